Source: an optimization exercise on an open RTL-to-GDS flow (aim: small area). Production flows keep margins and buffers that such runs may drop.
RTL that was checked went through simulation tests only; none was proved equivalent to the original.
Order is by start time. A run may have started before the one above it ended, and the first run may already hold edits.
Some runs may be left out. An edit can pass the tests and still lose a function that they never use.
Only the layout flow was run in runs 1, 18, 20 and 21; the RTL was not checked for function there.
The flow treats the clock pin as an ideal source, which a real chip does not have.

$ cat run.sh
#!/bin/bash
# synth_recipe.tcl (not shown) runs the flow's synth.tcl, then flattens the netlist and writes it again
# the make line also repeats each setting of config.mk as NAME=value (left out here)
make -C /OpenROAD-flow-scripts/flow DESIGN_CONFIG=/design/flow/config.mk WORK_HOME=/design/flow/orfs CLKGATE_MAP_FILE= SYNTH_SCRIPT=/design/flow/synth_recipe.tcl finish
$ cat config.mk
export PLATFORM = sky130hd
export DESIGN_NAME = top
export DESIGN_NICKNAME = top
export VERILOG_FILES = /design/flow/design.v
export SDC_FILE = /design/flow/constraint.sdc
export NUM_CORES = 4
export LEC_CHECK = 0
export CAP_MARGIN = 20
export CORE_MARGIN = 2
export CORE_UTILIZATION = 40
export SLEW_MARGIN = 20
$ cat constraint.sdc
create_clock -name core_clock -period 10.0 [get_ports {clk}]
set_input_delay 2.0000 -clock core_clock [delete_from_list [all_inputs] [get_ports {clk}]]
set_output_delay 2.0000 -clock core_clock [all_outputs]
set_load 0.01 [all_outputs]
$ cat design.v
`timescale 1ns/1ps
module tcounter
  #(
    parameter N=100
    )
   (
    input      clk,
    input      rst_l,
    input      clear,
    output reg done
    );
   integer     clk_count;
   always @(posedge clk, negedge rst_l) begin
      if (!rst_l) begin
	 done      <= 0;
	 clk_count <= 0;	 
      end
      else begin
	 if (clear) begin	    
	    clk_count <= 0;
	    done      <= 0;
	 end
	 else if (clk_count == N) 
	    done <= 1;
	 else 
	    clk_count <= clk_count + 1;	   	 
      end
   end
endmodule  
`timescale 1ns/1ps
module debouncer
  (
   input clk,
   input rst_l,
   input btn,
   output reg btn_db
   );
   reg [1:0]  state;
   reg              clear;
   wire       t;  
   localparam WAIT    = 0;
   localparam PRESS   = 1;
   localparam RELEASE = 2;
   tcounter T1
     (
      .clk(clk),
      .rst_l(rst_l),
      .clear(clear),
      .done(t)
      );
   always @(posedge clk, negedge rst_l) begin
      if (!rst_l) begin
        state  <= WAIT;
        clear  <= 1;
        btn_db <= 0;        
      end
      else begin
        case (state)
          WAIT:
            begin
              btn_db <= 0;
              if (btn) begin
                 state <= PRESS;   
                 clear <= 0;       
              end
              else
                clear <= 1;              
            end
          PRESS:
            begin
	       if(!btn & !t) begin
		  clear <= 1;
		  state <= WAIT;
	       end
	       else if(!btn & t) begin
		  clear <= 1;
		  btn_db <= 1;
		  state <= RELEASE;
	       end
	       else if(btn) begin
		  clear <= 0;
	       end
            end
          RELEASE:
            begin
	       if(t & !clear) begin
		  btn_db <= 0;
		  state <= WAIT;
	       end
	       else if(!t | clear) begin
		  btn_db <= 0;
		  clear <= 0;
	       end
            end
          default:
            begin
               btn_db <= 0;
              clear  <= 1;
              state  <= WAIT;
            end
        endcase
      end
   end
endmodule  
`timescale 1ns/1ps
module transmit(
    input cw,
    input ccw,
    input arm_up,
    input arm_down,
    input load_line_up,
    input load_line_down,
    input [1:0] speed,
    output reg [7:0] uart_send_byte
);
    reg valid_cw, valid_ccw;
    reg valid_arm_up, valid_arm_down;
    reg valid_load_line_up, valid_load_line_down;
    always @(*) begin
        uart_send_byte = 8'd0;
        valid_cw = cw & ~ccw;
        valid_ccw = ccw & ~cw;
        valid_arm_up = arm_up & ~arm_down;
        valid_arm_down = arm_down & ~arm_up;
        valid_load_line_up = load_line_up & ~load_line_down;
        valid_load_line_down = load_line_down & ~load_line_up;
        uart_send_byte = {speed, valid_cw, valid_ccw, valid_arm_up, valid_arm_down, valid_load_line_up, valid_load_line_down};
    end
endmodule
`timescale 1ns/1ps
module uart_tx (
    input clk,             
    input rst,             
    input [7:0] data_in,   
    output reg tx          
);
    parameter BAUD_RATE = 9600;
    parameter CLOCK_FREQ = 100000000;  
    localparam BIT_PERIOD = CLOCK_FREQ / BAUD_RATE;  
    reg [9:0] data;                 
    reg [3:0] bit_index;            
    reg [19:0] clk_counter;         
    reg [7:0] last_data;            
	reg [3:0] state;
    always @(posedge clk or posedge rst) begin
        if (rst) begin
            state <= 0;
            tx <= 1;   
            bit_index <= 0;
            clk_counter <= 0;
            last_data <= 8'b0;
        end else begin
            case (state)
                0: begin
                    tx <= 1;  
                    if (data_in != last_data) begin
                        last_data <= data_in;
                        state <= 1;
                    end
                end
                1: begin
                    data <= {1'b1, data_in, 1'b0};  
                    bit_index <= 0;
                    clk_counter <= BIT_PERIOD + 1;
                    state <= 2;
                end
                2: begin
                    if (clk_counter < BIT_PERIOD) begin
                        clk_counter <= clk_counter + 1;
                    end else begin
                        clk_counter <= 0;
                        tx <= (bit_index == 4'd10) ? 1'b1 : data[bit_index];  
		        bit_index <= bit_index + 1;
                        if (bit_index == 10) begin
                            state <= 3;
                        end
                    end
                end
                3: begin
                    tx <= 1;  
                    state <= 0;
		   bit_index <= 0;
                end
            endcase
        end
    end
endmodule
module sev_seg_display (
        input clk,
        input rst,
        input [7:0] data_in,
        output reg [6:0] seg,
        output reg [3:0] an
);
    reg [15:0] clk_div;  
    reg [1:0] clk_count;
    reg  cw, ccw, arm_up, arm_down, load_line_up, load_line_down;
    reg [1:0] speed;
    always @(posedge clk or posedge rst) begin
        if (rst) begin
            clk_div <= 16'd0;
            clk_count <= 2'd0;
        end else begin
        clk_div <= clk_div + 1;
        if (clk_div == 16'd50000) begin  
            clk_div <= 0;
            clk_count <= clk_count + 1;
        end
        end
    end
    always @(posedge clk or posedge rst) begin
        if (rst) begin
            {speed, cw, ccw, arm_up, arm_down, load_line_up, load_line_down} <= 8'd0;
        end else begin
        load_line_down <= data_in[0];
        load_line_up <= data_in[1];
        arm_down <= data_in[2];
        arm_up <= data_in[3];
        ccw <= data_in[4];
        cw <= data_in[5];
        speed[0] <= data_in[6];
        speed[1] <= data_in[7];
        end
    end
    always @(posedge clk or posedge rst) begin
        if (rst) begin
            seg <= 7'b1111111;
            an <= 4'b1111;
        end else begin
        seg <= 7'b1111111;
        an <= 4'b1111;
        case (clk_count)
            2'b00: begin  
                an <= 4'b1110;
                if (load_line_down) begin
		   seg <= 7'b0100011;  
		end else if (load_line_up) begin
		   seg <= 7'b0011100;  
		end else begin
		   seg <= 7'b0111111;
		end
            end
            2'b01: begin
	       an <= 4'b1101;
                if (arm_down) begin
		   seg <= 7'b0100011;  
		end else if (arm_up) begin
		   seg <= 7'b0011100;  
		end else begin
		   seg <= 7'b0111111;
		end
	    end
            2'b10: begin  
                an <= 4'b1011;
                if (cw)   seg <= 7'b0101111;  
                if (ccw)  seg <= 7'b1000111;  
            end
            2'b11: begin  
                an <= 4'b0111;
                case (speed)
                    2'b00: seg <= 7'b1111001;  
                    2'b01: seg <= 7'b0100100;  
                    2'b10: seg <= 7'b0110000;  
                    2'b11: seg <= 7'b0011001;  
                endcase
            end
        endcase
        end
    end
endmodule
`timescale 1ns/1ps
`timescale 1ns/1ps
module top (
	input  btn_up,
	input  btn_dn,
	input  clk,
	input  rst,
	input  cw,
	input  ccw,
	input  arm_up,
	input  arm_down,
	input  load_line_up,
	input  load_line_down,
	output wire [7:0] uart_data,
	output wire tx,  
	output wire [6:0] seg,
	output wire [3:0] an
);
    reg [1:0] speed;   
    wire speed_up, speed_dn;   
    debouncer db_up (
        .clk(clk),
        .rst_l(~rst),   
        .btn(btn_up),
        .btn_db(speed_up)
    );
    debouncer db_down (
        .clk(clk),
        .rst_l(~rst),
        .btn(btn_dn),
        .btn_db(speed_dn)
    );
    always @(posedge clk or posedge rst) begin
        if (rst)
            speed <= 2'b00;   
        else begin
            if (speed_up && speed < 2'b11)   
                speed <= speed + 1;
            if (speed_dn && speed > 2'b00)   
                speed <= speed - 1;
        end
    end
    transmit tx_module (
        .cw(cw),
        .ccw(ccw),
        .arm_up(arm_up),
        .arm_down(arm_down),
        .load_line_up(load_line_up),
        .load_line_down(load_line_down),
        .speed(speed),   
        .uart_send_byte(uart_data)
    );
    uart_tx uart_module (
		.clk(clk),
		.rst(rst),
		.data_in(uart_data),
		.tx(tx)		
    );
   sev_seg_display display (
			    .clk(clk),
			    .rst(rst),
			    .data_in(uart_data),
			    .seg(seg),
			    .an(an)
			    );
endmodule
==> metrics.cfg, run 1 <==
[grt]
grt_use_total_pct = 15.4
antenna_found_initial = 0
grt_pass1_vias = 5239
grt-ovfl-total = 0
grt_start_max_net_pins = 86
grt_pass1_wl_um = 25500

[setup_path]
required_ns = 8.00
slowest_stage = clkdlybuf4s50_1
cp-start-kind = input port
crit_buf_inv = 2
critPathMaxStageDelay_ns = 0.64
crit_path_frequent_cell = clkdlybuf4s50_1
end_kind = output pin
path_cells = clkdlybuf4s50_1 > nor2b_1 > clkdlybuf4s50_1
worst-setup-path-type = in2out
critPathMaxFanout = 6
cp_data_arrival_time_ns = 3.55
critPathTopFamily = buffers and inverters

[logic_synthesis]
synth_xor_area_share_pct = 8.95
ys_types = 64
netlist_area_mm2 = 0.00773
synth_async_sr_flop_share_pct = 94.9
ys_seq_elements = 156
syn_area_per_cell_um2 = 10.0
synth_edf_count = 8
synth_area_leaders = dfrtp_1 (43%), nor2_1 (5.3%), xor2_1 (5.1%)
syn-num-nets = 806
seq_area_frac_synth_pct = 51.2
synth_cells = 771
synth_top_family_by_area = simple AND/OR/NAND/NOR gates
synthMuxAreaShare_pct = 2.52
ys.flop_type = dfrtp_1
yosysWarnings = 6
synth_simple_gate_area_share_pct = 22.4
synth_area_leader_cell = dfrtp_1
synth_fa_ha_area_share_pct = 4.04
synth_top_area_share_pct = 43.4
synth_compound_area_share_pct = 7.28

[clocking]
cts-root-buf = clkbuf_16
cts_hold_buf = 0
cts_tree = yes
cts_buffers = 17
insertion_delay_ns = 0.42
cts_max_path_buffers = 2
clk_pin_slew_worst_paths_ns = 0.06
post_cts.repair.setup_buffers = 0
cts.sinks = 156
htreeDepth = 4
post_cts_resized = 0

[timing]
tns_ns = 0
worstMarginPinSlew_ns = 0.914
relSlewSlack_pct = 38.5
final-setup-viol-count = 0
fin_worst_skew_ns = 0.00903
holdWs_ns = 0.461
rsz0062_at_grt = no
fmax_mhz = 180
fin_crit_ns = 5.55
hold_viol = 0
report.final.slew_viol_count = 0
finalCritPeriodShare_pct = 55.5
setup_ws_ns = 4.45

[drt]
drt_iter0_drc = 368
drc = 0
viasPerCell = 5.16
wire_per_inst_um = 13.7
vias = 5519
wirelength_um = 14700
ant_nets = 0
firstDrtPassIters = 5

[floorplan]
core_area_mm2 = 0.0188
num_io_pins = 30
die_w_um = 143
die_h_um = 143
rows = 50
floorplan.initialDensity_pct = 41.1
die-area_mm2 = 0.0205

[place]
place_ws_ns = 4.45
place_congestion = 0.761
hpwl_um = 9770
dp_cells = 1037
io_buffers = 29

[final_layout]
area_growth_pct = 15.4
finalNonFillerCells = 1069
drive_above_1_share_pct = 8.65
nets = 831
num_antenna_cells = 0

[job]
max-cap-violations = 0

[outcome]
status = no timing/DRC/antenna violations

[hold_path]
hp-class = reg2reg

==> final cells by class <==
cell class,instances,area (µm²)
well taps,260,325
flip-flops and latches,156,3960
clock buffers,24,514
fillers,1772,9910
multi-input cells,547,3520
clock inverters,8,129
inverters,42,163
repair buffers,32,313
==> kinds of logic (layout without fill, tap and decap cells) <==
logic type,count (synthesis),after routing
buffers and inverters,68,106
AND/OR/NAND/NOR,337,337
multiplexers,18,18
flip-flops,156,156
adder cells (fa/ha/maj),25,25
AO/OA/AOI/OAI,88,88
XOR/XNOR,79,79
==> state kept, by name (all words and copies together) (netlist names), 2 cells and up <==
signal / flops
display.speed: 2
uart_module.data: 8
uart_module.state: 2
uart_module.bit_index: 4
display.an: 4
db_up.state: 2
uart_module.clk_counter: 20
uart_module.last_data: 8
display.clk_div: 16
db_down.T1.clk_count: 32
display.seg: 7
db_down.state: 2
db_up.T1.clk_count: 32
speed: 2
display.clk_count: 2
==> placed cells by master (no fill, tap or decap), drive strengths merged, types with 4 or more instances in the layout <==
| cell | Yosys | final |
|---|---|---|
| xor2 | 45 | 45 |
| clkinv | 1 | 4 |
| nand2b | 10 | 10 |
| and4 | 9 | 9 |
| xnor2 | 34 | 34 |
| nand2 | 45 | 45 |
| nor4b | 4 | 4 |
| nand4 | 32 | 32 |
| inv | 41 | 42 |
| mux2i | 6 | 6 |
| o2111ai | 5 | 5 |
| a21oi | 26 | 26 |
| o22ai | 4 | 4 |
| clkdlybuf4s50 | 0 | 29 |
| nor3 | 12 | 12 |
| edfxtp | 8 | 8 |
| dfstp | 14 | 14 |
| and3 | 12 | 12 |
| o21ai | 20 | 20 |
| ha | 25 | 25 |
| clkbuf | 20 | 24 |
| dfrtp | 134 | 134 |
| nor2 | 110 | 110 |
| nor2b | 13 | 13 |
| nor4 | 25 | 25 |
| a31oi | 7 | 7 |
| nand3 | 39 | 39 |
| and2 | 4 | 4 |
| mux2 | 12 | 12 |
==> worst register-to-register path, delay by kind of cell, from the launching register on <==
family	cells	cell delay, ns
buf+inv	1	0.12
fa+ha+maj	1	0.56
flops	1	0.42
compound gates	1	0.73
mux	1	0.31
simple gates	3	0.55
==> worst paths after layout <==
kind,endpoint,from,slack [ns],depth (start not counted)
hold reg to reg,db_up.clear,db_up.state[1],0.46,1
hold / removal,db_up.clear,db_up.state[1],0.46,1
max in group asynchronous,db_up.T1.clk_count[1],rst,6.58,3
setup reg to reg,uart_module.bit_index[0],uart_module.state[0],7.20,7
setup / recovery,uart_data[4],ccw,4.45,3
min in group asynchronous,uart_module.bit_index[1],rst,2.11,2
==> synth_stat cells, drive strengths merged, types with 3 or more instances <==
cell type,count
dfrtp,134
nor2,110
nand2,45
xor2,45
inv,41
nand3,39
xnor2,34
nand4,32
a21oi,26
ha,25
nor4,25
clkbuf,20
o21ai,20
dfstp,14
nor2b,13
and3,12
mux2,12
nor3,12
nand2b,10
and4,9
edfxtp,8
a31oi,7
buf,6
mux2i,6
o2111ai,5
and2,4
nor4b,4
o22ai,4
a21o,3
and3b,3
o31ai,3
or2,3
or3,3
==> through the flow <==
stage          utilization, %  area [µm²]
2_1_floorplan               -        7730
3_3_place_gp             43.9        8260
3_5_place_dp             43.9        8260
4_1_cts                  47.3        8910
5_1_grt                  47.4        8920
6_report                 47.4        8920
==> layer usage <==
layer | track usage (%) | routed length [µm] | vias to the layer above
met5 | 0 | 0 | -
met4 | 5.37 | 248 | 0
met3 | 2.92 | 405 | 21
met2 | 23.6 | 6540 | 77
met1 | 21.8 | 7500 | 2664
li1 | - | - | 2757
Power of run 1 is not shown: the default activity estimate is doubtful for this run.
==> run 2, diff against run 1 <==
==> design.v (replaced) <==
`timescale 1ns/1ps
module tcounter (
    input        clk,
    input        rst,
    input        clear,
    output       done
    );
   localparam [6:0] START = 7'b0010001;
   reg [6:0] c;
   wire      low6 = &c[5:0];
   assign    done = low6 & c[6];
   wire      fb   = ~(c[6] ^ c[0]) | low6;
   always @(posedge clk or posedge rst)
     if (rst) c[6] <= 1'b0;
     else     c[6] <= clear ? START[6] : c[5];
   always @(posedge clk)
     c[5:0] <= clear ? START[5:0] : {c[4:0], fb};
endmodule
`timescale 1ns/1ps
module debouncer (
   input  clk,
   input  rst,
   input  btn,
   output btn_db
   );
   localparam [1:0] IDLE = 2'd0, PRESS = 2'd1, PULSE = 2'd2, RELEASE = 2'd3;
   reg [1:0] ph;
   wire      t;
   wire clear = (ph == PULSE) |
                (ph == IDLE  & ~(btn & t)) |
                (ph == PRESS & ~btn);
   tcounter T1 (.clk(clk), .rst(rst), .clear(clear), .done(t));
   assign btn_db = (ph == PULSE);
   always @(posedge clk or posedge rst) begin
      if (rst)
        ph <= IDLE;
      else
        case (ph)
          IDLE:    if (btn) ph <= PRESS;
          PRESS:   if (!btn) ph <= t ? PULSE : IDLE;
          PULSE:   ph <= RELEASE;
          RELEASE: if (t) ph <= IDLE;
        endcase
   end
endmodule
`timescale 1ns/1ps
module transmit(
    input cw,
    input ccw,
    input arm_up,
    input arm_down,
    input load_line_up,
    input load_line_down,
    input [1:0] speed,
    output wire [7:0] uart_send_byte
);
    assign uart_send_byte = {speed,
                             cw & ~ccw, ccw & ~cw,
                             arm_up & ~arm_down, arm_down & ~arm_up,
                             load_line_up & ~load_line_down, load_line_down & ~load_line_up};
endmodule
`timescale 1ns/1ps
module uart_tx (
    input clk,
    input rst,
    input [7:0] data_in,
    output reg tx
);
    localparam [1:0] IDLE = 2'd0, LOAD = 2'd1, SEND = 2'd2, DONE = 2'd3;
    localparam [13:0] TFIRE = 14'b10010111110000;
    localparam [13:0] TMASK = 14'b01111111111111;   
    reg [1:0]  state;
    reg [7:0]  last_data;
    reg [9:0]  sh;
    reg [13:0] c;
    wire hit  = ((c & TMASK) == (TFIRE & TMASK));
    wire send = (state == SEND);
    wire fire = send & hit;
    wire fin  = ~|sh;
    always @(posedge clk or posedge rst) begin
        if (rst) begin
            state     <= IDLE;
            tx        <= 1'b1;
            last_data <= 8'b0;
        end else begin
            case (state)
                IDLE: begin
                    last_data <= data_in;
                    if (data_in != last_data) state <= LOAD;
                end
                LOAD: state <= SEND;
                SEND: if (hit) begin
                    tx <= sh[0] | fin;
                    if (fin) state <= DONE;
                end
                DONE: state <= IDLE;
            endcase
        end
    end
    always @(posedge clk) begin
        if (state == LOAD)
            sh <= {1'b1, data_in, 1'b0};
        else if (fire)
            sh <= {1'b0, sh[9:1]};
        c <= send ? {c[12:0], c[13] ^ c[0] ^ hit} : TFIRE;
    end
endmodule
module sev_seg_display (
        input clk,
        input rst,
        input [7:0] data_in,
        output wire [6:0] seg,
        output wire [3:0] an
);
    localparam [15:0] DSTART = 16'b0110011010000110;
    localparam [15:0] DLAST  = 16'b0011001101000011;
    localparam [15:0] DMASK  = 16'b0111111111111011;
    reg [15:0] d;
    reg [1:0]  digit;       
    reg [1:0]  pair;        
    reg        live;        
    reg [1:0]  sdigit;      
    reg [1:0]  spair;
    wire       wrap = ((d & DMASK) == (DLAST & DMASK));
    wire [1:0] digit_n = digit + {1'b0, wrap};
    always @(posedge clk or posedge rst) begin
        if (rst) begin
            d     <= DSTART;
            digit <= 2'd0;
            pair  <= 2'd0;
            live  <= 1'b0;
        end else begin
            d     <= {d[14:0], d[15] ^ d[8] ^ wrap};
            digit <= digit_n;
            pair  <= data_in[{digit_n, 1'b0} +: 2];
            live  <= 1'b1;
        end
    end
    always @(posedge clk) begin
        sdigit <= digit;
        spair  <= pair;
    end
    reg [6:0] s;
    always @(*) begin
        case (sdigit)
            2'd0, 2'd1: s = spair[0] ? 7'b0100011 : spair[1] ? 7'b0011100 : 7'b0111111;
            2'd2:       s = spair[0] ? 7'b1000111 : spair[1] ? 7'b0101111 : 7'b1111111;
            default:    case (spair)
                            2'd0: s = 7'b1111001;
                            2'd1: s = 7'b0100100;
                            2'd2: s = 7'b0110000;
                            default: s = 7'b0011001;
                        endcase
        endcase
    end
    assign seg = live ? s : 7'b1111111;
    assign an  = live ? ~(4'b0001 << sdigit) : 4'b1111;
endmodule
`timescale 1ns/1ps
module top (
	input  btn_up,
	input  btn_dn,
	input  clk,
	input  rst,
	input  cw,
	input  ccw,
	input  arm_up,
	input  arm_down,
	input  load_line_up,
	input  load_line_down,
	output wire [7:0] uart_data,
	output wire tx,
	output wire [6:0] seg,
	output wire [3:0] an
);
    reg  [1:0] speed;
    wire speed_up, speed_dn;   
    debouncer db_up   (.clk(clk), .rst(rst), .btn(btn_up), .btn_db(speed_up));
    debouncer db_down (.clk(clk), .rst(rst), .btn(btn_dn), .btn_db(speed_dn));
    always @(posedge clk or posedge rst) begin
        if (rst)
            speed <= 2'b00;
        else if (speed_dn && speed != 2'b00)
            speed <= speed - 2'b01;
        else if (speed_up && speed != 2'b11)
            speed <= speed + 2'b01;
    end
    transmit tx_module (
        .cw(cw), .ccw(ccw),
        .arm_up(arm_up), .arm_down(arm_down),
        .load_line_up(load_line_up), .load_line_down(load_line_down),
        .speed(speed),
        .uart_send_byte(uart_data)
    );
    uart_tx uart_module (.clk(clk), .rst(rst), .data_in(uart_data), .tx(tx));
    sev_seg_display display (.clk(clk), .rst(rst), .data_in(uart_data), .seg(seg), .an(an));
endmodule
==> run 2 against run 1 <==
Worst setup slack better by 0.029 ns; via count down 63%; sequential share of layout area increased by 5.7 points; utilization up 1.3 points; global-route usage is 1.5 points lower; maximum frequency rose by 0.53%; critical path depth stayed put; worst hold slack got worse by 0.11 ns; first-iteration DRC count fell by 79%; die area fell by 57%; flip-flop and latch count decreased by 76.
==> metrics.cfg, run 2 <==
[outcome]
status = no timing/DRC/antenna violations

[drt]
drt-met1-wl_um = 2620  ; -65%
wirelength_um = 5290  ; -64%
met3_length_um = 235  ; -42%
ant_nets = 0  ; unchanged
route.met2.wl_um = 2320  ; -64%
vias = 2038  ; -63%
drt_iter0_drc = 78  ; -79%
wire_per_inst_um = 12.7  ; -7.6%
drc = 0  ; unchanged
routed.top_layer = met4
viasPerCell = 4.90  ; -5.1%
firstDrtPassIters = 4  ; -1

[logic_synthesis]
yosysWarnings = 5  ; -1
synth_top_family_by_area = simple AND/OR/NAND/NOR gates
ys_seq_elements = 80  ; -49%
synth_cells = 277  ; -64%
syn_area_per_cell_um2 = 11.6  ; +15%
synth_area_leader_cell = dfrtp_1
synth_edf_count = 8  ; unchanged
synth_simple_gate_area_share_pct = 18.6  ; -3.8 points
synth_xor_area_share_pct = 3.00  ; -5.9 points
seq_area_frac_synth_pct = 58.9  ; +7.7 points
synth_async_sr_flop_share_pct = 50.0  ; -45 points
synth_compound_area_share_pct = 7.72  ; +0.44 points
netlist_area_mm2 = 0.00321  ; -59%
synthMuxAreaShare_pct = 5.58  ; +3.1 points
synth_area_leaders = dfrtp_1 (25%), dfxtp_1 (20%), edfxtp_1 (7.5%)
synth_top_cells_by_count = dfrtp_1 (32), dfxtp_1 (32), nand2_1 (26)
ys_types = 47  ; -27%
syn-num-nets = 296  ; -63%
ys.flop_type = dfxtp_1
synth_fa_ha_area_share_pct = 3.51  ; -0.54 points
synth_top_area_share_pct = 25.0  ; -18 points

[setup_path]
r2r-end = display.pair[0]
regToRegStartpoint = display.d[4]
required_ns = 8.00  ; about the same
r2r_cells = 6  ; -1
critPathMaxFanout = 5  ; -1
crit_start = cw
worst-setup-path-type = in2out
rrSetupSlack_ns = 7.64  ; +0.44 ns
cp-start-kind = input port
end_kind = output pin
cp_data_arrival_time_ns = 3.52  ; -0.03 ns

[final_layout]
area_growth_pct = 17.7
drive_above_1_share_pct = 13.4  ; +4.7 points
top_register = display.d
reg_top3 = display.d: 16 flops, uart_module.c: 14 flops, uart_module.sh: 10 flops
largest_register_ffs = 16
num_antenna_cells = 0  ; unchanged
final_cell_mix = dfrtp_1 (32), dfxtp_1 (32), clkdlybuf4s50_1 (29)
finish.utilization_pct = 48.6  ; +1.3 points
nets = 328  ; -61%

[clocking]
cts.sinks = 80  ; -49%
post_cts_resized = 0  ; unchanged
cts-root-buf = clkbuf_8
post_cts.repair.setup_buffers = 0  ; unchanged
insertion_delay_ns = 0.35  ; -0.07 ns
cts_buffers = 9  ; -8
clk_pin_slew_worst_paths_ns = 0.08  ; +0.02 ns
cts_tree = yes
cts_hold_buf = 0  ; unchanged
htreeDepth = 3  ; -1
cts_max_path_buffers = 2  ; unchanged

[timing]
hold_viol = 0  ; unchanged
fin_crit_ns = 5.52  ; -0.0291 ns
finalCritPeriodShare_pct = 55.2  ; -0.29 points
fin_worst_skew_ns = 0.00798  ; -0.00106 ns
fmax_mhz = 181  ; +0.53%
rsz0062_at_grt = no
setup_ws_ns = 4.48  ; +0.0291 ns
report.final.slew_viol_count = 0  ; unchanged
tns_ns = 0  ; unchanged
worstMarginPinSlew_ns = 0.545  ; -0.369 ns
relSlewSlack_pct = 63.6  ; +25 points
holdWs_ns = 0.355  ; -0.107 ns
final-setup-viol-count = 0  ; unchanged

[floorplan]
core_area_mm2 = 0.00777  ; -59%
rows = 32  ; -36%
die_w_um = 93.6  ; -35%
floorplan.initialDensity_pct = 41.3  ; +0.24 points
num_io_pins = 30  ; unchanged
die-area_mm2 = 0.00876  ; -57%
die_h_um = 93.6  ; -35%

[hold_path]
hold_end = display.spair[0]
hp-class = reg2reg
worstHoldStart = display.pair[0]
whs_path_depth = 0  ; -1

[grt]
antenna_found_initial = 0  ; unchanged
grt-ovfl-total = 0  ; unchanged
grt_use_total_pct = 13.8  ; -1.5 points
grt_pass1_wl_um = 9290  ; -64%
grt_pass1_vias = 1946  ; -63%
grt_start_max_net_pins = 41  ; -52%

[place]
place_ws_ns = 4.49  ; +0.0364 ns
place_congestion = 0.728  ; -4.4%
io_buffers = 29  ; unchanged
hpwl_um = 3640  ; -63%

[job]
max-cap-violations = 0  ; unchanged

[run 2: cell count changes after synthesis, sizes merged, moves of 16 or more]
cell	before	now
dfrtp	134	32
nor2	110	10
xor2	45	2
nand3	39	4
dfxtp	0	32
inv	41	12
nand4	32	5
xnor2	34	9
a21oi	26	5
nor4	25	4
nand2	45	26
ha	25	9
[run 2: routing by layer]
layer	track usage, %	vias up
met3	3.46	9
met5	0	-
met4	6.88	0
met1	18.8	966
li1	-	1024
met2	20.6	39
[run 2: cell families (layout without fill, tap and decap cells)]
kind of cell / Yosys count / after routing
buf+inv: 21 / 58
mux: 14 / 14
other cells: 1 / 1
simple gates: 103 / 103
flops: 80 / 80
compound gates: 38 / 38
fa+ha+maj: 9 / 9
xor+xnor: 11 / 11
[run 2: worst max path at each step]
stage                   endpoint  slack [ns]  depth (start not counted)
CTS                 uart_data[5]        4.45                          3
global placement    uart_data[0]        4.50                          3
floorplan           uart_data[5]        5.69                          1
global route        uart_data[5]        4.43                          3
finish              uart_data[5]        4.48                          3
detailed placement  uart_data[5]        4.49                          3
[run 2: final cells by class]
cell class              instances  area, µm²
well taps                     102        128
fillers                       718       3990
clock inverters                 6       51.3
clock buffers                  10        128
inverters                      12       45.0
flip-flops and latches         80       1890
multi-input cells             176       1240
repair buffers                 30        298
[run 2: per-stage QoR]
| step | cells | cell area, µm² |
|---|---|---|
| final | 416 | 3780 |
| after global routing | 416 | 3780 |
| after CTS | 416 | 3780 |
| after detailed placement | 400 | 3600 |
| after global placement | 400 | 3600 |
| after floorplan | 277 | 3210 |
[run 2: worst max-delay path, stage by stage]
cell and delay, ns:
clkdlybuf4s50_1 0.53, nor2b_1 0.38, clkdlybuf4s50_1 0.61
Power of run 2 is not shown: the default activity estimate is doubtful for this run.
==> run 3, diff against run 2 <==
==> flow/run.sh (new file) <==
#!/bin/bash
export BUFFER_PORTS_ARGS="-buffer_cell sky130_fd_sc_hd__buf_1"
export CTS_ARGS="-sink_clustering_enable -repair_clock_nets -dont_use_dummy_load -buf_list sky130_fd_sc_hd__clkbuf_16 -sink_clustering_size 100 -sink_clustering_max_diameter 500"
bash standard.sh > standard.log 2>&1
==> standard.sh (new file) <==
#!/bin/bash
# synth_recipe.tcl (not shown) runs the flow's synth.tcl, then flattens the netlist and writes it again
# the make line also repeats each setting of config.mk as NAME=value (left out here)
make -C /OpenROAD-flow-scripts/flow DESIGN_CONFIG=/design/flow/config.mk WORK_HOME=/design/flow/orfs CLKGATE_MAP_FILE= SYNTH_SCRIPT=/design/flow/synth_recipe.tcl "${@:-finish}"
removed: run.sh
==> run 3 against run 2 <==
Still clean; first-iteration DRC count up 26%; worst hold slack worse by 0.014 ns; design area down 3.6%; die area unchanged; wire length up 3.8%; area after synthesis unchanged; worst setup slack better by 0.77 ns; critical path depth unchanged; maximum frequency up 16%; critical path type unchanged; highest routed layer unchanged.
==> metrics.cfg, run 3 <==
[outcome]
status = no timing/DRC/antenna violations

[setup_path]
worst-setup-path-type = in2out
cp_data_arrival_time_ns = 2.75  ; -0.77 ns
end_kind = output pin
cp-start-kind = input port
required_ns = 8.00  ; about the same
critPathMaxFanout = 5  ; unchanged
path_cells = buf_1 > nor2b_1 > buf_1
slowest_stage = nor2b_1
critPathMaxStageDelay_ns = 0.36  ; -0.25 ns
crit_path_frequent_cell = buf_1

[place]
io_buffers = 29  ; unchanged
dp_cells = 400  ; unchanged
hpwl_um = 3770  ; +3.5%
place_congestion = 0.772  ; +6.1%

[timing]
rsz0062_at_grt = no
tns_ns = 0  ; unchanged
final-setup-viol-count = 0  ; unchanged
worstMarginPinSlew_ns = 0.615  ; +0.0692 ns
fin_crit_ns = 4.75  ; -0.775 ns
hold_viol = 0  ; unchanged
fmax_mhz = 211  ; +16%
fin_worst_skew_ns = 0.0185  ; +0.0105 ns
relSlewSlack_pct = 59.0  ; -4.6 points
report.final.slew_viol_count = 0  ; unchanged
finalCritPeriodShare_pct = 47.5  ; -7.7 points

[hold_path]
hp-class = reg2reg

[grt]
grt_start_max_net_pins = 41  ; unchanged
grt-ovfl-total = 0  ; unchanged
antenna_found_initial = 0  ; unchanged
grt_pass1_wl_um = 9390  ; +1.0%
grt_use_total_pct = 14.0  ; +0.16 points
grt_pass1_vias = 1957  ; +0.57%

[clocking]
cts.sinks = 80  ; unchanged
htreeDepth = 3  ; unchanged
post_cts.repair.setup_buffers = 0  ; unchanged
cts_max_path_buffers = 2  ; unchanged
post_cts_resized = 0  ; unchanged
cts_buffers = 9  ; unchanged
cts_hold_buf = 0  ; unchanged
insertion_delay_ns = 0.33  ; -0.02 ns
cts-root-buf = clkbuf_16
clk_pin_slew_worst_paths_ns = 0.04  ; -0.04 ns
cts_tree = yes

[logic_synthesis]
ys_types = 47  ; unchanged
syn-num-nets = 296  ; unchanged
synth_area_leader_cell = dfrtp_1
synth_async_sr_flop_share_pct = 50.0  ; unchanged
yosysWarnings = 5  ; unchanged
ys_seq_elements = 80  ; unchanged
synth_top_cells_by_count = dfrtp_1 (32), dfxtp_1 (32), nand2_1 (26)
synth_edf_count = 8  ; unchanged
synth_top_area_share_pct = 25.0  ; unchanged
netlist_area_mm2 = 0.00321  ; unchanged
synth_cells = 277  ; unchanged
seq_area_frac_synth_pct = 58.9  ; unchanged
ys.flop_type = dfxtp_1
syn_area_per_cell_um2 = 11.6  ; unchanged
synth_area_leaders = dfrtp_1 (25%), dfxtp_1 (20%), edfxtp_1 (7.5%)

[drt]
vias = 2068  ; +1.5%
wire_per_inst_um = 13.4  ; +5.6%
wirelength_um = 5490  ; +3.8%
drc = 0  ; unchanged
viasPerCell = 5.06  ; +3.2%
drt_iter0_drc = 98  ; +26%
ant_nets = 0  ; unchanged
firstDrtPassIters = 4  ; unchanged

[floorplan]
core_area_mm2 = 0.00777  ; unchanged
die_h_um = 93.6  ; unchanged
die-area_mm2 = 0.00876  ; unchanged
floorplan.initialDensity_pct = 41.3  ; unchanged
num_io_pins = 30  ; unchanged
die_w_um = 93.6  ; unchanged
rows = 32  ; unchanged

[final_layout]
final_cell_mix = dfrtp_1 (32), dfxtp_1 (32), buf_1 (29)
nets = 328  ; unchanged
reg_top3 = display.d: 16 flops, uart_module.c: 14 flops, uart_module.sh: 10 flops
num_antenna_cells = 0  ; unchanged
area_growth_pct = 13.5
finalNonFillerCells = 409  ; -1.7%
drive_above_1_share_pct = 11.7  ; -1.6 points
top_register = display.d
largest_register_ffs = 16  ; unchanged

[job]
max-cap-violations = 0  ; unchanged

run 3: changes by cell type in the layout (fill, tap and decap cells not counted):
| cell | before | now |
|---|---|---|
| buf_1 | 0 | 29 |
| clkdlybuf4s50_1 | 29 | 0 |
| clkbuf_16 | 0 | 9 |
| clkbuf_8 | 9 | 0 |
| clkinv_4 | 3 | 0 |
| inv_6 | 2 | 0 |
| clkbuf_1 | 1 | 0 |
| clkinvlp_4 | 1 | 0 |
run 3: cells by family after synthesis:
family	after synthesis	share of synthesized area (%)
AND/OR/NAND/NOR	103	18.6
flip-flops	80	58.9
AO/OA/AOI/OAI	38	7.72
buffers and inverters	21	2.49
multiplexers	14	5.57
XOR/XNOR	11	3.00
adder cells (fa/ha/maj)	9	3.51
other	1	0.117
run 3: stage by stage:
stage	hold slack (ns)	util, %	instance area [µm²]	setup WS, ns
finish	0.341	46.9	3640	5.25
global route	0.345	46.9	3640	5.19
CTS	0.342	46.9	3640	5.27
detailed placement	0.334	44.0	3420	5.28
global placement	0.328	44.0	3420	5.27
floorplan	0.324	-	3210	5.69
run 3: path summary, 6_finish.rpt:
| check | start | endpoint | slack, ns | cells past startpoint |
|---|---|---|---|---|
| worst max register to register | uart_module.c[0] | uart_module.sh[6] | 7.60 | 4 |
| worst min register to register | display.pair[1] | display.spair[1] | 0.34 | 0 |
| min in group asynchronous | rst | display.d[11] | 1.75 | 3 |
| max in group asynchronous | rst | display.d[13] | 7.87 | 3 |
| worst max-delay path | load_line_down | uart_data[0] | 5.25 | 3 |
| worst min-delay path | display.pair[1] | display.spair[1] | 0.34 | 0 |
run 3: critical path, delay by kind of cell:
family | cells | cell delay (ns)
buf+inv | 2 | 0.38
simple gates | 1 | 0.36
run 3: per-layer routing:
layer | global-route usage (%) | routed length (µm) | up-vias
met5 | 0 | 0 | -
met1 | 19.4 | 2680 | 994
met2 | 20.1 | 2430 | 56
met4 | 6.76 | 97 | 0
met3 | 3.87 | 280 | 9
li1 | - | - | 1009
run 3: cell type report:
cell class,count,area (µm²)
flip-flops and latches,80,1890
well taps,102,128
inverters,12,45.0
fillers,758,4120
multi-input cells,176,1240
clock buffers,9,225
repair buffers,30,116
Power of run 3 is not shown: the default activity estimate is doubtful for this run.
==> run 4, diff against run 3 <==
==> flow/run.sh (replaced) <==
#!/bin/bash
export BUFFER_PORTS_ARGS="-buffer_cell sky130_fd_sc_hd__buf_1"
export CTS_ARGS="-repair_clock_nets -dont_use_dummy_load -buf_list sky130_fd_sc_hd__clkbuf_8"
bash standard.sh > standard.log 2>&1
--- a/config.mk
+++ b/config.mk
@@ -7,5 +7,5 @@
 export LEC_CHECK = 0
 export CAP_MARGIN = 20
 export CORE_MARGIN = 2
-export CORE_UTILIZATION = 40
+export CORE_UTILIZATION = 65
 export SLEW_MARGIN = 20
==> run 4 against run 3 <==
Non-clock buffer count unchanged; maximum frequency increased by 0.90%; sequential share of layout area increased by 2.2 points; design area decreased by 4.0%; clock skew increased by 0.00059 ns; area after synthesis unchanged; wire length decreased by 6.9%; count of clock-buffer cells in the layout unchanged; register-to-register slack improved by 0.04 ns; first-iteration DRC count increased by 30%; global-route usage increased by 6.8 points.
==> metrics.cfg, run 4 <==
[drt]
viasPerCell = 5.27  ; +4.2%
wire_per_inst_um = 13.7  ; +1.8%
drt_iter0_drc = 127  ; +30%
vias = 1970  ; -4.7%
firstDrtPassIters = 4  ; unchanged
wirelength_um = 5110  ; -6.9%
ant_nets = 0  ; unchanged
drc = 0  ; unchanged

[timing]
hold_viol = 0  ; unchanged
worstMarginPinSlew_ns = 0.564  ; -0.0505 ns
rsz0062_at_grt = no
finalCritPeriodShare_pct = 47.1  ; -0.42 points
fin_crit_ns = 4.71  ; -0.0424 ns
relSlewSlack_pct = 62.4  ; +3.4 points
fmax_mhz = 212  ; +0.90%
tns_ns = 0  ; unchanged
fin_worst_skew_ns = 0.0191  ; +0.000594 ns
final-setup-viol-count = 0  ; unchanged
report.final.slew_viol_count = 0  ; unchanged

[setup_path]
path_cells = buf_1 > nor2b_1 > buf_1
cp_data_arrival_time_ns = 2.71  ; -0.04 ns
regToRegStartpoint = display.d[4]
r2r-end = display.pair[0]
crit_path_frequent_cell = buf_1
cp-start-kind = input port
r2r_cells = 6  ; +2
critPathTopFamily = buffers and inverters
endpoint = uart_data[0]
rrSetupSlack_ns = 7.64  ; +0.04 ns
required_ns = 8.00  ; about the same
slowest_stage = nor2b_1
worst-setup-path-type = in2out
critPathMaxStageDelay_ns = 0.33  ; -0.03 ns
cp.depth = 3  ; unchanged
crit_start = load_line_down
end_kind = output pin
critPathMaxFanout = 5  ; unchanged
crit_buf_inv = 2  ; unchanged

[logic_synthesis]
synth_top_area_share_pct = 25.0  ; unchanged
seq_area_frac_synth_pct = 58.9  ; unchanged
yosysWarnings = 5  ; unchanged
synth_top_family_by_area = simple AND/OR/NAND/NOR gates
netlist_area_mm2 = 0.00321  ; unchanged
synth_fa_ha_area_share_pct = 3.51  ; unchanged
synthMuxAreaShare_pct = 5.58  ; unchanged
synth_xor_area_share_pct = 3.00  ; unchanged
synth_edf_count = 8  ; unchanged
synth_area_leaders = dfrtp_1 (25%), dfxtp_1 (20%), edfxtp_1 (7.5%)
ys_seq_elements = 80  ; unchanged
synth_async_sr_flop_share_pct = 50.0  ; unchanged
ys_types = 47  ; unchanged
synth_compound_area_share_pct = 7.72  ; unchanged
synth_area_leader_cell = dfrtp_1
syn-num-nets = 296  ; unchanged
syn_area_per_cell_um2 = 11.6  ; unchanged
synth_simple_gate_area_share_pct = 18.6  ; unchanged
synth_cells = 277  ; unchanged
synth_top_cells_by_count = dfrtp_1 (32), dfxtp_1 (32), nand2_1 (26)
ys.flop_type = dfxtp_1

[place]
io_buffers = 29  ; unchanged
place_congestion = 0.768  ; -0.56%
hpwl_um = 3670  ; -2.7%

[grt]
grt_use_total_pct = 20.8  ; +6.8 points
grt_pass1_wl_um = 8370  ; -11%
grt_start_max_net_pins = 40  ; -2.4%
grt_pass1_vias = 1853  ; -5.3%
grt-ovfl-total = 0  ; unchanged
antenna_found_initial = 0  ; unchanged

[floorplan]
die_h_um = 74.3  ; -21%
rows = 25  ; -22%
die-area_mm2 = 0.00552  ; -37%
num_io_pins = 30  ; unchanged
floorplan.initialDensity_pct = 67.5  ; +26 points
core_area_mm2 = 0.00475  ; -39%
die_w_um = 74.3  ; -21%

[final_layout]
num_antenna_cells = 0  ; unchanged
nets = 328  ; unchanged
final_cell_mix = dfrtp_1 (32), dfxtp_1 (32), buf_1 (29)
area_growth_pct = 9.01
reg_top3 = display.d: 16 flops, uart_module.c: 14 flops, uart_module.sh: 10 flops
largest_register_ffs = 16  ; unchanged
drive_above_1_share_pct = 11.7  ; unchanged
top_register = display.d

[job]
max-cap-violations = 0  ; unchanged

[clocking]
cts_tree = yes
insertion_delay_ns = 0.34  ; about the same
post_cts.repair.setup_buffers = 0  ; unchanged
cts_max_path_buffers = 2  ; unchanged
post_cts_resized = 0  ; unchanged
cts_buffers = 9  ; unchanged
clk_pin_slew_worst_paths_ns = 0.08  ; +0.04 ns
cts-root-buf = clkbuf_8
htreeDepth = 3  ; unchanged
cts_hold_buf = 0  ; unchanged
cts.sinks = 80  ; unchanged

[outcome]
status = no timing/DRC/antenna violations

[hold_path]
hp-class = reg2reg
whs_path_depth = 0  ; unchanged

-- run 4: through the flow --
stage / cell area, µm² / hold WS, ns / cells / worst slack (ns) / util (%)
after floorplan: 3210 / 0.324 / 277 / 5.69 / -
after global placement: 3370 / 0.327 / 365 / 5.34 / 71.0
after detailed placement: 3370 / 0.334 / 365 / 5.30 / 71.0
after CTS: 3500 / 0.344 / 374 / 5.30 / 73.6
after global routing: 3500 / 0.353 / 374 / 5.23 / 73.6
final: 3500 / 0.346 / 374 / 5.29 / 73.6
-- run 4: worst min-delay path by stage --
stage | start | endpoint | slack [ns]
finish | display.d[9] | display.d[10] | 0.35
global route | display.pair[0] | display.spair[0] | 0.35
CTS | display.d[9] | display.d[10] | 0.34
detailed placement | display.pair[0] | display.spair[0] | 0.33
global placement | display.pair[0] | display.spair[0] | 0.33
floorplan | display.pair[0] | display.spair[0] | 0.32
-- run 4: cell type report --
cell class / count / area (µm²)
clock buffers: 9 / 124
fillers: 361 / 1260
inverters: 12 / 45.0
multi-input cells: 176 / 1240
flip-flops and latches: 80 / 1890
well taps: 67 / 83.8
repair buffers: 30 / 116
-- run 4: worst reg2reg max path, stage by stage (launching register included) --
cell and delay [ns]:
dfrtp_1 0.38, nor4_1 0.27, nand4_1 0.13, nor4_1 0.39, ha_1 0.25, xnor2_1 0.23, mux4_2 0.57
-- run 4: cell families (layout without fill, tap and decap cells) --
| logic type | Yosys count | in the layout |
|---|---|---|
| xor gates and xnor gates | 11 | 11 |
| DFF | 80 | 80 |
| and+or+nand+nor | 103 | 103 |
| muxes | 14 | 14 |
| adders and majority gates | 9 | 9 |
| AOI/OAI and AO/OA | 38 | 38 |
| buffers and inverters | 21 | 51 |
| other | 1 | 1 |
-- run 4: routing by layer --
metal	global-route usage, %	part of all wire [%]	vias to the layer above
met3	6.50	4.2	7
met2	30.6	43	35
met1	29.2	51	918
li1	-	-	1010
met5	0	0	-
met4	8.33	1.3	0
Power of run 4 is not shown: the default activity estimate is doubtful for this run.
==> run 5, diff against run 4 <==
==> flow/run.sh (replaced) <==
#!/bin/bash
export BUFFER_PORTS_ARGS="-buffer_cell sky130_fd_sc_hd__buf_1"
export CTS_ARGS="-repair_clock_nets -dont_use_dummy_load -buf_list sky130_fd_sc_hd__clkbuf_16 -sink_buffer_max_cap_derate 1.0"
bash standard.sh > standard.log 2>&1
==> run 5 against run 4 <==
Worst hold slack lost 0.0035 ns; critical path depth is the same; clock skew shrank 0.0064 ns; first-iteration DRC count shrank 13%; worst setup slack lost 0.014 ns; still clean; design area grew 2.9%; via count grew 3.1%; final cell count is the same; count of clock-buffer cells in the layout is the same; die area is the same; wire length grew 8.9%.
==> metrics.cfg, run 5 <==
[final_layout]
nets = 328  ; unchanged
regArea_mm2 = 0.00189  ; unchanged
drive_above_1_share_pct = 11.7  ; unchanged
area_growth_pct = 12.2
num_antenna_cells = 0  ; unchanged
fillers = 340  ; -5.8%
multiInputGateArea_mm2 = 0.00124  ; unchanged
reg_top3 = display.d: 16 flops, uart_module.c: 14 flops, uart_module.sh: 10 flops
largest_register_ffs = 16  ; unchanged
final_cell_mix = dfrtp_1 (32), dfxtp_1 (32), buf_1 (29)
top_register = display.d

[drt]
vias = 2032  ; +3.1%
ant_nets = 0  ; unchanged
met3_length_um = 187  ; -12%
routed.top_layer = met4
wire_per_inst_um = 14.9  ; +8.9%
wirelength_um = 5560  ; +8.9%
drt-met1-wl_um = 2730  ; +4.5%
firstDrtPassIters = 4  ; unchanged
viasPerCell = 5.43  ; +3.1%
route.met2.wl_um = 2530  ; +14%
drt_iter0_drc = 111  ; -13%
drc = 0  ; unchanged

[floorplan]
die_w_um = 74.3  ; unchanged
rows = 25  ; unchanged
die_h_um = 74.3  ; unchanged
floorplan.initialDensity_pct = 67.5  ; unchanged
core_area_mm2 = 0.00475  ; unchanged
die-area_mm2 = 0.00552  ; unchanged
num_io_pins = 30  ; unchanged

[clocking]
cts_max_path_buffers = 2  ; unchanged
insertion_delay_ns = 0.33  ; about the same
cts_tree = yes
cts_hold_buf = 0  ; unchanged
clk_pin_slew_worst_paths_ns = 0.05  ; -0.03 ns
cts_buffers = 9  ; unchanged
cts-root-buf = clkbuf_16
post_cts.repair.setup_buffers = 0  ; unchanged
cts.sinks = 80  ; unchanged
htreeDepth = 3  ; unchanged
post_cts_resized = 0  ; unchanged

[setup_path]
critPathTopFamily = buffers and inverters
required_ns = 8.00  ; about the same
slowest_stage = nor2b_1
rrSetupSlack_ns = 7.52  ; -0.12 ns
critPathMaxFanout = 5  ; unchanged
crit_start = load_line_down
end_kind = output pin
endpoint = uart_data[0]
r2r-end = display.pair[0]
critPathMaxStageDelay_ns = 0.34  ; about the same
regToRegStartpoint = display.d[4]
worst-setup-path-type = in2out
crit_path_frequent_cell = buf_1
cp-start-kind = input port
cp_data_arrival_time_ns = 2.72  ; about the same
crit_buf_inv = 2  ; unchanged
r2r_cells = 6  ; unchanged
path_cells = buf_1 > nor2b_1 > buf_1
cp.depth = 3  ; unchanged

[job]
max-cap-violations = 0  ; unchanged

[logic_synthesis]
synth_area_leaders = dfrtp_1 (25%), dfxtp_1 (20%), edfxtp_1 (7.5%)
seq_area_frac_synth_pct = 58.9  ; unchanged
synth_area_leader_cell = dfrtp_1
ys.flop_type = dfxtp_1
synth_fa_ha_area_share_pct = 3.51  ; unchanged
syn_area_per_cell_um2 = 11.6  ; unchanged
synth_top_family_by_area = simple AND/OR/NAND/NOR gates
synth_simple_gate_area_share_pct = 18.6  ; unchanged
synth_edf_count = 8  ; unchanged
synth_async_sr_flop_share_pct = 50.0  ; unchanged
synth_cells = 277  ; unchanged
yosysWarnings = 5  ; unchanged
netlist_area_mm2 = 0.00321  ; unchanged
syn-num-nets = 296  ; unchanged
synth_top_area_share_pct = 25.0  ; unchanged
ys_types = 47  ; unchanged
synth_compound_area_share_pct = 7.72  ; unchanged
synthMuxAreaShare_pct = 5.58  ; unchanged
synth_top_cells_by_count = dfrtp_1 (32), dfxtp_1 (32), nand2_1 (26)
synth_xor_area_share_pct = 3.00  ; unchanged
ys_seq_elements = 80  ; unchanged

[timing]
tns_ns = 0  ; unchanged
relSlewSlack_pct = 59.9  ; -2.5 points
report.final.slew_viol_count = 0  ; unchanged
fin_worst_skew_ns = 0.0126  ; -0.00642 ns
worstMarginPinSlew_ns = 0.601  ; +0.0374 ns
final-setup-viol-count = 0  ; unchanged
fin_crit_ns = 4.72  ; +0.0137 ns
hold_viol = 0  ; unchanged
rsz0062_at_grt = no
finalCritPeriodShare_pct = 47.2  ; +0.14 points
fmax_mhz = 212  ; -0.29%

[place]
place_congestion = 0.768  ; unchanged
io_buffers = 29  ; unchanged
hpwl_um = 3670  ; unchanged

[grt]
grt-ovfl-total = 0  ; unchanged
grt_pass1_vias = 1951  ; +5.3%
grt_use_total_pct = 22.2  ; +1.4 points
grt_start_max_net_pins = 40  ; unchanged
grt_pass1_wl_um = 8910  ; +6.5%
antenna_found_initial = 0  ; unchanged

[outcome]
status = no timing/DRC/antenna violations

[hold_path]
hp-class = reg2reg

## run 5: cell types whose count changed in the layout (fill, tap and decap cells not counted)
cell       before  now
clkbuf_16       0    9
clkbuf_8        9    0
## run 5: cell type report
cell class | count | share of cell area (%)
flip-flops and latches | 80 | 52.6
multi-input cells | 176 | 34.4
clock buffers | 9 | 6.26
repair buffers | 30 | 3.23
well taps | 67 | 2.33
inverters | 12 | 1.25
## run 5: worst min-delay path by stage
stage | start | endpoint | slack (ns) | cells after the start
after floorplan | display.pair[0] | display.spair[0] | 0.32 | 0
after global placement | display.pair[0] | display.spair[0] | 0.33 | 0
after detailed placement | display.pair[0] | display.spair[0] | 0.33 | 0
after CTS | display.pair[0] | display.spair[0] | 0.35 | 0
after global routing | display.pair[0] | display.spair[0] | 0.35 | 0
final | display.pair[0] | display.spair[0] | 0.34 | 0
## run 5: cell families after synthesis
family / Yosys count
AO/OA/AOI/OAI: 38
XOR/XNOR: 11
adder cells (fa/ha/maj): 9
buffers and inverters: 21
flip-flops: 80
multiplexers: 14
other: 1
AND/OR/NAND/NOR: 103
## run 5: per-layer routing
metal / vias up / GRT usage, %
met1: 966 / 30.6
li1: 1011 / -
met5: - / 0
met2: 43 / 34.2
met4: 0 / 11.3
met3: 12 / 4.07
## run 5: metrics by stage
stage	instances	utilization (%)	worst slack (ns)	area (µm²)	hold slack, ns
floorplan	277	-	5.69	3210	0.324
global placement	365	71.0	5.34	3370	0.327
detailed placement	365	71.0	5.30	3370	0.334
CTS	374	75.7	5.29	3600	0.346
global route	374	75.7	5.20	3600	0.348
finish	374	75.7	5.28	3600	0.343
## run 5: worst reg2reg max path, stage by stage (launching register included)
cell and delay (ns):
dfrtp_1 0.39, nor4_1 0.26, nand4_1 0.13, nor4_1 0.43, ha_1 0.26, xnor2_1 0.26, mux4_2 0.60
Power of run 5 is not shown: the default activity estimate is doubtful for this run.
==> run 6, diff against run 5 <==
==> flow/run.sh (replaced) <==
#!/bin/bash
export BUFFER_PORTS_ARGS="-buffer_cell sky130_fd_sc_hd__buf_1"
export CTS_ARGS="-sink_clustering_enable -repair_clock_nets -dont_use_dummy_load -buf_list sky130_fd_sc_hd__clkbuf_8 -sink_buffer_max_cap_derate 1.0 -sink_clustering_size 100 -sink_clustering_max_diameter 500"
bash standard.sh > standard.log 2>&1
==> run 6 against run 5 <==
Still clean; first-iteration DRC count grew 14%; die area is the same; global-route usage shrank 1.4 points; sequential share of layout area grew 1.5 points; via count shrank 3.1%; critical endpoint unchanged.
==> metrics.cfg, run 6 <==
[timing]
fin_crit_ns = 4.71  ; -0.0137 ns
fmax_mhz = 212  ; +0.29%
hold_viol = 0  ; unchanged
worstMarginPinSlew_ns = 0.564  ; -0.0374 ns
relSlewSlack_pct = 62.4  ; +2.5 points
finalCritPeriodShare_pct = 47.1  ; -0.14 points
tns_ns = 0  ; unchanged
report.final.slew_viol_count = 0  ; unchanged
rsz0062_at_grt = no
final-setup-viol-count = 0  ; unchanged
fin_worst_skew_ns = 0.0191  ; +0.00642 ns

[logic_synthesis]
seq_area_frac_synth_pct = 58.9  ; unchanged
synth_edf_count = 8  ; unchanged
synth_top_area_share_pct = 25.0  ; unchanged
synth_top_cells_by_count = dfrtp_1 (32), dfxtp_1 (32), nand2_1 (26)
synth_area_leaders = dfrtp_1 (25%), dfxtp_1 (20%), edfxtp_1 (7.5%)
ys_types = 47  ; unchanged
synth_area_leader_cell = dfrtp_1
syn-num-nets = 296  ; unchanged
synth_async_sr_flop_share_pct = 50.0  ; unchanged
ys_seq_elements = 80  ; unchanged
yosysWarnings = 5  ; unchanged
ys.flop_type = dfxtp_1
synth_cells = 277  ; unchanged
syn_area_per_cell_um2 = 11.6  ; unchanged
netlist_area_mm2 = 0.00321  ; unchanged

[place]
place_congestion = 0.768  ; unchanged
io_buffers = 29  ; unchanged
hpwl_um = 3670  ; unchanged

[grt]
grt_start_max_net_pins = 40  ; unchanged
grt_pass1_vias = 1853  ; -5.0%
grt_pass1_wl_um = 8370  ; -6.1%
grt_use_total_pct = 20.8  ; -1.4 points
antenna_found_initial = 0  ; unchanged
grt-ovfl-total = 0  ; unchanged

[setup_path]
end_kind = output pin
required_ns = 8.00  ; about the same
critPathMaxFanout = 5  ; unchanged
cp_data_arrival_time_ns = 2.71  ; about the same
crit_start = load_line_down
regToRegStartpoint = display.d[4]
cp-start-kind = input port
worst-setup-path-type = in2out

[clocking]
insertion_delay_ns = 0.34  ; about the same
clk_pin_slew_worst_paths_ns = 0.08  ; +0.03 ns
post_cts_resized = 0  ; unchanged
cts_hold_buf = 0  ; unchanged
htreeDepth = 3  ; unchanged
cts_max_path_buffers = 2  ; unchanged
cts-root-buf = clkbuf_8
cts.sinks = 80  ; unchanged
post_cts.repair.setup_buffers = 0  ; unchanged
cts_buffers = 9  ; unchanged
cts_tree = yes

[final_layout]
final_cell_mix = dfrtp_1 (32), dfxtp_1 (32), buf_1 (29)
drive_above_1_share_pct = 11.7  ; unchanged
fillers = 361  ; +6.2%
nets = 328  ; unchanged
reg_top3 = display.d: 16 flops, uart_module.c: 14 flops, uart_module.sh: 10 flops
largest_register_ffs = 16  ; unchanged
area_growth_pct = 9.01
top_register = display.d
num_antenna_cells = 0  ; unchanged

[outcome]
status = no timing/DRC/antenna violations

[floorplan]
floorplan.initialDensity_pct = 67.5  ; unchanged
die-area_mm2 = 0.00552  ; unchanged
die_h_um = 74.3  ; unchanged
rows = 25  ; unchanged
die_w_um = 74.3  ; unchanged
num_io_pins = 30  ; unchanged
core_area_mm2 = 0.00475  ; unchanged

[drt]
wirelength_um = 5110  ; -8.2%
drt_iter0_drc = 127  ; +14%
viasPerCell = 5.27  ; -3.1%
ant_nets = 0  ; unchanged
vias = 1970  ; -3.1%
wire_per_inst_um = 13.7  ; -8.2%
firstDrtPassIters = 4  ; unchanged
drc = 0  ; unchanged

[hold_path]
worstHoldStart = display.d[9]
hp-class = reg2reg

[job]
max-cap-violations = 0  ; unchanged

[run 6: cell count changes in the layout (fill, tap and decap cells not counted)]
cell / change
clkbuf_8: +9
clkbuf_16: -9
[run 6: area by class of cell]
class | instances | area, µm² | area share, %
Timing Repair Buffer | 30 | 116 | 3.33
Inverter | 12 | 45.0 | 1.29
Tap cell | 67 | 83.8 | 2.40
Sequential cell | 80 | 1890 | 54.1
Clock buffer | 9 | 124 | 3.54
Multi-Input combinational cell | 176 | 1240 | 35.4
[run 6: through the flow]
| stage | hold slack (ns) | setup WS, ns | instance area (µm²) | utilization [%] | cells |
|---|---|---|---|---|---|
| global route | 0.353 | 5.23 | 3500 | 73.6 | 374 |
| CTS | 0.344 | 5.30 | 3500 | 73.6 | 374 |
| global placement | 0.327 | 5.34 | 3370 | 71.0 | 365 |
| finish | 0.346 | 5.29 | 3500 | 73.6 | 374 |
| detailed placement | 0.334 | 5.30 | 3370 | 71.0 | 365 |
| floorplan | 0.324 | 5.69 | 3210 | - | 277 |
[run 6: routing by layer]
layer	vias to the layer above	track usage, %	share of wire (%)	wire, µm
li1	1010	-	-	-
met1	918	29.2	51	2610
met2	35	30.6	43	2220
met3	7	6.50	4.2	212
met4	0	8.33	1.3	66
met5	-	0	0	0
[run 6: worst paths after layout]
kind	slack [ns]	endpoint	cells past startpoint
max	5.29	uart_data[0]	3
min	0.35	display.d[10]	0
max reg2reg	7.64	display.pair[0]	6
min reg2reg	0.35	display.d[10]	0
max in group asynchronous	7.86	display.d[1]	3
min in group asynchronous	1.49	display.live	2
[run 6: critical path, stage by stage]
cell,delay (ns)
buf_1,0.19
nor2b_1,0.33
buf_1,0.19
[run 6: cell families after synthesis]
group	count (synthesis)	share of synthesized area [%]
DFF	80	58.9
and+or+nand+nor	103	18.6
AOI/OAI and AO/OA	38	7.72
xor gates and xnor gates	11	3.00
buffers and inverters	21	2.49
muxes	14	5.57
other	1	0.117
adders and majority gates	9	3.51
Power of run 6 is not shown: the default activity estimate is doubtful for this run.
==> run 7, diff against run 6 <==
--- a/design.v
+++ b/design.v
@@ -66,7 +66,7 @@
     input [7:0] data_in,
     output reg tx
 );
-    localparam [1:0] IDLE = 2'd0, LOAD = 2'd1, SEND = 2'd2, DONE = 2'd3;
+    localparam [1:0] IDLE = 2'd0, LOAD = 2'd1, SEND = 2'd3, DONE = 2'd2;
     localparam [13:0] TFIRE = 14'b10010111110000;
     localparam [13:0] TMASK = 14'b01111111111111;   
     reg [1:0]  state;
@@ -122,7 +122,15 @@
     reg [1:0]  sdigit;      
     reg [1:0]  spair;
     wire       wrap = ((d & DMASK) == (DLAST & DMASK));
-    wire [1:0] digit_n = digit + {1'b0, wrap};
+    wire [1:0] digit_n = {digit[1] ^ (digit[0] & wrap), digit[0] ^ wrap};
+    reg  [1:0] pair_n;
+    always @(*)
+        case (digit_n)
+            2'd0:    pair_n = data_in[1:0];
+            2'd1:    pair_n = data_in[3:2];
+            2'd2:    pair_n = data_in[5:4];
+            default: pair_n = data_in[7:6];
+        endcase
     always @(posedge clk or posedge rst) begin
         if (rst) begin
             d     <= DSTART;
@@ -132,7 +140,7 @@
         end else begin
             d     <= {d[14:0], d[15] ^ d[8] ^ wrap};
             digit <= digit_n;
-            pair  <= data_in[{digit_n, 1'b0} +: 2];
+            pair  <= pair_n;
             live  <= 1'b1;
         end
     end
@@ -140,21 +148,21 @@
         sdigit <= digit;
         spair  <= pair;
     end
-    reg [6:0] s;
-    always @(*) begin
-        case (sdigit)
-            2'd0, 2'd1: s = spair[0] ? 7'b0100011 : spair[1] ? 7'b0011100 : 7'b0111111;
-            2'd2:       s = spair[0] ? 7'b1000111 : spair[1] ? 7'b0101111 : 7'b1111111;
-            default:    case (spair)
-                            2'd0: s = 7'b1111001;
-                            2'd1: s = 7'b0100100;
-                            2'd2: s = 7'b0110000;
-                            default: s = 7'b0011001;
-                        endcase
-        endcase
-    end
-    assign seg = live ? s : 7'b1111111;
-    assign an  = live ? ~(4'b0001 << sdigit) : 4'b1111;
+    wire p1 = spair[1], p0 = spair[0];
+    wire lo = ~sdigit[1];                  
+    wire d2 = sdigit[1] & ~sdigit[0];
+    wire d3 = sdigit[1] & sdigit[0];
+    wire [6:0] s;
+    assign s[6] = ~lo & ~p1 & (d2 | ~p0);
+    assign s[5] = lo ? ~p1 : d2 ? ~p0 : ~(p1 & p0);
+    assign s[4] = d3 ? (p1 | ~p0) : ~p0 & ~(d2 & p1);
+    assign s[3] = d3 ? ~(p1 ^ p0) : ~p0;
+    assign s[2] = lo ? ~p0 : d2 | (~p1 & p0);
+    assign s[1] = lo ? ~p1 : d2;
+    assign s[0] = lo ? ~p1 : d2 | ~(p1 ^ p0);
+    assign seg = s | {7{~live}};
+    assign an  = {~live | ~d3, ~live | ~d2,
+                  ~live | ~(lo & sdigit[0]), ~live | ~(lo & ~sdigit[0])};
 endmodule
 `timescale 1ns/1ps
 module top (
==> flow/run.sh (replaced) <==
#!/bin/bash
export BUFFER_PORTS_ARGS="-buffer_cell sky130_fd_sc_hd__buf_1"
export CTS_ARGS="-sink_clustering_enable -repair_clock_nets -dont_use_dummy_load -buf_list {sky130_fd_sc_hd__clkbuf_4 sky130_fd_sc_hd__clkbuf_8}"
bash standard.sh > standard.log 2>&1
==> run 7 against run 6 <==
Count of clock-buffer cells in the layout unchanged; wire length increased by 0.16%; largest cell class unchanged; non-clock buffer count unchanged; design area decreased by 4.0%; clock skew about the same.
==> metrics.cfg, run 7 <==
[outcome]
status = no timing/DRC/antenna violations

[logic_synthesis]
netlist_area_mm2 = 0.00309  ; -3.6%
synth_top_cells_by_count = dfrtp_1 (32), dfxtp_1 (32), nand2_1 (15)
ys.flop_type = dfxtp_1
synth_area_leaders = dfrtp_1 (26%), dfxtp_1 (21%), edfxtp_1 (7.8%)
seq_area_frac_synth_pct = 61.2  ; +2.2 points
synth_edf_count = 8  ; unchanged
synth_area_leader_cell = dfrtp_1
synth_async_sr_flop_share_pct = 50.0  ; unchanged
yosysWarnings = 5  ; unchanged
synth_top_area_share_pct = 25.9  ; +0.94 points
ys_seq_elements = 80  ; unchanged
syn-num-nets = 265  ; -10%
ys_types = 49  ; +4.3%
syn_area_per_cell_um2 = 12.3  ; +5.9%
synth_cells = 252  ; -9.0%

[place]
hpwl_um = 3530  ; -3.9%
placed_cell_area_mm2 = 0.00324  ; -4.1%
io_buffers = 29  ; unchanged
place_congestion = 0.796  ; +3.6%

[timing]
fin_worst_skew_ns = 0.0194  ; +0.000363 ns
report.final.slew_viol_count = 0  ; unchanged
hold_viol = 0  ; unchanged
tns_ns = 0  ; unchanged
fin_crit_ns = 4.67  ; -0.0349 ns
finalCritPeriodShare_pct = 46.7  ; -0.35 points
final-setup-viol-count = 0  ; unchanged
rsz0062_at_grt = no
relSlewSlack_pct = 53.5  ; -8.8 points
worstMarginPinSlew_ns = 0.695  ; +0.131 ns
fmax_mhz = 214  ; +0.75%

[clocking]
post_cts_resized = 0  ; unchanged
htreeDepth = 3  ; unchanged
cts_tree = yes
cts_buffers = 9  ; unchanged
post_cts.repair.setup_buffers = 0  ; unchanged
cts_hold_buf = 0  ; unchanged
cts.sinks = 80  ; unchanged
insertion_delay_ns = 0.35  ; about the same
cts_max_path_buffers = 2  ; unchanged
cts-root-buf = clkbuf_8
clk_pin_slew_worst_paths_ns = 0.05  ; -0.03 ns

[floorplan]
die_w_um = 73.0  ; -1.7%
die-area_mm2 = 0.00533  ; -3.4%
core_area_mm2 = 0.00466  ; -2.0%
rows = 25  ; unchanged
num_io_pins = 30  ; unchanged
die_h_um = 73.0  ; -1.7%
floorplan.initialDensity_pct = 66.4  ; -1.1 points

[drt]
firstDrtPassIters = 4  ; unchanged
vias = 1923  ; -2.4%
viasPerCell = 5.74  ; +9.0%
ant_nets = 0  ; unchanged
wire_per_inst_um = 15.3  ; +12%
wirelength_um = 5120  ; +0.16%
drc = 0  ; unchanged
drt_iter0_drc = 80  ; -37%

[final_layout]
design_area_mm2 = 0.00336  ; -4.0%
nets = 296  ; -9.8%
area_growth_pct = 8.62
final_cell_mix = dfrtp_1 (32), dfxtp_1 (32), buf_1 (29)
drive_above_1_share_pct = 16.0  ; +4.3 points
num_antenna_cells = 0  ; unchanged
reg_top3 = display.d: 16 flops, uart_module.c: 14 flops, uart_module.sh: 10 flops
largest_register_ffs = 16  ; unchanged
top_register = display.d

[setup_path]
critPathTopFamily = simple AND/OR/NAND/NOR gates
end_kind = output pin
crit_path_frequent_cell = buf_1
critPathMaxFanout = 6  ; +1
crit_buf_inv = 2  ; unchanged
cp-start-kind = input port
slowest_stage = nor2b_1
path_cells = buf_1 > nor2b_1 > buf_1
cp_data_arrival_time_ns = 2.67  ; -0.04 ns
crit_start = arm_up
worst-setup-path-type = in2out
required_ns = 8.00  ; about the same
critPathMaxStageDelay_ns = 0.39  ; +0.06 ns
regToRegStartpoint = display.d[1]

[grt]
use_met1_pct = 29.3  ; +0.063 points
grt_start_max_net_pins = 34  ; -15%
grt_pass1_vias = 1800  ; -2.9%
grt-ovfl-total = 0  ; unchanged
met3_usage_pct = 8.98  ; +2.5 points
top_usage_layer = met2
grt_pass1_wl_um = 8430  ; +0.74%
grt_use_total_pct = 21.6  ; +0.82 points
grtUsageMet2_pct = 31.2  ; +0.68 points
antenna_found_initial = 0  ; unchanged

[hold_path]
hp-class = reg2reg
worstHoldStart = display.pair[1]

[job]
max-cap-violations = 0  ; unchanged

==> run 7: worst paths after layout <==
kind | to | slack [ns] | cells after the start
min reg2reg | display.spair[1] | 0.34 | 0
max | uart_data[3] | 5.33 | 3
max reg2reg | display.pair[1] | 7.34 | 6
max in group asynchronous | display.d[1] | 7.70 | 3
min in group asynchronous | uart_module.state[1] | 1.54 | 2
min | display.spair[1] | 0.34 | 0
==> run 7: logic make-up (layout without fill, tap and decap cells) <==
logic type	after synthesis	count (layout)	synth area share (%)
compound gates	31	31	7.20
flops	80	80	61.2
buf+inv	18	47	2.31
other cells	1	1	0.121
xor+xnor	9	9	2.55
simple gates	96	96	19.7
mux	14	14	5.74
fa+ha+maj	3	3	1.21
==> run 7: final cells by class <==
class	count	area [µm²]
multi-input cells	154	1130
fillers	348	1300
repair buffers	30	116
inverters	8	30.0
flip-flops and latches	80	1890
well taps	54	67.6
clock buffers	9	124
==> run 7: routing by layer <==
metal	wire length, µm	share of wire (%)
met5	0	0
met4	77	1.5
met3	262	5.1
met2	2300	45
met1	2480	48
==> run 7: stage by stage <==
| step | setup slack, ns | std cells | hold slack [ns] | util (%) |
|---|---|---|---|---|
| after global routing | 5.25 | 335 | 0.351 | 72.1 |
| final | 5.33 | 335 | 0.340 | 72.1 |
| after CTS | 5.33 | 335 | 0.342 | 72.1 |
| after detailed placement | 5.31 | 326 | 0.329 | 69.4 |
| after global placement | 5.33 | 326 | 0.327 | 69.4 |
| after floorplan | 5.67 | 252 | 0.324 | - |
==> run 7: worst register-to-register path, cell delays in order, from the launching register on <==
cell and delay, ns:
dfstp_2 0.54, nor4bb_1 0.34, nand4_1 0.15, nor4_1 0.37
ha_1 0.25, xor2_1 0.33, mux4_2 0.56
Power of run 7 is not shown: the default activity estimate is doubtful for this run.
==> run 8, diff against run 7 <==
==> flow/run.sh (replaced) <==
#!/bin/bash
export BUFFER_PORTS_ARGS="-buffer_cell sky130_fd_sc_hd__buf_1"
export CTS_ARGS="-sink_clustering_enable -repair_clock_nets -dont_use_dummy_load -buf_list sky130_fd_sc_hd__clkbuf_4"
bash standard.sh > standard.log 2>&1
==> run 8 against run 7 <==
Non-clock buffer count unchanged; register-to-register slack got worse by 0.02 ns; first-iteration DRC count increased by 11%; worst setup slack got worse by 0.0086 ns; worst hold slack improved by 0.0050 ns; sequential share of layout area increased by 0.96 points; clock skew increased by 0.014 ns; largest cell class unchanged.
==> metrics.cfg, run 8 <==
[timing]
fin_worst_skew_ns = 0.0334  ; +0.0139 ns
final-setup-viol-count = 0  ; unchanged
relSlewSlack_pct = 52.3  ; -1.3 points
fin_crit_ns = 4.68  ; +0.00863 ns
hold_viol = 0  ; unchanged
tns_ns = 0  ; unchanged
rsz0062_at_grt = no
finalCritPeriodShare_pct = 46.8  ; +0.086 points
fmax_mhz = 214  ; -0.18%
setup_ws_ns = 5.32  ; -0.00863 ns
report.final.slew_viol_count = 0  ; unchanged
worstMarginPinSlew_ns = 0.715  ; +0.0194 ns

[final_layout]
reg_top3 = display.d: 16 flops, uart_module.c: 14 flops, uart_module.sh: 10 flops
drive_above_1_share_pct = 16.0  ; unchanged
num_antenna_cells = 0  ; unchanged
nets = 296  ; unchanged
fillers = 352  ; +1.1%
final_cell_mix = dfrtp_1 (32), dfxtp_1 (32), buf_1 (29)
top_register = display.d
largest_register_ffs = 16  ; unchanged
design_area_mm2 = 0.00330  ; -1.7%
area_growth_pct = 6.80

[place]
place_ws_ns = 5.31  ; unchanged
hpwl_um = 3530  ; unchanged
io_buffers = 29  ; unchanged
place_congestion = 0.796  ; unchanged
placed_cell_area_mm2 = 0.00324  ; unchanged

[grt]
antenna_found_initial = 0  ; unchanged
grt_pass1_wl_um = 8380  ; -0.57%
grt-ovfl-total = 0  ; unchanged
grt_use_total_pct = 21.3  ; -0.28 points
grt_pass1_vias = 1774  ; -1.4%
grt_start_max_net_pins = 34  ; unchanged

[setup_path]
cp_data_arrival_time_ns = 2.68  ; about the same
end_kind = output pin
critPathMaxFanout = 6  ; unchanged
worst-setup-path-type = in2out
required_ns = 8.00  ; about the same
cp-start-kind = input port

[clocking]
cts_buffers = 9  ; unchanged
cts.sinks = 80  ; unchanged
post_cts.repair.setup_buffers = 0  ; unchanged
cts_max_path_buffers = 2  ; unchanged
clk_pin_slew_worst_paths_ns = 0.07  ; +0.02 ns
insertion_delay_ns = 0.41  ; +0.06 ns
cts_tree = yes
cts_hold_buf = 0  ; unchanged
htreeDepth = 3  ; unchanged
cts-root-buf = clkbuf_4
post_cts_resized = 0  ; unchanged

[floorplan]
die-area_mm2 = 0.00533  ; unchanged
floorplan.initialDensity_pct = 66.4  ; unchanged
die_h_um = 73.0  ; unchanged
rows = 25  ; unchanged
die_w_um = 73.0  ; unchanged
core_area_mm2 = 0.00466  ; unchanged
num_io_pins = 30  ; unchanged

[logic_synthesis]
yosysWarnings = 5  ; unchanged
seq_area_frac_synth_pct = 61.2  ; unchanged
synth_cells = 252  ; unchanged
syn-num-nets = 265  ; unchanged
synth_area_leaders = dfrtp_1 (26%), dfxtp_1 (21%), edfxtp_1 (7.8%)
syn_area_per_cell_um2 = 12.3  ; unchanged
synth_area_leader_cell = dfrtp_1
synth_async_sr_flop_share_pct = 50.0  ; unchanged
ys_seq_elements = 80  ; unchanged
synth_edf_count = 8  ; unchanged
ys_types = 49  ; unchanged
synth_top_cells_by_count = dfrtp_1 (32), dfxtp_1 (32), nand2_1 (15)
synth_top_area_share_pct = 25.9  ; unchanged
ys.flop_type = dfxtp_1
netlist_area_mm2 = 0.00309  ; unchanged

[drt]
wire_per_inst_um = 15.3  ; +0.12%
drc = 0  ; unchanged
drt_iter0_drc = 89  ; +11%
ant_nets = 0  ; unchanged
wirelength_um = 5120  ; +0.12%
vias = 1931  ; +0.42%
firstDrtPassIters = 4  ; unchanged
viasPerCell = 5.76  ; +0.42%

[hold_path]
hp-class = reg2reg

[job]
max-cap-violations = 0  ; unchanged

[outcome]
status = no timing/DRC/antenna violations

==> run 8: layer usage <==
metal	track usage (%)	vias up	part of all wire (%)
li1	-	955	-
met1	29.4	929	49
met2	31.3	41	45
met3	7.73	6	5.1
met4	7.41	0	1.4
met5	0	-	0
==> run 8: kinds of logic (layout without fill, tap and decap cells) <==
group,Yosys count,count (layout),share of synthesized area [%]
AO/OA/AOI/OAI,31,31,7.20
XOR/XNOR,9,9,2.55
adder cells (fa/ha/maj),3,3,1.21
buffers and inverters,18,47,2.31
flip-flops,80,80,61.2
multiplexers,14,14,5.74
other,1,1,0.121
AND/OR/NAND/NOR,96,96,19.7
==> run 8: final timing paths <==
| kind | slack [ns] | startpoint | end | depth (start not counted) |
|---|---|---|---|---|
| setup / recovery | 5.32 | arm_up | uart_data[3] | 3 |
| hold / removal | 0.34 | display.pair[1] | display.spair[1] | 0 |
| setup reg to reg | 7.32 | display.d[1] | display.pair[1] | 6 |
| hold reg to reg | 0.34 | display.pair[1] | display.spair[1] | 0 |
| max in group asynchronous | 7.75 | rst | display.d[1] | 3 |
| min in group asynchronous | 1.47 | rst | db_down.T1.c[6] | 2 |
==> run 8: area by class of cell <==
type | instances | area, µm² | share of cell area (%)
Tap cell | 54 | 67.6 | 2.05
Multi-Input combinational cell | 154 | 1130 | 34.2
Clock buffer | 9 | 67.6 | 2.05
Sequential cell | 80 | 1890 | 57.3
Timing Repair Buffer | 30 | 116 | 3.52
Inverter | 8 | 30.0 | 0.909
==> run 8: worst max-delay path, cell delays in order <==
cell     delay [ns]
buf_1          0.08
nor2b_1        0.40
buf_1          0.20
==> run 8: metrics by stage <==
| stage | utilization, % | hold WS (ns) | instances |
|---|---|---|---|
| 3_5_place_dp | 69.4 | 0.329 | 326 |
| 6_report | 70.9 | 0.345 | 335 |
| 3_3_place_gp | 69.4 | 0.327 | 326 |
| 2_1_floorplan | - | 0.324 | 252 |
| 4_1_cts | 70.9 | 0.347 | 335 |
| 5_1_grt | 70.9 | 0.356 | 335 |
Power of run 8 is not shown: the default activity estimate is doubtful for this run.
==> run 9, diff against run 8 <==
==> flow/run.sh (replaced) <==
#!/bin/bash
# The standard layout (standard.sh), with two changes: the port buffers
# use the smallest buffer cell, and clock tree synthesis uses clkbuf_4 and
# no dummy load cells. The full make output goes to standard.log.
export BUFFER_PORTS_ARGS="-buffer_cell sky130_fd_sc_hd__buf_1"
export CTS_ARGS="-sink_clustering_enable -repair_clock_nets -dont_use_dummy_load -buf_list sky130_fd_sc_hd__clkbuf_4"
bash standard.sh > standard.log 2>&1
==> run 9 against run 8 <==
Synthesized cell count unchanged; clock skew unchanged; area after synthesis unchanged; final cell count unchanged; highest routed layer unchanged; largest cell class unchanged.
==> metrics.cfg, run 9 <==
[outcome]
status = no timing/DRC/antenna violations

[clocking]
post_cts_resized = 0  ; unchanged
htreeDepth = 3  ; unchanged
cts-root-buf = clkbuf_4
cts_max_path_buffers = 2  ; unchanged
cts_hold_buf = 0  ; unchanged
cts_buffers = 9  ; unchanged
cts.sinks = 80  ; unchanged
cts_tree = yes
clk_pin_slew_worst_paths_ns = 0.07  ; about the same
post_cts.repair.setup_buffers = 0  ; unchanged
insertion_delay_ns = 0.41  ; about the same

[final_layout]
num_antenna_cells = 0  ; unchanged
top_register = display.d
nets = 296  ; unchanged
largest_register_ffs = 16  ; unchanged
area_growth_pct = 6.80  ; unchanged
drive_above_1_share_pct = 16.0  ; unchanged
fillers = 352  ; unchanged
final_cell_mix = dfrtp_1 (32), dfxtp_1 (32), buf_1 (29)
reg_top3 = display.d: 16 flops, uart_module.c: 14 flops, uart_module.sh: 10 flops
multiInputGateArea_mm2 = 0.00113  ; unchanged
regArea_mm2 = 0.00189  ; unchanged

[grt]
grt-ovfl-total = 0  ; unchanged
grt_use_total_pct = 21.3  ; unchanged
antenna_found_initial = 0  ; unchanged
grt_pass1_vias = 1774  ; unchanged
grt_pass1_wl_um = 8380  ; unchanged
grt_start_max_net_pins = 34  ; unchanged

[drt]
ant_nets = 0  ; unchanged
drc = 0  ; unchanged
drt_iter0_drc = 89  ; unchanged
vias = 1931  ; unchanged
wirelength_um = 5120  ; unchanged
wire_per_inst_um = 15.3  ; unchanged
firstDrtPassIters = 4  ; unchanged
viasPerCell = 5.76  ; unchanged

[logic_synthesis]
syn-num-nets = 265  ; unchanged
ys_types = 49  ; unchanged
synth_area_leaders = dfrtp_1 (26%), dfxtp_1 (21%), edfxtp_1 (7.8%)
netlist_area_mm2 = 0.00309  ; unchanged
synth_fa_ha_area_share_pct = 1.21  ; unchanged
synth_simple_gate_area_share_pct = 19.7  ; unchanged
synth_cells = 252  ; unchanged
ys.flop_type = dfxtp_1
synth_xor_area_share_pct = 2.55  ; unchanged
synth_compound_area_share_pct = 7.20  ; unchanged
synthMuxAreaShare_pct = 5.74  ; unchanged
seq_area_frac_synth_pct = 61.2  ; unchanged
synth_edf_count = 8  ; unchanged
syn_area_per_cell_um2 = 12.3  ; unchanged
synth_top_family_by_area = simple AND/OR/NAND/NOR gates
synth_top_area_share_pct = 25.9  ; unchanged
yosysWarnings = 5  ; unchanged
ys_seq_elements = 80  ; unchanged
synth_area_leader_cell = dfrtp_1
synth_top_cells_by_count = dfrtp_1 (32), dfxtp_1 (32), nand2_1 (15)
synth_async_sr_flop_share_pct = 50.0  ; unchanged

[setup_path]
path_cells = buf_1 > nor2b_1 > buf_1
rrSetupSlack_ns = 7.32  ; about the same
critPathMaxStageDelay_ns = 0.40  ; about the same
critPathTopFamily = simple AND/OR/NAND/NOR gates
cp-start-kind = input port
cp.depth = 3  ; unchanged
crit_path_frequent_cell = buf_1
end_kind = output pin
worst-setup-path-type = in2out
critPathMaxFanout = 6  ; unchanged
r2r_cells = 6  ; unchanged
required_ns = 8.00  ; about the same
crit_buf_inv = 2  ; unchanged
r2r-end = display.pair[1]
slowest_stage = nor2b_1
regToRegStartpoint = display.d[1]
cp_data_arrival_time_ns = 2.68  ; about the same

[floorplan]
core_area_mm2 = 0.00466  ; unchanged
die_h_um = 73.0  ; unchanged
rows = 25  ; unchanged
die_w_um = 73.0  ; unchanged
num_io_pins = 30  ; unchanged
die-area_mm2 = 0.00533  ; unchanged
floorplan.initialDensity_pct = 66.4  ; unchanged

[timing]
report.final.slew_viol_count = 0  ; unchanged
rsz0062_at_grt = no
final-setup-viol-count = 0  ; unchanged
hold_viol = 0  ; unchanged
worstMarginPinSlew_ns = 0.715  ; unchanged
finalCritPeriodShare_pct = 46.8  ; unchanged
fin_worst_skew_ns = 0.0334  ; unchanged
tns_ns = 0  ; unchanged
fin_crit_ns = 4.68  ; unchanged
relSlewSlack_pct = 52.3  ; unchanged
fmax_mhz = 214  ; unchanged

[place]
hpwl_um = 3530  ; unchanged
io_buffers = 29  ; unchanged
place_congestion = 0.796  ; unchanged

[hold_path]
whs_path_depth = 0  ; unchanged
hp-class = reg2reg
hold_end = display.spair[1]
worstHoldStart = display.pair[1]

[job]
max-cap-violations = 0  ; unchanged

run 9: cell counts in the layout (fill, tap and decap cells not counted):
Identical to the previous run, type by type.
run 9: cells by family after synthesis:
group,count (synthesis)
other,1
DFF,80
AOI/OAI and AO/OA,31
xor gates and xnor gates,9
adders and majority gates,3
muxes,14
buffers and inverters,18
and+or+nand+nor,96
run 9: worst max-delay path by stage:
stage,startpoint,to,slack [ns]
after floorplan,load_line_down,uart_data[0],5.67
after global placement,arm_up,uart_data[3],5.33
after detailed placement,load_line_up,uart_data[1],5.31
after CTS,arm_up,uart_data[3],5.33
after global routing,arm_down,uart_data[2],5.25
final,arm_up,uart_data[3],5.32
run 9: metrics by stage:
step	cell area [µm²]	setup WS (ns)	std cells	utilization, %	hold WS [ns]
floorplan	3090	5.67	252	-	0.324
global placement	3240	5.33	326	69.4	0.327
detailed placement	3240	5.31	326	69.4	0.329
CTS	3300	5.33	335	70.9	0.347
global route	3300	5.25	335	70.9	0.356
finish	3300	5.32	335	70.9	0.345
run 9: layer usage:
layer / share of wire (%) / track usage [%]
met4: 1.4 / 7.41
met3: 5.1 / 7.73
met5: 0 / 0
met1: 49 / 29.4
met2: 45 / 31.3
run 9: final cells by class:
class                           instances  area share [%]
Multi-Input combinational cell        154            34.2
Inverter                                8           0.909
Timing Repair Buffer                   30            3.52
Tap cell                               54            2.05
Clock buffer                            9            2.05
Sequential cell                        80            57.3
Power of run 9 is not shown: the default activity estimate is doubtful for this run.
==> run 10, diff against run 9 <==
--- a/design.v
+++ b/design.v
@@ -6,15 +6,18 @@
     output       done
     );
    localparam [6:0] START = 7'b0010001;
-   reg [6:0] c;
+   localparam [6:0] INV = 7'b0101010;
+   localparam [6:0] BSTART = START ^ INV;
+   reg [6:0] b;
+   wire [6:0] c = b ^ INV;
    wire      low6 = &c[5:0];
    assign    done = low6 & c[6];
    wire      fb   = ~(c[6] ^ c[0]) | low6;
    always @(posedge clk or posedge rst)
-     if (rst) c[6] <= 1'b0;
-     else     c[6] <= clear ? START[6] : c[5];
+     if (rst) b[6] <= INV[6];
+     else     b[6] <= clear ? BSTART[6] : ~b[5];
    always @(posedge clk)
-     c[5:0] <= clear ? START[5:0] : {c[4:0], fb};
+     b[5:0] <= clear ? BSTART[5:0] : {~b[4:0], fb ^ INV[0]};
 endmodule
 `timescale 1ns/1ps
 module debouncer (
@@ -69,10 +72,13 @@
     localparam [1:0] IDLE = 2'd0, LOAD = 2'd1, SEND = 2'd3, DONE = 2'd2;
     localparam [13:0] TFIRE = 14'b10010111110000;
     localparam [13:0] TMASK = 14'b01111111111111;   
+    localparam [13:0] TINV  = 14'b01010101010101;
+    localparam [13:0] UFIRE = TFIRE ^ TINV;
     reg [1:0]  state;
     reg [7:0]  last_data;
     reg [9:0]  sh;
-    reg [13:0] c;
+    reg [13:0] u;
+    wire [13:0] c = u ^ TINV;
     wire hit  = ((c & TMASK) == (TFIRE & TMASK));
     wire send = (state == SEND);
     wire fire = send & hit;
@@ -102,7 +108,7 @@
             sh <= {1'b1, data_in, 1'b0};
         else if (fire)
             sh <= {1'b0, sh[9:1]};
-        c <= send ? {c[12:0], c[13] ^ c[0] ^ hit} : TFIRE;
+        u <= send ? {~u[12:0], c[13] ^ c[0] ^ hit ^ TINV[0]} : UFIRE;
     end
 endmodule
 module sev_seg_display (
==> run 10 against run 9 <==
Global-route usage is 0.34 points higher; count of clock-buffer cells in the layout did not move; wire length shrank 2.0%; critical path depth unchanged; worst hold slack better by 0.011 ns; largest cell class unchanged.
==> metrics.cfg, run 10 <==
[grt]
met3_usage_pct = 6.39  ; -1.3 points
grt_pass1_wl_um = 8560  ; +2.1%
antenna_found_initial = 0  ; unchanged
top_usage_layer = met2
grt_start_max_net_pins = 41  ; +21%
grt_pass1_vias = 1875  ; +5.7%
grt-ovfl-total = 0  ; unchanged
grt_use_total_pct = 21.7  ; +0.34 points
grtUsageMet2_pct = 32.3  ; +0.98 points
use_met1_pct = 29.8  ; +0.35 points

[final_layout]
largest_register_ffs = 16  ; unchanged
area_growth_pct = 7.18
finalNonFillerCells = 342  ; +2.1%
top_register = display.d
final_cell_mix = dfrtp_1 (32), dfxtp_1 (32), nand2_1 (29), buf_1 (29), nor2_1 (16)
nets = 305  ; +3.0%
drive_above_1_share_pct = 12.4  ; -3.6 points
num_antenna_cells = 0  ; unchanged
reg_top3 = display.d: 16 flops, uart_module.u: 14 flops, uart_module.sh: 10 flops

[timing]
fmax_mhz = 212  ; -0.82%
setup_ws_ns = 5.28  ; -0.0386 ns
tns_ns = 0  ; unchanged
rsz0062_at_grt = no
fin_crit_ns = 4.72  ; +0.0386 ns
finalCritPeriodShare_pct = 47.2  ; +0.39 points
hold_viol = 0  ; unchanged
fin_worst_skew_ns = 0.0227  ; -0.0107 ns
worstMarginPinSlew_ns = 0.782  ; +0.0672 ns
final-setup-viol-count = 0  ; unchanged
relSlewSlack_pct = 47.8  ; -4.5 points
report.final.slew_viol_count = 0  ; unchanged

[clocking]
insertion_delay_ns = 0.41  ; about the same
cts-root-buf = clkbuf_4
cts_tree = yes
cts_buffers = 9  ; unchanged
post_cts_resized = 0  ; unchanged
cts_hold_buf = 0  ; unchanged
htreeDepth = 3  ; unchanged
post_cts.repair.setup_buffers = 0  ; unchanged
clk_pin_slew_worst_paths_ns = 0.11  ; +0.04 ns
cts_max_path_buffers = 2  ; unchanged
cts.sinks = 80  ; unchanged

[logic_synthesis]
netlist_area_mm2 = 0.00305  ; -1.4%
syn_area_per_cell_um2 = 11.8  ; -4.0%
ys_seq_elements = 80  ; unchanged
synth_edf_count = 8  ; unchanged
syn-num-nets = 272  ; +2.6%
ys.flop_type = dfxtp_1
synth_cells = 259  ; +2.8%
synth_area_leader_cell = dfrtp_1
ys_types = 44  ; -10%
synth_top_area_share_pct = 26.3  ; +0.36 points
synth_async_sr_flop_share_pct = 50.0  ; unchanged
yosysWarnings = 5  ; unchanged
synth_area_leaders = dfrtp_1 (26%), dfxtp_1 (21%), edfxtp_1 (7.9%)
seq_area_frac_synth_pct = 62.0  ; +0.85 points
synth_top_cells_by_count = dfrtp_1 (32), dfxtp_1 (32), nand2_1 (29)

[drt]
drc = 0  ; unchanged
drt_iter0_drc = 95  ; +6.7%
wire_per_inst_um = 14.7  ; -4.0%
wirelength_um = 5020  ; -2.0%
ant_nets = 0  ; unchanged
viasPerCell = 5.78  ; +0.24%
firstDrtPassIters = 4  ; unchanged
vias = 1976  ; +2.3%

[setup_path]
critPathTopFamily = simple AND/OR/NAND/NOR gates
required_ns = 8.00  ; about the same
critPathMaxStageDelay_ns = 0.37  ; -0.03 ns
cp_data_arrival_time_ns = 2.72  ; +0.04 ns
critPathMaxFanout = 5  ; -1
slowest_stage = nor2b_1
cp-start-kind = input port
crit_buf_inv = 2  ; unchanged
end_kind = output pin
crit_path_frequent_cell = buf_1
path_cells = buf_1 > nor2b_1 > buf_1
worst-setup-path-type = in2out

[outcome]
status = no timing/DRC/antenna violations

[place]
place_ws_ns = 5.31  ; -0.00348 ns
io_buffers = 29  ; unchanged
dp_cells = 333  ; +2.1%
place_congestion = 0.774  ; -2.8%
hpwl_um = 3520  ; -0.37%

[floorplan]
die_w_um = 72.5  ; -0.65%
num_io_pins = 30  ; unchanged
core_area_mm2 = 0.00444  ; -4.6%
floorplan.initialDensity_pct = 68.6  ; +2.3 points
die-area_mm2 = 0.00526  ; -1.3%
rows = 24  ; -4.0%
die_h_um = 72.5  ; -0.65%

[job]
max-cap-violations = 0  ; unchanged

[hold_path]
hp-class = reg2reg

run 10: changes by cell type after synthesis, moves of 3 or more:
cell,change
and3_1,-6
nor2_1,+10
nor2b_1,-3
and2_1,-7
or4_1,-3
nor3_1,+4
xnor2_1,+3
o21ai_0,+4
nand2_1,+14
nor4_1,+3
or2_2,-7
run 10: area by class of cell:
type	instances	area, µm²
tap	52	65.1
fill	315	1170
sequential	80	1890
inverter	9	33.8
timing repair buffer	30	116
clock buffer	9	67.6
multi-input combinational	162	1090
run 10: final timing paths:
| kind | startpoint | slack [ns] | cells past startpoint | end |
|---|---|---|---|---|
| max | load_line_down | 5.28 | 3 | uart_data[0] |
| min | display.pair[0] | 0.36 | 0 | display.spair[0] |
| max reg2reg | display.d[9] | 7.42 | 6 | display.pair[1] |
| min reg2reg | display.pair[0] | 0.36 | 0 | display.spair[0] |
| max in group asynchronous | rst | 7.96 | 3 | display.d[14] |
| min in group asynchronous | rst | 1.67 | 3 | display.d[11] |
run 10: metal layers:
| metal | vias to the layer above | wire length (µm) |
|---|---|---|
| met5 | - | 0 |
| met4 | 0 | 91 |
| met3 | 13 | 244 |
| met2 | 57 | 2230 |
| met1 | 924 | 2450 |
| li1 | 982 | - |
run 10: stage by stage:
stage | hold WS [ns] | area [µm²] | utilization (%)
2_1_floorplan | 0.324 | 3050 | -
6_report | 0.356 | 3270 | 73.6
5_1_grt | 0.376 | 3270 | 73.6
3_3_place_gp | 0.325 | 3200 | 72.0
3_5_place_dp | 0.340 | 3200 | 72.0
4_1_cts | 0.359 | 3270 | 73.6
run 10: kinds of logic (layout without fill, tap and decap cells):
| family | after synthesis | after routing | synth area share [%] |
|---|---|---|---|
| xor+xnor | 11 | 11 | 3.16 |
| simple gates | 102 | 102 | 19.0 |
| fa+ha+maj | 3 | 3 | 1.23 |
| mux | 10 | 10 | 4.43 |
| flops | 80 | 80 | 62.0 |
| compound gates | 35 | 35 | 8.00 |
| other cells | 1 | 1 | 0.123 |
| buf+inv | 17 | 48 | 2.09 |
Power of run 10 is not shown: the default activity estimate is doubtful for this run.
==> run 11, diff against run 10 <==
--- a/design.v
+++ b/design.v
@@ -76,13 +76,19 @@
     localparam [13:0] UFIRE = TFIRE ^ TINV;
     reg [1:0]  state;
     reg [7:0]  last_data;
-    reg [9:0]  sh;
     reg [13:0] u;
+    reg [7:0]  ring;
+    localparam [3:0] KSTART = 4'b0010;
+    localparam [3:0] KINV   = 4'b1010;
+    reg [3:0]  kb;
+    wire [3:0] k = kb ^ KINV;
     wire [13:0] c = u ^ TINV;
     wire hit  = ((c & TMASK) == (TFIRE & TMASK));
     wire send = (state == SEND);
-    wire fire = send & hit;
-    wire fin  = ~|sh;
+    wire load = (state == LOAD);
+    wire start = ~k[2] & ~k[0];         
+    wire high  = ~k[3] & ~k[1];         
+    wire fin   = k[2] & ~k[1] & k[0];   
     always @(posedge clk or posedge rst) begin
         if (rst) begin
             state     <= IDLE;
@@ -96,7 +102,7 @@
                 end
                 LOAD: state <= SEND;
                 SEND: if (hit) begin
-                    tx <= sh[0] | fin;
+                    tx <= ~start & (high | ring[7]);
                     if (fin) state <= DONE;
                 end
                 DONE: state <= IDLE;
@@ -104,11 +110,11 @@
         end
     end
     always @(posedge clk) begin
-        if (state == LOAD)
-            sh <= {1'b1, data_in, 1'b0};
-        else if (fire)
-            sh <= {1'b0, sh[9:1]};
-        u <= send ? {~u[12:0], c[13] ^ c[0] ^ hit ^ TINV[0]} : UFIRE;
+        u    <= send ? {~u[12:0], c[13] ^ c[0] ^ hit ^ TINV[0]} : UFIRE;
+        ring <= load ? {data_in[7], data_in[0], data_in[1], data_in[2],
+                        data_in[3], data_in[4], data_in[5], data_in[6]}
+                     : {ring[6:0], ring[7]};
+        kb   <= load ? KSTART ^ KINV : {~kb[2:0], k[3] ^ k[0] ^ KINV[0]};
     end
 endmodule
 module sev_seg_display (
==> run 11 against run 10 <==
Still clean on timing, DRC and antenna; clock skew up 0.0077 ns; critical path depth up 1; die area down 2.7%; first-iteration DRC count down 8.4%; critical endpoint is now uart_data[2]; highest routed layer unchanged.
==> metrics.cfg, run 11 <==
[outcome]
status = no timing/DRC/antenna violations

[setup_path]
critPathTopFamily = buffers and inverters
critPathMaxStageDelay_ns = 0.18  ; -0.19 ns
required_ns = 8.00  ; about the same
slowest_stage = nand2b_1
path_cells = buf_1 > nand2b_1 > inv_1 > buf_1
cp-start-kind = input port
crit_buf_inv = 3  ; +1
cp_data_arrival_time_ns = 2.56  ; -0.16 ns
critPathMaxFanout = 4  ; -1
worst-setup-path-type = in2out
cp.depth = 4  ; +1
crit_path_frequent_cell = buf_1
end_kind = output pin
r2r_cells = 6  ; unchanged

[logic_synthesis]
synth_top_cells_by_count = nand2_1 (49), dfxtp_1 (42), dfrtp_1 (32)
netlist_area_mm2 = 0.00296  ; -2.8%
yosysWarnings = 5  ; unchanged
synth_most_common_cell = nand2_1
synth_xor_area_share_pct = 4.14  ; +0.98 points
synth_top_family_by_area = simple AND/OR/NAND/NOR gates
synth_async_sr_flop_share_pct = 48.8  ; -1.2 points
syn_area_per_cell_um2 = 10.7  ; -9.5%
seq_area_frac_synth_pct = 62.5  ; +0.46 points
synth_simple_gate_area_share_pct = 19.3  ; +0.38 points
ys_seq_elements = 82  ; +2.5%
synth_area_leader_cell = dfxtp_1
ys.flop_type = dfxtp_1
synthMuxAreaShare_pct = 3.04  ; -1.4 points
synth_top_area_share_pct = 28.4  ; +2.1 points
synth_compound_area_share_pct = 6.92  ; -1.1 points
synth_edf_count = 0  ; -8
syn-num-nets = 291  ; +7.0%
synth_cells = 278  ; +7.3%
ys_types = 38  ; -14%
synth_area_leaders = dfxtp_1 (28%), dfrtp_1 (27%), dfstp_2 (7.1%)
synth_fa_ha_area_share_pct = 1.27  ; +0.036 points

[drt]
ant_nets = 0  ; unchanged
routed.top_layer = met4
drt_iter0_drc = 87  ; -8.4%
drt-met1-wl_um = 2330  ; -4.9%
firstDrtPassIters = 4  ; unchanged
drc = 0  ; unchanged
wirelength_um = 4610  ; -8.1%
met3_length_um = 191  ; -22%
route.met2.wl_um = 2030  ; -9.1%
wire_per_inst_um = 12.8  ; -13%
vias = 1904  ; -3.6%
viasPerCell = 5.29  ; -8.5%

[clocking]
cts_tree = yes
clk_pin_slew_worst_paths_ns = 0.11  ; about the same
cts_buffers = 9  ; unchanged
post_cts_resized = 0  ; unchanged
cts_max_path_buffers = 2  ; unchanged
cts-root-buf = clkbuf_4
cts.sinks = 82  ; +2.5%
insertion_delay_ns = 0.40  ; about the same
post_cts.repair.setup_buffers = 0  ; unchanged
cts_hold_buf = 0  ; unchanged
htreeDepth = 3  ; unchanged

[place]
place_ws_ns = 5.45  ; +0.140 ns
io_buffers = 29  ; unchanged
place_congestion = 0.853  ; +10%
hpwl_um = 3370  ; -4.1%

[timing]
final-setup-viol-count = 0  ; unchanged
fmax_mhz = 220  ; +3.6%
rsz0062_at_grt = no
finalCritPeriodShare_pct = 45.6  ; -1.6 points
holdWs_ns = 0.354  ; -0.00148 ns
tns_ns = 0  ; unchanged
report.final.slew_viol_count = 0  ; unchanged
hold_viol = 0  ; unchanged
fin_crit_ns = 4.56  ; -0.163 ns
setup_ws_ns = 5.44  ; +0.163 ns
fin_worst_skew_ns = 0.0304  ; +0.00768 ns

[floorplan]
floorplan.initialDensity_pct = 67.6  ; -1.0 points
die_w_um = 71.5  ; -1.3%
die-area_mm2 = 0.00512  ; -2.7%
num_io_pins = 30  ; unchanged
rows = 24  ; unchanged
die_h_um = 71.5  ; -1.3%
core_area_mm2 = 0.00438  ; -1.4%

[grt]
antenna_found_initial = 0  ; unchanged
grt_start_max_net_pins = 41  ; unchanged
grt-ovfl-total = 0  ; unchanged
grt_pass1_wl_um = 8200  ; -4.1%
grt_use_total_pct = 21.0  ; -0.70 points
grt_pass1_vias = 1877  ; +0.11%

[final_layout]
area_growth_pct = 7.22  ; about the same
mostFrequentLayoutCell = nand2_1
top_register = display.d
drive_above_1_share_pct = 9.42  ; -3.0 points
final_cell_mix = nand2_1 (49), dfxtp_1 (42), dfrtp_1 (32)
num_antenna_cells = 0  ; unchanged
nets = 323  ; +5.9%
reg_top3 = display.d: 16 flops, uart_module.u: 14 flops
largest_register_ffs = 16  ; unchanged

[hold_path]
hp-class = reg2reg
whs_path_depth = 0  ; unchanged

[job]
max-cap-violations = 0  ; unchanged

run 11: changes by cell type after synthesis, sizes merged, moves of 8 or more:
cell / before / now
dfxtp: 32 / 42
a22o: 8 / 0
nand2: 30 / 49
o21ai: 10 / 22
edfxtp: 8 / 0
run 11: worst paths after layout:
check,startpoint,endpoint,slack (ns)
setup / recovery,arm_up,uart_data[2],5.44
min in group asynchronous,rst,uart_module.last_data[5],1.67
hold reg to reg,display.pair[1],display.spair[1],0.35
hold / removal,display.pair[1],display.spair[1],0.35
max in group asynchronous,rst,display.d[10],7.95
setup reg to reg,display.d[13],display.pair[0],7.74
run 11: layout make-up:
type	count	area, µm²
clock buffer	9	67.6
tap	52	65.1
timing repair buffer	30	116
inverter	12	45.0
fill	349	1210
sequential	82	1850
multi-input combinational	175	1030
run 11: cell families after synthesis:
logic type	Yosys count
AND/OR/NAND/NOR	115
flip-flops	82
AO/OA/AOI/OAI	36
buffers and inverters	21
XOR/XNOR	14
multiplexers	6
adder cells (fa/ha/maj)	3
other	1
run 11: stage by stage:
step,util (%),cells,instance area [µm²]
after floorplan,-,278,2960
after global placement,70.9,351,3110
after detailed placement,70.9,351,3110
after CTS,72.5,360,3180
after global routing,72.5,360,3180
final,72.5,360,3180
run 11: metal layers:
metal	global-route usage, %	vias to the layer above
li1	-	988
met1	30.1	872
met2	31.1	37
met3	5.49	7
met4	8.18	0
met5	0	-
Power of run 11 is not shown: the default activity estimate is doubtful for this run.
==> run 12, diff against run 11 <==
--- a/design.v
+++ b/design.v
@@ -153,7 +153,7 @@
             d     <= {d[14:0], d[15] ^ d[8] ^ wrap};
             digit <= digit_n;
             pair  <= pair_n;
-            live  <= 1'b1;
+            live  <= ~rst;   
         end
     end
     always @(posedge clk) begin
==> flow/run.sh (replaced) <==
#!/bin/bash
# The standard layout (standard.sh), with these changes:
# - after the standard synthesis, each combinational cell is given its
#   smallest drive strength (downsize.py; registers are not touched), since
#   the 10 ns clock leaves ample slack; the resizer still repairs slew and
#   capacitance afterwards;
# - the port buffers use the smallest buffer cell;
# - clock tree synthesis uses clkbuf_4 and no dummy load cells.
# Each step's full output goes to its own log file here.
set -e
R=$PWD/orfs/results/$FLOW_PLATFORM/top/base
export BUFFER_PORTS_ARGS="-buffer_cell sky130_fd_sc_hd__buf_1"
export CTS_ARGS="-sink_clustering_enable -repair_clock_nets -dont_use_dummy_load -buf_list sky130_fd_sc_hd__clkbuf_16 -sink_clustering_size 100 -sink_clustering_max_diameter 1000"
export PRE_CTS_TCL=$PWD/flow/pre_cts.tcl
bash standard.sh $R/1_2_yosys.v > synth.log 2>&1
python3 flow/downsize.py $FLOW_HOME/platforms/$FLOW_PLATFORM/lib/sky130_fd_sc_hd__tt_025C_1v80.lib $R/1_2_yosys.v > downsize.log 2>&1
bash standard.sh > standard.log 2>&1
==> flow/downsize.py (new file) <==
#!/usr/bin/env python3
"""Give every combinational cell of a mapped netlist the smallest-area drive
strength of its kind (same function and pins, e.g. nor4_4 -> nor4_1).
Registers, tie cells and buffers are left as they are.
usage: downsize.py LIBERTY NETLIST  (NETLIST is rewritten in place)"""
import re, sys, collections

lib, net = sys.argv[1], sys.argv[2]
text = open(lib).read()
area = {m.group(1): float(m.group(2)) for m in re.finditer(
    r'cell\s*\(\s*"?(sky130_fd_sc_hd__\w+?)"?\s*\)\s*\{.*?area\s*:\s*([\d.]+)', text, re.S)}
dont = re.compile(r'__(lpflow|probe|df|edf|sdf|sedf|dl|conb|buf|clkbuf|clkinv|clkdly|tap|fill|decap|diode|ha_|fa_|macro)')
kinds = collections.defaultdict(list)
for c in area:
    m = re.match(r'(sky130_fd_sc_hd__\w+)_(\d+)$', c)
    if m and not dont.search(c):
        kinds[m.group(1)].append(c)
best = {}
for k, cells in kinds.items():
    for c in cells:
        small = min(cells, key=lambda x: (area[x], int(x.rsplit('_', 1)[1])))
        if area[small] < area[c]:
            best[c] = small
v = open(net).read()
count = collections.Counter()
def swap(m):
    c = m.group(1)
    if c in best:
        count[(c, best[c])] += 1
        return best[c] + m.group(2)
    return m.group(0)
v = re.sub(r'\b(sky130_fd_sc_hd__\w+)(\s+\S+\s*\()', swap, v)
open(net, 'w').write(v)
for (a, b), n in sorted(count.items()):
    print(f'{n:4d} {a} -> {b} ({area[a]} -> {area[b]})')
print('area saved:', round(sum(n * (area[a] - area[b]) for (a, b), n in count.items()), 3))
==> flow/pre_cts.tcl (new file) <==
set_max_fanout 100 [current_design]
==> run 12 against run 11 <==
Still clean on timing, DRC and antenna; global-route usage up 0.71 points; wire length up 5.2%; synthesized cell count down 1.8%; flip-flop and latch count unchanged; area after synthesis down 1.7%; clock skew down 0.014 ns; first-iteration DRC count up 91%; sequential share of layout area down 1.9 points; die area down 1.6%; worst setup slack worse by 0.040 ns; maximum frequency down 0.88%; via count up 1.7%.
==> metrics.cfg, run 12 <==
[outcome]
status = no timing/DRC/antenna violations

[setup_path]
critPathMaxFanout = 4  ; unchanged
crit_path_frequent_cell = buf_1
slowest_stage = nand2b_1
cp-start-kind = input port
end_kind = output pin
critPathMaxStageDelay_ns = 0.22  ; +0.04 ns
required_ns = 8.00  ; about the same
path_cells = buf_1 > nand2b_1 > inv_1 > buf_1
worst-setup-path-type = in2out
cp_data_arrival_time_ns = 2.60  ; +0.04 ns

[grt]
antenna_found_initial = 0  ; unchanged
top_usage_layer = met2
grt_start_max_net_pins = 42  ; +2.4%
grt-ovfl-total = 0  ; unchanged
grt_pass1_wl_um = 8260  ; +0.67%
met3_usage_pct = 7.55  ; +2.1 points
grt_use_total_pct = 21.7  ; +0.71 points
grtUsageMet2_pct = 34.6  ; +3.5 points
use_met1_pct = 27.5  ; -2.6 points
grt_pass1_vias = 1867  ; -0.53%

[drt]
firstDrtPassIters = 4  ; unchanged
ant_nets = 0  ; unchanged
drt_iter0_drc = 166  ; +91%
wirelength_um = 4850  ; +5.2%
drc = 0  ; unchanged
wire_per_inst_um = 13.7  ; +6.7%
viasPerCell = 5.45  ; +3.1%
vias = 1936  ; +1.7%

[final_layout]
final_cell_mix = nand2_1 (48), dfxtp_1 (42), dfrtp_1 (32)
nets = 318  ; -1.5%
num_antenna_cells = 0  ; unchanged
largest_register_ffs = 16  ; unchanged
area_growth_pct = 12.7
top_register = display.d
mostFrequentLayoutCell = nand2_1
reg_top3 = display.d: 16 flops, uart_module.u: 14 flops
drive_above_1_share_pct = 8.58  ; -0.83 points

[timing]
setup_ws_ns = 5.40  ; -0.0405 ns
rsz0062_at_grt = no
hold_viol = 0  ; unchanged
worstMarginPinSlew_ns = 0.487
report.final.slew_viol_count = 0  ; unchanged
tns_ns = 0  ; unchanged
relSlewSlack_pct = 67.2
fmax_mhz = 218  ; -0.88%
fin_worst_skew_ns = 0.0168  ; -0.0136 ns
finalCritPeriodShare_pct = 46.0  ; +0.40 points
fin_crit_ns = 4.60  ; +0.0405 ns
final-setup-viol-count = 0  ; unchanged

[floorplan]
floorplan.initialDensity_pct = 67.4  ; -0.25 points
num_io_pins = 30  ; unchanged
die_w_um = 70.9  ; -0.82%
die_h_um = 70.9  ; -0.82%
die-area_mm2 = 0.00503  ; -1.6%
rows = 24  ; unchanged
core_area_mm2 = 0.00432  ; -1.4%

[clocking]
post_cts_resized = 0  ; unchanged
cts_tree = yes
insertion_delay_ns = 0.32  ; -0.08 ns
cts.sinks = 82  ; unchanged
cts_buffers = 9  ; unchanged
cts_hold_buf = 0  ; unchanged
clk_pin_slew_worst_paths_ns = 0.05  ; -0.06 ns
post_cts.repair.setup_buffers = 0  ; unchanged

[place]
place_congestion = 0.788  ; -7.6%
hpwl_um = 3280  ; -2.8%
io_buffers = 29  ; unchanged
place_ws_ns = 5.41  ; -0.0337 ns

[job]
max-cap-violations = 0  ; unchanged

[logic_synthesis]
syn_area_per_cell_um2 = 10.7  ; about the same
netlist_area_mm2 = 0.00291  ; -1.7%
syn-num-nets = 286  ; -1.7%
synth_cells = 273  ; -1.8%
yosysWarnings = 5  ; unchanged

[hold_path]
hp-class = reg2reg

==> run 12: per-stage QoR <==
step | hold slack, ns | util [%] | instances | instance area, µm²
3_5_place_dp | 0.330 | 70.7 | 346 | 3060
6_report | 0.339 | 75.9 | 355 | 3280
4_1_cts | 0.342 | 75.9 | 355 | 3280
3_3_place_gp | 0.326 | 70.7 | 346 | 3060
5_1_grt | 0.345 | 75.9 | 355 | 3280
2_1_floorplan | 0.324 | - | 273 | 2910
==> run 12: per-layer routing <==
layer  vias to the layer above  wire [µm]
met1                       913       2200
met3                         8        221
met5                         -          0
met4                         0         68
li1                        971          -
met2                        44       2370
==> run 12: critical path, delay by kind of cell <==
family | cells | cell delay, ns
buffers and inverters | 3 | 0.38
and+or+nand+nor | 1 | 0.22
==> run 12: cell type report <==
class                      instances  area, µm²
tap                               52       65.1
clock buffer                       9        225
inverter                          12       45.0
sequential                        82       1850
fill                             297       1040
multi-input combinational        170        980
timing repair buffer              30        116
==> run 12: worst paths after layout <==
kind,start,endpoint,slack (ns),cells after the start
max in group asynchronous,rst,display.d[10],7.86,3
worst max-delay path,load_line_down,uart_data[1],5.40,4
worst min-delay path,display.pair[0],display.spair[0],0.34,0
worst min register to register,display.pair[0],display.spair[0],0.34,0
worst max register to register,display.d[1],display.pair[0],7.58,6
min in group asynchronous,rst,asynchronous set/reset pin,1.77,3
Power of run 12 is not shown: the default activity estimate is doubtful for this run.
==> run 13, diff against run 12 <==
--- a/flow/run.sh
+++ b/flow/run.sh
@@ -10,8 +10,7 @@
 set -e
 R=$PWD/orfs/results/$FLOW_PLATFORM/top/base
 export BUFFER_PORTS_ARGS="-buffer_cell sky130_fd_sc_hd__buf_1"
-export CTS_ARGS="-sink_clustering_enable -repair_clock_nets -dont_use_dummy_load -buf_list sky130_fd_sc_hd__clkbuf_16 -sink_clustering_size 100 -sink_clustering_max_diameter 1000"
-export PRE_CTS_TCL=$PWD/flow/pre_cts.tcl
+export CTS_ARGS="-sink_clustering_enable -repair_clock_nets -dont_use_dummy_load -buf_list sky130_fd_sc_hd__clkbuf_4"
 bash standard.sh $R/1_2_yosys.v > synth.log 2>&1
 python3 flow/downsize.py $FLOW_HOME/platforms/$FLOW_PLATFORM/lib/sky130_fd_sc_hd__tt_025C_1v80.lib $R/1_2_yosys.v > downsize.log 2>&1
 bash standard.sh > standard.log 2>&1
removed: flow/pre_cts.tcl
==> run 13 against run 12 <==
Largest cell class unchanged; area after synthesis unchanged; first-iteration DRC count decreased by 55%; sequential share of layout area increased by 2.8 points; die area unchanged; register-to-register slack got worse by 0.02 ns; global-route usage decreased by 0.90 points; highest routed layer unchanged; maximum frequency about the same; still clean; clock skew increased by 0.022 ns; design area decreased by 4.8%; final cell count unchanged; count of clock-buffer cells in the layout unchanged; worst hold slack improved by 0.012 ns.
==> metrics.cfg, run 13 <==
[timing]
worstMarginPinSlew_ns = 0.483  ; -0.00341 ns
fin_crit_ns = 4.59  ; -0.00441 ns
rsz0062_at_grt = no
finalCritPeriodShare_pct = 45.9  ; about the same
report.final.slew_viol_count = 0  ; unchanged
fmax_mhz = 218  ; about the same
fin_worst_skew_ns = 0.0388  ; +0.0220 ns
tns_ns = 0  ; unchanged
final-setup-viol-count = 0  ; unchanged
setup_ws_ns = 5.41  ; +0.00441 ns
hold_viol = 0  ; unchanged
relSlewSlack_pct = 67.5  ; +0.23 points

[clocking]
cts_max_path_buffers = 2
cts.sinks = 82  ; unchanged
cts_buffers = 9  ; unchanged
cts_hold_buf = 0  ; unchanged
post_cts_resized = 0  ; unchanged
cts-root-buf = clkbuf_4
clk_pin_slew_worst_paths_ns = 0.09  ; +0.04 ns
cts_tree = yes
htreeDepth = 3
insertion_delay_ns = 0.40  ; +0.08 ns
post_cts.repair.setup_buffers = 0  ; unchanged

[final_layout]
num_antenna_cells = 0  ; unchanged
reg_top3 = display.d: 16 flops, uart_module.u: 14 flops
area_growth_pct = 7.30
largest_register_ffs = 16  ; unchanged
final_cell_mix = nand2_1 (48), dfxtp_1 (42), dfrtp_1 (32)
mostFrequentLayoutCell = nand2_1
nets = 318  ; unchanged
top_register = display.d
drive_above_1_share_pct = 8.58  ; unchanged

[grt]
grt-ovfl-total = 0  ; unchanged
grt_start_max_net_pins = 42  ; unchanged
antenna_found_initial = 0  ; unchanged
grt_pass1_wl_um = 7870  ; -4.7%
grt_use_total_pct = 20.8  ; -0.90 points
grt_pass1_vias = 1822  ; -2.4%

[floorplan]
floorplan.initialDensity_pct = 67.4  ; unchanged
core_area_mm2 = 0.00432  ; unchanged
rows = 24  ; unchanged
num_io_pins = 30  ; unchanged
die_w_um = 70.9  ; unchanged
die_h_um = 70.9  ; unchanged
die-area_mm2 = 0.00503  ; unchanged

[setup_path]
worst-setup-path-type = in2out
critPathMaxFanout = 4  ; unchanged
cp-start-kind = input port
required_ns = 8.00  ; about the same
cp_data_arrival_time_ns = 2.59  ; about the same
end_kind = output pin

[place]
place_ws_ns = 5.41  ; unchanged
io_buffers = 29  ; unchanged
place_congestion = 0.788  ; unchanged
hpwl_um = 3280  ; unchanged

[logic_synthesis]
netlist_area_mm2 = 0.00291  ; unchanged
yosysWarnings = 5  ; unchanged
syn_area_per_cell_um2 = 10.7  ; unchanged
syn-num-nets = 286  ; unchanged
synth_cells = 273  ; unchanged

[drt]
vias = 1933  ; -0.15%
wire_per_inst_um = 13.0  ; -4.7%
drc = 0  ; unchanged
wirelength_um = 4630  ; -4.7%
viasPerCell = 5.45  ; -0.15%
drt_iter0_drc = 74  ; -55%
ant_nets = 0  ; unchanged
firstDrtPassIters = 4  ; unchanged

[job]
max-cap-violations = 0  ; unchanged

[outcome]
status = no timing/DRC/antenna violations

[hold_path]
hp-class = reg2reg

[run 13: changes by cell type in the layout (fill, tap and decap cells not counted)]
cell	before	now
clkbuf_16	9	0
clkbuf_4	0	9
[run 13: final cells by class]
cell class	count	area (µm²)
flip-flops and latches	82	1850
repair buffers	30	116
fillers	326	1200
inverters	12	45.0
well taps	52	65.1
multi-input cells	170	980
clock buffers	9	67.6
[run 13: metal layers]
metal | vias up | track usage (%) | wire, µm
met5 | - | 0 | 0
met3 | 6 | 9.83 | 265
met1 | 906 | 26.3 | 2150
met2 | 49 | 31.0 | 2150
met4 | 0 | 8.60 | 59
li1 | 972 | - | -
[run 13: through the flow]
stage               area, µm²  util (%)  hold slack (ns)  cells
floorplan                2910         -            0.324    273
global placement         3060      70.7            0.326    346
detailed placement       3060      70.7            0.330    346
CTS                      3130      72.3            0.353    355
global route             3130      72.3            0.359    355
finish                   3130      72.3            0.351    355
[run 13: final timing paths]
path,slack [ns],to,cells after the start,start
setup / recovery,5.41,uart_data[1],4,load_line_down
hold / removal,0.35,display.spair[0],0,display.pair[0]
setup reg to reg,7.56,display.pair[0],6,display.d[1]
hold reg to reg,0.35,display.spair[0],0,display.pair[0]
max in group asynchronous,7.95,display.d[10],3,rst
min in group asynchronous,1.68,uart_module.last_data[7],3,rst
[run 13: critical path: stages]
cell and delay [ns]:
buf_1 0.08, nand2b_1 0.22, inv_1 0.13, buf_1 0.16
Power of run 13 is not shown: the default activity estimate is doubtful for this run.
==> run 14, diff against run 13 <==
--- a/flow/run.sh
+++ b/flow/run.sh
@@ -10,7 +10,7 @@
 set -e
 R=$PWD/orfs/results/$FLOW_PLATFORM/top/base
 export BUFFER_PORTS_ARGS="-buffer_cell sky130_fd_sc_hd__buf_1"
-export CTS_ARGS="-sink_clustering_enable -repair_clock_nets -dont_use_dummy_load -buf_list sky130_fd_sc_hd__clkbuf_4"
+export CTS_ARGS="-repair_clock_nets -dont_use_dummy_load -buf_list sky130_fd_sc_hd__clkbuf_8 -distance_between_buffers 500 -sink_clustering_levels 1"
 bash standard.sh $R/1_2_yosys.v > synth.log 2>&1
 python3 flow/downsize.py $FLOW_HOME/platforms/$FLOW_PLATFORM/lib/sky130_fd_sc_hd__tt_025C_1v80.lib $R/1_2_yosys.v > downsize.log 2>&1
 bash standard.sh > standard.log 2>&1
==> run 14 against run 13 <==
Clock skew is 0.015 ns lower; sequential share of layout area is 1.0 points lower; synthesized cell count stayed put; worst setup slack better by 0.013 ns; global-route usage is 0.15 points higher; highest routed layer unchanged; die area stayed put; largest cell class unchanged; still clean on timing, DRC and antenna; maximum frequency is 0.28% higher; non-clock buffer count stayed put; register-to-register slack hardly changed.
==> metrics.cfg, run 14 <==
[clocking]
post_cts.repair.setup_buffers = 0  ; unchanged
cts_buffers = 9  ; unchanged
post_cts_resized = 0  ; unchanged
cts-root-buf = clkbuf_8
cts_hold_buf = 0  ; unchanged
cts_max_path_buffers = 2  ; unchanged
cts.sinks = 82  ; unchanged
clk_pin_slew_worst_paths_ns = 0.06  ; -0.03 ns
cts_tree = yes
htreeDepth = 3  ; unchanged
insertion_delay_ns = 0.34  ; -0.06 ns

[drt]
drt_iter0_drc = 118  ; +59%
firstDrtPassIters = 4  ; unchanged
viasPerCell = 5.41  ; -0.62%
ant_nets = 0  ; unchanged
vias = 1921  ; -0.62%
drc = 0  ; unchanged
wirelength_um = 4620  ; -0.13%
wire_per_inst_um = 13.0  ; -0.13%

[grt]
antenna_found_initial = 0  ; unchanged
grt_pass1_wl_um = 7930  ; +0.71%
grt_use_total_pct = 20.9  ; +0.15 points
grt-ovfl-total = 0  ; unchanged
grt_start_max_net_pins = 42  ; unchanged
grt_pass1_vias = 1838  ; +0.88%

[final_layout]
mostFrequentLayoutCell = nand2_1
area_growth_pct = 9.24
drive_above_1_share_pct = 8.58  ; unchanged
nets = 318  ; unchanged
final_cell_mix = nand2_1 (48), dfxtp_1 (42), dfrtp_1 (32)
design_area_mm2 = 0.00318  ; +1.8%
reg_top3 = display.d: 16 flops, uart_module.u: 14 flops
top_register = display.d
largest_register_ffs = 16  ; unchanged
num_antenna_cells = 0  ; unchanged

[timing]
hold_viol = 0  ; unchanged
relSlewSlack_pct = 67.4  ; about the same
finalCritPeriodShare_pct = 45.8  ; -0.13 points
worstMarginPinSlew_ns = 0.484  ; +0.000321 ns
rsz0062_at_grt = no
fin_crit_ns = 4.58  ; -0.0128 ns
holdWs_ns = 0.342  ; -0.00856 ns
fmax_mhz = 218  ; +0.28%
fin_worst_skew_ns = 0.0235  ; -0.0152 ns
final-setup-viol-count = 0  ; unchanged
tns_ns = 0  ; unchanged
report.final.slew_viol_count = 0  ; unchanged

[outcome]
status = no timing/DRC/antenna violations

[setup_path]
required_ns = 8.00  ; about the same
cp_data_arrival_time_ns = 2.58  ; about the same
worst-setup-path-type = in2out
cp-start-kind = input port
critPathMaxFanout = 4  ; unchanged
end_kind = output pin

[logic_synthesis]
synth_cells = 273  ; unchanged
netlist_area_mm2 = 0.00291  ; unchanged
syn-num-nets = 286  ; unchanged
yosysWarnings = 5  ; unchanged
syn_area_per_cell_um2 = 10.7  ; unchanged

[place]
io_buffers = 29  ; unchanged
hpwl_um = 3280  ; unchanged
placed_cell_area_mm2 = 0.00306  ; unchanged
place_congestion = 0.788  ; unchanged

[floorplan]
die_h_um = 70.9  ; unchanged
floorplan.initialDensity_pct = 67.4  ; unchanged
die_w_um = 70.9  ; unchanged
rows = 24  ; unchanged
num_io_pins = 30  ; unchanged
core_area_mm2 = 0.00432  ; unchanged
die-area_mm2 = 0.00503  ; unchanged

[hold_path]
hp-class = reg2reg

[job]
max-cap-violations = 0  ; unchanged

## run 14: per-layer routing
metal  routed length (µm)  up-vias  GRT usage (%)
met5                    0        -              0
met2                 2130       43           31.5
met1                 2160      896           26.9
li1                     -      975              -
met4                   80        0           9.64
met3                  252        7           8.40
## run 14: worst max-delay path, cell delays in order
cell      delay, ns
buf_1          0.08
nand2b_1       0.21
inv_1          0.12
buf_1          0.16
## run 14: per-stage QoR
stage | setup WS [ns] | std cells | utilization (%)
after floorplan | 5.72 | 273 | -
final | 5.42 | 355 | 73.6
after detailed placement | 5.41 | 346 | 70.7
after global placement | 5.46 | 346 | 70.7
after CTS | 5.41 | 355 | 73.6
after global routing | 5.33 | 355 | 73.6
## run 14: final cells by class
| class | count | area (µm²) |
|---|---|---|
| Clock buffer | 9 | 124 |
| Fill cell | 307 | 1140 |
| Inverter | 12 | 45.0 |
| Multi-Input combinational cell | 170 | 980 |
| Sequential cell | 82 | 1850 |
| Tap cell | 52 | 65.1 |
| Timing Repair Buffer | 30 | 116 |
## run 14: path summary, 6_finish.rpt
path | from | to | slack, ns | depth (start not counted)
max | load_line_down | uart_data[1] | 5.42 | 4
min | display.pair[0] | display.spair[0] | 0.34 | 0
max reg2reg | display.d[1] | display.pair[0] | 7.57 | 6
min reg2reg | display.pair[0] | display.spair[0] | 0.34 | 0
max in group asynchronous | rst | display.d[10] | 7.88 | 3
min in group asynchronous | rst | asynchronous set/reset pin | 1.75 | 3
Power of run 14 is not shown: the default activity estimate is doubtful for this run.
==> run 15, diff against run 14 <==
--- a/flow/run.sh
+++ b/flow/run.sh
@@ -10,7 +10,7 @@
 set -e
 R=$PWD/orfs/results/$FLOW_PLATFORM/top/base
 export BUFFER_PORTS_ARGS="-buffer_cell sky130_fd_sc_hd__buf_1"
-export CTS_ARGS="-repair_clock_nets -dont_use_dummy_load -buf_list sky130_fd_sc_hd__clkbuf_8 -distance_between_buffers 500 -sink_clustering_levels 1"
+export CTS_ARGS="-sink_clustering_enable -sink_clustering_size 40 -sink_clustering_max_diameter 200 -sink_clustering_levels 1 -repair_clock_nets -dont_use_dummy_load -buf_list sky130_fd_sc_hd__clkbuf_8"
 bash standard.sh $R/1_2_yosys.v > synth.log 2>&1
 python3 flow/downsize.py $FLOW_HOME/platforms/$FLOW_PLATFORM/lib/sky130_fd_sc_hd__tt_025C_1v80.lib $R/1_2_yosys.v > downsize.log 2>&1
 bash standard.sh > standard.log 2>&1
==> run 15 against run 14 <==
Area after synthesis is the same; worst hold slack did not move; global-route usage did not move; highest routed layer unchanged.
==> metrics.cfg, run 15 <==
[outcome]
status = no timing/DRC/antenna violations

[clocking]
clk_pin_slew_worst_paths_ns = 0.06  ; about the same
cts-root-buf = clkbuf_8
insertion_delay_ns = 0.34  ; about the same
cts_tree = yes
cts_buffers = 9  ; unchanged
htreeDepth = 3  ; unchanged
post_cts.repair.setup_buffers = 0  ; unchanged
post_cts_resized = 0  ; unchanged
cts_max_path_buffers = 2  ; unchanged
cts_hold_buf = 0  ; unchanged
cts.sinks = 82  ; unchanged

[drt]
drc = 0  ; unchanged
ant_nets = 0  ; unchanged
drt_iter0_drc = 118  ; unchanged
wirelength_um = 4620  ; unchanged
vias = 1921  ; unchanged
viasPerCell = 5.41  ; unchanged
wire_per_inst_um = 13.0  ; unchanged
firstDrtPassIters = 4  ; unchanged

[place]
hpwl_um = 3280  ; unchanged
placed_cell_area_mm2 = 0.00306  ; unchanged
place_congestion = 0.788  ; unchanged
io_buffers = 29  ; unchanged

[hold_path]
hp-class = reg2reg

[final_layout]
top_register = display.d
reg_top3 = display.d: 16 flops, uart_module.u: 14 flops
drive_above_1_share_pct = 8.58  ; unchanged
num_antenna_cells = 0  ; unchanged
largest_register_ffs = 16  ; unchanged
final_cell_mix = nand2_1 (48), dfxtp_1 (42), dfrtp_1 (32)
design_area_mm2 = 0.00318  ; unchanged
area_growth_pct = 9.24  ; unchanged
mostFrequentLayoutCell = nand2_1
fillers = 307  ; unchanged
nets = 318  ; unchanged

[logic_synthesis]
syn_area_per_cell_um2 = 10.7  ; unchanged
synth_cells = 273  ; unchanged
netlist_area_mm2 = 0.00291  ; unchanged
syn-num-nets = 286  ; unchanged
yosysWarnings = 5  ; unchanged

[grt]
antenna_found_initial = 0  ; unchanged
grt_start_max_net_pins = 42  ; unchanged
grt-ovfl-total = 0  ; unchanged
grt_use_total_pct = 20.9  ; unchanged
grt_pass1_vias = 1838  ; unchanged
grt_pass1_wl_um = 7930  ; unchanged

[setup_path]
crit_path_frequent_cell = buf_1
cp-start-kind = input port
required_ns = 8.00  ; about the same
cp_data_arrival_time_ns = 2.58  ; about the same
slowest_stage = nand2b_1
critPathMaxStageDelay_ns = 0.21  ; about the same
end_kind = output pin
worst-setup-path-type = in2out
path_cells = buf_1 > nand2b_1 > inv_1 > buf_1
critPathMaxFanout = 4  ; unchanged

[timing]
hold_viol = 0  ; unchanged
fmax_mhz = 218  ; unchanged
worstMarginPinSlew_ns = 0.484  ; unchanged
tns_ns = 0  ; unchanged
final-setup-viol-count = 0  ; unchanged
fin_worst_skew_ns = 0.0235  ; unchanged
fin_crit_ns = 4.58  ; unchanged
report.final.slew_viol_count = 0  ; unchanged
finalCritPeriodShare_pct = 45.8  ; unchanged
rsz0062_at_grt = no
relSlewSlack_pct = 67.4  ; unchanged

[floorplan]
die_w_um = 70.9  ; unchanged
die_h_um = 70.9  ; unchanged
core_area_mm2 = 0.00432  ; unchanged
floorplan.initialDensity_pct = 67.4  ; unchanged
die-area_mm2 = 0.00503  ; unchanged
rows = 24  ; unchanged
num_io_pins = 30  ; unchanged

[job]
max-cap-violations = 0  ; unchanged

[run 15: cell counts in the layout (fill, tap and decap cells not counted)]
No cell type changed its count.
[run 15: critical path, delay by kind of cell]
kind | cells | cell delay, ns
buffers and inverters | 3 | 0.36
AND/OR/NAND/NOR | 1 | 0.21
[run 15: final cells by class]
class / count / area, µm² / share of cell area (%)
Clock buffer: 9 / 124 / 3.89
Sequential cell: 82 / 1850 / 58.2
Multi-Input combinational cell: 170 / 980 / 30.8
Inverter: 12 / 45.0 / 1.42
Timing Repair Buffer: 30 / 116 / 3.66
Tap cell: 52 / 65.1 / 2.04
[run 15: per-layer routing]
metal  vias up  GRT usage (%)  routed length, µm
met3         7           8.40                252
met2        43           31.5               2130
met5         -              0                  0
met1       896           26.9               2160
li1        975              -                  -
met4         0           9.64                 80
[run 15: path summary, 6_finish.rpt]
check / depth (start not counted) / slack [ns] / start / end
hold / removal: 0 / 0.34 / display.pair[0] / display.spair[0]
hold reg to reg: 0 / 0.34 / display.pair[0] / display.spair[0]
setup reg to reg: 6 / 7.57 / display.d[1] / display.pair[0]
setup / recovery: 4 / 5.42 / load_line_down / uart_data[1]
min in group asynchronous: 3 / 1.75 / rst / asynchronous set/reset pin
max in group asynchronous: 3 / 7.88 / rst / display.d[10]
[run 15: through the flow]
step	hold slack, ns	setup slack [ns]	utilization, %	std cells
CTS	0.345	5.41	73.6	355
floorplan	0.324	5.72	-	273
finish	0.342	5.42	73.6	355
global route	0.349	5.33	73.6	355
detailed placement	0.330	5.41	70.7	346
global placement	0.326	5.46	70.7	346
Power of run 15 is not shown: the default activity estimate is doubtful for this run.
==> run 16, diff against run 15 <==
==> flow/run.sh (replaced) <==
#!/bin/bash
# The standard layout (standard.sh), with these changes:
# - after the standard synthesis, each combinational cell is given its
#   smallest drive strength (downsize.py; registers are not touched), since
#   the 10 ns clock leaves ample slack; the resizer still repairs slew and
#   capacitance afterwards;
# - the port buffers use the smallest buffer cell;
# - clock tree synthesis uses clkbuf_8 and no dummy load cells.
# Each step's full output goes to its own log file here.
set -e
R=$PWD/orfs/results/$FLOW_PLATFORM/top/base
export BUFFER_PORTS_ARGS="-buffer_cell sky130_fd_sc_hd__buf_1"
export CTS_ARGS="-sink_clustering_enable -repair_clock_nets -dont_use_dummy_load -buf_list sky130_fd_sc_hd__clkbuf_8"
bash standard.sh $R/1_2_yosys.v > synth.log 2>&1
python3 flow/downsize.py $FLOW_HOME/platforms/$FLOW_PLATFORM/lib/sky130_fd_sc_hd__tt_025C_1v80.lib $R/1_2_yosys.v > downsize.log 2>&1
bash standard.sh > standard.log 2>&1
==> run 16 against run 15 <==
Still clean on timing, DRC and antenna; worst hold slack did not move; clock skew stayed put; flip-flop and latch count unchanged; non-clock buffer count unchanged; wire length unchanged; sequential share of layout area is the same; worst setup slack unchanged; final cell count stayed put; largest cell class unchanged.
==> metrics.cfg, run 16 <==
[setup_path]
required_ns = 8.00  ; about the same
cp-start-kind = input port
path_cells = buf_1 > nand2b_1 > inv_1 > buf_1
slowest_stage = nand2b_1
critPathMaxFanout = 4  ; unchanged
end_kind = output pin
worst-setup-path-type = in2out
critPathMaxStageDelay_ns = 0.21  ; about the same
crit_buf_inv = 3  ; unchanged
cp_data_arrival_time_ns = 2.58  ; about the same
critPathTopFamily = buffers and inverters
crit_path_frequent_cell = buf_1

[final_layout]
final_cell_mix = nand2_1 (48), dfxtp_1 (42), dfrtp_1 (32)
num_antenna_cells = 0  ; unchanged
reg_top3 = display.d: 16 flops, uart_module.u: 14 flops
largest_register_ffs = 16  ; unchanged
top_register = display.d
design_area_mm2 = 0.00318  ; unchanged
drive_above_1_share_pct = 8.58  ; unchanged
area_growth_pct = 9.24  ; unchanged
finalNonFillerCells = 355  ; unchanged
mostFrequentLayoutCell = nand2_1
nets = 318  ; unchanged

[grt]
grt_start_max_net_pins = 42  ; unchanged
top_usage_layer = met2
met3_usage_pct = 8.40  ; unchanged
antenna_found_initial = 0  ; unchanged
grt_use_total_pct = 20.9  ; unchanged
grt_pass1_vias = 1838  ; unchanged
grtUsageMet2_pct = 31.5  ; unchanged
use_met1_pct = 26.9  ; unchanged
grt-ovfl-total = 0  ; unchanged
grt_pass1_wl_um = 7930  ; unchanged

[timing]
setup_ws_ns = 5.42  ; unchanged
final-setup-viol-count = 0  ; unchanged
worstMarginPinSlew_ns = 0.484  ; unchanged
fmax_mhz = 218  ; unchanged
tns_ns = 0  ; unchanged
fin_worst_skew_ns = 0.0235  ; unchanged
rsz0062_at_grt = no
finalCritPeriodShare_pct = 45.8  ; unchanged
fin_crit_ns = 4.58  ; unchanged
hold_viol = 0  ; unchanged
report.final.slew_viol_count = 0  ; unchanged
relSlewSlack_pct = 67.4  ; unchanged

[logic_synthesis]
syn-num-nets = 286  ; unchanged
synth_cells = 273  ; unchanged
yosysWarnings = 5  ; unchanged
netlist_area_mm2 = 0.00291  ; unchanged
syn_area_per_cell_um2 = 10.7  ; unchanged

[place]
place_congestion = 0.788  ; unchanged
io_buffers = 29  ; unchanged
hpwl_um = 3280  ; unchanged
place_ws_ns = 5.41  ; unchanged
placed_cell_area_mm2 = 0.00306  ; unchanged
dp_cells = 346  ; unchanged

[drt]
viasPerCell = 5.41  ; unchanged
wirelength_um = 4620  ; unchanged
vias = 1921  ; unchanged
firstDrtPassIters = 4  ; unchanged
drt_iter0_drc = 118  ; unchanged
wire_per_inst_um = 13.0  ; unchanged
ant_nets = 0  ; unchanged
drc = 0  ; unchanged

[clocking]
cts_max_path_buffers = 2  ; unchanged
post_cts.repair.setup_buffers = 0  ; unchanged
clk_pin_slew_worst_paths_ns = 0.06  ; about the same
cts-root-buf = clkbuf_8
insertion_delay_ns = 0.34  ; about the same
cts.sinks = 82  ; unchanged
htreeDepth = 3  ; unchanged
cts_hold_buf = 0  ; unchanged
post_cts_resized = 0  ; unchanged
cts_buffers = 9  ; unchanged
cts_tree = yes

[floorplan]
core_area_mm2 = 0.00432  ; unchanged
num_io_pins = 30  ; unchanged
floorplan.initialDensity_pct = 67.4  ; unchanged
rows = 24  ; unchanged
die-area_mm2 = 0.00503  ; unchanged
die_w_um = 70.9  ; unchanged
die_h_um = 70.9  ; unchanged

[hold_path]
hp-class = reg2reg

[job]
max-cap-violations = 0  ; unchanged

[outcome]
status = no timing/DRC/antenna violations

-- run 16: path summary, 6_finish.rpt --
path	start	slack [ns]	endpoint	cells after the start
hold reg to reg	display.pair[0]	0.34	display.spair[0]	0
hold / removal	display.pair[0]	0.34	display.spair[0]	0
setup / recovery	load_line_down	5.42	uart_data[1]	4
setup reg to reg	display.d[1]	7.57	display.pair[0]	6
min in group asynchronous	rst	1.75	asynchronous set/reset pin	3
max in group asynchronous	rst	7.88	display.d[10]	3
-- run 16: metal layers --
layer / vias up / share of wire (%)
met4: 0 / 1.7
met5: - / 0
met1: 896 / 47
li1: 975 / -
met2: 43 / 46
met3: 7 / 5.5
-- run 16: layout make-up --
class	count	area (µm²)
Inverter	12	45.0
Sequential cell	82	1850
Multi-Input combinational cell	170	980
Fill cell	307	1140
Tap cell	52	65.1
Timing Repair Buffer	30	116
Clock buffer	9	124
-- run 16: stage by stage --
step | hold WS, ns | util [%]
finish | 0.342 | 73.6
global route | 0.349 | 73.6
CTS | 0.345 | 73.6
detailed placement | 0.330 | 70.7
global placement | 0.326 | 70.7
floorplan | 0.324 | -
Power of run 16 is not shown: the default activity estimate is doubtful for this run.
==> run 17, diff against run 16 <==
==> flow/run.sh (replaced) <==
#!/bin/bash
# The standard layout (standard.sh), with these changes:
# - after the standard synthesis, each combinational cell is given its
#   smallest-area drive strength, the strongest of equal area (downsize.py;
#   registers are not touched), since
#   the 10 ns clock leaves ample slack; the resizer still repairs slew and
#   capacitance afterwards;
# - the port buffers use the smallest buffer cell;
# - clock tree synthesis uses clkbuf_4 and no dummy load cells.
# Each step's full output goes to its own log file here.
set -e
R=$PWD/orfs/results/$FLOW_PLATFORM/top/base
export BUFFER_PORTS_ARGS="-buffer_cell sky130_fd_sc_hd__buf_1"
export CTS_ARGS="-sink_clustering_enable -repair_clock_nets -dont_use_dummy_load -buf_list sky130_fd_sc_hd__clkbuf_4"
bash standard.sh $R/1_2_yosys.v > synth.log 2>&1
python3 flow/downsize.py $FLOW_HOME/platforms/$FLOW_PLATFORM/lib/sky130_fd_sc_hd__tt_025C_1v80.lib $R/1_2_yosys.v > downsize.log 2>&1
bash standard.sh > standard.log 2>&1
--- a/flow/downsize.py
+++ b/flow/downsize.py
@@ -1,6 +1,7 @@
 #!/usr/bin/env python3
 """Give every combinational cell of a mapped netlist the smallest-area drive
-strength of its kind (same function and pins, e.g. nor4_4 -> nor4_1).
+strength of its kind (same function and pins, e.g. nor4_4 -> nor4_1), and of
+those the strongest (inv_1 -> inv_2, which has the same area).
 Registers, tie cells and buffers are left as they are.
 usage: downsize.py LIBERTY NETLIST  (NETLIST is rewritten in place)"""
 import re, sys, collections
@@ -18,8 +19,8 @@
 best = {}
 for k, cells in kinds.items():
     for c in cells:
-        small = min(cells, key=lambda x: (area[x], int(x.rsplit('_', 1)[1])))
-        if area[small] < area[c]:
+        small = min(cells, key=lambda x: (area[x], -int(x.rsplit('_', 1)[1])))
+        if small != c and area[small] <= area[c]:
             best[c] = small
 v = open(net).read()
 count = collections.Counter()
==> run 17 against run 16 <==
Wire length fell by 3.2%; design area fell by 2.0%; final cell count fell by 0.28%; global-route usage fell by 1.4 points; worst hold slack improved by 0.014 ns; register-to-register slack barely moved; utilization fell by 1.5 points; critical endpoint is now uart_data[4]; worst setup slack improved by 0.012 ns; count of clock-buffer cells in the layout did not move; still clean; critical path type unchanged; flip-flop and latch count did not move; synthesized cell count did not move; maximum frequency rose by 0.27%.
==> metrics.cfg, run 17 <==
[final_layout]
fillers = 323  ; +5.2%
finalNonFillerCells = 354  ; -0.28%
reg_top3 = display.d: 16 flops, uart_module.u: 14 flops
design_area_mm2 = 0.00312  ; -2.0%
area_growth_pct = 7.04
num_antenna_cells = 0  ; unchanged
final_cell_mix = nand2_1 (48), dfxtp_1 (42), dfrtp_1 (32)
mostFrequentLayoutCell = nand2_1
largest_register_ffs = 16  ; unchanged
drive_above_1_share_pct = 12.3  ; +3.7 points
nets = 317  ; -0.31%
top_register = display.d

[floorplan]
die_w_um = 70.9  ; unchanged
rows = 24  ; unchanged
die_h_um = 70.9  ; unchanged
die-area_mm2 = 0.00503  ; unchanged
floorplan.initialDensity_pct = 67.4  ; unchanged
num_io_pins = 30  ; unchanged
core_area_mm2 = 0.00432  ; unchanged

[timing]
setup_ws_ns = 5.43  ; +0.0124 ns
fin_crit_ns = 4.57  ; -0.0124 ns
tns_ns = 0  ; unchanged
worstMarginPinSlew_ns = 0.787  ; +0.303 ns
fmax_mhz = 219  ; +0.27%
finalCritPeriodShare_pct = 45.7  ; -0.12 points
report.final.slew_viol_count = 0  ; unchanged
relSlewSlack_pct = 47.5  ; -20 points
fin_worst_skew_ns = 0.0220  ; -0.00150 ns
rsz0062_at_grt = no
hold_viol = 0  ; unchanged
final-setup-viol-count = 0  ; unchanged

[setup_path]
end_kind = output pin
cp-start-kind = input port
cp_data_arrival_time_ns = 2.57  ; about the same
worst-setup-path-type = in2out
rrSetupSlack_ns = 7.56  ; about the same
critPathMaxFanout = 5  ; +1
required_ns = 8.00  ; about the same

[clocking]
cts_buffers = 9  ; unchanged
cts.sinks = 82  ; unchanged
cts_max_path_buffers = 2  ; unchanged
post_cts.repair.setup_buffers = 0  ; unchanged
insertion_delay_ns = 0.40  ; +0.06 ns
cts_hold_buf = 0  ; unchanged
cts_tree = yes
cts-root-buf = clkbuf_4
htreeDepth = 3  ; unchanged
clk_pin_slew_worst_paths_ns = 0.11  ; +0.05 ns
post_cts_resized = 0  ; unchanged

[logic_synthesis]
netlist_area_mm2 = 0.00291  ; unchanged
syn_area_per_cell_um2 = 10.7  ; unchanged
syn-num-nets = 286  ; unchanged
yosysWarnings = 5  ; unchanged
synth_cells = 273  ; unchanged

[drt]
drc = 0  ; unchanged
viasPerCell = 5.34  ; -1.3%
wirelength_um = 4470  ; -3.2%
vias = 1890  ; -1.6%
drt_iter0_drc = 102  ; -14%
ant_nets = 0  ; unchanged
wire_per_inst_um = 12.6  ; -2.9%
firstDrtPassIters = 4  ; unchanged

[job]
max-cap-violations = 0  ; unchanged

[grt]
grt_pass1_vias = 1776  ; -3.4%
grt_start_max_net_pins = 42  ; unchanged
grt_pass1_wl_um = 7640  ; -3.7%
antenna_found_initial = 0  ; unchanged
grt-ovfl-total = 0  ; unchanged
grt_use_total_pct = 19.6  ; -1.4 points

[place]
hpwl_um = 3250  ; -0.97%
place_congestion = 0.802  ; +1.8%
dp_cells = 345  ; -0.29%
placed_cell_area_mm2 = 0.00305  ; -0.25%
place_ws_ns = 5.42  ; +0.00957 ns
io_buffers = 29  ; unchanged

[outcome]
status = no timing/DRC/antenna violations

[hold_path]
hp-class = reg2reg

## run 17: worst max-delay path: stages
cell and delay [ns]:
buf_1 0.08, nand2b_1 0.24, inv_2 0.09, buf_1 0.15
## run 17: metal layers
metal	vias up	share of wire [%]	GRT usage [%]
li1	970	-	-
met1	880	48	25.6
met2	33	45	30.8
met3	7	4.4	5.27
met4	0	1.9	8.81
met5	-	0	0
## run 17: path summary, 6_finish.rpt
kind,startpoint,end,cells past startpoint
worst min-delay path,display.pair[0],display.spair[0],0
worst max-delay path,cw,uart_data[4],4
max in group asynchronous,rst,uart_module.last_data[1],2
worst min register to register,display.pair[0],display.spair[0],0
min in group asynchronous,rst,display.d[4],2
worst max register to register,display.d[1],display.pair[0],6
## run 17: area by class of cell
class                      instances  area, µm²  area share [%]
clock buffer                       9       67.6            2.17
inverter                          12       45.0            1.44
multi-input combinational        170        980            31.4
sequential                        82       1850            59.4
tap                               52       65.1            2.09
timing repair buffer              29        109            3.49
## run 17: stage by stage
step / util (%) / hold slack, ns
4_1_cts: 72.1 / 0.357
5_1_grt: 72.1 / 0.362
2_1_floorplan: - / 0.324
3_5_place_dp: 70.5 / 0.334
6_report: 72.1 / 0.357
3_3_place_gp: 70.5 / 0.327
Power of run 17 is not shown: the default activity estimate is doubtful for this run.
==> run 18, diff against run 17 <==
--- a/design.v
+++ b/design.v
@@ -125,15 +125,18 @@
         output wire [3:0] an
 );
     localparam [15:0] DSTART = 16'b0110011010000110;
+    localparam [15:0] DNEXT  = 16'b1100110100001100;
     localparam [15:0] DLAST  = 16'b0011001101000011;
     localparam [15:0] DMASK  = 16'b0111111111111011;
-    reg [15:0] d;
+    localparam [15:0] DINV   = 16'b0101010101010101;
+    reg [15:0] db;
+    wire [15:0] d = db ^ DINV;
     reg [1:0]  digit;       
     reg [1:0]  pair;        
     reg        live;        
     reg [1:0]  sdigit;      
     reg [1:0]  spair;
-    wire       wrap = ((d & DMASK) == (DLAST & DMASK));
+    wire       wrap = live & ((d & DMASK) == (DLAST & DMASK));
     wire [1:0] digit_n = {digit[1] ^ (digit[0] & wrap), digit[0] ^ wrap};
     reg  [1:0] pair_n;
     always @(*)
@@ -145,18 +148,17 @@
         endcase
     always @(posedge clk or posedge rst) begin
         if (rst) begin
-            d     <= DSTART;
             digit <= 2'd0;
             pair  <= 2'd0;
             live  <= 1'b0;
         end else begin
-            d     <= {d[14:0], d[15] ^ d[8] ^ wrap};
             digit <= digit_n;
             pair  <= pair_n;
             live  <= ~rst;   
         end
     end
     always @(posedge clk) begin
+        db     <= live ? {~db[14:0], d[15] ^ d[8] ^ wrap ^ DINV[0]} : DNEXT ^ DINV;
         sdigit <= digit;
         spair  <= pair;
     end
==> run 18 against run 17 <==
Utilization rose by 0.11 points; highest routed layer unchanged; synthesized cell count rose by 8.4%; global-route usage rose by 1.6 points; wire length rose by 9.6%; flip-flop and latch count did not move; maximum frequency fell by 0.31%; non-clock buffer count did not move; critical path depth did not move; worst hold slack got worse by 0.00074 ns; die area rose by 1.1%.
==> metrics.cfg, run 18 <==
[place]
hpwl_um = 3580  ; +10%
place_congestion = 0.800  ; -0.25%
io_buffers = 29  ; unchanged

[drt]
viasPerCell = 5.53  ; +3.5%
drt_iter0_drc = 63  ; -38%
drc = 0  ; unchanged
wirelength_um = 4900  ; +9.6%
ant_nets = 0  ; unchanged
firstDrtPassIters = 4  ; unchanged
wire_per_inst_um = 13.1  ; +3.5%
vias = 2072  ; +9.6%

[clocking]
cts_tree = yes
insertion_delay_ns = 0.41  ; about the same
cts_max_path_buffers = 2  ; unchanged
cts-root-buf = clkbuf_4
cts_buffers = 9  ; unchanged
cts_hold_buf = 0  ; unchanged
post_cts.repair.setup_buffers = 0  ; unchanged
post_cts_resized = 0  ; unchanged
cts.sinks = 82  ; unchanged
htreeDepth = 3  ; unchanged
clk_pin_slew_worst_paths_ns = 0.12  ; about the same

[setup_path]
required_ns = 8.00  ; about the same
cp_data_arrival_time_ns = 2.58  ; about the same
critPathMaxFanout = 5  ; unchanged
r2r-end = display.pair[0]
cp-start-kind = input port
rrSetupSlack_ns = 7.77  ; +0.21 ns
end_kind = output pin
worst-setup-path-type = in2out
r2r_cells = 6  ; unchanged
regToRegStartpoint = display.db[14]

[hold_path]
worstHoldStart = display.pair[0]
hold_end = display.spair[0]
whs_path_depth = 0  ; unchanged
hp-class = reg2reg

[floorplan]
die-area_mm2 = 0.00509  ; +1.1%
num_io_pins = 30  ; unchanged
floorplan.initialDensity_pct = 67.6  ; +0.28 points
die_h_um = 71.3  ; +0.53%
die_w_um = 71.3  ; +0.53%
rows = 24  ; unchanged
core_area_mm2 = 0.00435  ; +0.69%

[final_layout]
drive_above_1_share_pct = 9.60  ; -2.7 points
fillers = 336  ; +4.0%
area_growth_pct = 6.75
nets = 338  ; +6.6%
multiInputGateArea_mm2 = 0.00109  ; +12%
final_cell_mix = dfxtp_1 (58), nand2_1 (52), nor2_1 (38)
mostFrequentLayoutCell = dfxtp_1
reg_top3 = display.db: 16 flops, uart_module.u: 14 flops
largest_register_ffs = 16  ; unchanged
top_register = display.db
num_antenna_cells = 0  ; unchanged
regArea_mm2 = 0.00176  ; -4.8%

[grt]
grt_pass1_wl_um = 8360  ; +9.5%
grt-ovfl-total = 0  ; unchanged
grt_use_total_pct = 21.2  ; +1.6 points
grt_start_max_net_pins = 26  ; -38%
antenna_found_initial = 0  ; unchanged
grt_pass1_vias = 1935  ; +9.0%

[logic_synthesis]
synth_cells = 296  ; +8.4%
syn-num-nets = 309  ; +8.0%
netlist_area_mm2 = 0.00295  ; +1.1%
syn_area_per_cell_um2 = 9.95  ; -6.7%
yosysWarnings = 5  ; unchanged

[timing]
final-setup-viol-count = 0  ; unchanged
finalCritPeriodShare_pct = 45.8  ; +0.14 points
tns_ns = 0  ; unchanged
worstMarginPinSlew_ns = 0.593  ; -0.194 ns
report.final.slew_viol_count = 0  ; unchanged
fin_crit_ns = 4.58  ; +0.0141 ns
fin_worst_skew_ns = 0.0265  ; +0.00452 ns
relSlewSlack_pct = 60.1  ; +13 points
rsz0062_at_grt = no
hold_viol = 0  ; unchanged
fmax_mhz = 218  ; -0.31%

[outcome]
status = no timing/DRC/antenna violations

[job]
max-cap-violations = 0  ; unchanged

==> run 18: worst max-delay path, stage by stage <==
cell and delay (ns):
buf_1 0.13, nand2b_1 0.21, inv_2 0.08, buf_1 0.15
==> run 18: final cells by class <==
class                           instances  share of cell area, %
Sequential cell                        82                   56.1
Multi-Input combinational cell        191                   34.8
Timing Repair Buffer                   29                   3.46
Clock buffer                            9                   2.15
Tap cell                               52                   2.07
Inverter                               12                   1.43
==> run 18: how the worst max path moves through the flow <==
stage / start / to / slack [ns] / cells after the start
global route: load_line_down / uart_data[0] / 5.35 / 4
finish: load_line_down / uart_data[1] / 5.42 / 4
detailed placement: load_line_down / uart_data[1] / 5.42 / 4
global placement: load_line_down / uart_data[1] / 5.44 / 4
floorplan: load_line_up / uart_data[0] / 5.76 / 2
CTS: load_line_down / uart_data[1] / 5.42 / 4
==> run 18: routing by layer <==
metal	global-route usage, %	share of wire, %	vias to the layer above
li1	-	-	1055
met1	25.7	44	969
met2	34.5	49	38
met3	7.17	4.4	10
met4	9.22	2.0	0
met5	0	0	-
==> run 18: stage by stage <==
| step | setup slack [ns] | hold WS [ns] | area, µm² | util, % | cells |
|---|---|---|---|---|---|
| floorplan | 5.76 | 0.324 | 2950 | - | 296 |
| global placement | 5.44 | 0.328 | 3080 | 70.7 | 366 |
| detailed placement | 5.42 | 0.331 | 3080 | 70.7 | 366 |
| CTS | 5.42 | 0.360 | 3140 | 72.2 | 375 |
| global route | 5.35 | 0.376 | 3140 | 72.2 | 375 |
| finish | 5.42 | 0.356 | 3140 | 72.2 | 375 |
Power of run 18 is not shown: the default activity estimate is doubtful for this run.
==> run 19, diff against run 18 <==
--- a/design.v
+++ b/design.v
@@ -144,7 +144,7 @@
             2'd0:    pair_n = data_in[1:0];
             2'd1:    pair_n = data_in[3:2];
             2'd2:    pair_n = data_in[5:4];
-            default: pair_n = data_in[7:6];
+            default: pair_n = {data_in[7], data_in[7] ^ data_in[6]};   
         endcase
     always @(posedge clk or posedge rst) begin
         if (rst) begin
@@ -168,12 +168,12 @@
     wire d3 = sdigit[1] & sdigit[0];
     wire [6:0] s;
     assign s[6] = ~lo & ~p1 & (d2 | ~p0);
-    assign s[5] = lo ? ~p1 : d2 ? ~p0 : ~(p1 & p0);
+    assign s[5] = lo ? ~p1 : d2 ? ~p0 : ~(p1 & ~p0);
     assign s[4] = d3 ? (p1 | ~p0) : ~p0 & ~(d2 & p1);
-    assign s[3] = d3 ? ~(p1 ^ p0) : ~p0;
+    assign s[3] = ~p0;
     assign s[2] = lo ? ~p0 : d2 | (~p1 & p0);
     assign s[1] = lo ? ~p1 : d2;
-    assign s[0] = lo ? ~p1 : d2 | ~(p1 ^ p0);
+    assign s[0] = lo ? ~p1 : d2 | ~p0;
     assign seg = s | {7{~live}};
     assign an  = {~live | ~d3, ~live | ~d2,
                   ~live | ~(lo & sdigit[0]), ~live | ~(lo & ~sdigit[0])};
==> run 19 against run 18 <==
Synthesized cell count fell by 2.7%; worst setup slack improved by 0.058 ns; utilization down 0.86 points; clock skew grew 0.0084 ns; count of clock-buffer cells in the layout unchanged; register-to-register slack got worse by 0.16 ns; via count down 5.8%; die area is 2.2% lower.
==> metrics.cfg, run 19 <==
[outcome]
status = no timing/DRC/antenna violations

[clocking]
cts.sinks = 82  ; unchanged
cts_hold_buf = 0  ; unchanged
clk_pin_slew_worst_paths_ns = 0.07  ; -0.05 ns
insertion_delay_ns = 0.40  ; about the same
cts-root-buf = clkbuf_4
cts_buffers = 9  ; unchanged
post_cts_resized = 0  ; unchanged
post_cts.repair.setup_buffers = 0  ; unchanged
cts_tree = yes
htreeDepth = 3  ; unchanged
cts_max_path_buffers = 2  ; unchanged

[setup_path]
critPathMaxStageDelay_ns = 0.21  ; about the same
path_cells = buf_1 > nand2b_1 > inv_2 > buf_1
end_kind = output pin
cp_data_arrival_time_ns = 2.52  ; -0.06 ns
cp-start-kind = input port
slowest_stage = nand2b_1
required_ns = 8.00  ; about the same
critPathMaxFanout = 4  ; -1
crit_path_frequent_cell = buf_1
worst-setup-path-type = in2out

[timing]
worstMarginPinSlew_ns = 0.596  ; +0.00255 ns
final-setup-viol-count = 0  ; unchanged
tns_ns = 0  ; unchanged
relSlewSlack_pct = 60.3  ; +0.19 points
fin_crit_ns = 4.52  ; -0.0581 ns
report.final.slew_viol_count = 0  ; unchanged
rsz0062_at_grt = no
hold_viol = 0  ; unchanged
fmax_mhz = 221  ; +1.3%
fin_worst_skew_ns = 0.0349  ; +0.00836 ns
finalCritPeriodShare_pct = 45.2  ; -0.58 points
holdWs_ns = 0.344  ; -0.0123 ns

[final_layout]
final_cell_mix = dfxtp_1 (58), nand2_1 (49), nor2_1 (33)
drive_above_1_share_pct = 10.4  ; +0.81 points
area_growth_pct = 7.22
num_antenna_cells = 0  ; unchanged
mostFrequentLayoutCell = dfxtp_1
top_register = display.db
regArea_mm2 = 0.00176  ; unchanged
nets = 332  ; -1.8%
reg_top3 = display.db: 16 flops, uart_module.u: 14 flops
largest_register_ffs = 16  ; unchanged
fillers = 343  ; +2.1%
multiInputGateArea_mm2 = 0.00102  ; -6.4%
finalNonFillerCells = 369  ; -1.6%

[drt]
vias = 1952  ; -5.8%
drc = 0  ; unchanged
wirelength_um = 4470  ; -8.8%
viasPerCell = 5.29  ; -4.3%
firstDrtPassIters = 4  ; unchanged
drt_iter0_drc = 66  ; +4.8%
wire_per_inst_um = 12.1  ; -7.3%
ant_nets = 0  ; unchanged

[logic_synthesis]
yosysWarnings = 5  ; unchanged
synth_cells = 288  ; -2.7%
netlist_area_mm2 = 0.00288  ; -2.3%
syn-num-nets = 301  ; -2.6%
syn_area_per_cell_um2 = 9.99  ; +0.42%

[place]
io_buffers = 29  ; unchanged
place_congestion = 0.807  ; +0.86%
hpwl_um = 3260  ; -8.9%
dp_cells = 360  ; -1.6%

[grt]
grt_pass1_wl_um = 8160  ; -2.5%
antenna_found_initial = 0  ; unchanged
grt_pass1_vias = 1895  ; -2.1%
grt_start_max_net_pins = 26  ; unchanged
grt-ovfl-total = 0  ; unchanged
grt_use_total_pct = 20.8  ; -0.36 points

[floorplan]
die-area_mm2 = 0.00498  ; -2.2%
floorplan.initialDensity_pct = 66.6  ; -1.1 points
num_io_pins = 30  ; unchanged
core_area_mm2 = 0.00432  ; -0.69%
rows = 24  ; unchanged
die_w_um = 70.5  ; -1.1%
die_h_um = 70.5  ; -1.1%

[job]
max-cap-violations = 0  ; unchanged

[hold_path]
hp-class = reg2reg

[run 19: final cells by class]
cell class / count / area share (%)
Inverter: 15 / 1.82
Tap cell: 52 / 2.11
Sequential cell: 82 / 57.1
Multi-Input combinational cell: 182 / 33.2
Clock buffer: 9 / 2.19
Timing Repair Buffer: 29 / 3.53
[run 19: final timing paths]
kind                                     to  cells after the start             from  slack (ns)
setup / recovery               uart_data[4]                      4               cw        5.48
hold / removal             display.spair[0]                      0  display.pair[0]        0.34
setup reg to reg            display.pair[1]                      6   display.db[14]        7.61
hold reg to reg            display.spair[0]                      0  display.pair[0]        0.34
max in group asynchronous   display.pair[1]                      2              rst        8.02
min in group asynchronous       db_up.ph[0]                      2              rst        1.61
[run 19: per-stage QoR]
| step | utilization, % | worst slack, ns | area [µm²] |
|---|---|---|---|
| 5_1_grt | 71.4 | 5.44 | 3090 |
| 3_3_place_gp | 69.8 | 5.48 | 3020 |
| 6_report | 71.4 | 5.48 | 3090 |
| 4_1_cts | 71.4 | 5.47 | 3090 |
| 3_5_place_dp | 69.8 | 5.48 | 3020 |
| 2_1_floorplan | - | 5.72 | 2880 |
[run 19: critical path, delay by kind of cell]
family                 cells  cell delay, ns
buffers and inverters      3            0.32
and+or+nand+nor            1            0.21
[run 19: per-layer routing]
metal	up-vias	part of all wire [%]	GRT usage (%)	wire length, µm
met3	10	4.0	4.56	179
met2	38	43	31.8	1920
met1	894	51	28.4	2270
met4	0	2.3	10.7	105
met5	-	0	0	0
li1	1010	-	-	-
Power of run 19 is not shown: the default activity estimate is doubtful for this run.
==> run 20, diff against run 19 <==
--- a/design.v
+++ b/design.v
@@ -1,7 +1,7 @@
 `timescale 1ns/1ps
 module tcounter (
     input        clk,
-    input        rst,
+    input        live,     
     input        clear,
     output       done
     );
@@ -11,18 +11,16 @@
    reg [6:0] b;
    wire [6:0] c = b ^ INV;
    wire      low6 = &c[5:0];
-   assign    done = low6 & c[6];
+   assign    done = low6 & c[6] & live;
    wire      fb   = ~(c[6] ^ c[0]) | low6;
-   always @(posedge clk or posedge rst)
-     if (rst) b[6] <= INV[6];
-     else     b[6] <= clear ? BSTART[6] : ~b[5];
    always @(posedge clk)
-     b[5:0] <= clear ? BSTART[5:0] : {~b[4:0], fb ^ INV[0]};
+     b <= clear ? BSTART : {~b[5:0], fb ^ INV[0]};
 endmodule
 `timescale 1ns/1ps
 module debouncer (
    input  clk,
    input  rst,
+   input  live,
    input  btn,
    output btn_db
    );
@@ -32,7 +30,7 @@
    wire clear = (ph == PULSE) |
                 (ph == IDLE  & ~(btn & t)) |
                 (ph == PRESS & ~btn);
-   tcounter T1 (.clk(clk), .rst(rst), .clear(clear), .done(t));
+   tcounter T1 (.clk(clk), .live(live), .clear(clear), .done(t));
    assign btn_db = (ph == PULSE);
    always @(posedge clk or posedge rst) begin
       if (rst)
@@ -122,7 +120,8 @@
         input rst,
         input [7:0] data_in,
         output wire [6:0] seg,
-        output wire [3:0] an
+        output wire [3:0] an,
+        output reg live         
 );
     localparam [15:0] DSTART = 16'b0110011010000110;
     localparam [15:0] DNEXT  = 16'b1100110100001100;
@@ -133,7 +132,6 @@
     wire [15:0] d = db ^ DINV;
     reg [1:0]  digit;       
     reg [1:0]  pair;        
-    reg        live;        
     reg [1:0]  sdigit;      
     reg [1:0]  spair;
     wire       wrap = live & ((d & DMASK) == (DLAST & DMASK));
@@ -197,8 +195,9 @@
 );
     reg  [1:0] speed;
     wire speed_up, speed_dn;   
-    debouncer db_up   (.clk(clk), .rst(rst), .btn(btn_up), .btn_db(speed_up));
-    debouncer db_down (.clk(clk), .rst(rst), .btn(btn_dn), .btn_db(speed_dn));
+    wire live;                 
+    debouncer db_up   (.clk(clk), .rst(rst), .live(live), .btn(btn_up), .btn_db(speed_up));
+    debouncer db_down (.clk(clk), .rst(rst), .live(live), .btn(btn_dn), .btn_db(speed_dn));
     always @(posedge clk or posedge rst) begin
         if (rst)
             speed <= 2'b00;
@@ -215,5 +214,5 @@
         .uart_send_byte(uart_data)
     );
     uart_tx uart_module (.clk(clk), .rst(rst), .data_in(uart_data), .tx(tx));
-    sev_seg_display display (.clk(clk), .rst(rst), .data_in(uart_data), .seg(seg), .an(an));
-endmodule
+    sev_seg_display display (.clk(clk), .rst(rst), .data_in(uart_data), .seg(seg), .an(an), .live(live));
+endmodule
==> run 20 against run 19 <==
Clock skew decreased by 0.014 ns; design area up 0.45%; synthesized cell count increased by 0.69%; non-clock buffer count unchanged; count of clock-buffer cells in the layout did not move; worst hold slack better by 0.027 ns.
==> metrics.cfg, run 20 <==
[floorplan]
core_area_mm2 = 0.00432  ; unchanged
die_w_um = 70.7  ; +0.28%
rows = 24  ; unchanged
num_io_pins = 30  ; unchanged
floorplan.initialDensity_pct = 67.0  ; +0.41 points
die_h_um = 70.7  ; +0.28%
die-area_mm2 = 0.00500  ; +0.57%

[timing]
fin_worst_skew_ns = 0.0214  ; -0.0135 ns
report.final.slew_viol_count = 0  ; unchanged
final-setup-viol-count = 0  ; unchanged
tns_ns = 0  ; unchanged
rsz0062_at_grt = no
worstMarginPinSlew_ns = 0.644  ; +0.0481 ns
fmax_mhz = 221  ; -0.17%
finalCritPeriodShare_pct = 45.3  ; +0.078 points
relSlewSlack_pct = 57.1  ; -3.2 points
hold_viol = 0  ; unchanged
fin_crit_ns = 4.53  ; +0.00778 ns

[final_layout]
nets = 333  ; +0.30%
multiInputGateArea_mm2 = 0.00105  ; +2.7%
drive_above_1_share_pct = 9.43  ; -0.98 points
mostFrequentLayoutCell = dfxtp_1
top_register = display.db
final_cell_mix = dfxtp_1 (60), nand2_1 (52), nor2_1 (29), buf_1 (29), o21ai_1 (23)
finish.utilization_pct = 71.7  ; +0.32 points
reg_top3 = display.db: 16 flops, uart_module.u: 14 flops
regArea_mm2 = 0.00175  ; -0.57%
fillers = 356  ; +3.8%
largest_register_ffs = 16  ; unchanged
num_antenna_cells = 0  ; unchanged
area_growth_pct = 7.04

[grt]
grt_start_max_net_pins = 24  ; -7.7%
grt-ovfl-total = 0  ; unchanged
grt_pass1_wl_um = 8400  ; +3.0%
grt_use_total_pct = 21.8  ; +0.99 points
antenna_found_initial = 0  ; unchanged
grt_pass1_vias = 1928  ; +1.7%

[outcome]
status = no timing/DRC/antenna violations

[drt]
viasPerCell = 5.44  ; +2.7%
vias = 2011  ; +3.0%
drc = 0  ; unchanged
firstDrtPassIters = 4  ; unchanged
wirelength_um = 4790  ; +7.2%
wire_per_inst_um = 12.9  ; +6.9%
drt_iter0_drc = 63  ; -4.5%
ant_nets = 0  ; unchanged

[clocking]
cts_hold_buf = 0  ; unchanged
post_cts_resized = 0  ; unchanged
cts_tree = yes
htreeDepth = 3  ; unchanged
post_cts.repair.setup_buffers = 0  ; unchanged
cts_max_path_buffers = 2  ; unchanged
cts_buffers = 9  ; unchanged
clk_pin_slew_worst_paths_ns = 0.10  ; +0.03 ns
insertion_delay_ns = 0.41  ; about the same
cts.sinks = 82  ; unchanged
cts-root-buf = clkbuf_4

[setup_path]
critPathMaxFanout = 4  ; unchanged
critPathMaxStageDelay_ns = 0.22  ; about the same
cp_data_arrival_time_ns = 2.53  ; about the same
cp-start-kind = input port
required_ns = 8.00  ; about the same
slowest_stage = nand2b_1
worst-setup-path-type = in2out
end_kind = output pin
r2r_cells = 5  ; -1
path_cells = buf_1 > nand2b_1 > inv_2 > buf_1
crit_path_frequent_cell = buf_1

[hold_path]
whs_path_depth = 0  ; unchanged
hp-class = reg2reg

[logic_synthesis]
syn_area_per_cell_um2 = 9.98  ; about the same
synth_cells = 290  ; +0.69%
netlist_area_mm2 = 0.00290  ; +0.61%
syn-num-nets = 303  ; +0.66%
yosysWarnings = 5  ; unchanged

[place]
io_buffers = 29  ; unchanged
place_congestion = 0.793  ; -1.7%
hpwl_um = 3460  ; +5.9%

[job]
max-cap-violations = 0  ; unchanged

[run 20: routing by layer]
layer  GRT usage (%)  share of wire [%]  routed length (µm)
met5               0                  0                   0
met4            8.18                1.5                  72
met3            8.97                5.6                 266
met2            34.3                 46                2210
met1            27.3                 47                2240
[run 20: worst max-delay path: cells and delay by family]
kind	cells	cell delay (ns)
buffers and inverters	3	0.30
AND/OR/NAND/NOR	1	0.22
[run 20: per-stage QoR]
stage,std cells,hold WS (ns),setup WS (ns),area (µm²)
after floorplan,290,0.324,5.72,2900
after global placement,361,0.328,5.48,3030
after detailed placement,361,0.336,5.47,3030
after CTS,370,0.365,5.47,3100
after global routing,370,0.392,5.41,3100
final,370,0.371,5.47,3100
[run 20: worst paths after layout]
| path | slack (ns) | endpoint | start |
|---|---|---|---|
| max reg2reg | 7.57 | display.pair[0] | display.live |
| max | 5.47 | uart_data[2] | arm_up |
| min reg2reg | 0.37 | display.spair[0] | display.pair[0] |
| min | 0.37 | display.spair[0] | display.pair[0] |
| min in group asynchronous | 1.59 | db_up.ph[0] | rst |
| max in group asynchronous | 8.05 | uart_module.tx | rst |
[run 20: final cells by class]
type                    instances  share of cell area [%]
flip-flops and latches         82                    56.6
multi-input cells             184                    34.0
repair buffers                 29                    3.51
clock buffers                   9                    2.18
well taps                      52                    2.10
inverters                      14                    1.70
Power of run 20 is not shown: the default activity estimate is doubtful for this run.
==> run 21, diff against run 20 <==
--- a/design.v
+++ b/design.v
@@ -65,6 +65,7 @@
     input clk,
     input rst,
     input [7:0] data_in,
+    input live,             
     output reg tx
 );
     localparam [1:0] IDLE = 2'd0, LOAD = 2'd1, SEND = 2'd3, DONE = 2'd2;
@@ -74,6 +75,7 @@
     localparam [13:0] UFIRE = TFIRE ^ TINV;
     reg [1:0]  state;
     reg [7:0]  last_data;
+    wire changed = live ? (data_in != last_data) : (data_in != 8'b0);
     reg [13:0] u;
     reg [7:0]  ring;
     localparam [3:0] KSTART = 4'b0010;
@@ -91,13 +93,9 @@
         if (rst) begin
             state     <= IDLE;
             tx        <= 1'b1;
-            last_data <= 8'b0;
         end else begin
             case (state)
-                IDLE: begin
-                    last_data <= data_in;
-                    if (data_in != last_data) state <= LOAD;
-                end
+                IDLE: if (changed) state <= LOAD;
                 LOAD: state <= SEND;
                 SEND: if (hit) begin
                     tx <= ~start & (high | ring[7]);
@@ -108,6 +106,7 @@
         end
     end
     always @(posedge clk) begin
+        if (state == IDLE) last_data <= data_in;
         u    <= send ? {~u[12:0], c[13] ^ c[0] ^ hit ^ TINV[0]} : UFIRE;
         ring <= load ? {data_in[7], data_in[0], data_in[1], data_in[2],
                         data_in[3], data_in[4], data_in[5], data_in[6]}
@@ -213,6 +212,6 @@
         .speed(speed),
         .uart_send_byte(uart_data)
     );
-    uart_tx uart_module (.clk(clk), .rst(rst), .data_in(uart_data), .tx(tx));
+    uart_tx uart_module (.clk(clk), .rst(rst), .data_in(uart_data), .live(live), .tx(tx));
     sev_seg_display display (.clk(clk), .rst(rst), .data_in(uart_data), .seg(seg), .an(an), .live(live));
 endmodule
==> run 21 against run 20 <==
Still clean on timing, DRC and antenna; worst hold slack lost 0.021 ns; count of clock-buffer cells in the layout is the same; flip-flop and latch count is the same; register-to-register slack lost 0.05 ns; via count shrank 7.4%; critical path depth shrank 1; design area grew 1.0%; global-route usage shrank 0.79 points; wire length shrank 4.6%.
==> metrics.cfg, run 21 <==
[logic_synthesis]
seq_area_frac_synth_pct = 61.2
synth_most_common_cell = dfxtp_1
syn_area_per_cell_um2 = 11.2  ; +12%
ys.flop_type = dfxtp_1
netlist_area_mm2 = 0.00292  ; +0.69%
ys_seq_elements = 82
ys_types = 43
synth_area_leaders = dfxtp_1 (41%), dfrtp_1 (11%), edfxtp_1 (8.2%)
synth_cells = 260  ; -10%
yosysWarnings = 5  ; unchanged
synth_chip_area_mm2 = 0.00293
synth_area_leader_cell = dfxtp_1
syn-num-nets = 279  ; -7.9%
synth_async_sr_flop_share_pct = 17.1
synth_top_area_share_pct = 41.0
synth_edf_count = 8
synth_top_cells_by_count = dfxtp_1 (60), nand2_1 (34), nor2_1 (28)

[drt]
firstDrtPassIters = 4  ; unchanged
drt_iter0_drc = 56  ; -11%
drc = 0  ; unchanged
wire_per_inst_um = 13.3  ; +2.9%
wirelength_um = 4570  ; -4.6%
vias = 1863  ; -7.4%
viasPerCell = 5.43  ; about the same
ant_nets = 0  ; unchanged

[timing]
worstMarginPinSlew_ns = 0.896  ; +0.252 ns
tns_ns = 0  ; unchanged
rsz0062_at_grt = no
finalCritPeriodShare_pct = 45.8  ; +0.49 points
fin_crit_ns = 4.58  ; +0.0494 ns
hold_viol = 0  ; unchanged
final-setup-viol-count = 0  ; unchanged
report.final.slew_viol_count = 0  ; unchanged
fin_worst_skew_ns = 0.0235  ; +0.00218 ns
fmax_mhz = 218  ; -1.1%
relSlewSlack_pct = 40.1  ; -17 points

[final_layout]
top_register = display.db
drive_above_1_share_pct = 13.1  ; +3.6 points
nets = 312  ; -6.3%
largest_register_ffs = 16  ; unchanged
final_cell_mix = dfxtp_1 (60), nand2_1 (35), buf_1 (29)
reg_top3 = display.db: 16 flops, uart_module.u: 14 flops
area_growth_pct = 7.38
mostFrequentLayoutCell = dfxtp_1
num_antenna_cells = 0  ; unchanged
fillers = 342  ; -3.9%
multiInputGateArea_mm2 = 0.00105  ; -0.48%
regArea_mm2 = 0.00179  ; +2.3%

[clocking]
post_cts.repair.setup_buffers = 0  ; unchanged
cts-root-buf = clkbuf_4
cts.sinks = 82  ; unchanged
clk_pin_slew_worst_paths_ns = 0.10  ; about the same
cts_max_path_buffers = 2  ; unchanged
cts_buffers = 9  ; unchanged
htreeDepth = 3  ; unchanged
cts_hold_buf = 0  ; unchanged
cts_tree = yes
post_cts_resized = 0  ; unchanged
insertion_delay_ns = 0.40  ; about the same

[floorplan]
num_io_pins = 30  ; unchanged
core_area_mm2 = 0.00432  ; unchanged
rows = 24  ; unchanged
die_h_um = 71.0  ; +0.33%
floorplan.initialDensity_pct = 67.4  ; +0.46 points
die-area_mm2 = 0.00504  ; +0.65%
die_w_um = 71.0  ; +0.33%

[setup_path]
cp_data_arrival_time_ns = 2.58  ; +0.05 ns
cp-start-kind = input port
worst-setup-path-type = in2out
required_ns = 8.00  ; about the same
end_kind = output pin
critPathMaxFanout = 5  ; +1

[place]
io_buffers = 29  ; unchanged
hpwl_um = 3240  ; -6.3%
place_congestion = 0.830  ; +4.6%

[grt]
grt_pass1_vias = 1793  ; -7.0%
grt_use_total_pct = 21.0  ; -0.79 points
grt_start_max_net_pins = 21  ; -13%
grt_pass1_wl_um = 8110  ; -3.5%
grt-ovfl-total = 0  ; unchanged
antenna_found_initial = 0  ; unchanged

[job]
max-cap-violations = 0  ; unchanged

[outcome]
status = no timing/DRC/antenna violations

[hold_path]
hp-class = reg2reg

## run 21: cell type report
cell class                 instances  share of cell area, %
clock buffer                       9                   2.16
tap                               52                   2.08
inverter                          13                   1.56
multi-input combinational        158                   33.5
sequential                        82                   57.3
timing repair buffer              29                   3.48
## run 21: path summary, 6_finish.rpt
kind	from	endpoint	slack, ns	cells past startpoint
worst max-delay path	arm_down	uart_data[2]	5.42	3
worst min-delay path	display.pair[1]	display.spair[1]	0.35	0
worst max register to register	display.live	display.pair[1]	7.52	5
worst min register to register	display.pair[1]	display.spair[1]	0.35	0
max in group asynchronous	rst	uart_module.tx	8.20	2
min in group asynchronous	rst	display.live	1.52	2
## run 21: routing by layer
metal | GRT usage (%) | up-vias | routed length, µm
met5 | 0 | - | 0
met3 | 8.97 | 4 | 246
met4 | 6.29 | 0 | 36
met2 | 32.4 | 45 | 2030
met1 | 27.3 | 874 | 2260
li1 | - | 940 | -
## run 21: stage by stage
stage          utilization, %  setup WS, ns  hold WS [ns]  std cells  area, µm²
2_1_floorplan               -          5.73         0.324        260       2920
3_3_place_gp             70.8          5.43         0.326        334       3060
3_5_place_dp             70.8          5.42         0.327        334       3060
4_1_cts                  72.4          5.42         0.349        343       3130
5_1_grt                  72.4          5.37         0.355        343       3130
6_report                 72.4          5.42         0.350        343       3130
## run 21: cells by family (layout without fill, tap and decap cells)
group           Yosys count  in the layout  share of synthesized area, %
simple gates             94             94                          15.6
fa+ha+maj                 9              9                          3.84
xor+xnor                 18             18                          5.38
mux                      12             12                          5.38
compound gates           25             25                          6.02
buf+inv                  20             51                          2.56
flops                    82             82                          61.2
## run 21: worst max-delay path, stage by stage
cell,delay (ns)
buf_1,0.12
ha_1,0.28
buf_1,0.18
Power of run 21 is not shown: the default activity estimate is doubtful for this run.
==> run 22, diff against run 21 <==
==> design.v: back to that of run 19 <==
--- a/flow/run.sh
+++ b/flow/run.sh
@@ -6,12 +6,12 @@
 #   the 10 ns clock leaves ample slack; the resizer still repairs slew and
 #   capacitance afterwards;
 # - the port buffers use the smallest buffer cell;
-# - clock tree synthesis uses clkbuf_4 and no dummy load cells.
+# - clock tree synthesis uses clkbuf_8 and no dummy load cells.
 # Each step's full output goes to its own log file here.
 set -e
 R=$PWD/orfs/results/$FLOW_PLATFORM/top/base
 export BUFFER_PORTS_ARGS="-buffer_cell sky130_fd_sc_hd__buf_1"
-export CTS_ARGS="-sink_clustering_enable -repair_clock_nets -dont_use_dummy_load -buf_list sky130_fd_sc_hd__clkbuf_4"
+export CTS_ARGS="-sink_clustering_enable -repair_clock_nets -dont_use_dummy_load -buf_list sky130_fd_sc_hd__clkbuf_8"
 bash standard.sh $R/1_2_yosys.v > synth.log 2>&1
 python3 flow/downsize.py $FLOW_HOME/platforms/$FLOW_PLATFORM/lib/sky130_fd_sc_hd__tt_025C_1v80.lib $R/1_2_yosys.v > downsize.log 2>&1
 bash standard.sh > standard.log 2>&1
==> run 22 against run 21 <==
Largest cell class unchanged; utilization is 0.26 points higher; critical path depth is 1 higher; design area grew 0.36%; die area decreased by 1.2%; sequential share of layout area fell by 1.2 points; global-route usage is 0.13 points higher; count of clock-buffer cells in the layout unchanged.
==> metrics.cfg, run 22 <==
[timing]
finalCritPeriodShare_pct = 45.2  ; -0.56 points
report.final.slew_viol_count = 0  ; unchanged
holdWs_ns = 0.339  ; -0.0110 ns
rsz0062_at_grt = no
hold_viol = 0  ; unchanged
fmax_mhz = 221  ; +1.2%
tns_ns = 0  ; unchanged
fin_worst_skew_ns = 0.0168  ; -0.00673 ns
fin_crit_ns = 4.52  ; -0.0565 ns
relSlewSlack_pct = 59.7  ; +20 points
worstMarginPinSlew_ns = 0.605  ; -0.291 ns
final-setup-viol-count = 0  ; unchanged

[final_layout]
area_growth_pct = 9.17
reg_top3 = display.db: 16 flops, uart_module.u: 14 flops
final_cell_mix = dfxtp_1 (58), nand2_1 (49), nor2_1 (33)
top_register = display.db
fillers = 338  ; -1.2%
drive_above_1_share_pct = 10.4  ; -2.6 points
finish.utilization_pct = 72.7  ; +0.26 points
mostFrequentLayoutCell = dfxtp_1
nets = 332  ; +6.4%
finalNonFillerCells = 369  ; +7.6%
num_antenna_cells = 0  ; unchanged
largest_register_ffs = 16  ; unchanged

[drt]
ant_nets = 0  ; unchanged
firstDrtPassIters = 4  ; unchanged
vias = 1954  ; +4.9%
drc = 0  ; unchanged
wire_per_inst_um = 12.3  ; -8.0%
drt_iter0_drc = 66  ; +18%
viasPerCell = 5.30  ; -2.5%
wirelength_um = 4520  ; -0.99%

[clocking]
cts_hold_buf = 0  ; unchanged
post_cts.repair.setup_buffers = 0  ; unchanged
post_cts_resized = 0  ; unchanged
cts_buffers = 9  ; unchanged
cts-root-buf = clkbuf_8
htreeDepth = 3  ; unchanged
cts_tree = yes
clk_pin_slew_worst_paths_ns = 0.05  ; -0.05 ns
cts.sinks = 82  ; unchanged
insertion_delay_ns = 0.34  ; -0.06 ns
cts_max_path_buffers = 2  ; unchanged

[floorplan]
core_area_mm2 = 0.00432  ; unchanged
num_io_pins = 30  ; unchanged
die_w_um = 70.5  ; -0.61%
floorplan.initialDensity_pct = 66.6  ; -0.87 points
die_h_um = 70.5  ; -0.61%
rows = 24  ; unchanged
die-area_mm2 = 0.00498  ; -1.2%

[place]
dp_cells = 360  ; +7.8%
io_buffers = 29  ; unchanged
hpwl_um = 3260  ; +0.72%
place_congestion = 0.807  ; -2.7%

[grt]
grt_start_max_net_pins = 26  ; +24%
grt-ovfl-total = 0  ; unchanged
grt_pass1_vias = 1898  ; +5.9%
antenna_found_initial = 0  ; unchanged
grt_pass1_wl_um = 8180  ; +0.85%
grt_use_total_pct = 21.2  ; +0.13 points

[outcome]
status = no timing/DRC/antenna violations

[setup_path]
required_ns = 8.00  ; about the same
critPathMaxFanout = 4  ; -1
cp_data_arrival_time_ns = 2.52  ; -0.06 ns
cp-start-kind = input port
worst-setup-path-type = in2out
end_kind = output pin

[hold_path]
hp-class = reg2reg

[logic_synthesis]
syn-num-nets = 301  ; +7.9%
synth_cells = 288  ; +11%
netlist_area_mm2 = 0.00288  ; -1.3%
yosysWarnings = 5  ; unchanged
syn_area_per_cell_um2 = 9.99  ; -11%

[job]
max-cap-violations = 0  ; unchanged

run 22: per-stage QoR:
stage | worst slack, ns | area [µm²]
global placement | 5.48 | 3020
CTS | 5.47 | 3140
detailed placement | 5.48 | 3020
global route | 5.44 | 3140
floorplan | 5.72 | 2880
finish | 5.48 | 3140
run 22: final cells by class:
type | count | area [µm²] | share of cell area [%]
clock buffer | 9 | 124 | 3.94
sequential | 82 | 1760 | 56.1
inverter | 15 | 56.3 | 1.79
tap | 52 | 65.1 | 2.07
timing repair buffer | 29 | 109 | 3.46
multi-input combinational | 182 | 1020 | 32.6
run 22: final timing paths:
check                                      from                    to  slack, ns  depth (start not counted)
worst min register to register  display.pair[0]      display.spair[0]       0.34                          0
worst max register to register   display.db[14]       display.pair[1]       7.64                          6
min in group asynchronous                   rst  uart_module.state[0]       1.67                          2
worst min-delay path            display.pair[0]      display.spair[0]       0.34                          0
worst max-delay path                         cw          uart_data[4]       5.48                          4
max in group asynchronous                   rst        uart_module.tx       7.98                          2
run 22: metal layers:
layer	routed length (µm)	global-route usage, %	up-vias
met5	0	0	-
met4	70	10.1	0
met3	193	6.27	6
met2	2000	32.3	38
met1	2260	28.1	902
li1	-	-	1008
run 22: critical path, cell delays in order:
cell and delay [ns]:
buf_1 0.08, nand2b_1 0.21, inv_2 0.09, buf_1 0.15
Power of run 22 is not shown: the default activity estimate is doubtful for this run.

port drivers added, routing unchanged:
The flow's constraints put no driver on any port. The routed layouts listed below were extracted and timed again, unchanged, in two steps. Step 1: set_driving_cell puts a clkbuf_16 on clk and a buf_2 on each other input, an assumption about the parent block. Step 2 times the ports against the registers' clock, not the clock port: input delays grow and output delays shrink by t, the midpoint of the rising clock arrivals with the driver on. a / b / c = ideal / step 1 / step 2; a / b = the first two.
run | t (ns) | slack for setup (ns) | worst hold slack (ns) | clock arrival spread, ns
run 1 | 0.456 | 4.447 / 4.422 / 4.422 | 0.461 / 0.461 / 0.461 | 0.009 / 0.010
run 2 | 0.373 | 4.476 / 4.451 / 4.451 | 0.355 / 0.355 / 0.355 | 0.009 / 0.010
run 3 | 0.353 | 5.251 / 5.226 / 5.226 | 0.341 / 0.341 / 0.341 | 0.019 / 0.019
run 4 | 0.357 | 5.294 / 5.266 / 5.266 | 0.346 / 0.346 / 0.346 | 0.022 / 0.022
run 5 | 0.353 | 5.280 / 5.255 / 5.255 | 0.343 / 0.343 / 0.343 | 0.015 / 0.015
run 6 | 0.357 | 5.294 / 5.266 / 5.266 | 0.346 / 0.346 / 0.346 | 0.022 / 0.022
run 7 | 0.369 | 5.329 / 5.303 / 5.303 | 0.340 / 0.340 / 0.340 | 0.020 / 0.020
run 8 | 0.418 | 5.320 / 5.294 / 5.294 | 0.345 / 0.345 / 0.345 | 0.034 / 0.034
run 9 | 0.418 | 5.320 / 5.294 / 5.294 | 0.345 / 0.345 / 0.345 | 0.034 / 0.034
run 10 | 0.420 | 5.281 / 5.257 / 5.257 | 0.356 / 0.356 / 0.356 | 0.023 / 0.023
run 11 | 0.408 | 5.444 / 5.420 / 5.420 | 0.354 / 0.354 / 0.354 | 0.032 / 0.032
run 12 | 0.346 | 5.404 / 5.384 / 5.384 | 0.339 / 0.339 / 0.339 | 0.017 / 0.017
run 13 | 0.409 | 5.408 / 5.388 / 5.388 | 0.351 / 0.351 / 0.351 | 0.039 / 0.039
run 14 | 0.355 | 5.421 / 5.401 / 5.401 | 0.342 / 0.342 / 0.342 | 0.023 / 0.024
run 15 | 0.355 | 5.421 / 5.401 / 5.401 | 0.342 / 0.342 / 0.342 | 0.023 / 0.024
run 16 | 0.355 | 5.421 / 5.401 / 5.401 | 0.342 / 0.342 / 0.342 | 0.023 / 0.024
run 17 | 0.416 | 5.433 / 5.414 / 5.414 | 0.357 / 0.357 / 0.357 | 0.022 / 0.022
run 18 | 0.426 | 5.419 / 5.388 / 5.388 | 0.356 / 0.356 / 0.356 | 0.027 / 0.026
run 19 | 0.408 | 5.477 / 5.457 / 5.457 | 0.344 / 0.344 / 0.344 | 0.035 / 0.035
run 20 | 0.422 | 5.470 / 5.448 / 5.448 | 0.371 / 0.371 / 0.371 | 0.022 / 0.023
run 21 | 0.417 | 5.420 / 5.394 / 5.394 | 0.350 / 0.350 / 0.350 | 0.023 / 0.024
run 22 | 0.355 | 5.477 / 5.456 / 5.456 | 0.339 / 0.339 / 0.339 | 0.017 / 0.017
After both steps setup and hold are still met in every run listed. For run 18, which loses most, drivers alone change the setup slack by -0.031 ns; drivers and shift together by -0.031 ns.
